Source: an optimization exercise on an open RTL-to-GDS flow (aim: small area). Production flows keep margins and buffers that such runs may drop.
RTL that was checked went through simulation tests only; none was proved equivalent to the original.
Order is by start time. A run may have started before the one above it ended, and the first run may already hold edits.
Some runs may be left out. An edit can pass the tests and still lose a function that they never use.
Function not checked in runs 16, 20 and 21: the RTL went through the layout flow alone.
Power figures rest on the tool's default switching activity, not on a simulated workload.

### design.v
`timescale 1ns/1ps
module alu(
    input  [31:0] a,
    input  [31:0] b,
    input  [3:0]  alu_ctrl,
    output reg [31:0] result,
    output zero
);
    assign zero = (result == 32'd0);
    always @(*) begin
        case (alu_ctrl)
            4'h0: result = a + b;           
            4'h1: result = a - b;           
            4'h2: result = a & b;           
            4'h3: result = a | b;           
            4'h4: result = (a < b) ? 32'd1 : 32'd0;  
            4'h5: result = a ^ b;           
            default: result = 32'd0;
        endcase
    end
endmodule
`timescale 1ns/1ps
module control_unit(
    input [5:0] opcode,
    input [5:0] funct,
    output reg reg_write,
    output reg alu_src,     
    output reg mem_read,
    output reg mem_write,
    output reg mem_to_reg,  
    output reg branch,
    output reg [3:0] alu_op
);
    localparam RTYPE = 6'd0;
    localparam LW    = 6'd35;  
    localparam SW    = 6'd43;  
    localparam BEQ   = 6'd4;   
    localparam ADDI  = 6'd8;   
    always @(*) begin
        reg_write = 0; alu_src = 0; mem_read = 0; mem_write = 0;
        mem_to_reg = 0; branch = 0; alu_op = 4'h0;
        case (opcode)
            RTYPE: begin
                reg_write = 1;
                alu_src = 0;
                mem_read = 0; mem_write = 0;
                mem_to_reg = 0;
                branch = 0;
                case(funct)
                    6'h20: alu_op = 4'h0;  
                    6'h22: alu_op = 4'h1;  
                    6'h24: alu_op = 4'h2;  
                    6'h25: alu_op = 4'h3;  
                    6'h2A: alu_op = 4'h4;  
                    6'h26: alu_op = 4'h5;  
                    default: alu_op = 4'h0;
                endcase
            end
            LW: begin
                reg_write = 1;
                alu_src = 1;
                mem_read = 1;
                mem_write = 0;
                mem_to_reg = 1;
                branch = 0;
                alu_op = 4'h0;  
            end
            SW: begin
                reg_write = 0;
                alu_src = 1;
                mem_read = 0;
                mem_write = 1;
                mem_to_reg = 0;
                branch = 0;
                alu_op = 4'h0;
            end
            BEQ: begin
                reg_write = 0;
                alu_src = 0;
                mem_read = 0;
                mem_write = 0;
                mem_to_reg = 0;
                branch = 1;
                alu_op = 4'h1;  
            end
            ADDI: begin
                reg_write = 1;
                alu_src = 1;
                mem_read = 0;
                mem_write = 0;
                mem_to_reg = 0;
                branch = 0;
                alu_op = 4'h0;  
            end
            default: begin
            end
        endcase
    end
endmodule
`timescale 1ns/1ps
module forwarding_unit(
    input [4:0] id_ex_rs, id_ex_rt,
    input [4:0] ex_mem_rd,
    input ex_mem_regwrite,
    input [4:0] mem_wb_rd,
    input mem_wb_regwrite,
    output reg [1:0] forwardA,
    output reg [1:0] forwardB
);
    always @(*) begin
        forwardA = 2'b00;
        forwardB = 2'b00;
        if (ex_mem_regwrite && (ex_mem_rd != 0) && (ex_mem_rd == id_ex_rs)) forwardA = 2'b10;
        if (ex_mem_regwrite && (ex_mem_rd != 0) && (ex_mem_rd == id_ex_rt)) forwardB = 2'b10;
        if (mem_wb_regwrite && (mem_wb_rd != 0) && (mem_wb_rd == id_ex_rs) && !(ex_mem_regwrite && (ex_mem_rd !=0) && (ex_mem_rd == id_ex_rs))) forwardA = 2'b01;
        if (mem_wb_regwrite && (mem_wb_rd != 0) && (mem_wb_rd == id_ex_rt) && !(ex_mem_regwrite && (ex_mem_rd !=0) && (ex_mem_rd == id_ex_rt))) forwardB = 2'b01;
    end
endmodule
`timescale 1ns/1ps
module hazard_unit(
    input id_ex_memread,
    input [4:0] id_ex_rt,
    input [4:0] if_id_rs,
    input [4:0] if_id_rt,
    output reg pc_write,
    output reg if_id_write,
    output reg control_stall
);
    always @(*) begin
        pc_write = 1;
        if_id_write = 1;
        control_stall = 0;
        if (id_ex_memread && ( (id_ex_rt == if_id_rs) || (id_ex_rt == if_id_rt) )) begin
            pc_write = 0;
            if_id_write = 0;
            control_stall = 1;  
        end
    end
endmodule
`timescale 1ns/1ps
module reg_file(
    input clk,
    input rst,
    input we,
    input [4:0] rd_addr,
    input [31:0] rd_data,
    input [4:0] rs1_addr,
    input [4:0] rs2_addr,
    output [31:0] rs1_data,
    output [31:0] rs2_data
);
    wire [32*32-1:0] regs_flat;
    assign regs_flat[31:0] = 32'd0;
    genvar g;
    generate
        for (g = 1; g < 32; g = g + 1) begin : R
            reg [31:0] q;
            always @(posedge clk or posedge rst) begin
                if (rst) q <= 32'd0;
                else if (we && rd_addr == g) q <= rd_data;
            end
            assign regs_flat[g*32 +: 32] = q;
        end
    endgenerate
    wire wr1 = we && (rd_addr != 0) && (rd_addr == rs1_addr);
    wire wr2 = we && (rd_addr != 0) && (rd_addr == rs2_addr);
    assign rs1_data = wr1 ? rd_data : regs_flat[rs1_addr*32 +: 32];
    assign rs2_data = wr2 ? rd_data : regs_flat[rs2_addr*32 +: 32];
endmodule
`timescale 1ns/1ps
module cpu_top(
    input clk,
    input rst,
    output [31:0] imem_addr,
    input  [31:0] imem_rdata,
    output [31:0] dmem_addr,
    output [31:0] dmem_wdata,
    output        dmem_we,
    input  [31:0] dmem_rdata
);
    reg [31:0] pc;
    wire [31:0] instr = imem_rdata;
    wire [31:0] pc_plus4 = pc + 4;
    assign imem_addr = pc;
    reg [31:0] if_id_pc4;
    reg [31:0] if_id_instr;
    reg [31:0] id_ex_pc4, id_ex_rs1_val, id_ex_rs2_val, id_ex_imm;
    reg [4:0] id_ex_rs1_addr_wire, id_ex_rs2_addr_wire, id_ex_rd_addr_wire;
    reg id_ex_regwrite, id_ex_alu_src, id_ex_mem_read, id_ex_mem_write, id_ex_mem_to_reg, id_ex_branch;
    reg [3:0] id_ex_alu_op;
    reg [31:0] ex_mem_alu_result, ex_mem_write_data, ex_mem_branch_target;
    reg [4:0] ex_mem_rd;
    reg ex_mem_regwrite, ex_mem_mem_read, ex_mem_mem_write, ex_mem_mem_to_reg, ex_mem_branch;
    reg [31:0] mem_wb_read_data, mem_wb_alu_result;
    reg [4:0] mem_wb_rd;
    reg mem_wb_regwrite, mem_wb_mem_to_reg;
    wire [5:0] id_opcode = if_id_instr[31:26];
    wire [4:0] id_rs     = if_id_instr[25:21];
    wire [4:0] id_rt     = if_id_instr[20:16];
    wire [4:0] id_rd     = if_id_instr[15:11];
    wire [5:0] id_funct  = if_id_instr[5:0];
    wire [15:0] id_imm16 = if_id_instr[15:0];
    wire [31:0] id_imm   = {{16{id_imm16[15]}}, id_imm16};
    wire [4:0] id_rs1_addr = if_id_instr[25:21];
    wire [4:0] id_rs2_addr = if_id_instr[20:16];
    wire [31:0] rf_rs1, rf_rs2;
    reg [4:0] rf_rd_addr;
    reg [31:0] rf_rd_data;
    reg rf_we;
    reg_file rf(.clk(clk), .rst(rst), .we(rf_we), .rd_addr(rf_rd_addr), .rd_data(rf_rd_data),
                .rs1_addr(id_rs1_addr), .rs2_addr(id_rs2_addr),
                .rs1_data(rf_rs1), .rs2_data(rf_rs2));
    wire cu_reg_write, cu_alu_src, cu_mem_read, cu_mem_write, cu_mem_to_reg, cu_branch;
    wire [3:0] cu_alu_op;
    control_unit cu(.opcode(id_opcode), .funct(id_funct), .reg_write(cu_reg_write),
                    .alu_src(cu_alu_src), .mem_read(cu_mem_read), .mem_write(cu_mem_write),
                    .mem_to_reg(cu_mem_to_reg), .branch(cu_branch), .alu_op(cu_alu_op));
    wire [1:0] forwardA, forwardB;
    forwarding_unit fwd(
        .id_ex_rs(id_ex_rs1_addr_wire), .id_ex_rt(id_ex_rs2_addr_wire),
        .ex_mem_rd(ex_mem_rd), .ex_mem_regwrite(ex_mem_regwrite),
        .mem_wb_rd(mem_wb_rd), .mem_wb_regwrite(mem_wb_regwrite),
        .forwardA(forwardA), .forwardB(forwardB)
    );
    wire pc_write, if_id_write, control_stall;
    hazard_unit hzd(.id_ex_memread(id_ex_mem_read), .id_ex_rt(id_ex_rs2_addr_wire),
                    .if_id_rs(if_id_instr[25:21]), .if_id_rt(if_id_instr[20:16]),
                    .pc_write(pc_write), .if_id_write(if_id_write), .control_stall(control_stall));
    reg [31:0] alu_a, alu_b;
    wire [31:0] alu_result;
    wire alu_zero;
    alu ALU(.a(alu_a), .b(alu_b), .alu_ctrl(id_ex_alu_op), .result(alu_result), .zero(alu_zero));
    wire [31:0] data_read = ex_mem_mem_read ? dmem_rdata : 32'd0;
    assign dmem_addr  = ex_mem_alu_result;
    assign dmem_wdata = ex_mem_write_data;
    assign dmem_we    = ex_mem_mem_write;
    wire ex_branch_taken = ex_mem_branch & (ex_mem_alu_result == 0);
    wire [31:0] pc_next = ex_branch_taken ? ex_mem_branch_target : pc_plus4;
    always @(posedge clk or posedge rst) begin
        if (rst) pc <= 0;
        else if (pc_write || ex_branch_taken) begin
            pc <= pc_next;
        end
    end
    always @(posedge clk or posedge rst) begin
        if (rst) begin
            if_id_pc4 <= 0; if_id_instr <= 0;
        end else if (ex_branch_taken) begin
            if_id_pc4 <= 0; if_id_instr <= 0;
        end else begin
            if (if_id_write) begin
                if_id_pc4 <= pc_plus4;
                if_id_instr <= instr;
            end
        end
    end
    reg [31:0] id_rs1_val, id_rs2_val;
    always @(*) begin
        id_rs1_val = rf_rs1;
        id_rs2_val = rf_rs2;
    end
    always @(posedge clk or posedge rst) begin
        if (rst) begin
            id_ex_pc4 <=0; id_ex_rs1_val<=0; id_ex_rs2_val<=0; id_ex_imm<=0;
            id_ex_rs1_addr_wire<=0; id_ex_rs2_addr_wire<=0; id_ex_rd_addr_wire<=0;
            id_ex_regwrite<=0; id_ex_alu_src<=0; id_ex_mem_read<=0; id_ex_mem_write<=0; id_ex_mem_to_reg<=0; id_ex_branch<=0;
            id_ex_alu_op<=0;
        end else begin
            id_ex_pc4 <= if_id_pc4;
            id_ex_rs1_val <= id_rs1_val;
            id_ex_rs2_val <= id_rs2_val;
            id_ex_imm <= id_imm;
            id_ex_rs1_addr_wire <= id_rs1_addr;
            id_ex_rs2_addr_wire <= id_rs2_addr;
            id_ex_rd_addr_wire <= (id_opcode==6'd0) ? id_rd : id_rt;  
            if (control_stall || ex_branch_taken) begin
                id_ex_regwrite <= 0;
                id_ex_alu_src <= 0;
                id_ex_mem_read <= 0;
                id_ex_mem_write <= 0;
                id_ex_mem_to_reg <= 0;
                id_ex_branch <= 0;
                id_ex_alu_op <= 0;
            end else begin
                id_ex_regwrite <= cu_reg_write;
                id_ex_alu_src <= cu_alu_src;
                id_ex_mem_read <= cu_mem_read;
                id_ex_mem_write <= cu_mem_write;
                id_ex_mem_to_reg <= cu_mem_to_reg;
                id_ex_branch <= cu_branch;
                id_ex_alu_op <= cu_alu_op;
            end
        end
    end
    reg [31:0] alu_input1, alu_input2;
    always @(*) begin
        case (forwardA)
            2'b00: alu_input1 = id_ex_rs1_val;
            2'b10: alu_input1 = ex_mem_alu_result;
            2'b01: alu_input1 = mem_wb_regwrite ? (mem_wb_mem_to_reg ? mem_wb_read_data : mem_wb_alu_result) : 0;
            default: alu_input1 = id_ex_rs1_val;
        endcase
        case (forwardB)
            2'b00: alu_input2 = id_ex_rs2_val;
            2'b10: alu_input2 = ex_mem_alu_result;
            2'b01: alu_input2 = mem_wb_regwrite ? (mem_wb_mem_to_reg ? mem_wb_read_data : mem_wb_alu_result) : 0;
            default: alu_input2 = id_ex_rs2_val;
        endcase
        alu_a = alu_input1;
        alu_b = id_ex_alu_src ? id_ex_imm : alu_input2;
    end
    always @(posedge clk or posedge rst) begin
        if (rst) begin
            ex_mem_alu_result <=0; ex_mem_write_data<=0; ex_mem_branch_target<=0; ex_mem_rd<=0;
            ex_mem_regwrite<=0; ex_mem_mem_read<=0; ex_mem_mem_write<=0; ex_mem_mem_to_reg<=0; ex_mem_branch<=0;
        end else begin
            ex_mem_alu_result <= alu_result;
            ex_mem_write_data <= alu_input2;
            ex_mem_branch_target <= id_ex_pc4 + {id_ex_imm[29:0], 2'b00};
            ex_mem_rd <= id_ex_rd_addr_wire;
            if (ex_branch_taken) begin
                ex_mem_regwrite <= 0; ex_mem_mem_read <= 0; ex_mem_mem_write <= 0;
                ex_mem_mem_to_reg <= 0; ex_mem_branch <= 0;
            end else begin
                ex_mem_regwrite <= id_ex_regwrite;
                ex_mem_mem_read <= id_ex_mem_read;
                ex_mem_mem_write <= id_ex_mem_write;
                ex_mem_mem_to_reg <= id_ex_mem_to_reg;
                ex_mem_branch <= id_ex_branch;
            end
        end
    end
    always @(posedge clk or posedge rst) begin
        if (rst) begin
            mem_wb_read_data <= 0; mem_wb_alu_result <= 0; mem_wb_rd <= 0; mem_wb_regwrite <=0; mem_wb_mem_to_reg<=0;
        end else begin
            mem_wb_read_data <= data_read;
            mem_wb_alu_result <= ex_mem_alu_result;
            mem_wb_rd <= ex_mem_rd;
            mem_wb_regwrite <= ex_mem_regwrite;
            mem_wb_mem_to_reg <= ex_mem_mem_to_reg;
        end
    end
    always @(*) begin
        rf_we = mem_wb_regwrite;
        rf_rd_addr = mem_wb_rd;
        rf_rd_data = mem_wb_mem_to_reg ? mem_wb_read_data : mem_wb_alu_result;
    end
endmodule
### run.sh
#!/bin/bash
# synth_recipe.tcl (not shown) runs the flow's synth.tcl, then flattens the netlist and writes it again
# the make line also repeats each setting of config.mk as NAME=value (left out here)
make -C /OpenROAD-flow-scripts/flow DESIGN_CONFIG=/design/flow/config.mk WORK_HOME=/design/flow/orfs CLKGATE_MAP_FILE= SYNTH_SCRIPT=/design/flow/synth_recipe.tcl finish
### config.mk
export PLATFORM = sky130hd
export DESIGN_NAME = cpu_top
export DESIGN_NICKNAME = cpu_top
export VERILOG_FILES = /design/flow/design.v
export SDC_FILE = /design/flow/constraint.sdc
export NUM_CORES = 4
export LEC_CHECK = 0
export CAP_MARGIN = 20
export CORE_MARGIN = 2
export CORE_UTILIZATION = 40
export SLEW_MARGIN = 20
### constraint.sdc
create_clock -name core_clock -period 7.0 [get_ports {clk}]
set_input_delay 1.4000 -clock core_clock [delete_from_list [all_inputs] [get_ports {clk}]]
set_output_delay 1.4000 -clock core_clock [all_outputs]
set_load 0.01 [all_outputs]
==> impl_metrics.json, run 1 <==
{
  "areaGrowthSynthToFinish_pct": 12.68,
  "final-hold-violation-count": 0,
  "route.antenna.remaining_nets": 0,
  "unrepaired_setup_endpoints_after_global_routing": "false",
  "remaining_drc_errors": 0,
  "timing.setup.tns_ns": 0,
  "detail_route.first_pass.iterations": 6,
  "largest_net_degree_at_the_start_of_global_routing": 175,
  "dieHeight_um": 432.5,
  "die_w_um": 432.5,
  "startpoint_type": "register",
  "post_cts_resized": 0,
  "routed_vias_inst": 5.965,
  "tritoncts": "yes",
  "fraction_of_final_layout_cells_with_drive_strength_greater_than_1_pct": 18.12,
  "routed_wirelength_um": 240000,
  "fp.coreArea_mm2": 0.1827,
  "worst_hold_path_type": "register to register",
  "worst_path_dominant_cell_family": "compound AO/OA/AOI/OAI gates",
  "drt-wirelength-per-cell_um": 26.56,
  "number_of_buffers_inserted_by_post_cts_setup_repair": 0,
  "cap_viol_max_count": 0,
  "worst-r2r-setup-slack_ns": 0.77,
  "buffer_ports.inserted": 162,
  "p_per_area_mw_per_mm2": 256.9,
  "grt_remaining_overflow": 0,
  "synth_area_per_cell_um2": 11.02,
  "dr.first_iter.drc_count": 5672,
  "start_util_pct": 40.20,
  "crit_arrival_ns": 6.89,
  "pleak_uw": 0.03575,
  "achievable-frequency_ghz": 0.1606,
  "peakVddDrop_mv": 0.2645,
  "vias": 53880,
  "ys_top_cells_by_area": "sky130_fd_sc_hd__dfrtp_1, sky130_fd_sc_hd__mux4_2, sky130_fd_sc_hd__a21oi_1",
  "worstSetupPathType": "register to register",
  "grt_first_pass_wirelength_um": 358300,
  "synth.lib_cells_used.distinct": 85,
  "status": "no timing/DRC/antenna violations",
  "post_synth_inst_count": 6667,
  "synth.cell_area_mm2": 0.07344,
  "grt_antenna_before_repair": 3,
  "worstPathMaxFanout": 25,
  "finalClockSkew_ns": 0.03378,
  "post-synth-top-area-fraction_pct": 47.67,
  "fin_crit_sh_pct": 88.98,
  "multiInputGateArea_mm2": 0.03623,
  "number_of_buffers_and_inverters_on_the_critical_path": 1,
  "postSynth.topFlopCell": "sky130_fd_sc_hd__dfrtp_1",
  "async_reset_ff_share_pct": 100.0,
  "io-pin-count": 163,
  "setup_violations": 0,
  "post-route-util_pct": 45.30,
  "area_taken_by_flip_flops_and_latches_mm2": 0.03505,
  "synth_edf_count": 0,
  "dp_hpwl_um": 145900,
  "core.rowCount": 157,
  "grt_pass1_vias": 53470,
  "slowest_cp_cell": "sky130_fd_sc_hd__nor4_4",
  "synth.largest_area_cell": "sky130_fd_sc_hd__dfrtp_1",
  "clock_latency_at_the_later_pin_of_the_worst_skew_pair_ns": 0.82,
  "cts.path.max_buffers": 3,
  "crit_path_max_incr_delay_ns": 0.72,
  "cts_inserted_buffers": 153,
  "final_period_minus_worst_setup_slack_ns": 6.228,
  "synth-seq-area-share_pct": 47.67,
  "floorplan.die_area_mm2": 0.1870,
  "ctsHoldBuffers": 0,
  "filler_cell_count": 16620,
  "yosys_register_bits": 1399,
  "crit_chain": "or2_2, o41ai_4, nor4_4, buf_4, mux2i_1, o21ai_0, mux2i_1, ha_1, nor4b_1, a21oi_1, o21ai_0, o21ai_1, a21oi_1, nor4_1, o41ai_1, xor2_1, o22ai_1",
  "register_containing_the_most_flip_flops_in_the_final_layout": "rf.R.q",
  "synthesis.yosys.warnings": 6,
  "htree_num_levels": 4,
  "final.hold.worst_slack_ns": 0.3472,
  "critical_path_required_ns": 7.66,
  "max-slew-margin-rel_pct": 19.99,
  "cts_sinks": 1399,
  "routabilityCongestion": 0.9419,
  "final_net_count": 6727,
  "worst_setup_path_end_kind": "register",
  "worst_slew_pin_slew_ns": 1.197,
  "largest_reg_flops": 992,
  "clk_root_buffer_cell": "sky130_fd_sc_hd__clkbuf_16",
  "grt_usage_pct": 25.72,
  "clk_pin_slew_worst_paths_ns": 0.06,
  "slew_violations": 0
}
==> power by group <==
group | switching [uW] | leakage (uW) | internal [uW]
sequential | 611 | 0.0190 | 8730
clock | 3460 | 0.00252 | 4850
combinational | 2090 | 0.0142 | 1510
total | 6160 | 0.0357 | 15100
==> area by class of cell <==
class,instances,share of cell area [%]
antenna,3,0.009072
clock buffer,228,5.579
clock inverter,45,0.6154
inverter,113,0.5171
multi-input combinational,4565,43.78
sequential,1399,42.35
tap,2385,3.606
timing repair buffer,296,3.541
==> through the flow <==
| step | setup slack (ns) | area (um^2) | instances | power, uW |
|---|---|---|---|---|
| after floorplan | -13.76 | 73440 | 6667 | 11740 |
| after global placement | 0.9350 | 77540 | 8755 | 12990 |
| after detailed placement | 0.8699 | 77590 | 8757 | 13050 |
| after CTS | 0.8538 | 82720 | 9030 | 21370 |
| after global routing | 0.4618 | 82740 | 9031 | 22120 |
| final | 0.7716 | 82750 | 9034 | 21260 |
==> synthesized netlist by cell type (45+ instances only) <==
master                     number
sky130_fd_sc_hd__and2_1        50
sky130_fd_sc_hd__dfrtp_1     1399
sky130_fd_sc_hd__nand3_1       45
sky130_fd_sc_hd__mux2_2       141
sky130_fd_sc_hd__buf_2         76
sky130_fd_sc_hd__o21ai_0      557
sky130_fd_sc_hd__a21oi_1      780
sky130_fd_sc_hd__ha_1         130
sky130_fd_sc_hd__nor2b_1       62
sky130_fd_sc_hd__nand2_1      606
sky130_fd_sc_hd__mux2i_1      145
sky130_fd_sc_hd__clkbuf_1     470
sky130_fd_sc_hd__a22o_1        65
sky130_fd_sc_hd__xor2_1        60
sky130_fd_sc_hd__mux4_2       577
sky130_fd_sc_hd__a211oi_1      46
sky130_fd_sc_hd__inv_1        111
sky130_fd_sc_hd__xnor2_1       76
sky130_fd_sc_hd__nor2_1       854
==> cell families after synthesis <==
group	count (synthesis)	share of synthesized area, %
buffers and inverters	703	3.748
muxes	863	21.83
xor gates and xnor gates	136	1.622
DFF	1399	47.67
adders and majority gates	133	2.297
AOI/OAI and AO/OA	1662	12.70
and+or+nand+nor	1771	10.13
==> metal layers <==
metal,wire [um],track usage [%]
met5,0,0
met2,112000,40.61
met1,99850,35.13
met4,10450,10.63
met3,17700,4.574
==> final timing paths <==
| kind | from | endpoint | cells after the start |
|---|---|---|---|
| worst max-delay path | mem_wb_rd[2] | ex_mem_alu_result[28] | 17 |
| worst min-delay path | id_ex_pc4[1] | ex_mem_branch_target[1] | 0 |
| worst max register to register | mem_wb_rd[2] | ex_mem_alu_result[28] | 17 |
| worst min register to register | id_ex_pc4[1] | ex_mem_branch_target[1] | 0 |
| max in group asynchronous | rst | rf.R[27].q[16] | 4 |
| min in group asynchronous | rst | if_id_instr[21] | 2 |
==> cells in the final DEF, fill, tap and decap left out, types with 113 or more instances in the layout <==
cell type	netlist	final
sky130_fd_sc_hd__a21oi_1	780	780
sky130_fd_sc_hd__clkbuf_16	0	158
sky130_fd_sc_hd__clkdlybuf4s50_1	0	162
sky130_fd_sc_hd__dfrtp_1	1399	1387
sky130_fd_sc_hd__ha_1	130	130
sky130_fd_sc_hd__mux2_2	141	141
sky130_fd_sc_hd__mux2i_1	145	113
sky130_fd_sc_hd__mux4_2	577	577
sky130_fd_sc_hd__nand2_1	606	595
sky130_fd_sc_hd__nor2_1	854	838
sky130_fd_sc_hd__o21ai_0	557	557
==> inputs of run 2 (changes only) <==
==> design.v (replaced) <==
`timescale 1ns/1ps
module reg_file(
    input clk,
    input [31:1] we,
    input [3:0] wdata,
    input [4:0] ra,
    input [4:0] rb,
    output [3:0] qa,
    output [3:0] qb
);
    wire [4*32-1:0] heads;
    assign heads[3:0] = 4'd0;
    genvar g;
    generate
        for (g = 1; g < 32; g = g + 1) begin : R
            reg [31:0] s;
            always @(posedge clk)
                s <= {we[g] ? wdata : s[3:0], s[31:4]};
            assign heads[g*4 +: 4] = s[3:0];
        end
    endgenerate
    assign qa = heads[ra*4 +: 4];
    assign qb = heads[rb*4 +: 4];
endmodule
`timescale 1ns/1ps
module cpu_top(
    input clk,
    input rst,
    output [31:0] imem_addr,
    input  [31:0] imem_rdata,
    output [31:0] dmem_addr,
    output [31:0] dmem_wdata,
    output        dmem_we,
    input  [31:0] dmem_rdata
);
    reg [2:0] ph;         
    reg init;             
    reg r2;               
    reg st_pend;          
    reg c;                
    reg eq;               
    reg [31:2] pc;
    reg [31:0] adr;       
    reg [31:0] wd;        
    assign imem_addr  = {pc, 2'b00};
    assign dmem_addr  = adr;
    assign dmem_wdata = wd;
    assign dmem_we    = st_pend;
    wire [31:0] ins = imem_rdata;
    wire [5:0] op  = ins[31:26];
    wire [4:0] rs  = ins[25:21];
    wire [4:0] rt  = ins[20:16];
    wire [4:0] rd  = ins[15:11];
    wire [5:0] fn  = ins[5:0];
    wire is_r    = op == 6'd0;
    wire is_lw   = op == 6'd35;
    wire is_sw   = op == 6'd43;
    wire is_beq  = op == 6'd4;
    wire is_addi = op == 6'd8;
    wire f_sub = fn == 6'h22;
    wire f_and = fn == 6'h24;
    wire f_or  = fn == 6'h25;
    wire f_xor = fn == 6'h26;
    wire f_slt = fn == 6'h2A;
    wire ph0  = ph == 3'd0;
    wire last = ph == 3'd7;
    wire [3:0] qa, qb;
    reg  [3:0] wnib;
    wire wen;
    wire [4:0] wa = is_r ? rd : rt;
    wire [31:1] we;
    genvar g;
    generate
        for (g = 1; g < 32; g = g + 1) begin : WE
            assign we[g] = init | (wen & (wa == g));
        end
    endgenerate
    reg_file rf(.clk(clk), .we(we), .wdata(wnib), .ra(rs), .rb(rt), .qa(qa), .qb(qb));
    wire [31:0] simm = {{16{ins[15]}}, ins[15:0]};
    wire [31:0] bimm = {simm[29:0], 2'b00};
    wire [31:0] pcw  = {pc, 2'b00};
    wire [3:0] imm_nib  = simm[ph*4 +: 4];
    wire [3:0] bimm_nib = bimm[ph*4 +: 4];
    wire [3:0] pc_nib   = pcw[ph*4 +: 4];
    wire tgt     = r2 & is_beq;                  
    wire use_imm = is_addi | is_lw | is_sw;
    wire do_sub  = is_r & (f_sub | f_slt);
    wire [3:0] a  = tgt ? (ph0 ? {pc[3:2], 2'b11} : pc_nib) : qa;
    wire [3:0] b0 = tgt ? bimm_nib : (use_imm ? imm_nib : qb);
    wire [3:0] b  = do_sub ? ~b0 : b0;
    wire cin = ph0 ? (do_sub | tgt) : c;
    wire [4:0] sum = {1'b0, a} + {1'b0, b} + {4'd0, cin};
    wire [3:0] x = a ^ b0;
    reg [3:0] res;
    always @(*) begin
        if (is_r & f_and)      res = a & b0;
        else if (is_r & f_or)  res = a | b0;
        else if (is_r & f_xor) res = x;
        else                   res = sum[3:0];
    end
    wire eq_now = (ph0 | eq) & (x == 4'd0);
    wire taken  = is_beq & eq_now;
    wire need_r2 = (is_r & f_slt) | is_lw | taken;
    assign wen = ~init & (r2 ? ((is_r & f_slt) | is_lw)
                             : ((is_r & ~f_slt) | is_addi));
    always @(*) begin
        if (init)       wnib = 4'd0;
        else if (!r2)   wnib = res;
        else if (is_lw) wnib = ph0 ? dmem_rdata[3:0] : adr[3:0];
        else            wnib = {3'd0, ph0 & ~c};
    end
    wire cap = r2 & is_lw & ph0;
    wire [31:0] tnext = {res, adr[31:4]};
    always @(posedge clk) begin
        c   <= sum[4];
        eq  <= eq_now;
        adr <= {res, cap ? dmem_rdata[31:4] : adr[31:4]};
        wd  <= {qb, wd[31:4]};
    end
    always @(posedge clk or posedge rst) begin
        if (rst) begin
            ph <= 3'd0; init <= 1'b1; r2 <= 1'b0; st_pend <= 1'b0; pc <= 30'd0;
        end else begin
            ph <= ph + 3'd1;
            st_pend <= ~init & ~r2 & is_sw & last;
            if (last) begin
                init <= 1'b0;
                if (!init) begin
                    r2 <= ~r2 & need_r2;
                    if (r2 | ~need_r2)
                        pc <= tgt ? tnext[31:2] : pc + 30'd1;
                end
            end
        end
    end
endmodule
==> run 2 against run 1 <==
First-iteration DRC count decreased by 81%; still clean; die area shrank 59%; critical path type is now primary input to register; combinational power decreased by 85%; fmax up 7.5%; worst hold slack lost 0.040 ns; global-route usage shrank 7.6 points; setup slack improved by 0.44 ns.
==> impl_metrics.json, run 2 <==
{
  "grt_usage_pct": 18.10,
  "worst_path_dominant_cell_family": "simple AND/OR/NAND/NOR gates",
  "largest_registers": "rf.R.s x992, adr x32, wd x32",
  "clk_pin_slew_worst_paths_ns": 0.07,
  "fin_crit_sh_pct": 82.76,
  "finalClockSkew_ns": 0.02969,
  "io-pin-count": 163,
  "async_reset_ff_share_pct": 3.291,
  "routed_vias_inst": 4.939,
  "grt_first_pass_wirelength_um": 105200,
  "pre_cts_ws_ns": 0.6881,
  "yosys_register_bits": 1094,
  "tritoncts": "yes",
  "crit_chain": "clkdlybuf4s50_1, or4_4, or3_1, nand2_1, o22a_1, and2_1, inv_1, fa_1, fa_1, a2bb2oi_1, o311ai_0, buf_4, o22a_1, buf_12, a211oi_1",
  "worst_r2r_startpoint": "r2",
  "clock_latency_at_the_later_pin_of_the_worst_skew_pair_ns": 0.65,
  "startpoint_type": "primary input",
  "fp.coreArea_mm2": 0.07321,
  "crit_arrival_ns": 6.34,
  "ctsHoldBuffers": 0,
  "timing.rr.end": "rf.R[25].s[29]",
  "synth_edf_count": 0,
  "worst_hold_path_type": "register to register",
  "route.antenna.remaining_nets": 0,
  "dieHeight_um": 276.6,
  "routed_wirelength_um": 69470,
  "postSynth.topFlopCell": "sky130_fd_sc_hd__dfxtp_1",
  "synth.lib_cells_used.distinct": 81,
  "largest_net_degree_at_the_start_of_global_routing": 57,
  "setup_violations": 0,
  "cts_sinks": 1094,
  "synth_most_common_cell": "sky130_fd_sc_hd__dfxtp_1",
  "grt_remaining_overflow": 0,
  "number_of_buffers_inserted_by_post_cts_setup_repair": 0,
  "ys_top_cells_by_count": "sky130_fd_sc_hd__dfxtp_1, sky130_fd_sc_hd__a21oi_1, sky130_fd_sc_hd__nand2_1, sky130_fd_sc_hd__nor2_1, sky130_fd_sc_hd__o21ai_0",
  "achievable-frequency_ghz": 0.1726,
  "filler_cell_count": 6311,
  "worst_slew_pin_slew_ns": 1.078,
  "status": "no timing/DRC/antenna violations",
  "post-synth-top-area-fraction_pct": 71.28,
  "cap_viol_max_count": 0,
  "p_per_area_mw_per_mm2": 344.8,
  "worst-r2r-setup-slack_ns": 2.11,
  "worstPathMaxFanout": 31,
  "post_synth_inst_count": 2116,
  "worstSetupPathType": "primary input to register",
  "pleak_uw": 0.01368,
  "die_w_um": 276.6,
  "hold-path-endpoint": "rf.R[12].s[9]",
  "synth-seq-area-share_pct": 74.31,
  "core.rowCount": 99,
  "floorplan.die_area_mm2": 0.07649,
  "cts_inserted_buffers": 97,
  "ys_top_cells_by_area": "sky130_fd_sc_hd__dfxtp_1, sky130_fd_sc_hd__mux4_2, sky130_fd_sc_hd__dfrtp_1",
  "grt_pass1_vias": 16450,
  "timing.setup.tns_ns": 0,
  "fraction_of_final_layout_cells_with_drive_strength_greater_than_1_pct": 14.72,
  "register_containing_the_most_flip_flops_in_the_final_layout": "rf.R.s",
  "drt-wirelength-per-cell_um": 20.72,
  "ff2ff_path_depth": 14,
  "final_period_minus_worst_setup_slack_ns": 5.793,
  "grt_antenna_before_repair": 2,
  "worst_setup_path_end_kind": "register",
  "vias": 16560,
  "hp-start": "rf.R[12].s[13]",
  "start_util_pct": 40.59,
  "slowest_cp_cell": "sky130_fd_sc_hd__or3_1",
  "post_cts_resized": 0,
  "detail_route.first_pass.iterations": 5,
  "largest_reg_flops": 992,
  "layout.cells.most_common": "sky130_fd_sc_hd__dfxtp_1",
  "dr.first_iter.drc_count": 1081,
  "synth.largest_area_cell": "sky130_fd_sc_hd__dfxtp_1",
  "unrepaired_setup_endpoints_after_global_routing": "false",
  "synthesis.yosys.warnings": 2,
  "final-hold-violation-count": 0,
  "peakVddDrop_mv": 0.1804,
  "cts.path.max_buffers": 3,
  "dp_hpwl_um": 47920,
  "final_cell_mix": "sky130_fd_sc_hd__dfxtp_1, sky130_fd_sc_hd__clkdlybuf4s50_1, sky130_fd_sc_hd__a21oi_1",
  "htree_num_levels": 3,
  "crit_path_max_incr_delay_ns": 0.74,
  "synth.cell_area_mm2": 0.02972,
  "final_net_count": 2397,
  "routabilityCongestion": 0.9167,
  "max-slew-margin-rel_pct": 27.76,
  "critical_path_required_ns": 7.54,
  "synth_area_per_cell_um2": 14.04,
  "hold_path_depth": 0,
  "clk_root_buffer_cell": "sky130_fd_sc_hd__clkbuf_16",
  "areaGrowthSynthToFinish_pct": 20.06,
  "slew_violations": 0,
  "number_of_buffers_and_inverters_on_the_critical_path": 4,
  "buffer_ports.inserted": 160,
  "remaining_drc_errors": 0,
  "worst_slack_ns": 1.207
}
-- run 2: cell count changes after synthesis, moves of 74 or more --
cell and change:
sky130_fd_sc_hd__a21oi_1 -653, sky130_fd_sc_hd__clkbuf_1 -410, sky130_fd_sc_hd__dfrtp_1 -1364, sky130_fd_sc_hd__dfxtp_1 +1058
sky130_fd_sc_hd__ha_1 -115, sky130_fd_sc_hd__inv_1 -88, sky130_fd_sc_hd__mux2_2 -101, sky130_fd_sc_hd__mux2i_1 -77
sky130_fd_sc_hd__mux4_2 -515, sky130_fd_sc_hd__nand2_1 -511, sky130_fd_sc_hd__nor2_1 -765, sky130_fd_sc_hd__o21ai_0 -486
sky130_fd_sc_hd__xnor2_1 -74
-- run 2: how the worst max path moves through the flow --
stage | startpoint | to | slack (ns) | depth (start not counted)
after global routing | imem_rdata[31] | rf.R[25].s[29] | 1.01 | 15
after CTS | imem_rdata[31] | rf.R[25].s[29] | 1.32 | 15
after global placement | imem_rdata[31] | rf.R[28].s[29] | 0.69 | 15
after detailed placement | imem_rdata[31] | rf.R[25].s[29] | 0.69 | 15
after floorplan | imem_rdata[22] | rf.R[12].s[31] | 1.78 | 16
final | imem_rdata[31] | rf.R[25].s[29] | 1.21 | 15
-- run 2: kinds of logic (layout without fill, tap and decap cells) --
family / count (synthesis) / count (layout) / synth area share [%]
AOI/OAI and AO/OA: 386 / 386 / 8.829
muxes: 170 / 170 / 8.505
adders and majority gates: 17 / 17 / 0.7663
buffers and inverters: 119 / 394 / 1.735
xor gates and xnor gates: 3 / 3 / 0.08844
and+or+nand+nor: 326 / 326 / 5.752
other: 1 / 4 / 0.01262
DFF: 1094 / 1094 / 74.31
-- run 2: power by group --
group	internal (uW)	switching [uW]
Clock	3070	2290
Sequential	6330	85.6
Combinational	246	279
Total	9650	2650
-- run 2: layer usage --
metal	track usage [%]	up-vias	wire length [um]
met5	0	-	13
met3	3.431	126	3979
met2	28.84	590	31540
met1	24.33	8054	31740
met4	7.216	2	2193
li1	-	7787	-
-- run 2: layout make-up --
type / instances / area [um^2] / share of cell area (%)
antenna: 2 / 5.005 / 0.01403
sequential: 1094 / 22080 / 61.89
multi-input combinational: 904 / 7141 / 20.01
clock inverter: 50 / 568.0 / 1.592
inverter: 25 / 93.84 / 0.2630
tap: 959 / 1200 / 3.363
clock buffer: 127 / 2724 / 7.635
timing repair buffer: 192 / 1864 / 5.225
-- run 2: through the flow --
stage	util [%]	area [um^2]	instances	hold slack [ns]	total power [uW]
2_1_floorplan	-	29720	2117	0.3096	6764
3_5_place_dp	44.23	32380	3174	0.3121	7082
4_1_cts	48.73	35670	3351	0.3061	12430
5_1_grt	48.73	35670	3351	0.3140	12720
6_report	48.74	35680	3353	0.3077	12300
3_3_place_gp	44.23	32380	3174	0.3096	7075
==> inputs of run 3 (changes only) <==
--- a/design.v
+++ b/design.v
@@ -70,24 +70,27 @@
     wire [4:0] wa = is_r ? rd : rt;
     wire [31:1] we;
+    wire [3:0] we_hi;
+    wire [7:0] we_lo;
     genvar g;
     generate
+        for (g = 0; g < 4; g = g + 1) begin : WH
+            assign we_hi[g] = init | (wen & (wa[4:3] == g));
+        end
+        for (g = 0; g < 8; g = g + 1) begin : WL
+            assign we_lo[g] = init | (wa[2:0] == g);
+        end
         for (g = 1; g < 32; g = g + 1) begin : WE
-            assign we[g] = init | (wen & (wa == g));
+            assign we[g] = we_hi[g >> 3] & we_lo[g & 7];
         end
     endgenerate
     reg_file rf(.clk(clk), .we(we), .wdata(wnib), .ra(rs), .rb(rt), .qa(qa), .qb(qb));
     wire [31:0] simm = {{16{ins[15]}}, ins[15:0]};
-    wire [31:0] bimm = {simm[29:0], 2'b00};
-    wire [31:0] pcw  = {pc, 2'b00};
-    wire [3:0] imm_nib  = simm[ph*4 +: 4];
-    wire [3:0] bimm_nib = bimm[ph*4 +: 4];
-    wire [3:0] pc_nib   = pcw[ph*4 +: 4];
-    wire tgt     = r2 & is_beq;                  
+    wire [3:0] imm_nib = simm[ph*4 +: 4];
     wire use_imm = is_addi | is_lw | is_sw;
     wire do_sub  = is_r & (f_sub | f_slt);
-    wire [3:0] a  = tgt ? (ph0 ? {pc[3:2], 2'b11} : pc_nib) : qa;
-    wire [3:0] b0 = tgt ? bimm_nib : (use_imm ? imm_nib : qb);
+    wire [3:0] a  = qa;
+    wire [3:0] b0 = use_imm ? imm_nib : qb;
     wire [3:0] b  = do_sub ? ~b0 : b0;
-    wire cin = ph0 ? (do_sub | tgt) : c;
+    wire cin = ph0 ? do_sub : c;
     wire [4:0] sum = {1'b0, a} + {1'b0, b} + {4'd0, cin};
     wire [3:0] x = a ^ b0;
@@ -111,5 +114,5 @@
     end
     wire cap = r2 & is_lw & ph0;
-    wire [31:0] tnext = {res, adr[31:4]};
+    wire [29:0] pc_add = (r2 & is_beq) ? simm[29:0] : 30'd0;
     always @(posedge clk) begin
         c   <= sum[4];
@@ -129,5 +132,5 @@
                     r2 <= ~r2 & need_r2;
                     if (r2 | ~need_r2)
-                        pc <= tgt ? tnext[31:2] : pc + 30'd1;
+                        pc <= pc + pc_add + 30'd1;
                 end
             end
--- a/config.mk
+++ b/config.mk
@@ -9,3 +9,6 @@
 export CORE_MARGIN = 2
 export CORE_UTILIZATION = 40
+export CTS_BUF_LIST = sky130_fd_sc_hd__clkbuf_4
+export CTS_CLUSTER_DIAMETER = 40
+export CTS_CLUSTER_SIZE = 10
 export SLEW_MARGIN = 20
==> run 3 against run 2 <==
Worst hold slack worse by 0.033 ns; clock-buffer cell count up 29; fmax up 9.3%; flip-flop and latch count unchanged; via count down 12%; synthesized area down 1.9%; design area down 6.5%; register-to-register slack better by 0.35 ns; core utilization down 2.3 points; cell count down 6.2%.
==> impl_metrics.json, run 3 <==
{
  "slowest_cp_cell": "sky130_fd_sc_hd__buf_2",
  "synth-seq-area-share_pct": 75.77,
  "status": "no timing/DRC/antenna violations",
  "dieHeight_um": 273.9,
  "synth_edf_count": 0,
  "p_per_area_mw_per_mm2": 289.3,
  "setup_violations": 0,
  "drt-wirelength-per-cell_um": 17.86,
  "fp.coreArea_mm2": 0.07185,
  "finalClockSkew_ns": 0.06187,
  "ff2ff_path_depth": 14,
  "remaining_drc_errors": 0,
  "worst_slack_ns": 1.698,
  "worst_slew_pin_slew_ns": 1.005,
  "post_synth_inst_count": 1880,
  "post_layout_nonfiller_instances": 3145,
  "io-pin-count": 163,
  "register_containing_the_most_flip_flops_in_the_final_layout": "rf.R.s",
  "worst_r2r_startpoint": "rf.R[31].s[0]",
  "worst-r2r-setup-slack_ns": 2.46,
  "largest_reg_flops": 992,
  "worstPathMaxFanout": 32,
  "worst_setup_path_end_kind": "register",
  "floorplan.die_area_mm2": 0.07503,
  "largest_registers": "rf.R.s x992, adr x32, wd x32",
  "timing.setup.tns_ns": 0,
  "pre_cts_ws_ns": 0.7041,
  "dr.first_iter.drc_count": 858,
  "number_of_buffers_and_inverters_on_the_critical_path": 3,
  "routed_wirelength_um": 56170,
  "max-slew-margin-rel_pct": 33.00,
  "vias": 14580,
  "crit_arrival_ns": 6.20,
  "final-hold-violation-count": 0,
  "start_util_pct": 40.56,
  "hold-path-endpoint": "rf.R[8].s[11]",
  "worstSetupPathType": "primary input to register",
  "fraction_of_final_layout_cells_with_drive_strength_greater_than_1_pct": 20.64,
  "final_cell_mix": "sky130_fd_sc_hd__dfxtp_1, sky130_fd_sc_hd__clkbuf_4, sky130_fd_sc_hd__clkdlybuf4s50_1",
  "post-layout-total-power_uw": 9646,
  "final_net_count": 2251,
  "hold_path_depth": 0,
  "cap_viol_max_count": 0,
  "synth.largest_area_cell": "sky130_fd_sc_hd__dfxtp_1",
  "timing.rr.end": "rf.R[3].s[30]",
  "dp_hpwl_um": 38080,
  "clk_root_buffer_cell": "sky130_fd_sc_hd__clkbuf_4",
  "synth.lib_cells_used.distinct": 66,
  "number_of_buffers_inserted_by_post_cts_setup_repair": 0,
  "grt_antenna_before_repair": 9,
  "crit_chain": "buf_2, buf_4, nor2b_1, a22o_1, mux4_2, mux2i_1, a21oi_1, xnor2_1, fa_1, fa_1, xnor2_1, a31oi_1, o211ai_2, nor2_1, a211oi_4, buf_4, mux2_2",
  "grt_usage_pct": 15.25,
  "slew_violations": 0,
  "worst_path_dominant_cell_family": "buffers and inverters",
  "clock_latency_at_the_later_pin_of_the_worst_skew_pair_ns": 0.97,
  "critical_path_required_ns": 7.89,
  "postSynth.topFlopCell": "sky130_fd_sc_hd__dfxtp_1",
  "die_w_um": 273.9,
  "synth.cell_area_mm2": 0.02914,
  "grt_remaining_overflow": 0,
  "ys_top_cells_by_count": "sky130_fd_sc_hd__dfxtp_1, sky130_fd_sc_hd__mux2_2, sky130_fd_sc_hd__nand2_1, sky130_fd_sc_hd__mux4_2, sky130_fd_sc_hd__o21ai_0",
  "grt_first_pass_wirelength_um": 85890,
  "worst_hold_path_type": "register to register",
  "routed_vias_inst": 4.634,
  "core.rowCount": 98,
  "yosys_register_bits": 1094,
  "peakVddDrop_mv": 0.1685,
  "largest_net_degree_at_the_start_of_global_routing": 37,
  "async_reset_ff_share_pct": 3.291,
  "clk_pin_slew_worst_paths_ns": 0.10,
  "startpoint_type": "primary input",
  "ys_top_cells_by_area": "sky130_fd_sc_hd__dfxtp_1, sky130_fd_sc_hd__mux4_2, sky130_fd_sc_hd__mux2_2",
  "tritoncts": "yes",
  "route.antenna.remaining_nets": 0,
  "ctsHoldBuffers": 0,
  "cts.path.max_buffers": 3,
  "cts_sinks": 1094,
  "dpl.cell_count": 2945,
  "buffer_ports.inserted": 160,
  "post-synth-top-area-fraction_pct": 72.68,
  "unrepaired_setup_endpoints_after_global_routing": "false",
  "achievable-frequency_ghz": 0.1886,
  "hp-start": "rf.R[8].s[15]",
  "htree_num_levels": 4,
  "post_cts_resized": 0,
  "crit_path_max_incr_delay_ns": 0.57,
  "layout.cells.most_common": "sky130_fd_sc_hd__dfxtp_1",
  "final.hold.worst_slack_ns": 0.2750,
  "synth_most_common_cell": "sky130_fd_sc_hd__dfxtp_1",
  "cp_num_cells": 17,
  "final_period_minus_worst_setup_slack_ns": 5.302,
  "areaGrowthSynthToFinish_pct": 14.41,
  "routabilityCongestion": 0.8417,
  "pleak_uw": 0.01359,
  "fin_crit_sh_pct": 75.74,
  "cts_inserted_buffers": 142,
  "grt_pass1_vias": 14660,
  "synth_area_per_cell_um2": 15.50,
  "detail_route.first_pass.iterations": 5,
  "synthesis.yosys.warnings": 2
}
==> run 3: metal layers <==
layer / track usage [%] / up-vias / part of all wire (%)
li1: - / 6978 / -
met2: 22.61 / 453 / 43
met3: 4.676 / 103 / 7.6
met5: 0 / - / 0.12
met4: 5.978 / 10 / 2.0
met1: 20.85 / 7031 / 47
==> run 3: power by group <==
group | switching [uW] | internal, uW | total, uW
clock | 1960 | 1240 | 3210
combinational | 98.3 | 95.3 | 194
sequential | 11.6 | 6240 | 6250
total | 2070 | 7570 | 9650
==> run 3: metrics by stage <==
| step | utilization [%] | instance area (um^2) |
|---|---|---|
| after floorplan | - | 29150 |
| after global placement | 44.23 | 31780 |
| after detailed placement | 44.24 | 31790 |
| after CTS | 46.39 | 33330 |
| after global routing | 46.40 | 33340 |
| final | 46.40 | 33340 |
==> run 3: layout make-up <==
type | count | area, um^2
fillers | 6316 | 38510
flip-flops and latches | 1094 | 22080
multi-input cells | 705 | 6733
repair buffers | 175 | 1707
well taps | 950 | 1189
clock buffers | 156 | 1171
clock inverters | 39 | 369.1
inverters | 21 | 78.83
diodes | 5 | 12.51
==> run 3: how the worst max path moves through the flow <==
stage                         from              to  slack (ns)
floorplan           imem_rdata[16]   rf.R[4].s[30]        1.57
global placement    imem_rdata[16]   rf.R[6].s[30]        0.78
detailed placement  imem_rdata[16]  rf.R[18].s[30]        0.70
CTS                 imem_rdata[16]  rf.R[10].s[31]        1.76
global route        imem_rdata[16]   rf.R[3].s[30]        1.37
finish              imem_rdata[16]   rf.R[3].s[30]        1.70
==> run 3: worst register-to-register path, stage by stage, from the launching register on <==
cell                       delay, ns
sky130_fd_sc_hd__dfxtp_1        0.39
sky130_fd_sc_hd__mux4_2         0.49
sky130_fd_sc_hd__mux4_2         0.52
sky130_fd_sc_hd__mux2i_1        0.35
sky130_fd_sc_hd__a21oi_1        0.19
sky130_fd_sc_hd__xnor2_1        0.19
sky130_fd_sc_hd__fa_1           0.45
sky130_fd_sc_hd__fa_1           0.42
sky130_fd_sc_hd__xnor2_1        0.24
sky130_fd_sc_hd__a31oi_1        0.13
sky130_fd_sc_hd__o211ai_2       0.12
sky130_fd_sc_hd__nor2_1         0.09
sky130_fd_sc_hd__a211oi_4       0.24
sky130_fd_sc_hd__buf_4          0.41
sky130_fd_sc_hd__mux2_2         0.25
==> run 3: logic make-up after synthesis <==
logic type,count (synthesis),share of synthesized area [%]
other,1,0.01287
AOI/OAI and AO/OA,166,3.645
muxes,257,12.82
adders and majority gates,46,2.052
buffers and inverters,82,1.258
xor gates and xnor gates,33,0.9917
DFF,1094,75.77
and+or+nand+nor,201,3.452
==> inputs of run 4 (changes only) <==
--- a/config.mk
+++ b/config.mk
@@ -9,6 +9,6 @@
 export CORE_MARGIN = 2
 export CORE_UTILIZATION = 40
-export CTS_BUF_LIST = sky130_fd_sc_hd__clkbuf_4
-export CTS_CLUSTER_DIAMETER = 40
-export CTS_CLUSTER_SIZE = 10
+export CTS_BUF_LIST = sky130_fd_sc_hd__clkbuf_8
+export CTS_CLUSTER_DIAMETER = 50
+export CTS_CLUSTER_SIZE = 16
 export SLEW_MARGIN = 20
==> run 4 against run 3 <==
Via count decreased by 2.7%; synthesized cell count unchanged; synthesized area unchanged; first-iteration DRC count unchanged; cell count decreased by 2.0%; clock power increased by 8.4%; clock skew decreased by 0.027 ns; critical endpoint is now rf.R[14].s[31].
==> impl_metrics.json, run 4 <==
{
  "status": "no timing/DRC/antenna violations",
  "startpoint_type": "primary input",
  "critical_path_required_ns": 7.64,
  "synth_area_per_cell_um2": 15.50,
  "routed_vias_inst": 4.601,
  "largest_registers": "rf.R.s x992, adr x32, wd x32",
  "dp_hpwl_um": 38080,
  "worst_hold_path_type": "register to register",
  "postSynth.topFlopCell": "sky130_fd_sc_hd__dfxtp_1",
  "route.antenna.remaining_nets": 0,
  "synthesis.yosys.warnings": 2,
  "buffer_ports.inserted": 160,
  "synth.largest_area_cell": "sky130_fd_sc_hd__dfxtp_1",
  "slew_violations": 0,
  "global_route.usage.met2_pct": 22.22,
  "worstSetupPathType": "primary input to register",
  "post_cts_resized": 0,
  "area_taken_by_flip_flops_and_latches_mm2": 0.02208,
  "synth.lib_cells_used.distinct": 66,
  "final_cell_mix": "sky130_fd_sc_hd__dfxtp_1, sky130_fd_sc_hd__clkdlybuf4s50_1, sky130_fd_sc_hd__mux2_2",
  "layout.cells.most_common": "sky130_fd_sc_hd__dfxtp_1",
  "start_util_pct": 40.56,
  "die_w_um": 273.9,
  "routabilityCongestion": 0.8417,
  "cap_viol_max_count": 0,
  "largest_reg_flops": 992,
  "filler_cell_count": 6225,
  "async_reset_ff_share_pct": 3.291,
  "ys_top_cells_by_count": "sky130_fd_sc_hd__dfxtp_1, sky130_fd_sc_hd__mux2_2, sky130_fd_sc_hd__nand2_1, sky130_fd_sc_hd__mux4_2, sky130_fd_sc_hd__o21ai_0",
  "worstPathMaxFanout": 31,
  "clk_pin_slew_worst_paths_ns": 0.09,
  "grt_remaining_overflow": 0,
  "drt-wirelength-per-cell_um": 18.10,
  "clock_latency_at_the_later_pin_of_the_worst_skew_pair_ns": 0.72,
  "crit_arrival_ns": 6.25,
  "fraction_of_final_layout_cells_with_drive_strength_greater_than_1_pct": 18.17,
  "final-hold-violation-count": 0,
  "final_period_minus_worst_setup_slack_ns": 5.608,
  "pleak_uw": 0.01362,
  "cts_inserted_buffers": 91,
  "globalRouteMet3Util_pct": 4.265,
  "dieHeight_um": 273.9,
  "busiest_layer": "met2",
  "post-synth-top-area-fraction_pct": 72.68,
  "finalClockSkew_ns": 0.03471,
  "final_net_count": 2200,
  "number_of_buffers_inserted_by_post_cts_setup_repair": 0,
  "dpl.cell_count": 2945,
  "areaGrowthSynthToFinish_pct": 15.16,
  "remaining_drc_errors": 0,
  "htree_num_levels": 3,
  "fin_crit_sh_pct": 80.11,
  "detail_route.first_pass.iterations": 5,
  "register_containing_the_most_flip_flops_in_the_final_layout": "rf.R.s",
  "post_layout_nonfiller_instances": 3083,
  "fp.coreArea_mm2": 0.07185,
  "yosys_register_bits": 1094,
  "dr.first_iter.drc_count": 858,
  "clk_root_buffer_cell": "sky130_fd_sc_hd__clkbuf_8",
  "max-slew-margin-rel_pct": 33.79,
  "worst_setup_path_end_kind": "register",
  "floorplan.die_area_mm2": 0.07503,
  "timing.setup.tns_ns": 0,
  "worst_slew_pin_slew_ns": 0.9932,
  "unrepaired_setup_endpoints_after_global_routing": "false",
  "routed_wirelength_um": 55790,
  "largest_net_degree_at_the_start_of_global_routing": 37,
  "vias": 14190,
  "cts_sinks": 1094,
  "grt_antenna_before_repair": 7,
  "core.rowCount": 98,
  "ys_top_cells_by_area": "sky130_fd_sc_hd__dfxtp_1, sky130_fd_sc_hd__mux4_2, sky130_fd_sc_hd__mux2_2",
  "ctsHoldBuffers": 0,
  "io-pin-count": 163,
  "synth-seq-area-share_pct": 75.77,
  "multiInputGateArea_mm2": 0.006733,
  "synth.cell_area_mm2": 0.02914,
  "grt_util_met1_pct": 21.00,
  "post_synth_inst_count": 1880,
  "synth_most_common_cell": "sky130_fd_sc_hd__dfxtp_1",
  "grt_first_pass_wirelength_um": 84470,
  "tritoncts": "yes",
  "synth_edf_count": 0,
  "cts.path.max_buffers": 3,
  "post-route-util_pct": 46.71,
  "achievable-frequency_ghz": 0.1783,
  "grt_pass1_vias": 14060,
  "grt_usage_pct": 14.89,
  "p_per_area_mw_per_mm2": 295.6,
  "peakVddDrop_mv": 0.1628,
  "setup_violations": 0
}
[run 4: critical path: stages]
cell and delay [ns]:
sky130_fd_sc_hd__buf_2 0.56, sky130_fd_sc_hd__buf_4 0.30, sky130_fd_sc_hd__mux4_2 0.53, sky130_fd_sc_hd__mux4_2 0.51, sky130_fd_sc_hd__mux2i_1 0.36, sky130_fd_sc_hd__a21oi_1 0.20
sky130_fd_sc_hd__xor2_1 0.19, sky130_fd_sc_hd__ha_1 0.30, sky130_fd_sc_hd__nor2b_1 0.13, sky130_fd_sc_hd__o21ai_0 0.14, sky130_fd_sc_hd__nand2b_1 0.09, sky130_fd_sc_hd__xnor2_1 0.15
sky130_fd_sc_hd__a2bb2oi_1 0.17, sky130_fd_sc_hd__a21boi_1 0.26, sky130_fd_sc_hd__nand2_1 0.10, sky130_fd_sc_hd__o21ai_2 0.07, sky130_fd_sc_hd__buf_4 0.47, sky130_fd_sc_hd__mux2_2 0.26
[run 4: final cells by class]
| class | instances | area share (%) |
|---|---|---|
| antenna | 3 | 0.02237 |
| clock buffer | 94 | 3.855 |
| clock inverter | 41 | 1.405 |
| inverter | 21 | 0.2349 |
| multi-input combinational | 705 | 20.06 |
| sequential | 1094 | 65.80 |
| tap | 950 | 3.542 |
| timing repair buffer | 175 | 5.085 |
[run 4: cell families after synthesis]
family	Yosys count	share of synthesized area [%]
muxes	257	12.82
other	1	0.01287
buffers and inverters	82	1.258
and+or+nand+nor	201	3.452
adders and majority gates	46	2.052
DFF	1094	75.77
AOI/OAI and AO/OA	166	3.645
xor gates and xnor gates	33	0.9917
[run 4: metal layers]
metal | share of wire [%] | up-vias
met5 | 0.11 | -
met4 | 1.9 | 10
met3 | 7.2 | 100
met2 | 43 | 424
met1 | 48 | 6850
li1 | - | 6801
[run 4: worst paths after layout]
| kind | from | endpoint | slack (ns) | cells past startpoint |
|---|---|---|---|---|
| setup / recovery | imem_rdata[16] | rf.R[14].s[31] | 1.39 | 18 |
| hold / removal | rf.R[17].s[23] | rf.R[17].s[19] | 0.31 | 0 |
| setup reg to reg | rf.R[31].s[0] | rf.R[10].s[30] | 2.42 | 14 |
| hold reg to reg | rf.R[17].s[23] | rf.R[17].s[19] | 0.31 | 0 |
| max in group asynchronous | rst | pc[17] | 5.48 | 3 |
| min in group asynchronous | rst | pc[2] | 1.13 | 3 |
[run 4: stage by stage]
step                power (uW)  setup WS, ns  area [um^2]  hold WS [ns]
finish                    9922         1.392        33560        0.3111
CTS                      10050         1.468        33550        0.3099
global route             10300         1.098        33560        0.3101
detailed placement        6586        0.7041        31790        0.3121
floorplan                 6486         1.572        29150        0.3096
global placement          6583        0.7834        31780        0.3095
[run 4: power breakdown]
group | internal, uW | total (uW) | switching (uW)
combinational | 95.3 | 194 | 98.5
clock | 1480 | 3480 | 2000
sequential | 6230 | 6250 | 11.5
total | 7810 | 9920 | 2110
==> inputs of run 5 (changes only) <==
==> flow/run.sh (new file) <==
#!/bin/bash
# The standard ORFS layout, with two changes to how it is built:
#  - port buffers are buf_1 instead of the flow's default pick;
#  - clock tree built from clkbuf_8 with smaller clusters.
# Each step's full output goes to a log of its own in this folder.
set -euo pipefail
bash standard.sh synth > synth.log 2>&1
bash standard.sh \
  "BUFFER_PORTS_ARGS=-buffer_cell sky130_fd_sc_hd__buf_1" \
  "CTS_ARGS=-sink_clustering_enable -repair_clock_nets -dont_use_dummy_load -buf_list sky130_fd_sc_hd__clkbuf_8 -sink_clustering_size 16 -sink_clustering_max_diameter 50" \
  finish > layout.log 2>&1
==> standard.sh (new file) <==
#!/bin/bash
# synth_recipe.tcl (not shown) runs the flow's synth.tcl, then flattens the netlist and writes it again
# the make line also repeats each setting of config.mk as NAME=value (left out here)
make -C /OpenROAD-flow-scripts/flow DESIGN_CONFIG=/design/flow/config.mk WORK_HOME=/design/flow/orfs CLKGATE_MAP_FILE= SYNTH_SCRIPT=/design/flow/synth_recipe.tcl "${@:-finish}"
--- a/config.mk
+++ b/config.mk
@@ -9,6 +9,3 @@
 export CORE_MARGIN = 2
 export CORE_UTILIZATION = 40
-export CTS_BUF_LIST = sky130_fd_sc_hd__clkbuf_8
-export CTS_CLUSTER_DIAMETER = 50
-export CTS_CLUSTER_SIZE = 16
 export SLEW_MARGIN = 20
removed: run.sh
==> run 5 against run 4 <==
Synthesized area unchanged; clock power decreased by 17%; largest power group unchanged; critical path type unchanged; via count decreased by 0.57%; die area unchanged; design area decreased by 4.5%; power decreased by 6.2%; worst hold slack got worse by 0.037 ns; clock skew increased by 0.067 ns; cell count decreased by 1.6%; flip-flop and latch count unchanged.
==> impl_metrics.json, run 5 <==
{
  "clock_latency_at_the_later_pin_of_the_worst_skew_pair_ns": 0.72,
  "io-pin-count": 163,
  "timing.rr.end": "rf.R[22].s[30]",
  "vias": 14100,
  "hp-start": "rf.R[2].s[5]",
  "dp_hpwl_um": 38080,
  "pwr-share-comb_pct": 1.7,
  "synth_edf_count": 0,
  "power.clock.fraction_pct": 31.1,
  "tritoncts": "yes",
  "postSynth.topFlopCell": "sky130_fd_sc_hd__dfxtp_1",
  "critical_path_required_ns": 7.57,
  "swShare_pct": 20.24,
  "number_of_buffers_inserted_by_post_cts_setup_repair": 0,
  "largest_registers": "rf.R.s x992, adr x32, wd x32",
  "worst_hold_path_type": "register to register",
  "cts.path.max_buffers": 3,
  "floorplan.die_area_mm2": 0.07503,
  "crit_path_max_incr_delay_ns": 0.60,
  "drt-wirelength-per-cell_um": 18.14,
  "cp_num_cells": 15,
  "grt_util_met1_pct": 20.79,
  "post_cts_resized": 0,
  "synth-seq-area-share_pct": 75.77,
  "grt_pass1_vias": 13990,
  "status": "no timing/DRC/antenna violations",
  "crit_path_end": "rf.R[22].s[30]",
  "dieHeight_um": 273.9,
  "areaGrowthSynthToFinish_pct": 9.982,
  "dr.first_iter.drc_count": 817,
  "worst_slew_pin_slew_ns": 0.9985,
  "post-layout-total-power_uw": 9303,
  "worstSetupStartpoint": "imem_rdata[16]",
  "worst_path_dominant_cell_family": "multiplexers",
  "layout.cells.most_common": "sky130_fd_sc_hd__dfxtp_1",
  "final_period_minus_worst_setup_slack_ns": 5.611,
  "buffer_ports.inserted": 160,
  "remaining_drc_errors": 0,
  "hold_path_depth": 0,
  "register_containing_the_most_flip_flops_in_the_final_layout": "rf.R.s",
  "cts_sinks": 1094,
  "global_route.usage.met2_pct": 22.28,
  "largest_reg_flops": 992,
  "globalRouteMet3Util_pct": 3.547,
  "grt_usage_pct": 14.72,
  "largest_net_degree_at_the_start_of_global_routing": 37,
  "synth_most_common_cell": "sky130_fd_sc_hd__dfxtp_1",
  "detail_route.first_pass.iterations": 5,
  "ys_top_cells_by_area": "sky130_fd_sc_hd__dfxtp_1, sky130_fd_sc_hd__mux4_2, sky130_fd_sc_hd__mux2_2",
  "fraction_of_final_layout_cells_with_drive_strength_greater_than_1_pct": 16.71,
  "synth.cell_area_mm2": 0.02914,
  "start_util_pct": 40.56,
  "p_per_area_mw_per_mm2": 290.2,
  "cts_inserted_buffers": 88,
  "ff2ff_path_depth": 14,
  "synthesis.yosys.warnings": 2,
  "htree_num_levels": 3,
  "die_w_um": 273.9,
  "timing.setup.tns_ns": 0,
  "routabilityCongestion": 0.8432,
  "synth.lib_cells_used.distinct": 66,
  "number_of_buffers_and_inverters_on_the_critical_path": 2,
  "finalClockSkew_ns": 0.1013,
  "grt_first_pass_wirelength_um": 83290,
  "post_synth_inst_count": 1880,
  "routed_wirelength_um": 55030,
  "worstSetupPathType": "primary input to register",
  "total_switching_power_uw": 1883,
  "synth_area_per_cell_um2": 15.50,
  "cap_viol_max_count": 0,
  "internal_power_uw": 7420,
  "max-slew-margin-rel_pct": 33.43,
  "ys_top_cells_by_count": "sky130_fd_sc_hd__dfxtp_1, sky130_fd_sc_hd__mux2_2, sky130_fd_sc_hd__nand2_1, sky130_fd_sc_hd__mux4_2, sky130_fd_sc_hd__o21ai_0",
  "core.rowCount": 98,
  "busiest_layer": "met2",
  "crit_arrival_ns": 6.18,
  "clk_root_buffer_cell": "sky130_fd_sc_hd__clkbuf_8",
  "async_reset_ff_share_pct": 3.291,
  "post-synth-top-area-fraction_pct": 72.68,
  "crit_chain": "clkbuf_2, mux4_2, mux4_2, mux2i_1, a21oi_1, xnor2_1, fa_1, fa_1, xnor2_1, a31oi_1, o211ai_2, nor2_1, a211oi_4, buf_4, mux2_1",
  "worst-r2r-setup-slack_ns": 2.42,
  "ctsHoldBuffers": 0,
  "route.antenna.remaining_nets": 0,
  "dpl.cell_count": 2945,
  "clk_pin_slew_worst_paths_ns": 0.10,
  "worst_setup_path_end_kind": "register",
  "grt_antenna_before_repair": 7,
  "slew_violations": 0,
  "startpoint_type": "primary input",
  "synth.largest_area_cell": "sky130_fd_sc_hd__dfxtp_1",
  "worstPathMaxFanout": 31,
  "post_layout_nonfiller_instances": 3034,
  "grt_remaining_overflow": 0,
  "setup_violations": 0,
  "achievable-frequency_ghz": 0.1782,
  "yosys_register_bits": 1094,
  "pleak_uw": 0.01297,
  "final_net_count": 2197,
  "pwr-share-seq_pct": 67.1,
  "final_cell_mix": "sky130_fd_sc_hd__dfxtp_1, sky130_fd_sc_hd__buf_1, sky130_fd_sc_hd__mux2_2",
  "fp.coreArea_mm2": 0.07185,
  "worst_r2r_startpoint": "rf.R[24].s[0]",
  "routed_vias_inst": 4.649,
  "unrepaired_setup_endpoints_after_global_routing": "false",
  "slowest_cp_cell": "sky130_fd_sc_hd__mux4_2",
  "peakVddDrop_mv": 0.1480,
  "fin_crit_sh_pct": 80.16,
  "final-hold-violation-count": 0
}
-- run 5: cell counts after synthesis --
No cell type changed its count.
-- run 5: layout make-up --
type                    count  area (um^2)
diodes                      1        2.502
flip-flops and latches   1094        22080
inverters                  21        78.83
clock buffers              88         1211
multi-input cells         705         6733
repair buffers            175        755.7
fillers                  6450        39800
well taps                 950         1189
-- run 5: stage by stage --
step,cell area [um^2],hold slack [ns],utilization [%],setup slack (ns)
6_report,32050,0.2742,44.61,1.389
5_1_grt,32050,0.2756,44.61,1.137
4_1_cts,32050,0.2777,44.60,1.415
3_5_place_dp,30840,0.3121,42.92,0.6578
3_3_place_gp,30830,0.3095,42.91,0.7960
2_1_floorplan,29150,0.3096,-,1.572
-- run 5: power by group through the flow --
stage               combinational [uW]  clock, uW  sequential [uW]
floorplan                         94.1          0             6390
global placement                   159          0             6390
detailed placement                 162          0             6390
CTS                                163       3020             6250
global route                       176       3250             6250
finish                             162       2890             6250
-- run 5: metal layers --
layer / share of wire, % / up-vias / wire length, um
li1: - / 6755 / -
met1: 48 / 6829 / 26650
met2: 43 / 397 / 23610
met3: 6.0 / 115 / 3317
met4: 2.6 / 8 / 1412
met5: 0.084 / - / 46
-- run 5: cells by family (layout without fill, tap and decap cells) --
family	count (synthesis)	in the layout	synth area share, %
and+or+nand+nor	201	201	3.452
xor gates and xnor gates	33	33	0.9917
DFF	1094	1094	75.77
other	1	3	0.01287
AOI/OAI and AO/OA	166	166	3.645
muxes	257	257	12.82
adders and majority gates	46	46	2.052
buffers and inverters	82	284	1.258
-- run 5: worst min path at each step --
stage | to | slack (ns)
after floorplan | rf.R[10].s[0] | 0.31
after global placement | rf.R[14].s[9] | 0.31
after detailed placement | rf.R[7].s[3] | 0.31
after CTS | rf.R[26].s[6] | 0.28
after global routing | rf.R[2].s[1] | 0.28
final | rf.R[2].s[1] | 0.27
==> inputs of run 6 (changes only) <==
==> flow/run.sh (replaced) <==
#!/bin/bash
# The standard ORFS layout, with two changes to how it is built:
#  - port buffers are buf_1 instead of the flow's default pick;
#  - clock tree built from clkbuf_4 with smaller clusters.
# Each step's full output goes to a log of its own in this folder.
set -euo pipefail
bash standard.sh synth > synth.log 2>&1
bash standard.sh \
  "BUFFER_PORTS_ARGS=-buffer_cell sky130_fd_sc_hd__buf_1" \
  "CTS_ARGS=-sink_clustering_enable -repair_clock_nets -dont_use_dummy_load -buf_list sky130_fd_sc_hd__clkbuf_4 -sink_clustering_size 10 -sink_clustering_max_diameter 40" \
  finish > layout.log 2>&1
==> run 6 against run 5 <==
Routed wire length rose by 0.71%; still clean on timing, DRC and antenna; flip-flop and latch count did not move; register-to-register slack barely moved; largest cell class unchanged; highest routed layer unchanged; critical path type unchanged.
==> impl_metrics.json, run 6 <==
{
  "synth-seq-area-share_pct": 75.77,
  "remaining_drc_errors": 0,
  "crit_path_max_incr_delay_ns": 0.60,
  "drt-wirelength-per-cell_um": 17.97,
  "route.antenna.remaining_nets": 0,
  "post_synth_inst_count": 1880,
  "worst_slew_pin_slew_ns": 1.010,
  "achievable-frequency_ghz": 0.1873,
  "post-route-util_pct": 44.35,
  "worst_setup_path_end_kind": "register",
  "post-synth-top-area-fraction_pct": 72.68,
  "synth-simple-area-share_pct": 3.452,
  "p_per_area_mw_per_mm2": 285.2,
  "pleak_uw": 0.01296,
  "worstSetupPathType": "primary input to register",
  "synth_top_family_by_area": "multiplexers",
  "grt_first_pass_wirelength_um": 84330,
  "final_net_count": 2245,
  "peakVddDrop_mv": 0.1407,
  "vias": 14350,
  "register_containing_the_most_flip_flops_in_the_final_layout": "rf.R.s",
  "synth.largest_area_cell": "sky130_fd_sc_hd__dfxtp_1",
  "synthMuxAreaShare_pct": 12.82,
  "routabilityCongestion": 0.8432,
  "setup_violations": 0,
  "fraction_of_final_layout_cells_with_drive_strength_greater_than_1_pct": 18.58,
  "max-slew-margin-rel_pct": 32.68,
  "internal_power_uw": 7194,
  "crit_arrival_ns": 6.16,
  "synth_most_common_cell": "sky130_fd_sc_hd__dfxtp_1",
  "fin_crit_sh_pct": 76.27,
  "ctsHoldBuffers": 0,
  "synth-adder-area-share_pct": 2.052,
  "dp_hpwl_um": 38080,
  "crit_chain": "clkbuf_2, mux4_2, mux4_2, mux2i_1, a21oi_1, xnor2_1, fa_1, fa_1, xnor2_1, a31oi_1, o211ai_2, nor2_1, a211oi_4, buf_4, mux2_1",
  "pwr-share-comb_pct": 1.8,
  "worst_hold_path_type": "register to register",
  "ys_top_cells_by_count": "sky130_fd_sc_hd__dfxtp_1, sky130_fd_sc_hd__mux2_2, sky130_fd_sc_hd__nand2_1, sky130_fd_sc_hd__mux4_2, sky130_fd_sc_hd__o21ai_0",
  "post_cts_resized": 0,
  "routed_vias_inst": 4.653,
  "total_switching_power_uw": 1895,
  "dr.first_iter.drc_count": 795,
  "start_util_pct": 40.56,
  "detail_route.first_pass.iterations": 5,
  "grt_antenna_before_repair": 7,
  "synth_xor_xnor_area_share_pct": 0.9918,
  "cts_sinks": 1094,
  "dieHeight_um": 273.9,
  "htree_num_levels": 4,
  "clk_root_buffer_cell": "sky130_fd_sc_hd__clkbuf_4",
  "synth_area_per_cell_um2": 15.50,
  "post-layout-total-power_uw": 9090,
  "final-hold-violation-count": 0,
  "io-pin-count": 163,
  "pwr-share-seq_pct": 68.7,
  "power.clock.fraction_pct": 29.5,
  "synth_compound_area_share_pct": 3.645,
  "ys_top_cells_by_area": "sky130_fd_sc_hd__dfxtp_1, sky130_fd_sc_hd__mux4_2, sky130_fd_sc_hd__mux2_2",
  "buffer_ports.inserted": 160,
  "synth_edf_count": 0,
  "die_w_um": 273.9,
  "worstPathMaxFanout": 31,
  "startpoint_type": "primary input",
  "tritoncts": "yes",
  "worst_path_dominant_cell_family": "multiplexers",
  "largest_reg_flops": 992,
  "slowest_cp_cell": "sky130_fd_sc_hd__mux4_2",
  "grt_remaining_overflow": 0,
  "slew_violations": 0,
  "number_of_buffers_inserted_by_post_cts_setup_repair": 0,
  "fp.coreArea_mm2": 0.07185,
  "swShare_pct": 20.85,
  "synth.lib_cells_used.distinct": 66,
  "finalClockSkew_ns": 0.1249,
  "synth.cell_area_mm2": 0.02914,
  "cts_inserted_buffers": 136,
  "floorplan.die_area_mm2": 0.07503,
  "critical_path_required_ns": 7.82,
  "largest_net_degree_at_the_start_of_global_routing": 37,
  "yosys_register_bits": 1094,
  "cap_viol_max_count": 0,
  "layout.cells.most_common": "sky130_fd_sc_hd__dfxtp_1",
  "filler_cell_count": 6487,
  "async_reset_ff_share_pct": 3.291,
  "final_cell_mix": "sky130_fd_sc_hd__dfxtp_1, sky130_fd_sc_hd__buf_1, sky130_fd_sc_hd__mux2_2",
  "grt_usage_pct": 15.06,
  "post_layout_nonfiller_instances": 3085,
  "clk_pin_slew_worst_paths_ns": 0.10,
  "routed_wirelength_um": 55430,
  "clock_latency_at_the_later_pin_of_the_worst_skew_pair_ns": 1.00,
  "areaGrowthSynthToFinish_pct": 9.355,
  "unrepaired_setup_endpoints_after_global_routing": "false",
  "synthesis.yosys.warnings": 2,
  "final_period_minus_worst_setup_slack_ns": 5.339,
  "status": "no timing/DRC/antenna violations",
  "number_of_buffers_and_inverters_on_the_critical_path": 2,
  "core.rowCount": 98,
  "timing.setup.tns_ns": 0,
  "cts.path.max_buffers": 3,
  "grt_pass1_vias": 14400,
  "postSynth.topFlopCell": "sky130_fd_sc_hd__dfxtp_1",
  "largest_registers": "rf.R.s x992, adr x32, wd x32",
  "dpl.cell_count": 2945
}
==> run 6: worst paths after layout <==
path / startpoint / end / slack (ns) / depth (start not counted)
worst max register to register: rf.R[31].s[0] / rf.R[11].s[30] / 2.42 / 14
worst min register to register: rf.R[14].s[14] / rf.R[14].s[10] / 0.27 / 0
min in group asynchronous: rst / pc[8] / 0.52 / 3
max in group asynchronous: rst / pc[17] / 6.05 / 3
worst min-delay path: rf.R[14].s[14] / rf.R[14].s[10] / 0.27 / 0
worst max-delay path: imem_rdata[16] / rf.R[11].s[30] / 1.66 / 15
==> run 6: final cells by class <==
class,instances,area [um^2],area share [%]
antenna,4,10.01,0.03141
clock buffer,136,1021,3.204
inverter,21,78.83,0.2473
multi-input combinational,705,6733,21.13
sequential,1094,22080,69.29
tap,950,1189,3.730
timing repair buffer,175,755.7,2.371
==> run 6: metrics by stage <==
step / hold slack (ns) / setup WS [ns] / cell area (um^2)
3_5_place_dp: 0.3121 / 0.6578 / 30840
2_1_floorplan: 0.3096 / 1.572 / 29150
4_1_cts: 0.2533 / 1.741 / 31860
6_report: 0.2664 / 1.661 / 31870
3_3_place_gp: 0.3095 / 0.7960 / 30830
5_1_grt: 0.2682 / 1.450 / 31860
==> run 6: kinds of logic (layout without fill, tap and decap cells) <==
logic type               after synthesis  count (layout)
AO/OA/AOI/OAI                        166             166
flip-flops                          1094            1094
other                                  1               6
XOR/XNOR                              33              33
adder cells (fa/ha/maj)               46              46
AND/OR/NAND/NOR                      201             201
multiplexers                         257             257
buffers and inverters                 82             332
==> run 6: power by group through the flow <==
stage | registers [uW] | clock network, uW | logic, uW
global placement | 6390 | 0 | 159
CTS | 6250 | 2830 | 163
global route | 6250 | 3090 | 176
finish | 6250 | 2680 | 162
floorplan | 6390 | 0 | 94.1
detailed placement | 6390 | 0 | 162
==> run 6: routing by layer <==
metal	vias to the layer above	routed length, um	GRT usage, %	share of wire (%)
li1	6893	-	-	-
met1	6902	26580	20.56	48
met5	-	51	0	0.092
met2	443	23670	22.41	43
met4	8	1325	6.064	2.4
met3	108	3799	4.457	6.9
==> run 6: worst reg2reg max path: stages (launching register included) <==
cell and delay (ns):
sky130_fd_sc_hd__dfxtp_1 0.37, sky130_fd_sc_hd__mux4_2 0.48, sky130_fd_sc_hd__mux4_2 0.52, sky130_fd_sc_hd__mux2i_1 0.34, sky130_fd_sc_hd__a21oi_1 0.20, sky130_fd_sc_hd__xnor2_1 0.18
sky130_fd_sc_hd__fa_1 0.46, sky130_fd_sc_hd__fa_1 0.44, sky130_fd_sc_hd__xnor2_1 0.18, sky130_fd_sc_hd__a31oi_1 0.23, sky130_fd_sc_hd__o211ai_2 0.13, sky130_fd_sc_hd__nor2_1 0.20
sky130_fd_sc_hd__a211oi_4 0.06, sky130_fd_sc_hd__buf_4 0.26, sky130_fd_sc_hd__mux2_1 0.35
==> inputs of run 7 (changes only) <==
==> flow/run.sh (replaced) <==
#!/bin/bash
# The standard ORFS layout, with two changes to how it is built:
#  - port buffers are buf_1 instead of the flow's default pick;
#  - clock tree built from clkbuf_8 with smaller clusters.
# Each step's full output goes to a log of its own in this folder.
set -euo pipefail
bash standard.sh synth > synth.log 2>&1
bash standard.sh \
  "BUFFER_PORTS_ARGS=-buffer_cell sky130_fd_sc_hd__buf_1" \
  "CTS_ARGS=-sink_clustering_enable -repair_clock_nets -dont_use_dummy_load -buf_list sky130_fd_sc_hd__clkbuf_8 -sink_clustering_size 20 -sink_clustering_max_diameter 60" \
  finish > layout.log 2>&1
--- a/config.mk
+++ b/config.mk
@@ -6,6 +6,7 @@
 export NUM_CORES = 4
 export LEC_CHECK = 0
-export CAP_MARGIN = 20
+export CAP_MARGIN = 0
 export CORE_MARGIN = 2
 export CORE_UTILIZATION = 40
-export SLEW_MARGIN = 20
+export GPL_TIMING_DRIVEN = 0
+export SLEW_MARGIN = 0
==> run 7 against run 6 <==
Sequential power barely moved; largest cell class unchanged; highest routed layer unchanged; clock skew fell by 0.050 ns; critical path type unchanged; sequential share of layout area barely moved; design area barely moved; clock-buffer cell count fell by 67; flip-flop and latch count did not move; critical path depth rose by 1; synthesized area did not move; via count fell by 1.4%; critical endpoint is now rf.R[10].s[29]; die area did not move.
==> impl_metrics.json, run 7 <==
{
  "status": "no timing/DRC/antenna violations",
  "synth-seq-area-share_pct": 75.77,
  "clk_pin_slew_worst_paths_ns": 0.10,
  "synth.lib_cells_used.distinct": 66,
  "remaining_drc_errors": 0,
  "areaGrowthSynthToFinish_pct": 9.317,
  "area_taken_by_flip_flops_and_latches_mm2": 0.02208,
  "async_reset_ff_share_pct": 3.291,
  "crit_arrival_ns": 7.29,
  "synth_most_common_cell": "sky130_fd_sc_hd__dfxtp_1",
  "ys_top_cells_by_count": "sky130_fd_sc_hd__dfxtp_1, sky130_fd_sc_hd__mux2_2, sky130_fd_sc_hd__nand2_1, sky130_fd_sc_hd__mux4_2, sky130_fd_sc_hd__o21ai_0",
  "synthesis.yosys.warnings": 2,
  "achievable-frequency_ghz": 0.1484,
  "core.rowCount": 98,
  "buffer_ports.inserted": 151,
  "synth.cell_area_mm2": 0.02914,
  "crit_path_max_incr_delay_ns": 0.63,
  "startpoint_type": "primary input",
  "largest_registers": "rf.R.s x992, adr x32, wd x32",
  "clk_root_buffer_cell": "sky130_fd_sc_hd__clkbuf_8",
  "cts.path.max_buffers": 3,
  "grt_usage_pct": 14.77,
  "cts_inserted_buffers": 69,
  "start_util_pct": 40.56,
  "synth.largest_area_cell": "sky130_fd_sc_hd__dfxtp_1",
  "multiInputGateArea_mm2": 0.006698,
  "routabilityCongestion": 0.8624,
  "final-hold-violation-count": 0,
  "synth_edf_count": 0,
  "yosys_register_bits": 1094,
  "pre_cts_ws_ns": -0.6447,
  "drt-wirelength-per-cell_um": 18.36,
  "setup_violations": 0,
  "routed_wirelength_um": 56030,
  "final.hold.worst_slack_ns": 0.2804,
  "worst_setup_path_end_kind": "register",
  "clock_latency_at_the_later_pin_of_the_worst_skew_pair_ns": 0.67,
  "filler_cell_count": 6374,
  "io-pin-count": 163,
  "worst_slack_ns": 0.2621,
  "slowest_cp_cell": "sky130_fd_sc_hd__clkbuf_1",
  "max-slew-margin-rel_pct": 23.95,
  "worst_hold_path_type": "register to register",
  "cap_viol_max_count": 0,
  "dp_hpwl_um": 39630,
  "synth_area_per_cell_um2": 15.50,
  "synth-adder-area-share_pct": 2.052,
  "htree_num_levels": 3,
  "dr.first_iter.drc_count": 827,
  "layout.cells.most_common": "sky130_fd_sc_hd__dfxtp_1",
  "grt_remaining_overflow": 0,
  "tritoncts": "yes",
  "fin_crit_sh_pct": 96.26,
  "post-route-util_pct": 44.34,
  "pleak_uw": 0.01288,
  "vias": 14160,
  "timing.setup.tns_ns": 0,
  "dieHeight_um": 273.9,
  "synthMuxAreaShare_pct": 12.82,
  "grt_pass1_vias": 13960,
  "postSynth.topFlopCell": "sky130_fd_sc_hd__dfxtp_1",
  "worst_slew_pin_slew_ns": 1.141,
  "die_w_um": 273.9,
  "number_of_buffers_inserted_by_post_cts_setup_repair": 0,
  "detail_route.first_pass.iterations": 5,
  "fraction_of_final_layout_cells_with_drive_strength_greater_than_1_pct": 15.94,
  "largest_net_degree_at_the_start_of_global_routing": 37,
  "synth-simple-area-share_pct": 3.452,
  "largest_reg_flops": 992,
  "floorplan.die_area_mm2": 0.07503,
  "final_cell_mix": "sky130_fd_sc_hd__dfxtp_1, sky130_fd_sc_hd__buf_1, sky130_fd_sc_hd__mux2_2",
  "fp.coreArea_mm2": 0.07185,
  "worstPathMaxFanout": 10,
  "grt_antenna_before_repair": 8,
  "unrepaired_setup_endpoints_after_global_routing": "false",
  "p_per_area_mw_per_mm2": 282.8,
  "final_net_count": 2215,
  "crit_chain": "buf_2, buf_2, mux4_2, mux4_2, mux2i_1, a21oi_1, xnor2_1, fa_1, fa_1, nand2_1, o31ai_1, a21oi_1, nand2_1, o21ai_1, clkbuf_1, mux2_2",
  "ys_top_cells_by_area": "sky130_fd_sc_hd__dfxtp_1, sky130_fd_sc_hd__mux4_2, sky130_fd_sc_hd__mux2_2",
  "route.antenna.remaining_nets": 0,
  "post_synth_inst_count": 1880,
  "synth_top_family_by_area": "multiplexers",
  "register_containing_the_most_flip_flops_in_the_final_layout": "rf.R.s",
  "post-synth-top-area-fraction_pct": 72.68,
  "grt_first_pass_wirelength_um": 82770,
  "worstSetupPathType": "primary input to register",
  "slew_violations": 0,
  "peakVddDrop_mv": 0.1462,
  "synth_compound_area_share_pct": 3.645,
  "synth_xor_xnor_area_share_pct": 0.9918,
  "cts_sinks": 1094,
  "critical_path_required_ns": 7.56,
  "final_period_minus_worst_setup_slack_ns": 6.738,
  "routed_vias_inst": 4.639,
  "finalClockSkew_ns": 0.07450
}
[run 7: cells by family (layout without fill, tap and decap cells)]
logic type	count (synthesis)	in the layout
and+or+nand+nor	201	201
other	1	3
buffers and inverters	82	302
muxes	257	257
adders and majority gates	46	46
DFF	1094	1094
AOI/OAI and AO/OA	166	166
xor gates and xnor gates	33	33
[run 7: through the flow]
step | total power [uW] | instance area (um^2) | cells
finish | 9011 | 31860 | 3052
floorplan | 6486 | 29150 | 1881
CTS | 9137 | 31850 | 3051
global placement | 6560 | 30900 | 2982
detailed placement | 6562 | 30900 | 2982
global route | 9387 | 31860 | 3052
[run 7: timing repair]
action,4_1_cts,5_1_grt
hold buffers,0,0
gates resized for setup,0,6
endpoints found under the setup margin,0,30
[run 7: report_power, final]
part / total [uW] / internal [uW] / leakage, uW / switching (uW)
clock network: 2590 / 894 / 0.000496 / 1700
logic: 171 / 61.2 / 0.00338 / 110
registers: 6250 / 6240 / 0.00901 / 11.2
[run 7: critical path, delay by kind of cell]
family,cells,cell delay [ns]
simple gates,2,0.18
buf+inv,3,1.58
xor+xnor,1,0.22
compound gates,4,1.03
mux,4,1.90
fa+ha+maj,2,0.95
[run 7: final timing paths]
check                                  to  cells past startpoint           start  slack (ns)
setup / recovery           rf.R[10].s[29]                     16  imem_rdata[16]        0.26
hold / removal             rf.R[10].s[27]                      0  rf.R[10].s[31]        0.28
setup reg to reg           rf.R[10].s[29]                     14   rf.R[31].s[0]        1.68
hold reg to reg            rf.R[10].s[27]                      0  rf.R[10].s[31]        0.28
max in group asynchronous          pc[24]                      2             rst        5.52
min in group asynchronous         st_pend                      2             rst        0.89
[run 7: metal layers]
metal  GRT usage (%)  vias to the layer above  part of all wire, %
li1                -                     6788                    -
met1           20.19                     6848                   47
met2           22.93                      400                   44
met3           3.494                      109                  6.2
met4           5.249                       12                  2.6
met5               0                        -                 0.12
[run 7: cell type report]
class / instances / share of cell area (%)
sequential: 1094 / 69.31
multi-input combinational: 705 / 21.02
tap: 950 / 3.731
clock buffer: 69 / 2.981
timing repair buffer: 151 / 1.779
buffer: 61 / 0.9151
inverter: 21 / 0.2474
antenna: 1 / 0.007855
==> inputs of run 8 (changes only) <==
==> flow/run.sh (replaced) <==
#!/bin/bash
# The standard ORFS flow with three changes to how the layout is made:
#  - synthesis maps the logic with an area-oriented ABC script (flow/area.abc);
#    everything else in synthesis, flip-flop mapping included, is the standard one;
#  - port buffers are buf_1;
#  - the clock tree is built from clkbuf_4 with small clusters and no dummy loads.
# Each step's full output goes to a log of its own in this folder.
set -euo pipefail
W=$(pwd)
cat > "$W/area_synth.tcl" <<EOT
# The standard flow's synthesis script, with ABC's mapping script replaced by flow/area.abc
proc abc {args} {
  set out {}
  set skip 0
  foreach a \$args {
    if {\$skip} { set skip 0; continue }
    if {\$a eq "-script" || \$a eq "-D"} { set skip 1; continue }
    lappend out \$a
  }
  yosys abc -script $W/flow/area.abc {*}\$out
}
source $W/synth_recipe.tcl
EOT
bash standard.sh "SYNTH_SCRIPT=$W/area_synth.tcl" synth > synth.log 2>&1
bash standard.sh \
  "SYNTH_SCRIPT=$W/area_synth.tcl" \
  "BUFFER_PORTS_ARGS=-buffer_cell sky130_fd_sc_hd__buf_1" \
  "CTS_ARGS=-sink_clustering_enable -repair_clock_nets -dont_use_dummy_load -buf_list sky130_fd_sc_hd__clkbuf_4 -sink_clustering_size 10 -sink_clustering_max_diameter 40" \
  finish > layout.log 2>&1
==> flow/area.abc (new file) <==
strash
&get -n
&st
&syn2
&dch -f
&nf -R 1000
&put
strash
&get -n
&st
&syn2
&dch -f
&nf -R 1000
&put
--- a/config.mk
+++ b/config.mk
@@ -6,7 +6,6 @@
 export NUM_CORES = 4
 export LEC_CHECK = 0
-export CAP_MARGIN = 0
+export CAP_MARGIN = 20
 export CORE_MARGIN = 2
 export CORE_UTILIZATION = 40
-export GPL_TIMING_DRIVEN = 0
-export SLEW_MARGIN = 0
+export SLEW_MARGIN = 20
==> run 8 against run 7 <==
Still clean on timing, DRC and antenna; design area fell by 2.3%; clock-buffer cell count increased by 70; setup slack improved by 1.1 ns; fmax is 20% higher; die area decreased by 3.6%; cell count grew 8.2%; critical path type unchanged.
==> impl_metrics.json, run 8 <==
{
  "unrepaired_setup_endpoints_after_global_routing": "false",
  "timing.setup.tns_ns": 0,
  "synth-seq-area-share_pct": 78.67,
  "critical_path.most_common_cell": "sky130_fd_sc_hd__o21ai_0",
  "tritoncts": "yes",
  "global_route.usage.met2_pct": 24.39,
  "finalClockSkew_ns": 0.1154,
  "fin_crit_sh_pct": 80.51,
  "async_reset_ff_share_pct": 3.291,
  "ff2ff_path_depth": 24,
  "ctsHoldBuffers": 0,
  "worst_path_dominant_cell_family": "compound AO/OA/AOI/OAI gates",
  "vias": 15460,
  "worst_slew_pin_slew_ns": 1.007,
  "largest_net_degree_at_the_start_of_global_routing": 40,
  "crit_path_end": "rf.R[1].s[30]",
  "globalRouteMet3Util_pct": 4.758,
  "start_util_pct": 40.22,
  "grt_usage_pct": 15.76,
  "post-synth-top-area-fraction_pct": 75.45,
  "clock_latency_at_the_later_pin_of_the_worst_skew_pair_ns": 0.97,
  "remaining_drc_errors": 0,
  "largest_registers": "rf.R.s x992, adr x32, wd x32",
  "worst_setup_path_end_kind": "register",
  "synthesis.yosys.warnings": 2,
  "post-route-util_pct": 44.59,
  "cap_viol_max_count": 0,
  "fraction_of_final_layout_cells_with_drive_strength_greater_than_1_pct": 8.771,
  "post_synth_inst_count": 2035,
  "startpoint_type": "primary input",
  "slowest_cp_cell": "sky130_fd_sc_hd__or2_1",
  "worstSetupStartpoint": "imem_rdata[17]",
  "yosys_register_bits": 1094,
  "dr.first_iter.drc_count": 1007,
  "peakVddDrop_mv": 0.1472,
  "postSynth.topFlopCell": "sky130_fd_sc_hd__dfxtp_1",
  "synth_area_per_cell_um2": 13.79,
  "grt_util_met1_pct": 20.55,
  "synth_edf_count": 0,
  "clk_pin_slew_worst_paths_ns": 0.10,
  "synth.largest_area_cell": "sky130_fd_sc_hd__dfxtp_1",
  "final-hold-violation-count": 0,
  "worstPathMaxFanout": 31,
  "final_net_count": 2474,
  "setup_violations": 0,
  "synth.lib_cells_used.distinct": 45,
  "routed_vias_inst": 4.682,
  "synth_most_common_cell": "sky130_fd_sc_hd__dfxtp_1",
  "grt_remaining_overflow": 0,
  "cts.path.max_buffers": 3,
  "slew_violations": 0,
  "grt_pass1_vias": 15240,
  "cp_num_cells": 20,
  "critical_path_required_ns": 7.82,
  "die_w_um": 268.9,
  "grt_antenna_before_repair": 6,
  "route.antenna.remaining_nets": 0,
  "routabilityCongestion": 0.8573,
  "cts_sinks": 1094,
  "register_containing_the_most_flip_flops_in_the_final_layout": "rf.R.s",
  "max-slew-margin-rel_pct": 32.90,
  "status": "no timing/DRC/antenna violations",
  "timing.rr.end": "pc[31]",
  "core.rowCount": 97,
  "crit_path_max_incr_delay_ns": 0.59,
  "p_per_area_mw_per_mm2": 307.9,
  "ys_top_cells_by_area": "sky130_fd_sc_hd__dfxtp_1, sky130_fd_sc_hd__o21ai_0, sky130_fd_sc_hd__dfrtp_1",
  "crit_arrival_ns": 6.46,
  "buffer_ports.inserted": 160,
  "drt-wirelength-per-cell_um": 16.94,
  "dieHeight_um": 268.9,
  "crit_chain": "buf_1, or2_1, buf_4, o22ai_1, nor3_1, nor2_1, o21ai_0, o21ai_0, a22o_1, xor2_1, fa_1, fa_1, nor2b_1, o21ai_0, o21ai_0, o221ai_1, a21oi_1, or2_1, buf_4, o21ai_0",
  "dp_hpwl_um": 37970,
  "number_of_buffers_inserted_by_post_cts_setup_repair": 0,
  "fp.coreArea_mm2": 0.06979,
  "worst_hold_path_type": "register to register",
  "areaGrowthSynthToFinish_pct": 10.85,
  "floorplan.die_area_mm2": 0.07231,
  "busiest_layer": "met2",
  "number_of_buffers_and_inverters_on_the_critical_path": 3,
  "pleak_uw": 0.01200,
  "cts_inserted_buffers": 139,
  "ys_top_cells_by_count": "sky130_fd_sc_hd__dfxtp_1, sky130_fd_sc_hd__o21ai_0, sky130_fd_sc_hd__nand2_1, sky130_fd_sc_hd__nor2_1, sky130_fd_sc_hd__o22ai_1",
  "worstSetupPathType": "primary input to register",
  "grt_first_pass_wirelength_um": 85550,
  "detail_route.first_pass.iterations": 6,
  "worst-r2r-setup-slack_ns": 1.53,
  "largest_reg_flops": 992,
  "layout.cells.most_common": "sky130_fd_sc_hd__dfxtp_1",
  "io-pin-count": 163,
  "routed_wirelength_um": 55940,
  "post_cts_resized": 0,
  "synth.cell_area_mm2": 0.02807,
  "clk_root_buffer_cell": "sky130_fd_sc_hd__clkbuf_4",
  "htree_num_levels": 4,
  "worst_r2r_startpoint": "r2",
  "final_period_minus_worst_setup_slack_ns": 5.635,
  "final_cell_mix": "sky130_fd_sc_hd__dfxtp_1, sky130_fd_sc_hd__o21ai_0, sky130_fd_sc_hd__nand2_1",
  "achievable-frequency_ghz": 0.1774
}
[run 8: changes by cell type after synthesis, sizes merged, moves of 29 or more]
cell,delta
mux4,-40
o21ai,+161
clkbuf,-32
clkinv,+29
o22ai,+54
mux2,-137
nor2,+76
nand2,+125
[run 8: per-layer routing]
layer	share of wire [%]	wire (um)
met5	0.079	44
met4	3.0	1654
met3	7.4	4132
met2	44	24360
met1	46	25740
[run 8: worst min-delay path by stage]
stage,startpoint,to,depth (start not counted)
3_3_place_gp,rf.R[30].s[6],rf.R[30].s[2],0
5_1_grt,rf.R[20].s[21],rf.R[20].s[17],0
3_5_place_dp,rf.R[21].s[23],rf.R[21].s[19],0
2_1_floorplan,rf.R[10].s[4],rf.R[10].s[0],0
4_1_cts,rf.R[20].s[21],rf.R[20].s[17],0
6_report,rf.R[20].s[21],rf.R[20].s[17],0
[run 8: final cells by class]
type | instances | area [um^2]
Inverter | 29 | 108.9
Clock buffer | 139 | 1044
Fill cell | 6410 | 38670
Multi-Input combinational cell | 911 | 5884
Antenna cell | 3 | 7.507
Sequential cell | 1094 | 22080
Tap cell | 940 | 1176
Timing Repair Buffer | 187 | 813.3
[run 8: power breakdown]
group / switching [uW] / internal, uW / total (uW)
Combinational: 311 / 151 / 462
Sequential: 66.9 / 6350 / 6420
Clock: 1790 / 915 / 2700
[run 8: stage by stage]
step | instance area [um^2] | worst slack, ns | std cells | hold slack [ns] | total power [uW]
floorplan | 28070 | 0.4471 | 2036 | 0.3096 | 6765
global placement | 30050 | 0.5749 | 3160 | 0.3095 | 7018
detailed placement | 30050 | 0.4560 | 3160 | 0.3121 | 7025
CTS | 31090 | 1.503 | 3299 | 0.2100 | 9741
global route | 31110 | 0.8800 | 3302 | 0.2216 | 10050
finish | 31120 | 1.365 | 3303 | 0.2209 | 9582
[run 8: logic make-up after synthesis]
kind of cell	Yosys count	synth area share, %
compound gates	368	7.332
xor+xnor	33	1.030
fa+ha+maj	46	2.131
buf+inv	31	0.4412
flops	1094	78.67
mux	82	4.671
other cells	1	0.01336
simple gates	380	5.714
==> inputs of run 9 (changes only) <==
--- a/design.v
+++ b/design.v
@@ -103,6 +103,5 @@
     end
     wire eq_now = (ph0 | eq) & (x == 4'd0);
-    wire taken  = is_beq & eq_now;
-    wire need_r2 = (is_r & f_slt) | is_lw | taken;
+    wire need_r2 = (is_r & f_slt) | is_lw | is_beq;
     assign wen = ~init & (r2 ? ((is_r & f_slt) | is_lw)
                              : ((is_r & ~f_slt) | is_addi));
@@ -114,8 +113,9 @@
     end
     wire cap = r2 & is_lw & ph0;
-    wire [29:0] pc_add = (r2 & is_beq) ? simm[29:0] : 30'd0;
+    wire pc_en = last & ~init & (r2 | ~need_r2);
+    wire [29:0] pc_add = (pc_en & r2 & is_beq & eq) ? simm[29:0] : 30'd0;
     always @(posedge clk) begin
         c   <= sum[4];
-        eq  <= eq_now;
+        if (!r2) eq <= eq_now;
         adr <= {res, cap ? dmem_rdata[31:4] : adr[31:4]};
         wd  <= {qb, wd[31:4]};
@@ -127,11 +127,9 @@
             ph <= ph + 3'd1;
             st_pend <= ~init & ~r2 & is_sw & last;
+            pc <= pc + pc_add + {29'd0, pc_en};
             if (last) begin
                 init <= 1'b0;
-                if (!init) begin
+                if (!init)
                     r2 <= ~r2 & need_r2;
-                    if (r2 | ~need_r2)
-                        pc <= pc + pc_add + 30'd1;
-                end
             end
         end
--- a/flow/run.sh
+++ b/flow/run.sh
@@ -4,5 +4,5 @@
 #    everything else in synthesis, flip-flop mapping included, is the standard one;
 #  - port buffers are buf_1;
-#  - the clock tree is built from clkbuf_4 with small clusters and no dummy loads.
+#  - the clock tree is built from clkbuf_8 and no dummy loads.
 # Each step's full output goes to a log of its own in this folder.
 set -euo pipefail
@@ -26,4 +26,4 @@
   "SYNTH_SCRIPT=$W/area_synth.tcl" \
   "BUFFER_PORTS_ARGS=-buffer_cell sky130_fd_sc_hd__buf_1" \
-  "CTS_ARGS=-sink_clustering_enable -repair_clock_nets -dont_use_dummy_load -buf_list sky130_fd_sc_hd__clkbuf_4 -sink_clustering_size 10 -sink_clustering_max_diameter 40" \
+  "CTS_ARGS=-sink_clustering_enable -repair_clock_nets -dont_use_dummy_load -buf_list sky130_fd_sc_hd__clkbuf_8 -sink_clustering_size 20 -sink_clustering_max_diameter 50" \
   finish > layout.log 2>&1
==> run 9 against run 8 <==
Largest power group unchanged; cell count decreased by 4.2%; combinational power increased by 12%; core utilization increased by 0.44 points; setup slack got worse by 0.29 ns; clock skew about the same; register-to-register slack improved by 0.05 ns; highest routed layer unchanged; non-clock buffer count decreased by 5; critical path depth increased by 8; die area decreased by 0.76%.
==> impl_metrics.json, run 9 <==
{
  "status": "no timing/DRC/antenna violations",
  "grt_usage_pct": 15.12,
  "synth.lib_cells_used.distinct": 51,
  "critical_path_required_ns": 7.58,
  "synth.cell_area_mm2": 0.02785,
  "grt_remaining_overflow": 0,
  "floorplan.die_area_mm2": 0.07176,
  "buffer_ports.inserted": 160,
  "synth_top_family_by_area": "compound AO/OA/AOI/OAI gates",
  "clk_root_buffer_cell": "sky130_fd_sc_hd__clkbuf_8",
  "routed_vias_inst": 4.611,
  "routabilityCongestion": 0.8685,
  "clock_latency_at_the_later_pin_of_the_worst_skew_pair_ns": 0.69,
  "cts_sinks": 1094,
  "worst_hold_path_type": "register to register",
  "routed_wirelength_um": 54450,
  "post-synth-top-area-fraction_pct": 75.97,
  "fraction_of_final_layout_cells_with_drive_strength_greater_than_1_pct": 6.717,
  "grt_first_pass_wirelength_um": 82880,
  "worst-r2r-setup-slack_ns": 1.58,
  "startpoint_type": "primary input",
  "timing.rr.end": "pc[31]",
  "worst_slew_pin_slew_ns": 1.005,
  "route.antenna.remaining_nets": 0,
  "synth-adder-area-share_pct": 2.174,
  "fin_crit_sh_pct": 84.62,
  "detail_route.first_pass.iterations": 5,
  "hp-start": "rf.R[16].s[10]",
  "synthesis.yosys.warnings": 2,
  "worstSetupPathType": "primary input to register",
  "grt_pass1_vias": 14520,
  "synth_compound_area_share_pct": 6.460,
  "largest_registers": "rf.R.s x992, adr x32, wd x32",
  "filler_cell_count": 6160,
  "cts_inserted_buffers": 81,
  "worst_path_dominant_cell_family": "compound AO/OA/AOI/OAI gates",
  "synth_xor_xnor_area_share_pct": 1.101,
  "core.rowCount": 96,
  "dp_hpwl_um": 36660,
  "remaining_drc_errors": 0,
  "slew_violations": 0,
  "synth_edf_count": 1,
  "final_cell_mix": "sky130_fd_sc_hd__dfxtp_1, sky130_fd_sc_hd__nand2_1, sky130_fd_sc_hd__o21ai_0",
  "critical_path.most_common_cell": "sky130_fd_sc_hd__nand2_1",
  "ys_top_cells_by_count": "sky130_fd_sc_hd__dfxtp_1, sky130_fd_sc_hd__o21ai_0, sky130_fd_sc_hd__nand2_1, sky130_fd_sc_hd__nor2_1, sky130_fd_sc_hd__o22ai_1",
  "ff2ff_path_depth": 26,
  "ctsHoldBuffers": 0,
  "slowest_cp_cell": "sky130_fd_sc_hd__a2111oi_0",
  "yosys_register_bits": 1094,
  "largest_net_degree_at_the_start_of_global_routing": 39,
  "grt_antenna_before_repair": 8,
  "crit_path_max_incr_delay_ns": 0.50,
  "areaGrowthSynthToFinish_pct": 11.27,
  "io-pin-count": 163,
  "post_synth_inst_count": 1971,
  "ys_top_cells_by_area": "sky130_fd_sc_hd__dfxtp_1, sky130_fd_sc_hd__mux4_2, sky130_fd_sc_hd__o21ai_0",
  "post_cts_resized": 0,
  "final_net_count": 2347,
  "p_per_area_mw_per_mm2": 314.9,
  "tritoncts": "yes",
  "crit_arrival_ns": 6.51,
  "hold_path_depth": 0,
  "worstPathMaxFanout": 5,
  "synthMuxAreaShare_pct": 4.820,
  "die_w_um": 267.9,
  "finalClockSkew_ns": 0.1159,
  "setup_violations": 0,
  "synth_most_common_cell": "sky130_fd_sc_hd__dfxtp_1",
  "register_containing_the_most_flip_flops_in_the_final_layout": "rf.R.s",
  "achievable-frequency_ghz": 0.1688,
  "unrepaired_setup_endpoints_after_global_routing": "false",
  "cts.path.max_buffers": 3,
  "clk_pin_slew_worst_paths_ns": 0.11,
  "vias": 14590,
  "dr.first_iter.drc_count": 865,
  "number_of_buffers_and_inverters_on_the_critical_path": 2,
  "peakVddDrop_mv": 0.1779,
  "drt-wirelength-per-cell_um": 17.20,
  "htree_num_levels": 3,
  "worst_setup_path_end_kind": "register",
  "synth-seq-area-share_pct": 79.32,
  "final-hold-violation-count": 0,
  "fp.coreArea_mm2": 0.06883,
  "hold-path-endpoint": "rf.R[16].s[6]",
  "number_of_buffers_inserted_by_post_cts_setup_repair": 0,
  "async_reset_ff_share_pct": 3.291,
  "dieHeight_um": 267.9,
  "final_period_minus_worst_setup_slack_ns": 5.924,
  "start_util_pct": 40.47,
  "max-slew-margin-rel_pct": 33.01,
  "postSynth.topFlopCell": "sky130_fd_sc_hd__dfxtp_1",
  "synth-simple-area-share_pct": 5.656,
  "timing.setup.tns_ns": 0,
  "cap_viol_max_count": 0,
  "layout.cells.most_common": "sky130_fd_sc_hd__dfxtp_1",
  "synth_area_per_cell_um2": 14.13,
  "synth.largest_area_cell": "sky130_fd_sc_hd__dfxtp_1",
  "pleak_uw": 0.01201,
  "largest_reg_flops": 992,
  "worst_r2r_startpoint": "ph[1]",
  "post-layout-total-power_uw": 9760
}
[run 9: worst reg2reg max path, stage by stage (launching register included)]
cell and delay, ns:
sky130_fd_sc_hd__dfrtp_1 0.51, sky130_fd_sc_hd__ha_1 0.20, sky130_fd_sc_hd__ha_1 0.17, sky130_fd_sc_hd__nor2b_1 0.29, sky130_fd_sc_hd__nand3_1 0.12, sky130_fd_sc_hd__nor2_1 0.11
sky130_fd_sc_hd__buf_4 0.20, sky130_fd_sc_hd__nand2_1 0.13, sky130_fd_sc_hd__clkinv_1 0.08, sky130_fd_sc_hd__ha_1 0.21, sky130_fd_sc_hd__nor2b_1 0.12, sky130_fd_sc_hd__o21ai_0 0.15
sky130_fd_sc_hd__nand2b_1 0.11, sky130_fd_sc_hd__nand3_1 0.10, sky130_fd_sc_hd__nand2_1 0.08, sky130_fd_sc_hd__nand3_1 0.11, sky130_fd_sc_hd__a31oi_1 0.13, sky130_fd_sc_hd__and3_1 0.20
sky130_fd_sc_hd__a211o_1 0.31, sky130_fd_sc_hd__a21oi_1 0.22, sky130_fd_sc_hd__nor2_1 0.07, sky130_fd_sc_hd__a211oi_1 0.40, sky130_fd_sc_hd__o31ai_1 0.19, sky130_fd_sc_hd__a41oi_1 0.32
sky130_fd_sc_hd__nor3_1 0.10, sky130_fd_sc_hd__a2111oi_0 0.50, sky130_fd_sc_hd__xor2_1 0.20
[run 9: worst max path at each step]
stage                         startpoint        endpoint  slack (ns)  cells past startpoint
after global routing      imem_rdata[27]          pc[31]        0.42                     28
after detailed placement  imem_rdata[27]          pc[31]        0.44                     28
final                     imem_rdata[27]          pc[31]        1.08                     28
after global placement    imem_rdata[27]          pc[31]        0.52                     28
after floorplan           imem_rdata[17]  rf.R[10].s[29]        0.41                     15
after CTS                 imem_rdata[27]          pc[31]        1.14                     28
[run 9: cell families (layout without fill, tap and decap cells)]
group / after synthesis / in the layout
AOI/OAI and AO/OA: 324 / 324
xor gates and xnor gates: 35 / 35
adders and majority gates: 46 / 46
buffers and inverters: 32 / 293
DFF: 1094 / 1094
muxes: 79 / 79
other: 1 / 3
and+or+nand+nor: 360 / 360
[run 9: cell type report]
class | count | area, um^2 | share of cell area [%]
Timing Repair Buffer | 182 | 855.8 | 2.762
Sequential cell | 1094 | 22090 | 71.29
Inverter | 30 | 112.6 | 0.3634
Tap cell | 931 | 1165 | 3.759
Antenna cell | 1 | 2.502 | 0.008075
Multi-Input combinational cell | 846 | 5648 | 18.22
Clock buffer | 81 | 1115 | 3.597
[run 9: where the power goes]
part	total [uW]	internal [uW]	switching [uW]
combinational	518	175	343
sequential	6450	6370	75.9
clock	2790	1040	1760
[run 9: through the flow]
stage | instances | hold slack [ns] | cell area (um^2) | setup WS [ns] | util [%]
floorplan | 1972 | 0.3096 | 27860 | 0.4103 | -
CTS | 3164 | 0.2393 | 30990 | 1.138 | 45.02
global placement | 3083 | 0.3096 | 29870 | 0.5206 | 43.40
global route | 3164 | 0.2368 | 30990 | 0.4154 | 45.02
finish | 3165 | 0.2432 | 30990 | 1.076 | 45.03
detailed placement | 3083 | 0.3121 | 29870 | 0.4358 | 43.40
[run 9: layer usage]
layer,part of all wire [%],track usage (%),vias to the layer above
met5,0.14,0,-
met4,3.1,6.462,14
met3,6.6,3.665,122
met2,42,23.18,433
met1,48,20.45,6926
li1,-,-,7099
==> inputs of run 10 (changes only) <==
--- a/flow/run.sh
+++ b/flow/run.sh
@@ -4,5 +4,5 @@
 #    everything else in synthesis, flip-flop mapping included, is the standard one;
 #  - port buffers are buf_1;
-#  - the clock tree is built from clkbuf_8 and no dummy loads.
+#  - the clock tree is built from clkbuf_4 with small clusters and no dummy loads.
 # Each step's full output goes to a log of its own in this folder.
 set -euo pipefail
@@ -26,4 +26,4 @@
   "SYNTH_SCRIPT=$W/area_synth.tcl" \
   "BUFFER_PORTS_ARGS=-buffer_cell sky130_fd_sc_hd__buf_1" \
-  "CTS_ARGS=-sink_clustering_enable -repair_clock_nets -dont_use_dummy_load -buf_list sky130_fd_sc_hd__clkbuf_8 -sink_clustering_size 20 -sink_clustering_max_diameter 50" \
+  "CTS_ARGS=-sink_clustering_enable -repair_clock_nets -dont_use_dummy_load -buf_list sky130_fd_sc_hd__clkbuf_4 -sink_clustering_size 12 -sink_clustering_max_diameter 45" \
   finish > layout.log 2>&1
--- a/config.mk
+++ b/config.mk
@@ -8,4 +8,4 @@
 export CAP_MARGIN = 20
 export CORE_MARGIN = 2
-export CORE_UTILIZATION = 40
+export CORE_UTILIZATION = 65
 export SLEW_MARGIN = 20
==> run 10 against run 9 <==
Sequential share of layout area up 2.0 points; global-route usage up 8.3 points; highest routed layer is now met4; clock-buffer cell count up 25; largest power group unchanged; power down 4.4%; register-to-register slack worse by 0.08 ns; critical path depth unchanged; via count up 1.3%; combinational power down 4.2%.
==> impl_metrics.json, run 10 <==
{
  "status": "no timing/DRC/antenna violations",
  "vias": 14780,
  "timing.setup.tns_ns": 0,
  "slew_violations": 0,
  "crit_path_max_incr_delay_ns": 0.47,
  "fin_crit_sh_pct": 82.49,
  "synth_compound_area_share_pct": 6.460,
  "layout.cells.most_common": "sky130_fd_sc_hd__dfxtp_1",
  "io-pin-count": 163,
  "number_of_buffers_and_inverters_on_the_critical_path": 2,
  "worst_setup_path_end_kind": "register",
  "post_cts_resized": 0,
  "clk_pin_slew_worst_paths_ns": 0.11,
  "startpoint_type": "primary input",
  "finalClockSkew_ns": 0.09929,
  "global_route.usage.met2_pct": 36.66,
  "post-layout-total-power_uw": 9329,
  "floorplan.die_area_mm2": 0.04452,
  "async_reset_ff_share_pct": 3.291,
  "ys_top_cells_by_area": "sky130_fd_sc_hd__dfxtp_1, sky130_fd_sc_hd__mux4_2, sky130_fd_sc_hd__o21ai_0",
  "yosys_register_bits": 1094,
  "hold_path_depth": 0,
  "worst_path_dominant_cell_family": "compound AO/OA/AOI/OAI gates",
  "ctsHoldBuffers": 0,
  "dr.first_iter.drc_count": 1217,
  "worst_r2r_startpoint": "ph[0]",
  "cap_viol_max_count": 0,
  "dp_hpwl_um": 34680,
  "routabilityCongestion": 0.9263,
  "cts.path.max_buffers": 3,
  "synth_xor_xnor_area_share_pct": 1.101,
  "start_util_pct": 66.11,
  "route.antenna.remaining_nets": 0,
  "number_of_buffers_inserted_by_post_cts_setup_repair": 0,
  "filler_cell_count": 2879,
  "max-slew-margin-rel_pct": 29.07,
  "post-synth-top-area-fraction_pct": 75.97,
  "final-hold-violation-count": 0,
  "unrepaired_setup_endpoints_after_global_routing": "false",
  "globalRouteMet3Util_pct": 5.025,
  "largest_reg_flops": 992,
  "drt-wirelength-per-cell_um": 18.37,
  "post_synth_inst_count": 1971,
  "grt_remaining_overflow": 0,
  "largest_registers": "rf.R.s x992, adr x32, wd x32",
  "worst_slew_pin_slew_ns": 1.064,
  "postSynth.topFlopCell": "sky130_fd_sc_hd__dfxtp_1",
  "final.hold.worst_slack_ns": 0.2740,
  "setup_violations": 0,
  "busiest_layer": "met2",
  "fp.coreArea_mm2": 0.04213,
  "ys_top_cells_by_count": "sky130_fd_sc_hd__dfxtp_1, sky130_fd_sc_hd__o21ai_0, sky130_fd_sc_hd__nand2_1, sky130_fd_sc_hd__nor2_1, sky130_fd_sc_hd__o22ai_1",
  "worst_slack_ns": 1.225,
  "buffer_ports.inserted": 160,
  "synth_area_per_cell_um2": 14.13,
  "core.rowCount": 75,
  "synth.lib_cells_used.distinct": 51,
  "largest_net_degree_at_the_start_of_global_routing": 39,
  "worst_hold_path_type": "register to register",
  "detail_route.first_pass.iterations": 6,
  "crit_arrival_ns": 6.50,
  "pre_cts_ws_ns": 0.4643,
  "achievable-frequency_ghz": 0.1732,
  "synth-adder-area-share_pct": 2.174,
  "final_net_count": 2370,
  "routed_vias_inst": 5.280,
  "worstSetupPathType": "primary input to register",
  "area_taken_by_flip_flops_and_latches_mm2": 0.02209,
  "synth.cell_area_mm2": 0.02785,
  "synth_top_family_by_area": "compound AO/OA/AOI/OAI gates",
  "grt_pass1_vias": 14540,
  "areaGrowthSynthToFinish_pct": 8.243,
  "timing.rr.end": "pc[31]",
  "register_containing_the_most_flip_flops_in_the_final_layout": "rf.R.s",
  "hp-start": "rf.R[19].s[14]",
  "synth.largest_area_cell": "sky130_fd_sc_hd__dfxtp_1",
  "routed_wirelength_um": 51420,
  "critical_path_required_ns": 7.73,
  "dieHeight_um": 211.0,
  "hold-path-endpoint": "rf.R[19].s[10]",
  "tritoncts": "yes",
  "pleak_uw": 0.01189,
  "final_period_minus_worst_setup_slack_ns": 5.775,
  "post_layout_nonfiller_instances": 2799,
  "worstPathMaxFanout": 5,
  "final_cell_mix": "sky130_fd_sc_hd__dfxtp_1, sky130_fd_sc_hd__nand2_1, sky130_fd_sc_hd__o21ai_0",
  "clock_latency_at_the_later_pin_of_the_worst_skew_pair_ns": 0.88,
  "dpl.cell_count": 2689,
  "worst-r2r-setup-slack_ns": 1.50,
  "peakVddDrop_mv": 0.2705,
  "grt_antenna_before_repair": 3,
  "synthesis.yosys.warnings": 2,
  "clk_root_buffer_cell": "sky130_fd_sc_hd__clkbuf_4",
  "slowest_cp_cell": "sky130_fd_sc_hd__a2111oi_0",
  "synth-seq-area-share_pct": 79.32,
  "grt_usage_pct": 23.44,
  "grt_first_pass_wirelength_um": 78770,
  "grt_util_met1_pct": 32.91,
  "synth_most_common_cell": "sky130_fd_sc_hd__dfxtp_1",
  "synth-simple-area-share_pct": 5.656,
  "cts_sinks": 1094,
  "synth_edf_count": 1,
  "cts_inserted_buffers": 106,
  "critical_path.most_common_cell": "sky130_fd_sc_hd__nand2_1",
  "die_w_um": 211.0,
  "htree_num_levels": 3,
  "remaining_drc_errors": 0,
  "multiInputGateArea_mm2": 0.005648,
  "fraction_of_final_layout_cells_with_drive_strength_greater_than_1_pct": 7.668,
  "ff2ff_path_depth": 26,
  "p_per_area_mw_per_mm2": 309.4,
  "synthMuxAreaShare_pct": 4.820
}
run 10: cells by family after synthesis:
family | count (synthesis)
buffers and inverters | 32
muxes | 79
adders and majority gates | 46
DFF | 1094
and+or+nand+nor | 360
xor gates and xnor gates | 35
other | 1
AOI/OAI and AO/OA | 324
run 10: power breakdown:
group | leakage, uW | internal (uW) | switching [uW]
Combinational | 0.00237 | 168 | 328
Sequential | 0.00903 | 6370 | 70.0
Clock | 0.000488 | 697 | 1690
run 10: worst max-delay path by stage:
stage	cells after the start	slack [ns]	endpoint	from
2_1_floorplan	15	0.41	rf.R[10].s[29]	imem_rdata[17]
3_3_place_gp	28	0.58	pc[31]	imem_rdata[27]
3_5_place_dp	28	0.46	pc[31]	imem_rdata[27]
4_1_cts	28	1.32	pc[31]	imem_rdata[27]
5_1_grt	28	0.65	pc[31]	imem_rdata[27]
6_report	28	1.23	pc[31]	imem_rdata[27]
run 10: area by class of cell:
cell class                      count  share of cell area, %
Antenna cell                        4                0.03320
Multi-Input combinational cell    846                  18.73
Clock buffer                      106                  2.639
Sequential cell                  1094                  73.28
Timing Repair Buffer              180                  2.706
Inverter                           30                 0.3735
Tap cell                          539                  2.237
run 10: worst register-to-register path, cell delays in order, from the launching register on:
cell	delay (ns)
sky130_fd_sc_hd__dfrtp_1	0.56
sky130_fd_sc_hd__ha_1	0.22
sky130_fd_sc_hd__ha_1	0.17
sky130_fd_sc_hd__nor2b_1	0.29
sky130_fd_sc_hd__nand3_1	0.11
sky130_fd_sc_hd__nor2_1	0.12
sky130_fd_sc_hd__buf_4	0.20
sky130_fd_sc_hd__nand2_1	0.11
sky130_fd_sc_hd__clkinv_1	0.07
sky130_fd_sc_hd__ha_1	0.21
sky130_fd_sc_hd__nor2b_1	0.12
sky130_fd_sc_hd__o21ai_0	0.18
sky130_fd_sc_hd__nand2b_1	0.12
sky130_fd_sc_hd__nand3_1	0.10
sky130_fd_sc_hd__nand2_1	0.08
sky130_fd_sc_hd__nand3_1	0.11
sky130_fd_sc_hd__a31oi_1	0.13
sky130_fd_sc_hd__and3_1	0.21
sky130_fd_sc_hd__a211o_1	0.31
sky130_fd_sc_hd__a21oi_1	0.21
sky130_fd_sc_hd__nor2_1	0.06
sky130_fd_sc_hd__a211oi_1	0.41
sky130_fd_sc_hd__o31ai_1	0.20
sky130_fd_sc_hd__a41oi_1	0.37
sky130_fd_sc_hd__nor3_1	0.11
sky130_fd_sc_hd__a2111oi_0	0.47
sky130_fd_sc_hd__xor2_1	0.19
run 10: routing by layer:
layer | up-vias | routed length (um)
met2 | 498 | 22810
met3 | 102 | 3075
met1 | 6983 | 24250
met4 | 0 | 1281
li1 | 7195 | -
met5 | - | 0
run 10: metrics by stage:
step / util (%) / area, um^2
2_1_floorplan: - / 27860
3_3_place_gp: 69.64 / 29340
3_5_place_dp: 69.64 / 29340
4_1_cts: 71.53 / 30140
5_1_grt: 71.54 / 30140
6_report: 71.55 / 30150
==> inputs of run 11 (changes only) <==
--- a/flow/run.sh
+++ b/flow/run.sh
@@ -26,4 +26,4 @@
   "SYNTH_SCRIPT=$W/area_synth.tcl" \
   "BUFFER_PORTS_ARGS=-buffer_cell sky130_fd_sc_hd__buf_1" \
-  "CTS_ARGS=-sink_clustering_enable -repair_clock_nets -dont_use_dummy_load -buf_list sky130_fd_sc_hd__clkbuf_4 -sink_clustering_size 12 -sink_clustering_max_diameter 45" \
+  "CTS_ARGS=-sink_clustering_enable -repair_clock_nets -dont_use_dummy_load -buf_list sky130_fd_sc_hd__clkbuf_4 -sink_clustering_size 10 -sink_clustering_max_diameter 40" \
   finish > layout.log 2>&1
==> run 11 against run 10 <==
Still clean; cell count up 1.0%; global-route usage up 0.59 points; die area unchanged; core utilization up 0.49 points.
==> impl_metrics.json, run 11 <==
{
  "status": "no timing/DRC/antenna violations",
  "worstSetupPathType": "primary input to register",
  "worstPathMaxFanout": 5,
  "unrepaired_setup_endpoints_after_global_routing": "false",
  "filler_cell_count": 2875,
  "startpoint_type": "primary input",
  "grt_remaining_overflow": 0,
  "worst_setup_path_end_kind": "register",
  "grt_util_met1_pct": 32.69,
  "fraction_of_final_layout_cells_with_drive_strength_greater_than_1_pct": 8.760,
  "timing.setup.tns_ns": 0,
  "synth.largest_area_cell": "sky130_fd_sc_hd__dfxtp_1",
  "clk_pin_slew_worst_paths_ns": 0.09,
  "synthesis.yosys.warnings": 2,
  "die_w_um": 211.0,
  "p_per_area_mw_per_mm2": 315.2,
  "finalClockSkew_ns": 0.07299,
  "fin_crit_sh_pct": 81.30,
  "worst_hold_path_type": "register to register",
  "layout.cells.most_common": "sky130_fd_sc_hd__dfxtp_1",
  "globalRouteMet3Util_pct": 5.813,
  "ys_top_cells_by_area": "sky130_fd_sc_hd__dfxtp_1, sky130_fd_sc_hd__mux4_2, sky130_fd_sc_hd__o21ai_0",
  "largest_net_degree_at_the_start_of_global_routing": 39,
  "clk_root_buffer_cell": "sky130_fd_sc_hd__clkbuf_4",
  "post-route-util_pct": 72.04,
  "grt_pass1_vias": 14890,
  "htree_num_levels": 4,
  "global_route.usage.met2_pct": 36.40,
  "post_cts_resized": 0,
  "final_net_count": 2397,
  "drt-wirelength-per-cell_um": 18.43,
  "peakVddDrop_mv": 0.2636,
  "async_reset_ff_share_pct": 3.291,
  "setup_violations": 0,
  "fp.coreArea_mm2": 0.04213,
  "cts.path.max_buffers": 3,
  "synth_area_per_cell_um2": 14.13,
  "dp_hpwl_um": 34680,
  "vias": 14930,
  "core.rowCount": 75,
  "synth_most_common_cell": "sky130_fd_sc_hd__dfxtp_1",
  "areaGrowthSynthToFinish_pct": 8.980,
  "routed_vias_inst": 5.280,
  "final_cell_mix": "sky130_fd_sc_hd__dfxtp_1, sky130_fd_sc_hd__nand2_1, sky130_fd_sc_hd__o21ai_0",
  "crit_arrival_ns": 6.52,
  "ctsHoldBuffers": 0,
  "grt_antenna_before_repair": 3,
  "yosys_register_bits": 1094,
  "grt_first_pass_wirelength_um": 79670,
  "cts_inserted_buffers": 133,
  "synth.lib_cells_used.distinct": 51,
  "largest_registers": "rf.R.s x992, adr x32, wd x32",
  "post_synth_inst_count": 1971,
  "io-pin-count": 163,
  "dr.first_iter.drc_count": 1207,
  "cap_viol_max_count": 0,
  "synth_edf_count": 1,
  "final_period_minus_worst_setup_slack_ns": 5.691,
  "detail_route.first_pass.iterations": 5,
  "post-synth-top-area-fraction_pct": 75.97,
  "critical_path_required_ns": 7.83,
  "register_containing_the_most_flip_flops_in_the_final_layout": "rf.R.s",
  "clock_latency_at_the_later_pin_of_the_worst_skew_pair_ns": 0.94,
  "final-hold-violation-count": 0,
  "slew_violations": 0,
  "remaining_drc_errors": 0,
  "busiest_layer": "met2",
  "post-layout-total-power_uw": 9568,
  "route.antenna.remaining_nets": 0,
  "pleak_uw": 0.01202,
  "routabilityCongestion": 0.9263,
  "grt_usage_pct": 24.03,
  "routed_wirelength_um": 52100,
  "number_of_buffers_inserted_by_post_cts_setup_repair": 0,
  "largest_reg_flops": 992,
  "cts_sinks": 1094,
  "achievable-frequency_ghz": 0.1757,
  "dieHeight_um": 211.0,
  "buffer_ports.inserted": 160,
  "postSynth.topFlopCell": "sky130_fd_sc_hd__dfxtp_1",
  "start_util_pct": 66.11,
  "tritoncts": "yes",
  "worst_slew_pin_slew_ns": 1.074,
  "max-slew-margin-rel_pct": 28.43,
  "ys_top_cells_by_count": "sky130_fd_sc_hd__dfxtp_1, sky130_fd_sc_hd__o21ai_0, sky130_fd_sc_hd__nand2_1, sky130_fd_sc_hd__nor2_1, sky130_fd_sc_hd__o22ai_1",
  "final.hold.worst_slack_ns": 0.2737,
  "synth-seq-area-share_pct": 79.32,
  "floorplan.die_area_mm2": 0.04452,
  "synth.cell_area_mm2": 0.02785
}
[run 11: cell families (layout without fill, tap and decap cells)]
group | after synthesis | in the layout | synth area share, %
flip-flops | 1094 | 1094 | 79.32
AND/OR/NAND/NOR | 360 | 360 | 5.656
multiplexers | 79 | 79 | 4.820
AO/OA/AOI/OAI | 324 | 324 | 6.460
buffers and inverters | 32 | 343 | 0.4582
XOR/XNOR | 35 | 35 | 1.101
other | 1 | 7 | 0.01346
adder cells (fa/ha/maj) | 46 | 46 | 2.174
[run 11: power breakdown]
group / switching [uW] / total, uW / internal, uW
clock network: 1750 / 2630 / 879
logic: 328 / 497 / 168
registers: 70.6 / 6440 / 6370
total: 2150 / 9570 / 7420
[run 11: critical path, cell delays in order]
cell	delay, ns
sky130_fd_sc_hd__buf_1	0.08
sky130_fd_sc_hd__nor4_1	0.35
sky130_fd_sc_hd__nor2b_1	0.27
sky130_fd_sc_hd__nand2b_1	0.10
sky130_fd_sc_hd__or2_0	0.34
sky130_fd_sc_hd__clkinv_1	0.12
sky130_fd_sc_hd__a21oi_1	0.08
sky130_fd_sc_hd__nand2_1	0.08
sky130_fd_sc_hd__nand2_1	0.05
sky130_fd_sc_hd__nand2_1	0.11
sky130_fd_sc_hd__fa_1	0.23
sky130_fd_sc_hd__nor2b_1	0.06
sky130_fd_sc_hd__o21ai_0	0.18
sky130_fd_sc_hd__nand2b_1	0.12
sky130_fd_sc_hd__nand3_1	0.10
sky130_fd_sc_hd__nand2_1	0.07
sky130_fd_sc_hd__nand3_1	0.11
sky130_fd_sc_hd__a31oi_1	0.13
sky130_fd_sc_hd__and3_1	0.21
sky130_fd_sc_hd__a211o_1	0.31
sky130_fd_sc_hd__a21oi_1	0.21
sky130_fd_sc_hd__nor2_1	0.06
sky130_fd_sc_hd__a211oi_1	0.41
sky130_fd_sc_hd__o31ai_1	0.20
sky130_fd_sc_hd__a41oi_1	0.35
sky130_fd_sc_hd__nor3_1	0.10
sky130_fd_sc_hd__a2111oi_0	0.47
sky130_fd_sc_hd__xor2_1	0.19
[run 11: worst paths after layout]
| kind | startpoint | end | slack (ns) | depth (start not counted) |
|---|---|---|---|---|
| min in group asynchronous | rst | pc[10] | 0.52 | 3 |
| hold / removal | rf.R[3].s[11] | rf.R[3].s[7] | 0.27 | 0 |
| setup reg to reg | ph[0] | pc[31] | 1.53 | 26 |
| max in group asynchronous | rst | pc[2] | 6.09 | 3 |
| setup / recovery | imem_rdata[27] | pc[31] | 1.31 | 28 |
| hold reg to reg | rf.R[3].s[11] | rf.R[3].s[7] | 0.27 | 0 |
[run 11: layout make-up]
| cell class | instances | area [um^2] | share of cell area, % |
|---|---|---|---|
| inverter | 30 | 112.6 | 0.3710 |
| multi-input combinational | 846 | 5648 | 18.61 |
| clock buffer | 133 | 998.5 | 3.289 |
| timing repair buffer | 180 | 815.8 | 2.688 |
| sequential | 1094 | 22090 | 72.78 |
| antenna | 5 | 12.51 | 0.04122 |
| tap | 539 | 674.4 | 2.222 |
[run 11: per-layer routing]
| metal | share of wire, % | vias up |
|---|---|---|
| li1 | - | 7249 |
| met1 | 46 | 7001 |
| met2 | 45 | 545 |
| met3 | 6.3 | 132 |
| met4 | 3.2 | 0 |
| met5 | 0 | - |
[run 11: per-stage QoR]
step | instance area [um^2] | std cells | worst slack (ns)
floorplan | 27860 | 1972 | 0.4103
detailed placement | 29340 | 2689 | 0.4643
global placement | 29340 | 2689 | 0.5802
CTS | 30340 | 2822 | 1.433
finish | 30350 | 2827 | 1.309
global route | 30350 | 2824 | 0.7515
==> inputs of run 12 (changes only) <==
==> flow/area.abc (replaced) <==
strash
&get -n
&st
&syn2
&dch -f
&nf -R 1000
&put
strash
&get -n
&st
&syn2
&dch -f
&put
amap -m
==> run 12 against run 11 <==
Fmax fell by 7.7%; synthesized area shrank 0.42%; clock skew rose by 0.042 ns; power increased by 3.5%; clock-buffer cell count grew 2.
==> impl_metrics.json, run 12 <==
{
  "worst_setup_path_end_kind": "register",
  "cts_sinks": 1094,
  "worst_r2r_startpoint": "init",
  "routabilityCongestion": 0.8789,
  "slowest_cp_cell": "sky130_fd_sc_hd__or4_1",
  "hp-start": "rf.R[12].s[31]",
  "ff2ff_path_depth": 26,
  "die_w_um": 210.6,
  "cts_inserted_buffers": 135,
  "ys_top_cells_by_area": "sky130_fd_sc_hd__dfxtp_1, sky130_fd_sc_hd__dfrtp_1, sky130_fd_sc_hd__o22ai_1",
  "yosys_register_bits": 1094,
  "cap_viol_max_count": 0,
  "synth.cell_area_mm2": 0.02774,
  "final_period_minus_worst_setup_slack_ns": 6.169,
  "synth_edf_count": 1,
  "synthesis.yosys.warnings": 2,
  "clk_pin_slew_worst_paths_ns": 0.08,
  "synth.largest_area_cell": "sky130_fd_sc_hd__dfxtp_1",
  "route.antenna.remaining_nets": 0,
  "fin_crit_sh_pct": 88.13,
  "post-route-util_pct": 72.19,
  "postSynth.topFlopCell": "sky130_fd_sc_hd__dfxtp_1",
  "synth.lib_cells_used.distinct": 47,
  "hold-path-endpoint": "rf.R[12].s[27]",
  "peakVddDrop_mv": 0.2685,
  "fp.coreArea_mm2": 0.04204,
  "io-pin-count": 163,
  "finalClockSkew_ns": 0.1155,
  "grt_antenna_before_repair": 2,
  "dr.first_iter.drc_count": 1636,
  "ys_top_cells_by_count": "sky130_fd_sc_hd__dfxtp_1, sky130_fd_sc_hd__clkinv_1, sky130_fd_sc_hd__o21ai_0, sky130_fd_sc_hd__o22ai_1, sky130_fd_sc_hd__nand2_1",
  "register_containing_the_most_flip_flops_in_the_final_layout": "rf.R.s",
  "fraction_of_final_layout_cells_with_drive_strength_greater_than_1_pct": 7.420,
  "drt-wirelength-per-cell_um": 20.72,
  "worstSetupPathType": "primary input to register",
  "core.rowCount": 75,
  "area_taken_by_flip_flops_and_latches_mm2": 0.02209,
  "number_of_buffers_inserted_by_post_cts_setup_repair": 0,
  "synth_most_common_cell": "sky130_fd_sc_hd__dfxtp_1",
  "remaining_drc_errors": 0,
  "startpoint_type": "primary input",
  "filler_cell_count": 2810,
  "timing.setup.tns_ns": 0,
  "buffer_ports.inserted": 160,
  "worstPathMaxFanout": 4,
  "critical_path_required_ns": 7.67,
  "htree_num_levels": 4,
  "worst-r2r-setup-slack_ns": 1.39,
  "crit_arrival_ns": 6.84,
  "floorplan.die_area_mm2": 0.04434,
  "max-slew-margin-rel_pct": 32.93,
  "largest_reg_flops": 992,
  "vias": 16600,
  "async_reset_ff_share_pct": 3.291,
  "worst_slew_pin_slew_ns": 0.9956,
  "grt_pass1_vias": 16490,
  "dieHeight_um": 210.6,
  "crit_path_max_incr_delay_ns": 0.59,
  "largest_registers": "rf.R.s x992, adr x32, wd x32",
  "dp_hpwl_um": 40720,
  "critical_path.most_common_cell": "sky130_fd_sc_hd__nor2_1",
  "grt_usage_pct": 27.81,
  "p_per_area_mw_per_mm2": 326.3,
  "ctsHoldBuffers": 0,
  "areaGrowthSynthToFinish_pct": 9.424,
  "hold_path_depth": 0,
  "detail_route.first_pass.iterations": 6,
  "routed_wirelength_um": 60910,
  "multiInputGateArea_mm2": 0.005059,
  "timing.rr.end": "pc[28]",
  "worst_hold_path_type": "register to register",
  "setup_violations": 0,
  "synth-seq-area-share_pct": 79.65,
  "synth_area_per_cell_um2": 13.41,
  "slew_violations": 0,
  "grt_first_pass_wirelength_um": 92250,
  "clk_root_buffer_cell": "sky130_fd_sc_hd__clkbuf_4",
  "pleak_uw": 0.01191,
  "largest_net_degree_at_the_start_of_global_routing": 59,
  "post_synth_inst_count": 2069,
  "grt_remaining_overflow": 0,
  "layout.cells.most_common": "sky130_fd_sc_hd__dfxtp_1",
  "status": "no timing/DRC/antenna violations",
  "achievable-frequency_ghz": 0.1621,
  "cts.path.max_buffers": 3,
  "routed_vias_inst": 5.645,
  "start_util_pct": 65.98,
  "post-synth-top-area-fraction_pct": 76.29,
  "final_net_count": 2513,
  "tritoncts": "yes",
  "post_cts_resized": 0,
  "unrepaired_setup_endpoints_after_global_routing": "false",
  "clock_latency_at_the_later_pin_of_the_worst_skew_pair_ns": 0.87,
  "final-hold-violation-count": 0,
  "final_cell_mix": "sky130_fd_sc_hd__dfxtp_1, sky130_fd_sc_hd__clkinv_1, sky130_fd_sc_hd__buf_1"
}
run 12: changes by cell type after synthesis, sizes merged, moves of 14 or more:
cell / before / now
clkinv: 30 / 159
o22a: 0 / 30
mux4: 41 / 0
o21ai: 182 / 133
xnor2: 17 / 0
mux2: 31 / 0
nand2: 179 / 104
nand2b: 20 / 1
o22ai: 57 / 132
xor2: 18 / 0
a31oi: 2 / 16
and2: 18 / 0
a221oi: 1 / 32
o221ai: 1 / 36
run 12: area by class of cell:
| cell class | count | area share [%] |
|---|---|---|
| Sequential cell | 1094 | 72.79 |
| Multi-Input combinational cell | 815 | 16.67 |
| Clock buffer | 135 | 3.339 |
| Timing Repair Buffer | 196 | 2.997 |
| Tap cell | 539 | 2.222 |
| Inverter | 159 | 1.966 |
| Antenna cell | 2 | 0.01649 |
run 12: per-layer routing:
metal	global-route usage (%)	share of wire [%]	routed length, um	vias to the layer above
li1	-	-	-	7836
met1	37.34	44	26680	7781
met2	42.53	44	26720	787
met3	7.166	8.3	5036	191
met4	13.26	4.1	2476	0
met5	0	0	0	-
run 12: kinds of logic (layout without fill, tap and decap cells):
kind of cell | count (synthesis) | in the layout | share of synthesized area (%)
DFF | 1094 | 1094 | 79.65
AOI/OAI and AO/OA | 498 | 498 | 11.81
and+or+nand+nor | 269 | 269 | 4.137
buffers and inverters | 161 | 490 | 2.206
adders and majority gates | 46 | 46 | 2.183
other | 1 | 4 | 0.01352
run 12: how the worst max path moves through the flow:
stage / startpoint / to / slack, ns / cells after the start
2_1_floorplan: imem_rdata[26] / pc[31] / 0.21 / 28
3_3_place_gp: imem_rdata[26] / pc[31] / 0.11 / 29
3_5_place_dp: imem_rdata[26] / pc[31] / 0.09 / 29
4_1_cts: imem_rdata[26] / pc[31] / 0.94 / 29
5_1_grt: imem_rdata[26] / pc[31] / 0.11 / 29
6_report: imem_rdata[26] / pc[31] / 0.83 / 29
run 12: power by group:
part / total [uW] / internal, uW / leakage, uW / switching (uW)
sequential: 6530 / 6430 / 0.00913 / 95.1
clock: 2660 / 891 / 0.000621 / 1770
combinational: 718 / 247 / 0.00216 / 470
total: 9900 / 7570 / 0.0119 / 2330
run 12: critical path: cells and delay by family:
kind / cells / cell delay [ns]
AOI/OAI and AO/OA: 11 / 2.72
adders and majority gates: 1 / 0.29
buffers and inverters: 5 / 0.47
and+or+nand+nor: 12 / 1.96
run 12: metrics by stage:
step / setup slack, ns / total power, uW / hold slack [ns] / instance area (um^2) / cells
floorplan: 0.2066 / 6994 / 0.3096 / 27740 / 2070
global placement: 0.1142 / 7353 / 0.3097 / 29330 / 2803
detailed placement: 0.08863 / 7370 / 0.3121 / 29330 / 2803
CTS: 0.9365 / 9970 / 0.2648 / 30350 / 2938
global route: 0.1136 / 10290 / 0.2674 / 30350 / 2939
finish: 0.8312 / 9904 / 0.2687 / 30350 / 2940
==> inputs of run 13 (changes only) <==
--- a/flow/run.sh
+++ b/flow/run.sh
@@ -4,5 +4,5 @@
 #    everything else in synthesis, flip-flop mapping included, is the standard one;
 #  - port buffers are buf_1;
-#  - the clock tree is built from clkbuf_4 with small clusters and no dummy loads.
+#  - the clock tree is built from clkbuf_8 and no dummy loads.
 # Each step's full output goes to a log of its own in this folder.
 set -euo pipefail
@@ -26,4 +26,4 @@
   "SYNTH_SCRIPT=$W/area_synth.tcl" \
   "BUFFER_PORTS_ARGS=-buffer_cell sky130_fd_sc_hd__buf_1" \
-  "CTS_ARGS=-sink_clustering_enable -repair_clock_nets -dont_use_dummy_load -buf_list sky130_fd_sc_hd__clkbuf_4 -sink_clustering_size 10 -sink_clustering_max_diameter 40" \
+  "CTS_ARGS=-sink_clustering_enable -repair_clock_nets -dont_use_dummy_load -buf_list sky130_fd_sc_hd__clkbuf_8 -sink_clustering_size 20 -sink_clustering_max_diameter 45" \
   finish > layout.log 2>&1
==> flow/area.abc (replaced) <==
strash
&get -n
&st
&syn2
&dch -f
&nf -R 1000
&put
strash
&get -n
&st
&syn2
&dch -f
&nf -R 1000
&put
==> run 13 against run 12 <==
Still clean on timing, DRC and antenna; synthesized cell count down 4.7%; worst hold slack worse by 0.00061 ns; critical path depth fell by 1; via count is 12% lower; critical endpoint unchanged; largest cell class unchanged.
==> impl_metrics.json, run 13 <==
{
  "synth.largest_area_cell": "sky130_fd_sc_hd__dfxtp_1",
  "synth-seq-area-share_pct": 79.32,
  "drt-wirelength-per-cell_um": 18.56,
  "register_containing_the_most_flip_flops_in_the_final_layout": "rf.R.s",
  "worstSetupPathType": "primary input to register",
  "ys_top_cells_by_count": "sky130_fd_sc_hd__dfxtp_1, sky130_fd_sc_hd__o21ai_0, sky130_fd_sc_hd__nand2_1, sky130_fd_sc_hd__nor2_1, sky130_fd_sc_hd__o22ai_1",
  "yosys_register_bits": 1094,
  "peakVddDrop_mv": 0.2665,
  "die_w_um": 211.0,
  "postSynth.topFlopCell": "sky130_fd_sc_hd__dfxtp_1",
  "worst_slack_ns": 0.9827,
  "cts_sinks": 1094,
  "synth.cell_area_mm2": 0.02785,
  "critical_path_required_ns": 7.53,
  "areaGrowthSynthToFinish_pct": 9.065,
  "grt_usage_pct": 23.32,
  "tritoncts": "yes",
  "layout.cells.most_common": "sky130_fd_sc_hd__dfxtp_1",
  "setup_violations": 0,
  "synth.lib_cells_used.distinct": 51,
  "final_period_minus_worst_setup_slack_ns": 6.017,
  "post_synth_inst_count": 1971,
  "timing.setup.tns_ns": 0,
  "swShare_pct": 21.89,
  "buffer_ports.inserted": 160,
  "final_net_count": 2339,
  "start_util_pct": 66.11,
  "fin_crit_sh_pct": 85.96,
  "routabilityCongestion": 0.9263,
  "status": "no timing/DRC/antenna violations",
  "max-slew-margin-rel_pct": 28.47,
  "grt_remaining_overflow": 0,
  "cts_inserted_buffers": 75,
  "largest_registers": "rf.R.s x992, adr x32, wd x32",
  "dr.first_iter.drc_count": 1194,
  "ys_top_cells_by_area": "sky130_fd_sc_hd__dfxtp_1, sky130_fd_sc_hd__mux4_2, sky130_fd_sc_hd__o21ai_0",
  "worst_slew_pin_slew_ns": 1.073,
  "worst_hold_path_type": "register to register",
  "slew_violations": 0,
  "fp.coreArea_mm2": 0.04213,
  "pwr-share-seq_pct": 67.0,
  "cap_viol_max_count": 0,
  "core.rowCount": 75,
  "grt_first_pass_wirelength_um": 78210,
  "synthesis.yosys.warnings": 2,
  "dp_hpwl_um": 34680,
  "io-pin-count": 163,
  "floorplan.die_area_mm2": 0.04452,
  "fraction_of_final_layout_cells_with_drive_strength_greater_than_1_pct": 6.382,
  "crit_arrival_ns": 6.55,
  "final-hold-violation-count": 0,
  "largest_reg_flops": 992,
  "detail_route.first_pass.iterations": 6,
  "remaining_drc_errors": 0,
  "p_per_area_mw_per_mm2": 316.3,
  "dieHeight_um": 211.0,
  "worst_r2r_startpoint": "ph[0]",
  "unrepaired_setup_endpoints_after_global_routing": "false",
  "post-synth-top-area-fraction_pct": 75.97,
  "pre_cts_ws_ns": 0.4643,
  "achievable-frequency_ghz": 0.1662,
  "clock_latency_at_the_later_pin_of_the_worst_skew_pair_ns": 0.67,
  "final_cell_mix": "sky130_fd_sc_hd__dfxtp_1, sky130_fd_sc_hd__nand2_1, sky130_fd_sc_hd__o21ai_0",
  "worstPathMaxFanout": 5,
  "finalClockSkew_ns": 0.07088,
  "startpoint_type": "primary input",
  "number_of_buffers_inserted_by_post_cts_setup_repair": 0,
  "cts.path.max_buffers": 3,
  "hp-start": "rf.R[19].s[20]",
  "pwr-share-comb_pct": 5.2,
  "async_reset_ff_share_pct": 3.291,
  "pleak_uw": 0.01195,
  "worst_setup_path_end_kind": "register",
  "clk_pin_slew_worst_paths_ns": 0.11,
  "internal_power_uw": 7505,
  "clk_root_buffer_cell": "sky130_fd_sc_hd__clkbuf_8",
  "synth_area_per_cell_um2": 14.13,
  "synth_edf_count": 1,
  "routed_vias_inst": 5.261,
  "total_switching_power_uw": 2103,
  "routed_wirelength_um": 51310,
  "htree_num_levels": 3,
  "post_cts_resized": 0,
  "vias": 14550,
  "grt_pass1_vias": 14340,
  "synth_most_common_cell": "sky130_fd_sc_hd__dfxtp_1",
  "largest_net_degree_at_the_start_of_global_routing": 39,
  "worstSetupStartpoint": "imem_rdata[27]",
  "ctsHoldBuffers": 0,
  "grt_antenna_before_repair": 1,
  "route.antenna.remaining_nets": 0,
  "power.clock.fraction_pct": 27.8
}
run 13: changes by cell type after synthesis, moves of 35 or more:
| cell | before | now |
|---|---|---|
| sky130_fd_sc_hd__clkinv_1 | 159 | 30 |
| sky130_fd_sc_hd__o22ai_1 | 132 | 57 |
| sky130_fd_sc_hd__nand2_1 | 104 | 179 |
| sky130_fd_sc_hd__mux4_2 | 0 | 41 |
| sky130_fd_sc_hd__o221ai_1 | 36 | 1 |
| sky130_fd_sc_hd__o21ai_0 | 133 | 182 |
run 13: per-stage QoR:
stage                     std cells  power (uW)  utilization, %  hold slack, ns  cell area, um^2
after global routing           2764        9958           72.09          0.2647            30380
after floorplan                1972        6809               -          0.3096            27860
after global placement         2689        7070           69.64          0.3095            29340
after detailed placement       2689        7082           69.64          0.3121            29340
after CTS                      2764        9704           72.09          0.2675            30380
final                          2765        9608           72.10          0.2681            30380
run 13: logic make-up after synthesis:
kind of cell	count (synthesis)	share of synthesized area [%]
simple gates	360	5.656
xor+xnor	35	1.101
other cells	1	0.01346
buf+inv	32	0.4582
compound gates	324	6.460
fa+ha+maj	46	2.174
mux	79	4.820
flops	1094	79.32
run 13: power by group through the flow:
stage / sequential [uW] / combinational [uW] / clock, uW
6_report: 6440 / 497 / 2670
5_1_grt: 6460 / 541 / 2960
4_1_cts: 6440 / 499 / 2760
3_5_place_dp: 6590 / 496 / 0
2_1_floorplan: 6610 / 199 / 0
3_3_place_gp: 6580 / 491 / 0
run 13: path summary, 6_finish.rpt:
kind                                   to  slack (ns)  cells after the start
max                                pc[31]        0.98                     28
min                        rf.R[19].s[16]        0.27                      0
max reg2reg                        pc[31]        1.45                     26
min in group asynchronous          pc[28]        0.82                      3
max in group asynchronous           pc[2]        5.80                      3
min reg2reg                rf.R[19].s[16]        0.27                      0
run 13: worst max-delay path, cell delays in order:
cell	delay (ns)
sky130_fd_sc_hd__buf_1	0.08
sky130_fd_sc_hd__nor4_1	0.35
sky130_fd_sc_hd__nor2b_1	0.27
sky130_fd_sc_hd__nand2b_1	0.10
sky130_fd_sc_hd__or2_0	0.34
sky130_fd_sc_hd__clkinv_1	0.12
sky130_fd_sc_hd__a21oi_1	0.08
sky130_fd_sc_hd__nand2_1	0.08
sky130_fd_sc_hd__nand2_1	0.05
sky130_fd_sc_hd__nand2_1	0.11
sky130_fd_sc_hd__fa_1	0.23
sky130_fd_sc_hd__nor2b_1	0.06
sky130_fd_sc_hd__o21ai_0	0.18
sky130_fd_sc_hd__nand2b_1	0.12
sky130_fd_sc_hd__nand3_1	0.10
sky130_fd_sc_hd__nand2_1	0.07
sky130_fd_sc_hd__nand3_1	0.11
sky130_fd_sc_hd__a31oi_1	0.13
sky130_fd_sc_hd__and3_1	0.21
sky130_fd_sc_hd__a211o_1	0.31
sky130_fd_sc_hd__a21oi_1	0.20
sky130_fd_sc_hd__nor2_1	0.06
sky130_fd_sc_hd__a211oi_1	0.42
sky130_fd_sc_hd__o31ai_1	0.20
sky130_fd_sc_hd__a41oi_1	0.36
sky130_fd_sc_hd__nor3_1	0.11
sky130_fd_sc_hd__a2111oi_0	0.48
sky130_fd_sc_hd__xor2_1	0.19
run 13: cell type report:
| class | instances | area (um^2) |
|---|---|---|
| antenna | 1 | 2.502 |
| clock buffer | 75 | 1032 |
| fill | 2807 | 11760 |
| inverter | 30 | 112.6 |
| multi-input combinational | 846 | 5648 |
| sequential | 1094 | 22090 |
| tap | 539 | 674.4 |
| timing repair buffer | 180 | 815.8 |
run 13: layer usage:
| metal | GRT usage (%) | part of all wire (%) | vias up |
|---|---|---|---|
| met5 | 0 | 0 | - |
| met4 | 8.815 | 2.9 | 0 |
| li1 | - | - | 7085 |
| met3 | 4.698 | 6.3 | 112 |
| met1 | 32.75 | 47 | 6863 |
| met2 | 36.20 | 44 | 488 |
==> inputs of run 14 (changes only) <==
--- a/flow/run.sh
+++ b/flow/run.sh
@@ -4,5 +4,5 @@
 #    everything else in synthesis, flip-flop mapping included, is the standard one;
 #  - port buffers are buf_1;
-#  - the clock tree is built from clkbuf_8 and no dummy loads.
+#  - the clock tree is built from clkbuf_4 with small clusters and no dummy loads.
 # Each step's full output goes to a log of its own in this folder.
 set -euo pipefail
@@ -26,4 +26,4 @@
   "SYNTH_SCRIPT=$W/area_synth.tcl" \
   "BUFFER_PORTS_ARGS=-buffer_cell sky130_fd_sc_hd__buf_1" \
-  "CTS_ARGS=-sink_clustering_enable -repair_clock_nets -dont_use_dummy_load -buf_list sky130_fd_sc_hd__clkbuf_8 -sink_clustering_size 20 -sink_clustering_max_diameter 45" \
+  "CTS_ARGS=-sink_clustering_enable -dont_use_dummy_load -buf_list sky130_fd_sc_hd__clkbuf_4 -sink_clustering_size 10 -sink_clustering_max_diameter 40" \
   finish > layout.log 2>&1
==> run 14 against run 13 <==
Still clean on timing, DRC and antenna; cell count increased by 2.2%; clock skew increased by 0.0021 ns; worst hold slack better by 0.0057 ns; fmax rose by 5.7%; routed wire length increased by 1.6%; clock power shrank 1%; via count up 2.6%.
==> impl_metrics.json, run 14 <==
{
  "status": "no timing/DRC/antenna violations",
  "final_cell_mix": "sky130_fd_sc_hd__dfxtp_1, sky130_fd_sc_hd__nand2_1, sky130_fd_sc_hd__o21ai_0",
  "timing.setup.tns_ns": 0,
  "ys_top_cells_by_count": "sky130_fd_sc_hd__dfxtp_1, sky130_fd_sc_hd__o21ai_0, sky130_fd_sc_hd__nand2_1, sky130_fd_sc_hd__nor2_1, sky130_fd_sc_hd__o22ai_1",
  "peakVddDrop_mv": 0.2636,
  "register_containing_the_most_flip_flops_in_the_final_layout": "rf.R.s",
  "largest_net_degree_at_the_start_of_global_routing": 39,
  "vias": 14930,
  "core.rowCount": 75,
  "worst_r2r_startpoint": "ph[0]",
  "async_reset_ff_share_pct": 3.291,
  "start_util_pct": 66.11,
  "cts_sinks": 1094,
  "htree_num_levels": 4,
  "grt_first_pass_wirelength_um": 79670,
  "routed_wirelength_um": 52100,
  "grt_pass1_vias": 14890,
  "synth_most_common_cell": "sky130_fd_sc_hd__dfxtp_1",
  "final_net_count": 2397,
  "placed_area_mm2": 0.02934,
  "pleak_uw": 0.01202,
  "drt-wirelength-per-cell_um": 18.43,
  "synthesis.yosys.warnings": 2,
  "fraction_of_final_layout_cells_with_drive_strength_greater_than_1_pct": 8.760,
  "critical_path_required_ns": 7.83,
  "synth.largest_area_cell": "sky130_fd_sc_hd__dfxtp_1",
  "synth_area_per_cell_um2": 14.13,
  "fp.coreArea_mm2": 0.04213,
  "clk_pin_slew_worst_paths_ns": 0.09,
  "final-hold-violation-count": 0,
  "post_synth_inst_count": 1971,
  "clock_latency_at_the_later_pin_of_the_worst_skew_pair_ns": 0.94,
  "worstSetupPathType": "primary input to register",
  "remaining_drc_errors": 0,
  "cap_viol_max_count": 0,
  "worst_slew_pin_slew_ns": 1.074,
  "crit_arrival_ns": 6.52,
  "hold-path-endpoint": "rf.R[3].s[7]",
  "startpoint_type": "primary input",
  "dr.first_iter.drc_count": 1207,
  "postSynth.topFlopCell": "sky130_fd_sc_hd__dfxtp_1",
  "setup_violations": 0,
  "p_per_area_mw_per_mm2": 315.2,
  "yosys_register_bits": 1094,
  "tritoncts": "yes",
  "worst_setup_path_end_kind": "register",
  "layout.cells.most_common": "sky130_fd_sc_hd__dfxtp_1",
  "grt_remaining_overflow": 0,
  "hp-start": "rf.R[3].s[11]",
  "max-slew-margin-rel_pct": 28.43,
  "clk_root_buffer_cell": "sky130_fd_sc_hd__clkbuf_4",
  "post_cts_resized": 0,
  "buffer_ports.inserted": 160,
  "floorplan.die_area_mm2": 0.04452,
  "areaGrowthSynthToFinish_pct": 8.980,
  "worst-r2r-setup-slack_ns": 1.53,
  "filler_cell_count": 2875,
  "slew_violations": 0,
  "detail_route.first_pass.iterations": 5,
  "ys_top_cells_by_area": "sky130_fd_sc_hd__dfxtp_1, sky130_fd_sc_hd__mux4_2, sky130_fd_sc_hd__o21ai_0",
  "grt_usage_pct": 24.03,
  "die_w_um": 211.0,
  "fin_crit_sh_pct": 81.30,
  "io-pin-count": 163,
  "route.antenna.remaining_nets": 0,
  "ff2ff_path_depth": 26,
  "final_period_minus_worst_setup_slack_ns": 5.691,
  "achievable-frequency_ghz": 0.1757,
  "synth.cell_area_mm2": 0.02785,
  "grt_antenna_before_repair": 3,
  "finalClockSkew_ns": 0.07299,
  "unrepaired_setup_endpoints_after_global_routing": "false",
  "ctsHoldBuffers": 0,
  "largest_reg_flops": 992,
  "routabilityCongestion": 0.9263,
  "dp_hpwl_um": 34680,
  "worst_hold_path_type": "register to register",
  "dieHeight_um": 211.0,
  "synth.lib_cells_used.distinct": 51,
  "hold_path_depth": 0,
  "timing.rr.end": "pc[31]",
  "cts.path.max_buffers": 3,
  "finish.instance_area_mm2": 0.03035,
  "largest_registers": "rf.R.s x992, adr x32, wd x32",
  "routed_vias_inst": 5.280,
  "synth_edf_count": 1,
  "worstPathMaxFanout": 5,
  "cts_inserted_buffers": 133,
  "number_of_buffers_inserted_by_post_cts_setup_repair": 0,
  "synth-seq-area-share_pct": 79.32,
  "post-synth-top-area-fraction_pct": 75.97
}
-- run 14: cell counts after synthesis --
No cell type changed its count.
-- run 14: kinds of logic after synthesis --
kind of cell	count (synthesis)	synth area share, %
adder cells (fa/ha/maj)	46	2.174
XOR/XNOR	35	1.101
flip-flops	1094	79.32
other	1	0.01346
buffers and inverters	32	0.4582
AND/OR/NAND/NOR	360	5.656
AO/OA/AOI/OAI	324	6.460
multiplexers	79	4.820
-- run 14: how the worst max path moves through the flow --
stage	start	to	slack (ns)	cells past startpoint
3_3_place_gp	imem_rdata[27]	pc[31]	0.58	28
6_report	imem_rdata[27]	pc[31]	1.31	28
2_1_floorplan	imem_rdata[17]	rf.R[10].s[29]	0.41	15
5_1_grt	imem_rdata[27]	pc[31]	0.75	28
4_1_cts	imem_rdata[27]	pc[31]	1.43	28
3_5_place_dp	imem_rdata[27]	pc[31]	0.46	28
-- run 14: layout make-up --
cell class                      instances  area (um^2)  share of cell area, %
Sequential cell                      1094        22090                  72.78
Multi-Input combinational cell        846         5648                  18.61
Clock buffer                          133        998.5                  3.289
Timing Repair Buffer                  180        815.8                  2.688
Tap cell                              539        674.4                  2.222
Inverter                               30        112.6                 0.3710
Antenna cell                            5        12.51                0.04122
-- run 14: per-stage QoR --
stage	setup slack [ns]	hold WS [ns]	cells	utilization (%)	total power, uW
floorplan	0.4103	0.3096	1972	-	6809
global placement	0.5802	0.3095	2689	69.64	7070
detailed placement	0.4643	0.3121	2689	69.64	7082
CTS	1.433	0.2742	2822	72.01	9677
global route	0.7515	0.2757	2824	72.02	9979
finish	1.309	0.2737	2827	72.04	9568
-- run 14: worst max-delay path: stages --
cell and delay (ns):
sky130_fd_sc_hd__buf_1 0.08, sky130_fd_sc_hd__nor4_1 0.35, sky130_fd_sc_hd__nor2b_1 0.27, sky130_fd_sc_hd__nand2b_1 0.10
sky130_fd_sc_hd__or2_0 0.34, sky130_fd_sc_hd__clkinv_1 0.12, sky130_fd_sc_hd__a21oi_1 0.08, sky130_fd_sc_hd__nand2_1 0.08
sky130_fd_sc_hd__nand2_1 0.05, sky130_fd_sc_hd__nand2_1 0.11, sky130_fd_sc_hd__fa_1 0.23, sky130_fd_sc_hd__nor2b_1 0.06
sky130_fd_sc_hd__o21ai_0 0.18, sky130_fd_sc_hd__nand2b_1 0.12, sky130_fd_sc_hd__nand3_1 0.10, sky130_fd_sc_hd__nand2_1 0.07
sky130_fd_sc_hd__nand3_1 0.11, sky130_fd_sc_hd__a31oi_1 0.13, sky130_fd_sc_hd__and3_1 0.21, sky130_fd_sc_hd__a211o_1 0.31
sky130_fd_sc_hd__a21oi_1 0.21, sky130_fd_sc_hd__nor2_1 0.06, sky130_fd_sc_hd__a211oi_1 0.41, sky130_fd_sc_hd__o31ai_1 0.20
sky130_fd_sc_hd__a41oi_1 0.35, sky130_fd_sc_hd__nor3_1 0.10, sky130_fd_sc_hd__a2111oi_0 0.47, sky130_fd_sc_hd__xor2_1 0.19
-- run 14: routing by layer --
layer	vias to the layer above	share of wire [%]	GRT usage, %
met5	-	0	0
met1	7001	46	32.69
met4	0	3.2	11.90
met3	132	6.3	5.813
met2	545	45	36.40
li1	7249	-	-
-- run 14: report_power, final --
| group | switching (uW) | leakage [uW] | total, uW | internal [uW] |
|---|---|---|---|---|
| Sequential | 70.6 | 0.00903 | 6440 | 6370 |
| Combinational | 328 | 0.00237 | 497 | 168 |
| Clock | 1750 | 0.000612 | 2630 | 879 |
| Total | 2150 | 0.0120 | 9570 | 7420 |
==> inputs of run 15 (changes only) <==
--- a/flow/run.sh
+++ b/flow/run.sh
@@ -26,4 +26,4 @@
   "SYNTH_SCRIPT=$W/area_synth.tcl" \
   "BUFFER_PORTS_ARGS=-buffer_cell sky130_fd_sc_hd__buf_1" \
-  "CTS_ARGS=-sink_clustering_enable -dont_use_dummy_load -buf_list sky130_fd_sc_hd__clkbuf_4 -sink_clustering_size 10 -sink_clustering_max_diameter 40" \
+  "CTS_ARGS=-sink_clustering_enable -repair_clock_nets -dont_use_dummy_load -buf_list sky130_fd_sc_hd__clkbuf_4 -sink_clustering_size 10 -sink_clustering_max_diameter 40" \
   finish > layout.log 2>&1
--- a/config.mk
+++ b/config.mk
@@ -8,4 +8,4 @@
 export CAP_MARGIN = 20
 export CORE_MARGIN = 2
-export CORE_UTILIZATION = 65
+export CORE_UTILIZATION = 72
 export SLEW_MARGIN = 20
==> run 15 against run 14 <==
First-iteration DRC count fell by 3.6%; synthesized area did not move; largest power group unchanged; critical endpoint unchanged; critical path type unchanged; clock power fell by 2%; core utilization rose by 6.9 points; sequential power barely moved; register-to-register slack got worse by 0.16 ns; setup slack got worse by 0.032 ns; largest cell class unchanged; clock skew rose by 0.011 ns.
==> impl_metrics.json, run 15 <==
{
  "floorplan.die_area_mm2": 0.04027,
  "final-hold-violation-count": 0,
  "synth_most_common_cell": "sky130_fd_sc_hd__dfxtp_1",
  "busiest_layer": "met2",
  "worst_setup_path_end_kind": "register",
  "critical_path_required_ns": 7.77,
  "post-route-util_pct": 78.90,
  "p_per_area_mw_per_mm2": 315.1,
  "postSynth.topFlopCell": "sky130_fd_sc_hd__dfxtp_1",
  "synth_edf_count": 1,
  "dr.first_iter.drc_count": 1164,
  "synth.lib_cells_used.distinct": 51,
  "dieHeight_um": 200.7,
  "layout.cells.most_common": "sky130_fd_sc_hd__dfxtp_1",
  "core.rowCount": 72,
  "pleak_uw": 0.01200,
  "routed_vias_inst": 5.415,
  "buffer_ports.inserted": 160,
  "crit_arrival_ns": 6.50,
  "cts_inserted_buffers": 131,
  "dp_hpwl_um": 35480,
  "cap_viol_max_count": 0,
  "grt_pass1_vias": 15610,
  "clock_latency_at_the_later_pin_of_the_worst_skew_pair_ns": 0.87,
  "largest_reg_flops": 992,
  "vias": 15190,
  "clk_root_buffer_cell": "sky130_fd_sc_hd__clkbuf_4",
  "remaining_drc_errors": 0,
  "dpl.cell_count": 2669,
  "finalClockSkew_ns": 0.08394,
  "filler_cell_count": 2313,
  "startpoint_type": "primary input",
  "htree_num_levels": 4,
  "worst_hold_path_type": "register to register",
  "synth.cell_area_mm2": 0.02785,
  "synth.largest_area_cell": "sky130_fd_sc_hd__dfxtp_1",
  "synth-seq-area-share_pct": 79.32,
  "tritoncts": "yes",
  "synth_area_per_cell_um2": 14.13,
  "worst_path_dominant_cell_family": "compound AO/OA/AOI/OAI gates",
  "achievable-frequency_ghz": 0.1747,
  "ys_top_cells_by_area": "sky130_fd_sc_hd__dfxtp_1, sky130_fd_sc_hd__mux4_2, sky130_fd_sc_hd__o21ai_0",
  "fp.coreArea_mm2": 0.03838,
  "pre_cts_ws_ns": 0.4918,
  "status": "no timing/DRC/antenna violations",
  "register_containing_the_most_flip_flops_in_the_final_layout": "rf.R.s",
  "route.antenna.remaining_nets": 0,
  "crit_path_max_incr_delay_ns": 0.48,
  "yosys_register_bits": 1094,
  "ctsHoldBuffers": 0,
  "slowest_cp_cell": "sky130_fd_sc_hd__a2111oi_0",
  "detail_route.first_pass.iterations": 6,
  "area_taken_by_flip_flops_and_latches_mm2": 0.02209,
  "unrepaired_setup_endpoints_after_global_routing": "false",
  "max-slew-margin-rel_pct": 26.86,
  "globalRouteMet3Util_pct": 7.175,
  "largest_net_degree_at_the_start_of_global_routing": 39,
  "final.hold.worst_slack_ns": 0.2693,
  "number_of_buffers_and_inverters_on_the_critical_path": 2,
  "clk_pin_slew_worst_paths_ns": 0.10,
  "drt-wirelength-per-cell_um": 18.94,
  "die_w_um": 200.7,
  "worstSetupPathType": "primary input to register",
  "cts.path.max_buffers": 3,
  "post_layout_nonfiller_instances": 2804,
  "routed_wirelength_um": 53120,
  "grt_usage_pct": 26.92,
  "start_util_pct": 72.58,
  "final_net_count": 2396,
  "grt_first_pass_wirelength_um": 82880,
  "multiInputGateArea_mm2": 0.005648,
  "routabilityCongestion": 0.9106,
  "worst_slack_ns": 1.277,
  "io-pin-count": 163,
  "global_route.usage.met2_pct": 41.42,
  "setup_violations": 0,
  "number_of_buffers_inserted_by_post_cts_setup_repair": 0,
  "async_reset_ff_share_pct": 3.291,
  "fraction_of_final_layout_cells_with_drive_strength_greater_than_1_pct": 8.720,
  "post_cts_resized": 0,
  "slew_violations": 0,
  "critical_path.most_common_cell": "sky130_fd_sc_hd__nand2_1",
  "timing.setup.tns_ns": 0,
  "post_synth_inst_count": 1971,
  "grt_remaining_overflow": 0,
  "ys_top_cells_by_count": "sky130_fd_sc_hd__dfxtp_1, sky130_fd_sc_hd__o21ai_0, sky130_fd_sc_hd__nand2_1, sky130_fd_sc_hd__nor2_1, sky130_fd_sc_hd__o22ai_1",
  "largest_registers": "rf.R.s x992, adr x32, wd x32",
  "final_cell_mix": "sky130_fd_sc_hd__dfxtp_1, sky130_fd_sc_hd__nand2_1, sky130_fd_sc_hd__o21ai_0",
  "final_period_minus_worst_setup_slack_ns": 5.723,
  "cts_sinks": 1094,
  "grt_util_met1_pct": 36.38,
  "worstPathMaxFanout": 5,
  "worst_slew_pin_slew_ns": 1.097,
  "fin_crit_sh_pct": 81.76,
  "peakVddDrop_mv": 0.2417,
  "grt_antenna_before_repair": 7,
  "synthesis.yosys.warnings": 2,
  "areaGrowthSynthToFinish_pct": 8.715,
  "post-synth-top-area-fraction_pct": 75.97
}
==> run 15: cell types whose count changed in the layout (fill, tap and decap cells not counted) <==
cell,change
sky130_fd_sc_hd__buf_4,+4
sky130_fd_sc_hd__buf_12,-3
sky130_fd_sc_hd__clkbuf_4,-2
sky130_fd_sc_hd__diode_2,-1
==> run 15: routing by layer <==
metal / vias up / share of wire (%)
li1: 7262 / -
met1: 7168 / 44
met2: 619 / 45
met3: 132 / 7.6
met4: 4 / 3.2
met5: - / 0.043
==> run 15: through the flow <==
step                total power [uW]  area [um^2]
global placement                7074        29290
detailed placement              7089        29290
CTS                             9624        30270
finish                          9541        30280
floorplan                       6809        27860
global route                    9919        30280
==> run 15: final timing paths <==
kind / from / to / slack, ns / depth (start not counted)
worst min register to register: rf.R[16].s[22] / rf.R[16].s[18] / 0.27 / 0
worst max-delay path: imem_rdata[27] / pc[31] / 1.28 / 28
worst max register to register: ph[0] / pc[31] / 1.37 / 25
min in group asynchronous: rst / pc[28] / 0.61 / 3
worst min-delay path: rf.R[16].s[22] / rf.R[16].s[18] / 0.27 / 0
max in group asynchronous: rst / init / 6.03 / 3
==> run 15: final cells by class <==
type	count	share of cell area (%)
sequential	1094	72.96
inverter	30	0.3719
clock buffer	131	3.248
timing repair buffer	181	2.595
tap	518	2.140
antenna	4	0.03306
multi-input combinational	846	18.65
==> run 15: cells by family (layout without fill, tap and decap cells) <==
logic type	after synthesis	in the layout	share of synthesized area, %
other	1	6	0.01346
xor gates and xnor gates	35	35	1.101
DFF	1094	1094	79.32
muxes	79	79	4.820
AOI/OAI and AO/OA	324	324	6.460
buffers and inverters	32	342	0.4582
adders and majority gates	46	46	2.174
and+or+nand+nor	360	360	5.656
==> run 15: where the power goes <==
part / switching [uW] / total, uW / internal [uW]
logic: 338 / 502 / 165
registers: 75.6 / 6450 / 6370
clock network: 1730 / 2590 / 866
total: 2140 / 9540 / 7400
==> inputs of run 16 (changes only) <==
--- a/design.v
+++ b/design.v
@@ -37,14 +37,10 @@
     reg init;             
     reg r2;               
-    reg st_pend;          
     reg c;                
     reg eq;               
     reg [31:2] pc;
     reg [31:0] adr;       
-    reg [31:0] wd;        
+    reg [27:0] wd;        
     assign imem_addr  = {pc, 2'b00};
-    assign dmem_addr  = adr;
-    assign dmem_wdata = wd;
-    assign dmem_we    = st_pend;
     wire [31:0] ins = imem_rdata;
     wire [5:0] op  = ins[31:26];
@@ -102,4 +98,7 @@
         else                   res = sum[3:0];
     end
+    assign dmem_addr  = {res, adr[31:4]};
+    assign dmem_wdata = {qb, wd};
+    assign dmem_we    = last & ~init & ~r2 & is_sw;
     wire eq_now = (ph0 | eq) & (x == 4'd0);
     wire need_r2 = (is_r & f_slt) | is_lw | is_beq;
@@ -109,8 +108,8 @@
         if (init)       wnib = 4'd0;
         else if (!r2)   wnib = res;
-        else if (is_lw) wnib = ph0 ? dmem_rdata[3:0] : adr[3:0];
+        else if (is_lw) wnib = adr[3:0];
         else            wnib = {3'd0, ph0 & ~c};
     end
-    wire cap = r2 & is_lw & ph0;
+    wire cap = last & ~init & ~r2 & is_lw;
     wire pc_en = last & ~init & (r2 | ~need_r2);
     wire [29:0] pc_add = (pc_en & r2 & is_beq & eq) ? simm[29:0] : 30'd0;
@@ -118,13 +117,12 @@
         c   <= sum[4];
         if (!r2) eq <= eq_now;
-        adr <= {res, cap ? dmem_rdata[31:4] : adr[31:4]};
-        wd  <= {qb, wd[31:4]};
+        adr <= cap ? dmem_rdata : {res, adr[31:4]};
+        wd  <= {qb, wd[27:4]};
     end
     always @(posedge clk or posedge rst) begin
         if (rst) begin
-            ph <= 3'd0; init <= 1'b1; r2 <= 1'b0; st_pend <= 1'b0; pc <= 30'd0;
+            ph <= 3'd0; init <= 1'b1; r2 <= 1'b0; pc <= 30'd0;
         end else begin
             ph <= ph + 3'd1;
-            st_pend <= ~init & ~r2 & is_sw & last;
             pc <= pc + pc_add + {29'd0, pc_en};
             if (last) begin
==> run 16 against run 15 <==
Still clean; synthesized area up 0.53%; synthesized cell count up 2.0%; global-route usage up 1.6 points; routed wire length up 8.2%; largest cell class unchanged.
==> impl_metrics.json, run 16 <==
{
  "pwr-share-seq_pct": 66.9,
  "number_of_buffers_inserted_by_post_cts_setup_repair": 0,
  "drt-wirelength-per-cell_um": 20.40,
  "fraction_of_final_layout_cells_with_drive_strength_greater_than_1_pct": 8.715,
  "synth_xor_xnor_area_share_pct": 1.063,
  "internal_power_uw": 7411,
  "areaGrowthSynthToFinish_pct": 8.106,
  "ff2ff_path_depth": 20,
  "finalClockSkew_ns": 0.1124,
  "worst_path_dominant_cell_family": "compound AO/OA/AOI/OAI gates",
  "post_synth_inst_count": 2010,
  "synth_edf_count": 1,
  "unrepaired_setup_endpoints_after_global_routing": "false",
  "async_reset_ff_share_pct": 3.214,
  "area_taken_by_flip_flops_and_latches_mm2": 0.02199,
  "hp-start": "rf.R[10].s[20]",
  "synthesis.yosys.warnings": 2,
  "ys_top_cells_by_area": "sky130_fd_sc_hd__dfxtp_1, sky130_fd_sc_hd__o21ai_0, sky130_fd_sc_hd__dfrtp_1",
  "routabilityCongestion": 0.8789,
  "synthMuxAreaShare_pct": 4.795,
  "clk_pin_slew_worst_paths_ns": 0.09,
  "detail_route.first_pass.iterations": 5,
  "synth-adder-area-share_pct": 2.163,
  "total_switching_power_uw": 2216,
  "global_route.usage.met2_pct": 46.11,
  "layout.cells.most_common": "sky130_fd_sc_hd__dfxtp_1",
  "busiest_layer": "met2",
  "worst_slack_ns": 0.3198,
  "dp_hpwl_um": 37940,
  "io-pin-count": 163,
  "ctsHoldBuffers": 0,
  "synth_compound_area_share_pct": 6.564,
  "crit_arrival_ns": 5.28,
  "grt_antenna_before_repair": 5,
  "pre_cts_ws_ns": 0.3151,
  "crit_path_max_incr_delay_ns": 0.56,
  "critical_path_required_ns": 5.60,
  "grt_util_met1_pct": 37.14,
  "final_net_count": 2409,
  "cts_sinks": 1089,
  "worstSetupPathType": "primary input to output port",
  "grt_pass1_vias": 15360,
  "timing.rr.end": "pc[31]",
  "routed_wirelength_um": 57480,
  "cts_inserted_buffers": 130,
  "clk_root_buffer_cell": "sky130_fd_sc_hd__clkbuf_4",
  "synth.cell_area_mm2": 0.02800,
  "synth-simple-area-share_pct": 5.764,
  "synth-seq-area-share_pct": 78.52,
  "postSynth.topFlopCell": "sky130_fd_sc_hd__dfxtp_1",
  "final_period_minus_worst_setup_slack_ns": 6.680,
  "worst_r2r_startpoint": "init",
  "fin_crit_sh_pct": 95.43,
  "startpoint_type": "primary input",
  "grt_first_pass_wirelength_um": 86550,
  "worst_slew_pin_slew_ns": 1.112,
  "final_cell_mix": "sky130_fd_sc_hd__dfxtp_1, sky130_fd_sc_hd__o21ai_0, sky130_fd_sc_hd__nand2_1",
  "setup_violations": 0,
  "multiInputGateArea_mm2": 0.005729,
  "routed_vias_inst": 5.470,
  "post-route-util_pct": 78.51,
  "worst_hold_path_type": "register to register",
  "swShare_pct": 23.02,
  "largest_net_degree_at_the_start_of_global_routing": 39,
  "core.rowCount": 72,
  "post_cts_resized": 0,
  "tritoncts": "yes",
  "worst-r2r-setup-slack_ns": 1.35,
  "p_per_area_mw_per_mm2": 318.0,
  "synth_most_common_cell": "sky130_fd_sc_hd__dfxtp_1",
  "register_containing_the_most_flip_flops_in_the_final_layout": "rf.R.s",
  "grt_usage_pct": 28.56,
  "htree_num_levels": 4,
  "dr.first_iter.drc_count": 1074,
  "slowest_cp_cell": "sky130_fd_sc_hd__mux4_2",
  "max-slew-margin-rel_pct": 25.45,
  "clock_latency_at_the_later_pin_of_the_worst_skew_pair_ns": 0.87,
  "crit_chain": "buf_1, nand2b_1, buf_12, o22ai_1, o21ai_0, o21ai_0, mux4_2, a22oi_2, xnor2_1, fa_1, clkinv_1, fa_1, mux2_1, o21ai_0, o21ai_0, buf_1",
  "synth_top_family_by_area": "compound AO/OA/AOI/OAI gates",
  "globalRouteMet3Util_pct": 6.236,
  "achievable-frequency_ghz": 0.1497,
  "final-hold-violation-count": 0,
  "worstPathMaxFanout": 28,
  "power.clock.fraction_pct": 27.1,
  "cap_viol_max_count": 0,
  "die_w_um": 201.2,
  "hold_path_depth": 0,
  "synth.lib_cells_used.distinct": 47,
  "timing.setup.tns_ns": 0,
  "buffer_ports.inserted": 160,
  "fp.coreArea_mm2": 0.03856,
  "number_of_buffers_and_inverters_on_the_critical_path": 4,
  "route.antenna.remaining_nets": 0,
  "floorplan.die_area_mm2": 0.04048,
  "synth.largest_area_cell": "sky130_fd_sc_hd__dfxtp_1",
  "status": "no timing/DRC/antenna violations",
  "worst_setup_path_end_kind": "output port",
  "remaining_drc_errors": 0,
  "synth_area_per_cell_um2": 13.93,
  "dieHeight_um": 201.2,
  "peakVddDrop_mv": 0.2383,
  "pleak_uw": 0.01199,
  "pwr-share-comb_pct": 6.0,
  "post-synth-top-area-fraction_pct": 75.28,
  "largest_reg_flops": 992,
  "yosys_register_bits": 1089,
  "critical_path.most_common_cell": "sky130_fd_sc_hd__o21ai_0",
  "slew_violations": 0,
  "largest_registers": "rf.R.s x992, adr x32, pc x30",
  "vias": 15410,
  "filler_cell_count": 2229,
  "ys_top_cells_by_count": "sky130_fd_sc_hd__dfxtp_1, sky130_fd_sc_hd__o21ai_0, sky130_fd_sc_hd__nand2_1, sky130_fd_sc_hd__nor2_1, sky130_fd_sc_hd__a21oi_1",
  "cts.path.max_buffers": 3,
  "start_util_pct": 72.62,
  "hold-path-endpoint": "rf.R[10].s[16]",
  "grt_remaining_overflow": 0
}
run 16: cell type report:
| type | instances | area share, % |
|---|---|---|
| Sequential cell | 1089 | 72.64 |
| Multi-Input combinational cell | 869 | 18.93 |
| Clock buffer | 130 | 3.224 |
| Timing Repair Buffer | 184 | 2.753 |
| Tap cell | 518 | 2.141 |
| Inverter | 23 | 0.2852 |
| Antenna cell | 4 | 0.03307 |
run 16: metal layers:
layer / vias to the layer above / part of all wire, %
li1: 7319 / -
met1: 7324 / 42
met2: 631 / 47
met3: 132 / 7.0
met4: 2 / 3.8
met5: - / 0.024
run 16: power groups by stage:
stage               Clock [uW]  Sequential, uW  Combinational (uW)
global placement             0            6580                 565
floorplan                    0            6570                 348
CTS                       2680            6440                 577
global route              2930            6460                 613
detailed placement           0            6580                 570
finish                    2610            6440                 574
run 16: worst max-delay path by stage:
stage                           endpoint            from  cells past startpoint  slack [ns]
after floorplan           rf.R[10].s[29]  imem_rdata[17]                     15        0.32
after global placement     dmem_addr[30]  imem_rdata[16]                     18        0.44
after detailed placement   dmem_addr[30]  imem_rdata[16]                     18        0.32
after CTS                  dmem_addr[29]  imem_rdata[16]                     16        0.27
after global routing       dmem_addr[30]  imem_rdata[16]                     18        0.09
final                      dmem_addr[29]  imem_rdata[16]                     16        0.32
run 16: per-stage QoR:
stage	std cells	hold WS, ns	instance area [um^2]	power [uW]
after floorplan	2011	0.3096	28000	6919
after global placement	2683	0.3095	29280	7141
after detailed placement	2683	0.3121	29280	7154
after CTS	2813	0.2734	30260	9704
after global routing	2817	0.2646	30270	10000
final	2817	0.2667	30270	9627
run 16: worst reg2reg max path: stages, from the launching register on:
cell and delay (ns):
sky130_fd_sc_hd__dfstp_2 0.53, sky130_fd_sc_hd__buf_4 0.46, sky130_fd_sc_hd__nand2b_1 0.31, sky130_fd_sc_hd__nor3_1 0.09, sky130_fd_sc_hd__buf_4 0.19, sky130_fd_sc_hd__and2_0 0.21, sky130_fd_sc_hd__fa_1 0.43, sky130_fd_sc_hd__a21o_1 0.18
sky130_fd_sc_hd__a21oi_1 0.21, sky130_fd_sc_hd__o21ai_0 0.15, sky130_fd_sc_hd__and2_0 0.22, sky130_fd_sc_hd__a221oi_1 0.44, sky130_fd_sc_hd__o21ai_0 0.27, sky130_fd_sc_hd__a41oi_1 0.33, sky130_fd_sc_hd__o21ai_0 0.20, sky130_fd_sc_hd__a41oi_1 0.36
sky130_fd_sc_hd__nor3_1 0.10, sky130_fd_sc_hd__nor2_1 0.18, sky130_fd_sc_hd__nor3_1 0.08, sky130_fd_sc_hd__a2111oi_0 0.48, sky130_fd_sc_hd__xor2_1 0.18
run 16: logic make-up after synthesis:
logic type      after synthesis
compound gates              333
xor+xnor                     34
fa+ha+maj                    46
buf+inv                      53
flops                      1089
mux                          83
other cells                   1
simple gates                371
==> inputs of run 17 (changes only) <==
--- a/design.v
+++ b/design.v
@@ -37,10 +37,14 @@
     reg init;             
     reg r2;               
+    reg st_pend;          
     reg c;                
     reg eq;               
     reg [31:2] pc;
     reg [31:0] adr;       
-    reg [27:0] wd;        
+    reg [31:0] wd;        
     assign imem_addr  = {pc, 2'b00};
+    assign dmem_addr  = adr;
+    assign dmem_wdata = wd;
+    assign dmem_we    = st_pend;
     wire [31:0] ins = imem_rdata;
     wire [5:0] op  = ins[31:26];
@@ -82,11 +86,16 @@
     reg_file rf(.clk(clk), .we(we), .wdata(wnib), .ra(rs), .rb(rt), .qa(qa), .qb(qb));
     wire [31:0] simm = {{16{ins[15]}}, ins[15:0]};
-    wire [3:0] imm_nib = simm[ph*4 +: 4];
+    wire [31:0] bimm = {simm[29:0], 2'b00};
+    wire [31:0] pcw  = {pc, 2'b00};
+    wire [3:0] imm_nib  = simm[ph*4 +: 4];
+    wire [3:0] bimm_nib = bimm[ph*4 +: 4];
+    wire [3:0] pc_nib   = pcw[ph*4 +: 4];
+    wire tgt     = r2 & is_beq;                  
     wire use_imm = is_addi | is_lw | is_sw;
     wire do_sub  = is_r & (f_sub | f_slt);
-    wire [3:0] a  = qa;
-    wire [3:0] b0 = use_imm ? imm_nib : qb;
+    wire [3:0] a  = tgt ? (ph0 ? {pc[3:2], 2'b11} : pc_nib) : qa;
+    wire [3:0] b0 = tgt ? bimm_nib : (use_imm ? imm_nib : qb);
     wire [3:0] b  = do_sub ? ~b0 : b0;
-    wire cin = ph0 ? do_sub : c;
+    wire cin = ph0 ? (do_sub | tgt) : c;
     wire [4:0] sum = {1'b0, a} + {1'b0, b} + {4'd0, cin};
     wire [3:0] x = a ^ b0;
@@ -98,7 +107,4 @@
         else                   res = sum[3:0];
     end
-    assign dmem_addr  = {res, adr[31:4]};
-    assign dmem_wdata = {qb, wd};
-    assign dmem_we    = last & ~init & ~r2 & is_sw;
     wire eq_now = (ph0 | eq) & (x == 4'd0);
     wire need_r2 = (is_r & f_slt) | is_lw | is_beq;
@@ -108,22 +114,26 @@
         if (init)       wnib = 4'd0;
         else if (!r2)   wnib = res;
-        else if (is_lw) wnib = adr[3:0];
+        else if (is_lw) wnib = ph0 ? dmem_rdata[3:0] : adr[3:0];
         else            wnib = {3'd0, ph0 & ~c};
     end
-    wire cap = last & ~init & ~r2 & is_lw;
+    wire cap = r2 & is_lw & ph0;
     wire pc_en = last & ~init & (r2 | ~need_r2);
-    wire [29:0] pc_add = (pc_en & r2 & is_beq & eq) ? simm[29:0] : 30'd0;
+    wire [31:0] tnext = {res, adr[31:4]};
     always @(posedge clk) begin
         c   <= sum[4];
         if (!r2) eq <= eq_now;
-        adr <= cap ? dmem_rdata : {res, adr[31:4]};
-        wd  <= {qb, wd[27:4]};
+        adr <= {res, cap ? dmem_rdata[31:4] : adr[31:4]};
+        wd  <= {qb, wd[31:4]};
     end
     always @(posedge clk or posedge rst) begin
         if (rst) begin
-            ph <= 3'd0; init <= 1'b1; r2 <= 1'b0; pc <= 30'd0;
+            ph <= 3'd0; init <= 1'b1; r2 <= 1'b0; st_pend <= 1'b0; pc <= 30'd0;
         end else begin
             ph <= ph + 3'd1;
-            pc <= pc + pc_add + {29'd0, pc_en};
+            st_pend <= ~init & ~r2 & is_sw & last;
+            if (pc_en & tgt & eq)
+                pc <= tnext[31:2];
+            else
+                pc <= pc + {29'd0, pc_en};
             if (last) begin
                 init <= 1'b0;
==> run 17 against run 16 <==
Critical path depth grew 4; clock power grew 3%; power shrank 2.5%; first-iteration DRC count grew 29%; die area shrank 0.80%; non-clock buffer count shrank 5; sequential power is essentially flat; still clean on timing, DRC and antenna; setup slack gained 1.3 ns; sequential share of layout area grew 0.59 points; synthesized area shrank 0.81%; global-route usage grew 2.0 points.
==> impl_metrics.json, run 17 <==
{
  "achievable-frequency_ghz": 0.1855,
  "number_of_buffers_and_inverters_on_the_critical_path": 3,
  "number_of_buffers_inserted_by_post_cts_setup_repair": 0,
  "grt_first_pass_wirelength_um": 92560,
  "finalClockSkew_ns": 0.1010,
  "post_synth_inst_count": 1917,
  "grt_usage_pct": 30.53,
  "detail_route.first_pass.iterations": 6,
  "fraction_of_final_layout_cells_with_drive_strength_greater_than_1_pct": 10.15,
  "unrepaired_setup_endpoints_after_global_routing": "false",
  "worst_path_dominant_cell_family": "compound AO/OA/AOI/OAI gates",
  "hp-start": "rf.R[20].s[17]",
  "synth-seq-area-share_pct": 79.55,
  "synth-adder-area-share_pct": 0.8650,
  "yosys_register_bits": 1094,
  "worst_setup_path_end_kind": "register",
  "vias": 15460,
  "crit_path_max_incr_delay_ns": 0.68,
  "dr.first_iter.drc_count": 1381,
  "synth_top_family_by_area": "multiplexers",
  "clock_latency_at_the_later_pin_of_the_worst_skew_pair_ns": 0.88,
  "synth_compound_area_share_pct": 5.600,
  "cts.path.max_buffers": 3,
  "routabilityCongestion": 0.9136,
  "largest_net_degree_at_the_start_of_global_routing": 37,
  "start_util_pct": 73.39,
  "worst-r2r-setup-slack_ns": 1.76,
  "worstSetupStartpoint": "imem_rdata[17]",
  "slowest_cp_cell": "sky130_fd_sc_hd__clkbuf_2",
  "remaining_drc_errors": 0,
  "p_per_area_mw_per_mm2": 311.0,
  "cts_sinks": 1094,
  "layout.cells.most_common": "sky130_fd_sc_hd__dfxtp_1",
  "routed_wirelength_um": 59970,
  "synthesis.yosys.warnings": 2,
  "startpoint_type": "primary input",
  "dieHeight_um": 200.4,
  "dp_hpwl_um": 39370,
  "post-synth-top-area-fraction_pct": 76.19,
  "cts_inserted_buffers": 131,
  "die_w_um": 200.4,
  "routed_vias_inst": 5.644,
  "timing.setup.tns_ns": 0,
  "route.antenna.remaining_nets": 0,
  "cap_viol_max_count": 0,
  "synth_edf_count": 1,
  "fin_crit_sh_pct": 77.00,
  "synthMuxAreaShare_pct": 7.474,
  "drt-wirelength-per-cell_um": 21.89,
  "clk_root_buffer_cell": "sky130_fd_sc_hd__clkbuf_4",
  "grt_remaining_overflow": 0,
  "synth.lib_cells_used.distinct": 51,
  "status": "no timing/DRC/antenna violations",
  "clk_pin_slew_worst_paths_ns": 0.11,
  "peakVddDrop_mv": 0.2872,
  "max-slew-margin-rel_pct": 13.83,
  "synth.cell_area_mm2": 0.02777,
  "worstSetupPathType": "primary input to register",
  "synth_area_per_cell_um2": 14.49,
  "slew_violations": 0,
  "grt_antenna_before_repair": 2,
  "synth_most_common_cell": "sky130_fd_sc_hd__dfxtp_1",
  "crit_arrival_ns": 6.15,
  "io-pin-count": 163,
  "worstPathMaxFanout": 31,
  "postSynth.topFlopCell": "sky130_fd_sc_hd__dfxtp_1",
  "worst_r2r_startpoint": "ph[1]",
  "final-hold-violation-count": 0,
  "critical_path_required_ns": 7.76,
  "htree_num_levels": 4,
  "areaGrowthSynthToFinish_pct": 8.636,
  "ys_top_cells_by_area": "sky130_fd_sc_hd__dfxtp_1, sky130_fd_sc_hd__mux4_2, sky130_fd_sc_hd__dfrtp_1",
  "buffer_ports.inserted": 160,
  "ys_top_cells_by_count": "sky130_fd_sc_hd__dfxtp_1, sky130_fd_sc_hd__nand2_1, sky130_fd_sc_hd__o21ai_0, sky130_fd_sc_hd__a21oi_1, sky130_fd_sc_hd__nor2_1",
  "final.hold.worst_slack_ns": 0.2917,
  "final_cell_mix": "sky130_fd_sc_hd__dfxtp_1, sky130_fd_sc_hd__nand2_1, sky130_fd_sc_hd__buf_1",
  "largest_reg_flops": 992,
  "post_cts_resized": 0,
  "fp.coreArea_mm2": 0.03784,
  "final_net_count": 2312,
  "synth_xor_xnor_area_share_pct": 1.009,
  "core.rowCount": 71,
  "largest_registers": "rf.R.s x992, adr x32, wd x32",
  "tritoncts": "yes",
  "floorplan.die_area_mm2": 0.04016,
  "ctsHoldBuffers": 0,
  "final_period_minus_worst_setup_slack_ns": 5.390,
  "synth.largest_area_cell": "sky130_fd_sc_hd__dfxtp_1",
  "grt_pass1_vias": 15900,
  "async_reset_ff_share_pct": 3.291,
  "register_containing_the_most_flip_flops_in_the_final_layout": "rf.R.s",
  "setup_violations": 0,
  "worst_hold_path_type": "register to register",
  "pleak_uw": 0.01178,
  "crit_chain": "clkbuf_2, o21ai_0, a21oi_1, o21bai_1, mux4_2, nor2_1, a21oi_1, mux2i_1, a21oi_1, xnor2_1, fa_1, clkinv_1, fa_1, xnor2_1, nand2_1, o21ai_0, a221oi_1, o21ai_2, buf_4, o21ai_0",
  "synth-simple-area-share_pct": 5.019,
  "worst_slew_pin_slew_ns": 1.282
}
[run 17: cell types whose count changed after synthesis, moves of 18 or more]
cell / change
sky130_fd_sc_hd__nand2_1: +18
sky130_fd_sc_hd__mux4_2: +27
sky130_fd_sc_hd__o21ai_0: -51
sky130_fd_sc_hd__buf_4: -28
sky130_fd_sc_hd__ha_1: -26
sky130_fd_sc_hd__nor2_1: -19
sky130_fd_sc_hd__o22ai_1: -45
sky130_fd_sc_hd__a21oi_1: +37
[run 17: metrics by stage]
stage | worst slack (ns) | util (%) | std cells | cell area (um^2) | power [uW]
after floorplan | 0.6050 | - | 1918 | 27780 | 6663
after global placement | 1.006 | 77.07 | 2606 | 29170 | 6821
after detailed placement | 0.8507 | 77.08 | 2606 | 29170 | 6837
after CTS | 1.714 | 79.68 | 2737 | 30150 | 9430
after global routing | 1.289 | 79.72 | 2739 | 30170 | 9703
final | 1.610 | 79.73 | 2740 | 30170 | 9384
[run 17: cells by family (layout without fill, tap and decap cells)]
family / Yosys count / in the layout
compound gates: 281 / 281
xor+xnor: 32 / 32
fa+ha+maj: 18 / 18
buf+inv: 33 / 341
flops: 1094 / 1094
mux: 123 / 123
other cells: 1 / 5
simple gates: 335 / 335
[run 17: power breakdown]
group          internal [uW]  leakage, uW  switching, uW  total [uW]
sequential              6340      0.00905           71.4        6420
clock                    867     0.000603           1820        2680
combinational            100      0.00214            185         285
total                   7310       0.0118           2070        9380
[run 17: worst paths after layout]
path / depth (start not counted) / endpoint
worst max-delay path: 20 / rf.R[4].s[30]
min in group asynchronous: 3 / pc[4]
worst min-delay path: 0 / rf.R[20].s[13]
worst max register to register: 17 / rf.R[14].s[31]
max in group asynchronous: 3 / init
worst min register to register: 0 / rf.R[20].s[13]
[run 17: metal layers]
layer | global-route usage (%) | part of all wire (%) | up-vias
met5 | 0 | 0 | -
met4 | 10.45 | 2.7 | 0
met3 | 6.476 | 7.1 | 139
met2 | 49.03 | 47 | 731
met1 | 41.88 | 43 | 7527
li1 | - | - | 7067
[run 17: worst register-to-register path: stages (launching register included)]
cell and delay (ns):
sky130_fd_sc_hd__dfrtp_1 0.87, sky130_fd_sc_hd__clkinv_1 0.40, sky130_fd_sc_hd__nand2_1 0.36, sky130_fd_sc_hd__nor2_1 0.08, sky130_fd_sc_hd__o41ai_1 0.63, sky130_fd_sc_hd__mux2i_1 0.15, sky130_fd_sc_hd__o21ai_0 0.38, sky130_fd_sc_hd__xnor2_1 0.23
sky130_fd_sc_hd__ha_1 0.29, sky130_fd_sc_hd__a21o_1 0.16, sky130_fd_sc_hd__a21oi_1 0.20, sky130_fd_sc_hd__xnor2_1 0.16, sky130_fd_sc_hd__a21oi_1 0.09, sky130_fd_sc_hd__a211oi_1 0.37, sky130_fd_sc_hd__o2bb2ai_1 0.16, sky130_fd_sc_hd__nand2_1 0.07
sky130_fd_sc_hd__buf_4 0.27, sky130_fd_sc_hd__o21ai_0 0.30
[run 17: area by class of cell]
class / instances / area (um^2)
antenna: 3 / 7.507
multi-input combinational: 791 / 5584
clock buffer: 131 / 983.4
timing repair buffer: 179 / 748.2
fill: 2059 / 7672
inverter: 31 / 116.4
sequential: 1094 / 22090
tap: 511 / 639.4
==> inputs of run 18 (changes only) <==
--- a/flow/run.sh
+++ b/flow/run.sh
@@ -1,6 +1,7 @@
 #!/bin/bash
 # The standard ORFS flow with three changes to how the layout is made:
-#  - synthesis maps the logic with an area-oriented ABC script (flow/area.abc);
-#    everything else in synthesis, flip-flop mapping included, is the standard one;
+#  - synthesis maps the logic with an area-oriented ABC script (flow/area.abc) and
+#    leaves adders to ABC instead of mapping them to adder cells first; everything
+#    else in synthesis, flip-flop mapping included, is the standard one;
 #  - port buffers are buf_1;
 #  - the clock tree is built from clkbuf_4 with small clusters and no dummy loads.
@@ -22,7 +23,7 @@
 source $W/synth_recipe.tcl
 EOT
-bash standard.sh "SYNTH_SCRIPT=$W/area_synth.tcl" synth > synth.log 2>&1
+bash standard.sh "SYNTH_SCRIPT=$W/area_synth.tcl" "ADDER_MAP_FILE=" synth > synth.log 2>&1
 bash standard.sh \
-  "SYNTH_SCRIPT=$W/area_synth.tcl" \
+  "SYNTH_SCRIPT=$W/area_synth.tcl" "ADDER_MAP_FILE=" \
   "BUFFER_PORTS_ARGS=-buffer_cell sky130_fd_sc_hd__buf_1" \
   "CTS_ARGS=-sink_clustering_enable -repair_clock_nets -dont_use_dummy_load -buf_list sky130_fd_sc_hd__clkbuf_4 -sink_clustering_size 10 -sink_clustering_max_diameter 40" \
==> run 18 against run 17 <==
Combinational power is 15% higher; synthesized area down 1.0%; clock skew rose by 0.033 ns; design area fell by 1.0%; routed wire length increased by 4.4%; first-iteration DRC count is 13% lower; die area shrank 0.98%; power grew 0.60%; clock-buffer cell count is 1 higher; via count up 0.12%; critical path depth increased by 2.
==> impl_metrics.json, run 18 <==
{
  "grt_remaining_overflow": 0,
  "cts_sinks": 1094,
  "crit_arrival_ns": 6.48,
  "start_util_pct": 73.00,
  "achievable-frequency_ghz": 0.1723,
  "crit_path_max_incr_delay_ns": 0.62,
  "post_cts_resized": 0,
  "number_of_buffers_and_inverters_on_the_critical_path": 1,
  "fin_crit_sh_pct": 82.93,
  "busiest_layer": "met2",
  "timing.setup.tns_ns": 0,
  "finalClockSkew_ns": 0.1344,
  "worstPathMaxFanout": 8,
  "io-pin-count": 163,
  "floorplan.die_area_mm2": 0.03977,
  "final_cell_mix": "sky130_fd_sc_hd__dfxtp_1, sky130_fd_sc_hd__nor2_1, sky130_fd_sc_hd__a21oi_1",
  "dr.first_iter.drc_count": 1207,
  "detail_route.first_pass.iterations": 7,
  "fp.coreArea_mm2": 0.03767,
  "worst-r2r-setup-slack_ns": 1.22,
  "synth_most_common_cell": "sky130_fd_sc_hd__dfxtp_1",
  "p_per_area_mw_per_mm2": 316.1,
  "status": "no timing/DRC/antenna violations",
  "tritoncts": "yes",
  "synth_edf_count": 1,
  "startpoint_type": "primary input",
  "slowest_cp_cell": "sky130_fd_sc_hd__nor3_1",
  "htree_num_levels": 4,
  "largest_registers": "rf.R.s x992, adr x32, wd x32",
  "synth.largest_area_cell": "sky130_fd_sc_hd__dfxtp_1",
  "clock_latency_at_the_later_pin_of_the_worst_skew_pair_ns": 0.88,
  "register_containing_the_most_flip_flops_in_the_final_layout": "rf.R.s",
  "yosys_register_bits": 1094,
  "die_w_um": 199.4,
  "routed_vias_inst": 5.690,
  "cap_viol_max_count": 0,
  "area_taken_by_flip_flops_and_latches_mm2": 0.02209,
  "route.antenna.remaining_nets": 0,
  "peakVddDrop_mv": 0.2765,
  "synth_xor_xnor_area_share_pct": 0.8601,
  "ys_top_cells_by_count": "sky130_fd_sc_hd__dfxtp_1, sky130_fd_sc_hd__nor2_1, sky130_fd_sc_hd__a21oi_1, sky130_fd_sc_hd__nand2_1, sky130_fd_sc_hd__mux4_2",
  "finish.instance_area_mm2": 0.02986,
  "cts.path.max_buffers": 3,
  "core.rowCount": 71,
  "worst_setup_path_end_kind": "register",
  "post-layout-total-power_uw": 9440,
  "worst_path_dominant_cell_family": "simple AND/OR/NAND/NOR gates",
  "grt_util_met1_pct": 41.03,
  "fraction_of_final_layout_cells_with_drive_strength_greater_than_1_pct": 9.850,
  "synth-simple-area-share_pct": 5.078,
  "multiInputGateArea_mm2": 0.005314,
  "grt_first_pass_wirelength_um": 92090,
  "clk_pin_slew_worst_paths_ns": 0.09,
  "synthesis.yosys.warnings": 2,
  "synth_top_family_by_area": "multiplexers",
  "synth-seq-area-share_pct": 80.35,
  "slew_violations": 0,
  "synth.cell_area_mm2": 0.02750,
  "remaining_drc_errors": 0,
  "final-hold-violation-count": 0,
  "cts_inserted_buffers": 132,
  "largest_reg_flops": 992,
  "unrepaired_setup_endpoints_after_global_routing": "false",
  "grt_usage_pct": 32.19,
  "synth-adder-area-share_pct": 0.07281,
  "routabilityCongestion": 0.9472,
  "routed_wirelength_um": 62590,
  "post_synth_inst_count": 1897,
  "setup_violations": 0,
  "grt_pass1_vias": 15580,
  "ys_top_cells_by_area": "sky130_fd_sc_hd__dfxtp_1, sky130_fd_sc_hd__mux4_2, sky130_fd_sc_hd__a21oi_1",
  "clk_root_buffer_cell": "sky130_fd_sc_hd__clkbuf_4",
  "buffer_ports.inserted": 160,
  "synth.lib_cells_used.distinct": 47,
  "postSynth.topFlopCell": "sky130_fd_sc_hd__dfxtp_1",
  "dieHeight_um": 199.4,
  "globalRouteMet3Util_pct": 7.392,
  "drt-wirelength-per-cell_um": 23.00,
  "vias": 15480,
  "ctsHoldBuffers": 0,
  "synth_compound_area_share_pct": 6.107,
  "final_period_minus_worst_setup_slack_ns": 5.805,
  "post-synth-top-area-fraction_pct": 76.96,
  "async_reset_ff_share_pct": 3.291,
  "worst_slew_pin_slew_ns": 1.271,
  "worstSetupPathType": "primary input to register",
  "dp_hpwl_um": 41290,
  "crit_chain": "buf_1, nor4_1, nand3_1, a31oi_1, nor3_1, and3_1, and3_1, and3_1, and2_0, and3_1, nand3_1, nor4_1, and2_0, nand2_1, nor2_1, nand3_1, nor2_1, and3_1, nand3_1, xnor2_1, nand2_1, o21ai_0",
  "synth_area_per_cell_um2": 14.49,
  "critical_path.most_common_cell": "sky130_fd_sc_hd__and3_1",
  "synthMuxAreaShare_pct": 7.135,
  "grt_antenna_before_repair": 4,
  "layout.cells.most_common": "sky130_fd_sc_hd__dfxtp_1",
  "final_net_count": 2271,
  "critical_path_required_ns": 7.68,
  "number_of_buffers_inserted_by_post_cts_setup_repair": 0,
  "largest_net_degree_at_the_start_of_global_routing": 61,
  "filler_cell_count": 2071,
  "worst_hold_path_type": "register to register",
  "max-slew-margin-rel_pct": 15.27,
  "pleak_uw": 0.01176,
  "placed_area_mm2": 0.02884,
  "areaGrowthSynthToFinish_pct": 8.610,
  "global_route.usage.met2_pct": 52.10
}
==> run 18: through the flow <==
step | hold slack, ns | utilization (%) | setup WS (ns) | cells
2_1_floorplan | 0.3096 | - | 1.406 | 1898
3_3_place_gp | 0.3095 | 76.56 | 0.7446 | 2581
3_5_place_dp | 0.3121 | 76.56 | 0.5623 | 2581
4_1_cts | 0.2596 | 79.20 | 1.426 | 2713
5_1_grt | 0.2746 | 79.28 | 0.8310 | 2720
6_report | 0.2422 | 79.28 | 1.195 | 2721
==> run 18: cell type report <==
cell class | instances | area share [%]
timing repair buffer | 175 | 2.405
clock buffer | 132 | 3.318
inverter | 24 | 0.3017
tap | 511 | 2.141
antenna | 7 | 0.05866
sequential | 1094 | 73.98
multi-input combinational | 778 | 17.79
==> run 18: worst reg2reg max path, stage by stage, from the launching register on <==
cell and delay (ns):
sky130_fd_sc_hd__dfrtp_1 0.83, sky130_fd_sc_hd__nand3_1 0.34, sky130_fd_sc_hd__nor3_1 0.73, sky130_fd_sc_hd__and3_1 0.33
sky130_fd_sc_hd__and3_1 0.24, sky130_fd_sc_hd__and3_1 0.22, sky130_fd_sc_hd__and2_0 0.21, sky130_fd_sc_hd__and3_1 0.25
sky130_fd_sc_hd__nand3_1 0.28, sky130_fd_sc_hd__nor4_1 0.50, sky130_fd_sc_hd__and2_0 0.24, sky130_fd_sc_hd__nand2_1 0.10
sky130_fd_sc_hd__nor2_1 0.21, sky130_fd_sc_hd__nand3_1 0.18, sky130_fd_sc_hd__nor2_1 0.23, sky130_fd_sc_hd__and3_1 0.27
sky130_fd_sc_hd__nand3_1 0.14, sky130_fd_sc_hd__xnor2_1 0.15, sky130_fd_sc_hd__nand2_1 0.07, sky130_fd_sc_hd__o21ai_0 0.11
==> run 18: cells by family after synthesis <==
| kind of cell | count (synthesis) |
|---|---|
| flops | 1094 |
| simple gates | 333 |
| compound gates | 302 |
| mux | 112 |
| xor+xnor | 27 |
| buf+inv | 26 |
| fa+ha+maj | 2 |
| other cells | 1 |
==> run 18: worst paths after layout <==
| path | from | cells past startpoint | to |
|---|---|---|---|
| worst max-delay path | imem_rdata[0] | 22 | pc[31] |
| worst min-delay path | rf.R[24].s[15] | 0 | rf.R[24].s[11] |
| worst max register to register | ph[2] | 19 | pc[31] |
| worst min register to register | rf.R[24].s[15] | 0 | rf.R[24].s[11] |
| max in group asynchronous | rst | 3 | pc[28] |
| min in group asynchronous | rst | 3 | pc[11] |
==> run 18: where the power goes <==
| group | total, uW | internal (uW) | switching (uW) |
|---|---|---|---|
| Sequential | 6430 | 6350 | 85.9 |
| Combinational | 329 | 110 | 219 |
| Clock | 2680 | 873 | 1810 |
==> run 18: metal layers <==
| layer | wire length (um) | share of wire [%] |
|---|---|---|
| met1 | 25120 | 40 |
| met2 | 29110 | 47 |
| met3 | 5146 | 8.2 |
| met4 | 3221 | 5.1 |
| met5 | 0 | 0 |
==> inputs of run 19 (changes only) <==
--- a/flow/run.sh
+++ b/flow/run.sh
@@ -27,4 +27,4 @@
   "SYNTH_SCRIPT=$W/area_synth.tcl" "ADDER_MAP_FILE=" \
   "BUFFER_PORTS_ARGS=-buffer_cell sky130_fd_sc_hd__buf_1" \
-  "CTS_ARGS=-sink_clustering_enable -repair_clock_nets -dont_use_dummy_load -buf_list sky130_fd_sc_hd__clkbuf_4 -sink_clustering_size 10 -sink_clustering_max_diameter 40" \
+  "CTS_ARGS=-sink_clustering_enable -repair_clock_nets -dont_use_dummy_load -buf_list sky130_fd_sc_hd__clkbuf_4 -sink_clustering_size 9 -sink_clustering_max_diameter 36" \
   finish > layout.log 2>&1
==> run 19 against run 18 <==
Via count decreased by 0.18%; flip-flop and latch count unchanged; sequential share of layout area decreased by 0.22 points; synthesized area unchanged; first-iteration DRC count increased by 4.4%; clock power increased by 4%; register-to-register slack improved by 0.07 ns; clock skew decreased by 0.052 ns; critical path type unchanged; largest cell class unchanged; largest power group unchanged.
==> impl_metrics.json, run 19 <==
{
  "setup_violations": 0,
  "start_util_pct": 73.00,
  "synth.lib_cells_used.distinct": 47,
  "largest_reg_flops": 992,
  "synth_area_per_cell_um2": 14.49,
  "register_containing_the_most_flip_flops_in_the_final_layout": "rf.R.s",
  "yosys_register_bits": 1094,
  "filler_cell_count": 2042,
  "io-pin-count": 163,
  "areaGrowthSynthToFinish_pct": 8.938,
  "route.antenna.remaining_nets": 0,
  "multiInputGateArea_mm2": 0.005321,
  "worstPathMaxFanout": 8,
  "routabilityCongestion": 0.9472,
  "achievable-frequency_ghz": 0.1735,
  "worst_setup_path_end_kind": "register",
  "post-synth-top-area-fraction_pct": 76.96,
  "buffer_ports.inserted": 160,
  "dr.first_iter.drc_count": 1260,
  "post_synth_inst_count": 1897,
  "finalClockSkew_ns": 0.08214,
  "routed_vias_inst": 5.661,
  "core.rowCount": 71,
  "slowest_cp_cell": "sky130_fd_sc_hd__nor3_1",
  "die_w_um": 199.4,
  "htree_num_levels": 4,
  "drt-wirelength-per-cell_um": 22.87,
  "synth-seq-area-share_pct": 80.35,
  "worstSetupStartpoint": "imem_rdata[0]",
  "final_cell_mix": "sky130_fd_sc_hd__dfxtp_1, sky130_fd_sc_hd__nor2_1, sky130_fd_sc_hd__a21oi_1",
  "final-hold-violation-count": 0,
  "layout.cells.most_common": "sky130_fd_sc_hd__dfxtp_1",
  "synth_most_common_cell": "sky130_fd_sc_hd__dfxtp_1",
  "grt_usage_pct": 32.23,
  "crit_arrival_ns": 6.43,
  "fin_crit_sh_pct": 82.36,
  "worst_r2r_startpoint": "ph[2]",
  "detail_route.first_pass.iterations": 6,
  "p_per_area_mw_per_mm2": 319.0,
  "floorplan.die_area_mm2": 0.03977,
  "synth_edf_count": 1,
  "cts.path.max_buffers": 3,
  "post_cts_resized": 0,
  "synth.largest_area_cell": "sky130_fd_sc_hd__dfxtp_1",
  "postSynth.topFlopCell": "sky130_fd_sc_hd__dfxtp_1",
  "crit_path_max_incr_delay_ns": 0.62,
  "slew_violations": 0,
  "largest_registers": "rf.R.s x992, adr x32, wd x32",
  "grt_pass1_vias": 15710,
  "max-slew-margin-rel_pct": 32.69,
  "routed_wirelength_um": 62440,
  "cts_inserted_buffers": 145,
  "critical_path_required_ns": 7.66,
  "ctsHoldBuffers": 0,
  "area_taken_by_flip_flops_and_latches_mm2": 0.02209,
  "synth.cell_area_mm2": 0.02750,
  "fp.coreArea_mm2": 0.03767,
  "unrepaired_setup_endpoints_after_global_routing": "false",
  "status": "no timing/DRC/antenna violations",
  "clk_root_buffer_cell": "sky130_fd_sc_hd__clkbuf_4",
  "dieHeight_um": 199.4,
  "final_period_minus_worst_setup_slack_ns": 5.765,
  "remaining_drc_errors": 0,
  "largest_net_degree_at_the_start_of_global_routing": 61,
  "grt_remaining_overflow": 0,
  "clk_pin_slew_worst_paths_ns": 0.09,
  "dpl.cell_count": 2581,
  "peakVddDrop_mv": 0.2498,
  "ys_top_cells_by_area": "sky130_fd_sc_hd__dfxtp_1, sky130_fd_sc_hd__mux4_2, sky130_fd_sc_hd__a21oi_1",
  "final_net_count": 2283,
  "number_of_buffers_inserted_by_post_cts_setup_repair": 0,
  "grt_first_pass_wirelength_um": 92330,
  "post-layout-total-power_uw": 9553,
  "fraction_of_final_layout_cells_with_drive_strength_greater_than_1_pct": 10.43,
  "post_layout_nonfiller_instances": 2730,
  "worst_hold_path_type": "register to register",
  "pleak_uw": 0.01182,
  "async_reset_ff_share_pct": 3.291,
  "post-route-util_pct": 79.52,
  "hp-start": "rf.R[12].s[13]",
  "grt_antenna_before_repair": 4,
  "critical_path.most_common_cell": "sky130_fd_sc_hd__and3_1",
  "cap_viol_max_count": 0,
  "ys_top_cells_by_count": "sky130_fd_sc_hd__dfxtp_1, sky130_fd_sc_hd__nor2_1, sky130_fd_sc_hd__a21oi_1, sky130_fd_sc_hd__nand2_1, sky130_fd_sc_hd__mux4_2",
  "dp_hpwl_um": 41290,
  "tritoncts": "yes",
  "clock_latency_at_the_later_pin_of_the_worst_skew_pair_ns": 0.88,
  "startpoint_type": "primary input",
  "cts_sinks": 1094,
  "worst_slew_pin_slew_ns": 1.000,
  "worstSetupPathType": "primary input to register",
  "synthesis.yosys.warnings": 2,
  "timing.setup.tns_ns": 0,
  "crit_chain": "buf_1, nor4_1, nand3_1, a31oi_1, nor3_1, and3_1, and3_1, and3_1, and2_0, and3_1, nand3_1, nor4_1, and2_0, nand2_1, nor2_1, nand3_1, nor2_1, and3_1, nand3_1, xnor2_1, nand2_1, o21ai_0",
  "vias": 15460
}
## run 19: kinds of logic (layout without fill, tap and decap cells)
family	count (synthesis)	in the layout	synth area share, %
and+or+nand+nor	333	333	5.079
AOI/OAI and AO/OA	302	302	6.107
DFF	1094	1094	80.35
adders and majority gates	2	2	0.07281
buffers and inverters	26	343	0.3822
muxes	112	112	7.135
xor gates and xnor gates	27	27	0.8600
other	1	6	0.01364
## run 19: path summary, 6_finish.rpt
| kind | endpoint | slack [ns] | depth (start not counted) |
|---|---|---|---|
| setup / recovery | pc[31] | 1.23 | 22 |
| hold / removal | rf.R[12].s[9] | 0.27 | 0 |
| setup reg to reg | pc[31] | 1.29 | 19 |
| hold reg to reg | rf.R[12].s[9] | 0.27 | 0 |
| max in group asynchronous | pc[31] | 5.93 | 3 |
| min in group asynchronous | pc[11] | 0.64 | 3 |
## run 19: worst max-delay path, delay by kind of cell
kind	cells	cell delay (ns)
buffers and inverters	1	0.33
and+or+nand+nor	18	4.34
AOI/OAI and AO/OA	2	0.20
xor gates and xnor gates	1	0.15
## run 19: layout make-up
class | instances | area share, %
Antenna cell | 4 | 0.03342
Clock buffer | 145 | 3.634
Inverter | 24 | 0.3008
Multi-Input combinational cell | 778 | 17.77
Sequential cell | 1094 | 73.76
Tap cell | 511 | 2.135
Timing Repair Buffer | 174 | 2.373
## run 19: routing by layer
metal	vias to the layer above	track usage, %	wire length [um]
li1	7050	-	-
met1	7438	40.94	25210
met2	769	51.79	29000
met3	198	7.105	4933
met4	0	18.22	3290
met5	-	0	0
## run 19: metrics by stage
stage,hold slack (ns),setup slack [ns],cell area (um^2)
global placement,0.3095,0.7446,28840
finish,0.2707,1.235,29950
detailed placement,0.3121,0.5623,28840
floorplan,0.3096,1.406,27500
global route,0.2790,0.9045,29950
CTS,0.2717,1.361,29930
## run 19: report_power, final
group          total (uW)  switching (uW)  internal (uW)
Combinational         330             221            110
Clock                2790            1840            956
Sequential           6430            85.8           6350
==> inputs of run 20 (changes only) <==
--- a/design.v
+++ b/design.v
@@ -20,6 +20,16 @@
         end
     endgenerate
-    assign qa = heads[ra*4 +: 4];
-    assign qb = heads[rb*4 +: 4];
+    reg [3:0] qa_r, qb_r;
+    integer i;
+    always @(*) begin
+        qa_r = 4'd0;
+        qb_r = 4'd0;
+        for (i = 1; i < 32; i = i + 1) begin
+            qa_r = qa_r | (heads[i*4 +: 4] & {4{ra == i}});
+            qb_r = qb_r | (heads[i*4 +: 4] & {4{rb == i}});
+        end
+    end
+    assign qa = qa_r;
+    assign qb = qb_r;
 endmodule
 `timescale 1ns/1ps
==> run 20 against run 19 <==
Clock power barely moved; synthesized area fell by 0.56%; power fell by 3.3%; clock skew rose by 0.036 ns; sequential share of layout area rose by 0.43 points; worst hold slack improved by 0.0013 ns; still clean on timing, DRC and antenna; global-route usage rose by 10 points.
==> impl_metrics.json, run 20 <==
{
  "dieHeight_um": 198.9,
  "ys_top_cells_by_count": "sky130_fd_sc_hd__dfxtp_1, sky130_fd_sc_hd__nand2_1, sky130_fd_sc_hd__o21ai_0, sky130_fd_sc_hd__nor2_1, sky130_fd_sc_hd__a22oi_1",
  "io-pin-count": 163,
  "areaGrowthSynthToFinish_pct": 8.914,
  "crit_arrival_ns": 6.85,
  "total_switching_power_uw": 2012,
  "register_containing_the_most_flip_flops_in_the_final_layout": "rf.R.s",
  "layout.cells.most_common": "sky130_fd_sc_hd__dfxtp_1",
  "final-hold-violation-count": 0,
  "fraction_of_final_layout_cells_with_drive_strength_greater_than_1_pct": 6.864,
  "cts_sinks": 1094,
  "synth.cell_area_mm2": 0.02734,
  "hold_path_depth": 0,
  "core.rowCount": 71,
  "number_of_buffers_inserted_by_post_cts_setup_repair": 0,
  "peakVddDrop_mv": 0.3032,
  "clk_root_buffer_cell": "sky130_fd_sc_hd__clkbuf_4",
  "slowest_cp_cell": "sky130_fd_sc_hd__o21ai_0",
  "remaining_drc_errors": 0,
  "final_net_count": 2399,
  "detail_route.first_pass.iterations": 8,
  "clock_latency_at_the_later_pin_of_the_worst_skew_pair_ns": 0.92,
  "htree_num_levels": 4,
  "yosys_register_bits": 1094,
  "fp.coreArea_mm2": 0.03749,
  "internal_power_uw": 7227,
  "achievable-frequency_ghz": 0.1632,
  "ff2ff_path_depth": 18,
  "timing.setup.tns_ns": 0,
  "cap_viol_max_count": 0,
  "postSynth.topFlopCell": "sky130_fd_sc_hd__dfxtp_1",
  "vias": 18060,
  "worst_path_dominant_cell_family": "compound AO/OA/AOI/OAI gates",
  "die_w_um": 198.9,
  "routabilityCongestion": 1.038,
  "post-synth-top-area-fraction_pct": 77.39,
  "unrepaired_setup_endpoints_after_global_routing": "false",
  "synth-seq-area-share_pct": 80.80,
  "ctsHoldBuffers": 0,
  "critical_path.most_common_cell": "sky130_fd_sc_hd__o21ai_0",
  "swShare_pct": 21.78,
  "largest_registers": "rf.R.s x992, adr x32, wd x32",
  "largest_reg_flops": 992,
  "worst_setup_path_end_kind": "register",
  "grt_pass1_vias": 18220,
  "synth_edf_count": 1,
  "grt_remaining_overflow": 0,
  "finalClockSkew_ns": 0.1177,
  "fin_crit_sh_pct": 87.55,
  "power.clock.fraction_pct": 30.5,
  "dr.first_iter.drc_count": 2111,
  "async_reset_ff_share_pct": 3.291,
  "tritoncts": "yes",
  "post-route-util_pct": 79.44,
  "critical_path_required_ns": 7.73,
  "worstSetupPathType": "primary input to register",
  "filler_cell_count": 1875,
  "worst_slack_ns": 0.8715,
  "routed_vias_inst": 6.337,
  "crit_path_max_incr_delay_ns": 0.84,
  "post-layout-total-power_uw": 9239,
  "grt_antenna_before_repair": 9,
  "largest_net_degree_at_the_start_of_global_routing": 61,
  "synth_area_per_cell_um2": 13.56,
  "floorplan.die_area_mm2": 0.03955,
  "cts.path.max_buffers": 3,
  "clk_pin_slew_worst_paths_ns": 0.11,
  "pwr-share-seq_pct": 67.9,
  "synthesis.yosys.warnings": 2,
  "synth.largest_area_cell": "sky130_fd_sc_hd__dfxtp_1",
  "final_period_minus_worst_setup_slack_ns": 6.129,
  "slew_violations": 0,
  "worst_slew_pin_slew_ns": 1.195,
  "grt_first_pass_wirelength_um": 117300,
  "buffer_ports.inserted": 160,
  "worstPathMaxFanout": 31,
  "setup_violations": 0,
  "worst_hold_path_type": "register to register",
  "drt-wirelength-per-cell_um": 29.08,
  "synth_most_common_cell": "sky130_fd_sc_hd__dfxtp_1",
  "cts_inserted_buffers": 142,
  "routed_wirelength_um": 82850,
  "post_synth_inst_count": 2017,
  "dp_hpwl_um": 57050,
  "final_cell_mix": "sky130_fd_sc_hd__dfxtp_1, sky130_fd_sc_hd__nand2_1, sky130_fd_sc_hd__buf_1",
  "cp_num_cells": 21,
  "grt_usage_pct": 42.24,
  "pre_cts_ws_ns": 0.5614,
  "status": "no timing/DRC/antenna violations",
  "post_cts_resized": 0,
  "p_per_area_mw_per_mm2": 310.3,
  "startpoint_type": "primary input",
  "ys_top_cells_by_area": "sky130_fd_sc_hd__dfxtp_1, sky130_fd_sc_hd__dfrtp_1, sky130_fd_sc_hd__o21ai_0",
  "start_util_pct": 72.94,
  "crit_chain": "buf_1, nand2b_1, nor2_1, a22o_1, a221oi_1, nand3_1, or4_1, o21ai_0, o21ai_0, clkinv_1, nor2_1, a211o_1, a21oi_1, nand2_1, o211ai_1, xnor2_1, a22o_1, o22ai_1, nand2b_1, buf_4, o21ai_0",
  "synth.lib_cells_used.distinct": 51,
  "max-slew-margin-rel_pct": 19.22,
  "pwr-share-comb_pct": 1.6,
  "pleak_uw": 0.01152,
  "number_of_buffers_and_inverters_on_the_critical_path": 3,
  "route.antenna.remaining_nets": 0
}
## run 20: cell count changes in the layout (fill, tap and decap cells not counted), moves of 21 or more
cell / before / now
sky130_fd_sc_hd__a21oi_1: 175 / 46
sky130_fd_sc_hd__a221oi_1: 3 / 32
sky130_fd_sc_hd__a22o_1: 0 / 32
sky130_fd_sc_hd__a22oi_1: 1 / 58
sky130_fd_sc_hd__mux4_2: 64 / 0
sky130_fd_sc_hd__nand2_1: 66 / 188
sky130_fd_sc_hd__nand4_1: 2 / 23
sky130_fd_sc_hd__nor2_1: 201 / 141
sky130_fd_sc_hd__o21ai_0: 57 / 149
## run 20: layout make-up
class	count	area (um^2)	share of cell area, %
Clock buffer	142	1066	3.580
Tap cell	511	639.4	2.147
Timing Repair Buffer	173	698.2	2.344
Sequential cell	1094	22090	74.19
Antenna cell	7	17.52	0.05882
Multi-Input combinational cell	901	5187	17.42
Inverter	21	78.83	0.2647
## run 20: cells by family after synthesis
logic type	after synthesis	share of synthesized area (%)
flip-flops	1094	80.80
AND/OR/NAND/NOR	445	7.175
other	1	0.01371
buffers and inverters	23	0.3432
AO/OA/AOI/OAI	381	8.978
adder cells (fa/ha/maj)	1	0.03661
multiplexers	44	1.757
XOR/XNOR	28	0.8969
## run 20: final timing paths
kind                                 from        endpoint  slack, ns
setup / recovery           imem_rdata[16]  rf.R[10].s[30]       0.87
hold / removal             rf.R[19].s[23]  rf.R[19].s[19]       0.27
setup reg to reg                       r2  rf.R[10].s[30]       1.33
hold reg to reg            rf.R[19].s[23]  rf.R[19].s[19]       0.27
max in group asynchronous             rst            init       6.03
min in group asynchronous             rst          pc[12]       0.59
## run 20: through the flow
stage | cell area [um^2] | hold WS (ns) | cells
after global routing | 29770 | 0.2698 | 2845
after detailed placement | 28680 | 0.3121 | 2700
after CTS | 29750 | 0.2700 | 2842
after floorplan | 27350 | 0.3096 | 2018
after global placement | 28680 | 0.3096 | 2700
final | 29780 | 0.2720 | 2849
## run 20: routing by layer
| metal | part of all wire, % | up-vias | global-route usage, % |
|---|---|---|---|
| met5 | 0.14 | - | 1.788 |
| met4 | 8.0 | 10 | 28.47 |
| met3 | 11 | 499 | 13.72 |
| met2 | 46 | 1420 | 68.01 |
| met1 | 34 | 8603 | 48.12 |
| li1 | - | 7523 | - |
## run 20: worst register-to-register path, stage by stage, from the launching register on
cell	delay (ns)
sky130_fd_sc_hd__dfrtp_1	0.56
sky130_fd_sc_hd__clkinv_1	0.31
sky130_fd_sc_hd__nor3_2	0.79
sky130_fd_sc_hd__buf_4	0.37
sky130_fd_sc_hd__o21ai_0	0.18
sky130_fd_sc_hd__nor2_1	0.27
sky130_fd_sc_hd__nor2_1	0.15
sky130_fd_sc_hd__nor2b_1	0.27
sky130_fd_sc_hd__nor2_1	0.09
sky130_fd_sc_hd__a211o_1	0.30
sky130_fd_sc_hd__a21oi_1	0.30
sky130_fd_sc_hd__nand2_1	0.09
sky130_fd_sc_hd__o211ai_1	0.14
sky130_fd_sc_hd__xnor2_1	0.10
sky130_fd_sc_hd__a22o_1	0.27
sky130_fd_sc_hd__o22ai_1	0.16
sky130_fd_sc_hd__nand2b_1	0.07
sky130_fd_sc_hd__buf_4	0.28
sky130_fd_sc_hd__o21ai_0	0.85
## run 20: power groups by stage
stage | Combinational (uW) | Clock, uW | Sequential [uW]
2_1_floorplan | 65.1 | 0 | 6410
3_3_place_gp | 137 | 0 | 6410
3_5_place_dp | 143 | 0 | 6410
6_report | 151 | 2810 | 6270
4_1_cts | 144 | 2830 | 6270
5_1_grt | 157 | 3040 | 6280
==> inputs of run 21 (changes only) <==
--- a/flow/run.sh
+++ b/flow/run.sh
@@ -27,4 +27,4 @@
   "SYNTH_SCRIPT=$W/area_synth.tcl" "ADDER_MAP_FILE=" \
   "BUFFER_PORTS_ARGS=-buffer_cell sky130_fd_sc_hd__buf_1" \
-  "CTS_ARGS=-sink_clustering_enable -repair_clock_nets -dont_use_dummy_load -buf_list sky130_fd_sc_hd__clkbuf_4 -sink_clustering_size 9 -sink_clustering_max_diameter 36" \
+  "CTS_ARGS=-sink_clustering_enable -repair_clock_nets -dont_use_dummy_load -buf_list sky130_fd_sc_hd__clkbuf_4 -sink_clustering_size 8 -sink_clustering_max_diameter 32" \
   finish > layout.log 2>&1
==> run 21 against run 20 <==
Still clean; clock skew fell by 0.0022 ns; die area unchanged; power increased by 1.4%; register-to-register slack improved by 0.28 ns; cell count rose by 0.46%; design area increased by 0.38%; global-route usage decreased by 0.17 points; worst hold slack better by 0.0044 ns; sequential power hardly changed; non-clock buffer count unchanged; first-iteration DRC count shrank 2.2%; critical path type unchanged.
==> impl_metrics.json, run 21 <==
{
  "status": "no timing/DRC/antenna violations",
  "areaGrowthSynthToFinish_pct": 9.326,
  "synth.cell_area_mm2": 0.02734,
  "yosys_register_bits": 1094,
  "worstSetupPathType": "primary input to register",
  "fin_crit_sh_pct": 86.36,
  "synth-seq-area-share_pct": 80.80,
  "detail_route.first_pass.iterations": 8,
  "ys_top_cells_by_count": "sky130_fd_sc_hd__dfxtp_1, sky130_fd_sc_hd__nand2_1, sky130_fd_sc_hd__o21ai_0, sky130_fd_sc_hd__nor2_1, sky130_fd_sc_hd__a22oi_1",
  "synth.largest_area_cell": "sky130_fd_sc_hd__dfxtp_1",
  "largest_reg_flops": 992,
  "die_w_um": 198.9,
  "post-layout-total-power_uw": 9372,
  "clk_root_buffer_cell": "sky130_fd_sc_hd__clkbuf_4",
  "grt_remaining_overflow": 0,
  "dpl.cell_count": 2700,
  "unrepaired_setup_endpoints_after_global_routing": "false",
  "finalClockSkew_ns": 0.1154,
  "worst_slew_pin_slew_ns": 1.192,
  "ys_top_cells_by_area": "sky130_fd_sc_hd__dfxtp_1, sky130_fd_sc_hd__dfrtp_1, sky130_fd_sc_hd__o21ai_0",
  "max-slew-margin-rel_pct": 19.41,
  "clock_latency_at_the_later_pin_of_the_worst_skew_pair_ns": 0.90,
  "io-pin-count": 163,
  "routed_wirelength_um": 82680,
  "worst_slack_ns": 0.9551,
  "core.rowCount": 71,
  "cts_sinks": 1094,
  "post-synth-top-area-fraction_pct": 77.39,
  "grt_pass1_vias": 18250,
  "post_synth_inst_count": 2017,
  "final_period_minus_worst_setup_slack_ns": 6.045,
  "setup_violations": 0,
  "final-hold-violation-count": 0,
  "ff2ff_path_depth": 14,
  "hp-start": "rf.R[22].s[19]",
  "hold-path-endpoint": "rf.R[22].s[15]",
  "number_of_buffers_inserted_by_post_cts_setup_repair": 0,
  "synth_edf_count": 1,
  "post_layout_nonfiller_instances": 2862,
  "peakVddDrop_mv": 0.2573,
  "post_cts_resized": 0,
  "cap_viol_max_count": 0,
  "start_util_pct": 72.94,
  "drt-wirelength-per-cell_um": 28.89,
  "final_net_count": 2415,
  "floorplan.die_area_mm2": 0.03955,
  "p_per_area_mw_per_mm2": 313.5,
  "synth.lib_cells_used.distinct": 51,
  "fp.coreArea_mm2": 0.03749,
  "largest_net_degree_at_the_start_of_global_routing": 61,
  "remaining_drc_errors": 0,
  "cts_inserted_buffers": 158,
  "dr.first_iter.drc_count": 2064,
  "htree_num_levels": 4,
  "buffer_ports.inserted": 160,
  "pre_cts_ws_ns": 0.5614,
  "grt_usage_pct": 42.07,
  "layout.cells.most_common": "sky130_fd_sc_hd__dfxtp_1",
  "worst_r2r_startpoint": "ph[2]",
  "dp_hpwl_um": 57050,
  "startpoint_type": "primary input",
  "worst-r2r-setup-slack_ns": 1.61,
  "pleak_uw": 0.01159,
  "timing.rr.end": "pc[31]",
  "grt_antenna_before_repair": 9,
  "postSynth.topFlopCell": "sky130_fd_sc_hd__dfxtp_1",
  "slew_violations": 0,
  "dieHeight_um": 198.9,
  "routabilityCongestion": 1.038,
  "route.antenna.remaining_nets": 0,
  "timing.setup.tns_ns": 0,
  "ctsHoldBuffers": 0,
  "worst_setup_path_end_kind": "register",
  "final_cell_mix": "sky130_fd_sc_hd__dfxtp_1, sky130_fd_sc_hd__nand2_1, sky130_fd_sc_hd__buf_1",
  "achievable-frequency_ghz": 0.1654,
  "register_containing_the_most_flip_flops_in_the_final_layout": "rf.R.s",
  "tritoncts": "yes",
  "vias": 17980,
  "fraction_of_final_layout_cells_with_drive_strength_greater_than_1_pct": 7.499,
  "largest_registers": "rf.R.s x992, adr x32, wd x32",
  "grt_first_pass_wirelength_um": 116900,
  "async_reset_ff_share_pct": 3.291,
  "clk_pin_slew_worst_paths_ns": 0.08,
  "synth_most_common_cell": "sky130_fd_sc_hd__dfxtp_1",
  "hold_path_depth": 0,
  "routed_vias_inst": 6.281,
  "synth_area_per_cell_um2": 13.56,
  "worstPathMaxFanout": 17,
  "crit_arrival_ns": 6.74,
  "synthesis.yosys.warnings": 2,
  "worst_hold_path_type": "register to register",
  "cts.path.max_buffers": 3,
  "critical_path_required_ns": 7.70
}
[run 21: changes by cell type in the layout (fill, tap and decap cells not counted), sizes merged]
cell / change
diode: -3
clkbuf: +16
[run 21: critical path: stages]
cell,delay (ns)
sky130_fd_sc_hd__buf_1,0.26
sky130_fd_sc_hd__nand2b_1,0.35
sky130_fd_sc_hd__nor2_1,0.27
sky130_fd_sc_hd__a22o_1,0.25
sky130_fd_sc_hd__a221oi_1,0.26
sky130_fd_sc_hd__nand3_1,0.21
sky130_fd_sc_hd__or4_1,0.53
sky130_fd_sc_hd__o21ai_0,0.19
sky130_fd_sc_hd__o21ai_0,0.36
sky130_fd_sc_hd__a21oi_1,0.55
sky130_fd_sc_hd__o21ai_0,0.22
sky130_fd_sc_hd__o21ai_0,0.19
sky130_fd_sc_hd__clkinv_1,0.20
sky130_fd_sc_hd__o21ai_2,0.89
sky130_fd_sc_hd__buf_4,0.40
sky130_fd_sc_hd__o21ai_0,0.19
[run 21: worst max-delay path by stage]
| stage | start | endpoint | slack, ns | cells after the start |
|---|---|---|---|---|
| after detailed placement | imem_rdata[16] | rf.R[14].s[28] | 0.56 | 16 |
| after floorplan | imem_rdata[16] | rf.R[10].s[28] | 1.52 | 14 |
| after CTS | imem_rdata[16] | rf.R[29].s[28] | 1.42 | 16 |
| final | imem_rdata[16] | rf.R[1].s[28] | 0.96 | 16 |
| after global routing | imem_rdata[16] | rf.R[26].s[28] | 0.95 | 16 |
| after global placement | imem_rdata[16] | rf.R[14].s[28] | 0.85 | 16 |
[run 21: kinds of logic after synthesis]
family,Yosys count,share of synthesized area [%]
AOI/OAI and AO/OA,381,8.978
xor gates and xnor gates,28,0.8969
adders and majority gates,1,0.03661
buffers and inverters,23,0.3432
DFF,1094,80.80
muxes,44,1.757
other,1,0.01371
and+or+nand+nor,445,7.175
[run 21: stage by stage]
stage | utilization [%] | area, um^2 | hold slack, ns
after floorplan | - | 27350 | 0.3096
after global placement | 76.51 | 28680 | 0.3096
after detailed placement | 76.51 | 28680 | 0.3121
after CTS | 79.67 | 29870 | 0.2605
after global routing | 79.72 | 29890 | 0.2719
final | 79.74 | 29890 | 0.2764
[run 21: power breakdown]
group	internal (uW)	leakage, uW	switching, uW
Sequential	6240	0.00898	28.3
Combinational	45.0	0.00188	106
Clock	1040	0.000727	1910
Total	7330	0.0116	2040
[run 21: area by class of cell]
| class | count | area [um^2] |
|---|---|---|
| Sequential cell | 1094 | 22090 |
| Fill cell | 1863 | 7596 |
| Multi-Input combinational cell | 901 | 5187 |
| Clock buffer | 158 | 1186 |
| Timing Repair Buffer | 173 | 698.2 |
| Tap cell | 511 | 639.4 |
| Inverter | 21 | 78.83 |
| Antenna cell | 4 | 10.01 |
[run 21: metal layers]
| metal | wire [um] | up-vias | track usage (%) |
|---|---|---|---|
| met5 | 46 | - | 0 |
| li1 | - | 7558 | - |
| met3 | 9369 | 502 | 14.94 |
| met2 | 37460 | 1437 | 66.82 |
| met1 | 28740 | 8473 | 47.24 |
| met4 | 7063 | 6 | 30.27 |

separate check: timing with driven ports:
The results above use ideal ports. As a check the final layouts listed here were re-extracted and re-timed, cells and wires unchanged. Step 1, drivers: a clkbuf_16 drives clk and a buf_2 each remaining input, both assumed. Step 2 adds t to the input delays and takes it off the output delays; t is the mean of the earliest and latest rising clock arrival at the registers after step 1. Input paths then give back, and output paths get back, about the clock's delay inside the block. Three values: ideal ports, drivers, drivers and shift; two values: the first two.
| run | t, ns | setup WS [ns] | latest minus earliest clock arrival (ns) |
|---|---|---|---|
| run 1 | 0.895 | 0.772 / 0.772 / 0.772 | 0.039 / 0.039 |
| run 2 | 0.701 | 1.207 / 1.240 / 0.539 | 0.030 / 0.030 |
| run 3 | 1.006 | 1.698 / 1.697 / 0.691 | 0.067 / 0.067 |
| run 4 | 0.756 | 1.392 / 1.387 / 0.631 | 0.039 / 0.039 |
| run 5 | 0.725 | 1.389 / 1.369 / 0.645 | 0.103 / 0.103 |
| run 6 | 0.992 | 1.661 / 1.657 / 0.665 | 0.125 / 0.125 |
| run 7 | 0.687 | 0.262 / 0.247 / -0.440 | 0.075 / 0.074 |
| run 8 | 0.972 | 1.365 / 1.353 / 0.381 | 0.124 / 0.124 |
| run 9 | 0.691 | 1.076 / 1.110 / 0.419 | 0.125 / 0.124 |
| run 10 | 0.879 | 1.225 / 1.258 / 0.379 | 0.105 / 0.105 |
| run 11 | 0.964 | 1.309 / 1.344 / 0.381 | 0.073 / 0.073 |
| run 12 | 0.859 | 0.831 / 0.857 / -0.002 | 0.116 / 0.116 |
| run 13 | 0.686 | 0.983 / 1.016 / 0.330 | 0.082 / 0.082 |
| run 14 | 0.964 | 1.309 / 1.344 / 0.381 | 0.073 / 0.073 |
| run 15 | 0.857 | 1.277 / 1.313 / 0.456 | 0.130 / 0.130 |
| run 16 | 0.861 | 0.320 / 0.260 / 0.222 | 0.118 / 0.118 |
| run 17 | 0.885 | 1.610 / 1.605 / 0.720 | 0.102 / 0.102 |
| run 18 | 0.876 | 1.195 / 1.152 / 0.276 | 0.135 / 0.134 |
| run 19 | 0.889 | 1.235 / 1.223 / 0.334 | 0.082 / 0.082 |
| run 20 | 0.911 | 0.871 / 0.865 / -0.046 | 0.132 / 0.132 |
| run 21 | 0.895 | 0.955 / 0.933 / 0.038 | 0.122 / 0.122 |
Met with ideal ports but missed after step 2: setup timing in run 7, run 12 and run 20. The setup slack of run 3, which loses most, moves by -0.001 ns with the drivers and by -1.007 ns with both steps.
